Source: an optimization exercise on an open RTL-to-GDS flow (aim: small area, a short achievable clock period and few clock cycles). Production flows keep margins and buffers that such runs may drop.
Where RTL was checked, it was by simulation tests only, not by an equivalence proof against the original.
Order is by start time. A run may have started before the one above it ended, and the first run may already hold edits.
Some runs may be left out. An edit can pass the tests and still lose a function that they never use.
Only the layout flow was run in run 2; the RTL was not checked for function there.
Power figures rest on the tool's default switching activity, not on a simulated workload.

`flow/constraint.sdc`:
```
create_clock -name core_clock -period 9.5 [get_ports {clk}]
set_input_delay 1.9000 -clock core_clock [delete_from_list [all_inputs] [get_ports {clk}]]
set_output_delay 1.9000 -clock core_clock [all_outputs]
set_load 0.01 [all_outputs]
```
`flow/run.sh`:
```
#!/bin/bash
# synth_recipe.tcl (not shown) runs the flow's synth.tcl, then flattens the netlist and writes it again
# the make line also repeats each setting of config.mk as NAME=value (left out here)
make -C /OpenROAD-flow-scripts/flow DESIGN_CONFIG=/design/flow/config.mk WORK_HOME=/design/flow/orfs CLKGATE_MAP_FILE= SYNTH_SCRIPT=/design/flow/synth_recipe.tcl finish
```
`flow/design.v`:
```
module Register #(parameter N = 32) (clk, rst, ld_en, flush, PL, Q);
    input clk, rst, ld_en, flush;
    input [N-1:0] PL;
    output reg [N-1:0] Q;
    always @(posedge clk, posedge rst) begin
        if(rst) Q <= N'('d0);
        else if(ld_en) begin
            if(flush)  Q <= N'('d0);
            else Q <= PL;
        end
    end
endmodule
module Mux_2to1 #(parameter N = 32) (s, J0, J1,  W);
    input s;
    input [N-1:0] J0;
    input [N-1:0] J1;
    output [N-1:0] W;
	assign W = s ? J1 : J0;
endmodule
module Mux_3to1 #(parameter N = 32) (s, J0, J1, J2, W);
    input [1:0] s;
    input [N-1:0] J0, J1, J2;
    output [N-1:0] W;
	assign W = (s == 2'b00) ? J0 :
               (s == 2'b01) ? J1 :
               (s == 2'b10) ? J2 : J0;
endmodule 
module Mux_4to1 #(parameter N = 32) (s, J0, J1, J2, J3, W);
    input [1:0] s;
    input [N-1:0] J0, J1, J2, J3;
    output [N-1:0] W;
	assign W = (s == 2'b00) ? J0 :
               (s == 2'b01) ? J1 :
               (s == 2'b10) ? J2 :
               (s == 2'b11) ? J3 : J0;
endmodule 
module Adder #(parameter len = 32)(a, b, result);
input [len -1 : 0] a;
input [len -1 : 0] b;
output  [len -1 : 0] result;
assign result = a + b;
endmodule
module Lshifter #(parameter num_of_shifts = 2, input_len = 32) (in, out);
input [input_len - 1 : 0] in;
output [input_len - 1 : 0] out;
assign out = in << num_of_shifts;
endmodule
module SignExt(in, out);
input [15:0] in;
output [31:0] out;
assign out = (in[15]) ? {16'b1111111111111111, in} : {16'b0000000000000000, in};
endmodule
module EqComparator(IN_A, IN_B, OUT_Q);
    input [31:0] IN_A, IN_B;
    output OUT_Q;
    assign OUT_Q = (IN_A == IN_B) ? 1'b1 : 1'b0;
endmodule
module ALU (operation, A, B, result, zero);
    input [2:0] operation;
    input [31:0] A;
    input [31:0] B;
    output reg [31:0] result; 
    output zero;
    parameter [2:0] ADD = 3'b010, SUB = 3'b110, SLT = 3'b111;
    always @(A, B, operation) begin
        result = 32'd0;
        case (operation)
            ADD : result = A+B;
            SUB : result = A-B;
            SLT : result = (A<B)? 32'd1 : 32'd0;
            default : result = 32'd0;
        endcase
    end
    assign zero = (result == 32'd0) ? 1'b1 : 1'b0;
endmodule
module RegFile #(parameter AddrL = 5, WL = 32) (clk, rst, regwrite, ReadReg1, ReadReg2, WriteReg, WriteData, ReadData1, ReadData2);
    input clk, rst, regwrite;
    input [AddrL - 1:0] ReadReg1, ReadReg2, WriteReg;
    input [WL-1:0] WriteData;
    output [WL-1:0] ReadData1, ReadData2;
    reg [WL-1:0] RF [1:(2**AddrL)-1];
    assign ReadData1 = (ReadReg1 ==  AddrL'('d0) | rst) ? WL'('d0) : RF[ReadReg1];
    assign ReadData2 = (ReadReg2 == AddrL'('d0) | rst) ? WL'('d0) : RF[ReadReg2];
    always @(negedge clk) begin
        if(regwrite & ~rst & (WriteReg != AddrL'('d0))) RF[WriteReg] <= WriteData;
    end
endmodule
module New_PC(input clk, rst, ld_en, input [31:0]PL, output [31:0] Q);
Register #(32) pc (clk, rst, ld_en, 1'b0, PL, Q);
endmodule
module IF_ID(input clk, rst, IF_ID_en, IF_ID_flush, input[31:0] inst_pl, output [31:0] inst_q,
                input [31:0] pc_pl, output [31:0] pc_q);
    Register #(32) instruction_reg (.clk(clk), .rst(rst), .ld_en(IF_ID_en), .flush(IF_ID_flush), .PL(inst_pl), .Q(inst_q));
    Register #(32) pc_after_addition (.clk(clk), .rst(rst), .ld_en(IF_ID_en), .flush(IF_ID_flush), .PL(pc_pl), .Q(pc_q));
endmodule
module ID_EX(input clk, 
             input rst,
             input [31:0] data_1_pl,
             input [31:0] data_2_pl,
             input [31:0] extended_pl,
             input [31:0] pc_after_add_pl, 
             input [4:0] rt_pl,
             input [4:0] rd_pl,
             input [4:0] rs_pl,
             input [2:0] we_pl, input [1:0] m_pl, input [5:0] ex_pl,
             output [31:0] data_1_out,
             output [31:0] data_2_out,
             output [31:0] extended_out,
             output [31:0] pc_after_add_out, 
             output [4:0] rt_out,
             output [4:0] rd_out,
             output [4:0] rs_out, 
             output [2:0] we_out, output [1:0] m_out, output [5:0] ex_out);
    Register #(32) read_data_1 (.clk(clk), .rst(rst), .ld_en(1'b1), .flush(1'b0), .PL(data_1_pl), .Q(data_1_out));
    Register #(32) read_data_2 (.clk(clk), .rst(rst), .ld_en(1'b1), .flush(1'b0), .PL(data_2_pl), .Q(data_2_out));
    Register #(32) extended (.clk(clk), .rst(rst), .ld_en(1'b1), .flush(1'b0), .PL(extended_pl), .Q(extended_out));
    Register #(32) pc_after_addition (.clk(clk), .rst(rst), .ld_en(1'b1), .flush(1'b0), .PL(pc_after_add_pl), .Q(pc_after_add_out));
    Register #(5) Rt (.clk(clk), .rst(rst), .ld_en(1'b1), .flush(1'b0), .PL(rt_pl), .Q(rt_out));
    Register #(5) Rd (.clk(clk), .rst(rst), .ld_en(1'b1), .flush(1'b0), .PL(rd_pl), .Q(rd_out));
    Register #(5) Rs (.clk(clk), .rst(rst), .ld_en(1'b1), .flush(1'b0), .PL(rs_pl), .Q(rs_out));
    Register #(3) WE (.clk(clk), .rst(rst), .ld_en(1'b1), .flush(1'b0), .PL(we_pl), .Q(we_out));   
    Register #(2) M (.clk(clk), .rst(rst), .ld_en(1'b1), .flush(1'b0), .PL(m_pl), .Q(m_out));   
    Register #(6) EX (.clk(clk), .rst(rst), .ld_en(1'b1), .flush(1'b0), .PL(ex_pl), .Q(ex_out));  
endmodule
module EX_MEM(input clk, 
             input rst,
             input [31:0] alu_result_pl,
             input [31:0] data_from_reg_pl,
             input [31:0] pc_after_add_pl,
             input [4:0] write_address_pl,
             input [2:0] we_pl, input [1:0] m_pl,
             output  [31:0] alu_result_out,
             output  [31:0] data_from_reg_out,
             output  [31:0] pc_after_add_out,
             output  [4:0] write_address_out,
             output  [2:0] we_out, output [1:0] m_out);
    Register #(32) alu_result (.clk(clk), .rst(rst), .ld_en(1'b1), .flush(1'b0), .PL(alu_result_pl), .Q(alu_result_out));
    Register #(32) read_data_from_reg (.clk(clk), .rst(rst), .ld_en(1'b1), .flush(1'b0), .PL(data_from_reg_pl), .Q(data_from_reg_out));
    Register #(32) pc_after_addition (.clk(clk), .rst(rst), .ld_en(1'b1), .flush(1'b0), .PL(pc_after_add_pl), .Q(pc_after_add_out));
    Register #(5) write_address (.clk(clk), .rst(rst), .ld_en(1'b1), .flush(1'b0), .PL(write_address_pl), .Q(write_address_out));
    Register #(3) WE (.clk(clk), .rst(rst), .ld_en(1'b1), .flush(1'b0), .PL(we_pl), .Q(we_out)); 
    Register #(2) M (.clk(clk), .rst(rst), .ld_en(1'b1), .flush(1'b0), .PL(m_pl), .Q(m_out));
endmodule
module MEM_WB(input clk, 
             input rst, 
             input [31:0] alu_result_pl,
             input [31:0] data_from_mem_pl,
             input [31:0] pc_after_add_pl,
             input [4:0] write_address_pl,
             input [2:0]we_pl,
             output  [31:0] alu_result_out,
             output  [31:0] data_from_mem_out,
             output  [31:0] pc_after_add_out,
             output  [4:0] write_address_out,
             output  [2:0]we_out);
    Register #(32) alu_result (.clk(clk), .rst(rst), .ld_en(1'b1), .flush(1'b0), .PL(alu_result_pl), .Q(alu_result_out));
    Register #(32) read_data_from_mem (.clk(clk), .rst(rst), .ld_en(1'b1), .flush(1'b0), .PL(data_from_mem_pl), .Q(data_from_mem_out));
    Register #(32) pc_after_addition (.clk(clk), .rst(rst), .ld_en(1'b1), .flush(1'b0), .PL(pc_after_add_pl), .Q(pc_after_add_out));
    Register #(5) write_address (.clk(clk), .rst(rst), .ld_en(1'b1), .flush(1'b0), .PL(write_address_pl), .Q(write_address_out));
    Register #(3) WE (.clk(clk), .rst(rst), .ld_en(1'b1), .flush(1'b0), .PL(we_pl), .Q(we_out)); 
endmodule
module alu_control(alu_op, function_bits, alu_operation, is_jr);
    input [1:0]alu_op;
    input [5:0]function_bits;
    output reg [2:0]alu_operation;
    output reg is_jr;
    always@(alu_op, function_bits) begin
        alu_operation = 3'd0;
        if(alu_op == 2'b00) begin                     
            alu_operation = 3'b010;
        end
        else if (alu_op == 2'b01) begin               
            alu_operation = 3'b110;
        end
        else if (alu_op == 2'b11) begin                
            alu_operation = 3'b111;
        end
        else begin
            case(function_bits)
            6'b100000: alu_operation = 3'b010;       
            6'b100010: alu_operation = 3'b110;       
            6'b101010: alu_operation = 3'b111;       
            6'b001000: alu_operation = 3'b111;       
            endcase
        end
    end
    always@(alu_op, function_bits) begin
        is_jr = 1'b0;
        if(alu_op == 2'b10 && function_bits == 6'b001000) begin
            is_jr = 1'b1;
        end
    end
endmodule
module central_control(opcode, is_jr, alu_op, pc_src, reg_dst, Ch_31, reg_write, alu_src, mem_read, mem_write, mem_to_reg, pc_to_reg, zero_flag, hazard_en, cond_hazard, IF_flush);
    input [5:0]opcode;
    input is_jr;
    output reg [1:0] alu_op;
    output reg [1:0] pc_src;
    output  reg reg_dst, Ch_31, reg_write, alu_src, mem_read, mem_write, mem_to_reg, pc_to_reg, hazard_en, cond_hazard, IF_flush;
    input zero_flag;
    always@(opcode) begin  
        alu_op = 2'b00;
        case(opcode)
            6'b000000: alu_op = 2'b10;  
            6'b100011: alu_op = 2'b00;  
            6'b101011: alu_op = 2'b00;  
            6'b001000: alu_op = 2'b00;  
            6'b001010: alu_op = 2'b11;  
            6'b000010: alu_op = 2'b01;  
            6'b000011: alu_op = 2'b01;  
            6'b000100: alu_op = 2'b01;  
            6'b000101: alu_op = 2'b01;  
        endcase
    end
    always@(opcode, is_jr) begin  
        {reg_dst, Ch_31, reg_write, alu_src, mem_read, mem_write, mem_to_reg, pc_to_reg, hazard_en, cond_hazard} = 10'b0000000000;
        case(opcode)
            6'b000000: begin
                if(is_jr == 1'b1) begin
                    {reg_dst, Ch_31, reg_write, alu_src, mem_read, mem_write, mem_to_reg, pc_to_reg, hazard_en, cond_hazard} = 10'b0000000011;  
                end
                else
                    {reg_dst, Ch_31, reg_write, alu_src, mem_read, mem_write, mem_to_reg, pc_to_reg, hazard_en, cond_hazard} = 10'b1010000010;  
            end
            6'b100011: {reg_dst, Ch_31, reg_write, alu_src, mem_read, mem_write, mem_to_reg, pc_to_reg, hazard_en, cond_hazard} = 10'b0011101010;  
            6'b101011: {reg_dst, Ch_31, reg_write, alu_src, mem_read, mem_write, mem_to_reg, pc_to_reg, hazard_en, cond_hazard} = 10'b0001010010;  
            6'b001000: {reg_dst, Ch_31, reg_write, alu_src, mem_read, mem_write, mem_to_reg, pc_to_reg, hazard_en, cond_hazard} = 10'b0011000010;  
            6'b001010: {reg_dst, Ch_31, reg_write, alu_src, mem_read, mem_write, mem_to_reg, pc_to_reg, hazard_en, cond_hazard} = 10'b0011000010;  
            6'b000010: {reg_dst, Ch_31, reg_write, alu_src, mem_read, mem_write, mem_to_reg, pc_to_reg, hazard_en, cond_hazard} = 10'b0000000000;  
            6'b000011: {reg_dst, Ch_31, reg_write, alu_src, mem_read, mem_write, mem_to_reg, pc_to_reg, hazard_en, cond_hazard} = 10'b0110000100;  
            6'b000100: {reg_dst, Ch_31, reg_write, alu_src, mem_read, mem_write, mem_to_reg, pc_to_reg, hazard_en, cond_hazard} = 10'b0000000011;  
            6'b000101: {reg_dst, Ch_31, reg_write, alu_src, mem_read, mem_write, mem_to_reg, pc_to_reg, hazard_en, cond_hazard} = 10'b0000000011;  
        endcase
    end
    always@(opcode, is_jr, zero_flag) begin  
        if(is_jr == 1'b1) begin pc_src = 2'b11; IF_flush = 1'b1; end        
        else if(opcode == 6'b000010 || opcode == 6'b000011) begin pc_src = 2'b10; IF_flush = 1'b1; end 
        else if(opcode == 6'b000100 && zero_flag == 1'b1) begin pc_src = 2'b01; IF_flush = 1'b1; end 
        else if(opcode == 6'b000101 && zero_flag == 1'b0) begin pc_src = 2'b01; IF_flush = 1'b1; end 
        else begin pc_src = 2'b00; IF_flush = 1'b0; end                                      
    end
endmodule
module Controller(opcode, function_bits, pc_src, reg_dst, Ch_31, reg_write, alu_src, mem_read, mem_write, mem_to_reg, pc_to_reg, alu_operation, zero_flag, hazard_en, cond_hazard, IF_flush);
    input [5:0] opcode;
    input [5:0] function_bits;
    input zero_flag;
    output [1:0] pc_src;
    output reg_dst, Ch_31, reg_write, alu_src, mem_read, mem_write, mem_to_reg, pc_to_reg, hazard_en, cond_hazard, IF_flush;
    output [2:0] alu_operation;
    wire [1:0]alu_op;
    wire is_jr;
    alu_control ALU_CU(.alu_op(alu_op), .function_bits(function_bits), .alu_operation(alu_operation), .is_jr(is_jr));
    central_control CENTERAL_CU(.opcode(opcode), .is_jr(is_jr), .alu_op(alu_op), .pc_src(pc_src), .reg_dst(reg_dst), .Ch_31(Ch_31),
                    .reg_write(reg_write), .alu_src(alu_src), .mem_read(mem_read), .mem_write(mem_write), .mem_to_reg(mem_to_reg), .pc_to_reg(pc_to_reg), .zero_flag(zero_flag),
                    .hazard_en(hazard_en), .cond_hazard(cond_hazard), .IF_flush(IF_flush));
endmodule
module HazardUnit(  
                    hazard_en,cond_hazard,
                    ID_EX_Rd,ID_EX_MemRead,ID_EX_RegWtrite,
                    EX_MEM_Rd,EX_MEM_RegWrite,
                    IF_ID_Rs,IF_ID_Rt,
                    IF_ID_Write,PC_Write,Inst_src
                );
    input hazard_en,cond_hazard;
    input ID_EX_MemRead,ID_EX_RegWtrite,EX_MEM_RegWrite;
    input [4:0] ID_EX_Rd,EX_MEM_Rd,IF_ID_Rs,IF_ID_Rt;
    output reg IF_ID_Write,PC_Write,Inst_src;
    always @(hazard_en,cond_hazard,
            ID_EX_Rd,ID_EX_MemRead,ID_EX_RegWtrite,
            EX_MEM_Rd,EX_MEM_RegWrite,
            IF_ID_Rs,IF_ID_Rt)
    begin
        {IF_ID_Write, PC_Write, Inst_src} = 3'b111;
        if(hazard_en) begin  
            if(cond_hazard) begin  
                if((ID_EX_MemRead | ID_EX_RegWtrite) & (ID_EX_Rd == IF_ID_Rs | ID_EX_Rd == IF_ID_Rt) & ID_EX_Rd != 5'b0000)
                    {IF_ID_Write, PC_Write, Inst_src} = 3'b000;
                else if(EX_MEM_RegWrite & (EX_MEM_Rd == IF_ID_Rs | EX_MEM_Rd == IF_ID_Rt) & EX_MEM_Rd != 5'b0000)
                    {IF_ID_Write, PC_Write, Inst_src} = 3'b000;
            end
            else begin   
                if(ID_EX_MemRead & (ID_EX_Rd == IF_ID_Rs | ID_EX_Rd == IF_ID_Rt) & ID_EX_Rd != 5'b0000)
                    {IF_ID_Write, PC_Write, Inst_src} = 3'b000;
            end
        end
    end
endmodule
module ForwardingUnit(MEM_WB_Rd, EX_MEM_Rd, EX_MEM_RegWrite, MEM_WB_RegWrite, ID_EX_Rs, ID_EX_Rt, forwardA, forwardB);
    input [4:0] MEM_WB_Rd, EX_MEM_Rd, ID_EX_Rs, ID_EX_Rt;
    input EX_MEM_RegWrite, MEM_WB_RegWrite;
    output reg [1:0] forwardA, forwardB;
    always @(MEM_WB_Rd, EX_MEM_Rd, EX_MEM_RegWrite, MEM_WB_RegWrite, ID_EX_Rs) begin
        if(EX_MEM_RegWrite & EX_MEM_Rd == ID_EX_Rs & EX_MEM_Rd != 5'b00000) forwardA = 2'b01;  
        else if (MEM_WB_RegWrite & MEM_WB_Rd == ID_EX_Rs & MEM_WB_Rd != 5'b00000) forwardA = 2'b10;  
        else forwardA = 2'b00;
    end
    always @(MEM_WB_Rd, EX_MEM_Rd, EX_MEM_RegWrite, MEM_WB_RegWrite, ID_EX_Rt) begin
        if(EX_MEM_RegWrite & EX_MEM_Rd == ID_EX_Rt & EX_MEM_Rd != 5'b00000) forwardB = 2'b01;  
        else if (MEM_WB_RegWrite & MEM_WB_Rd == ID_EX_Rt & MEM_WB_Rd != 5'b00000) forwardB = 2'b10;  
        else forwardB = 2'b00;
    end
endmodule
module pipeline_dp
(imem_addr, imem_rdata, dmem_addr, dmem_wdata, dmem_rd_en, dmem_wr_en, dmem_rdata, clk, rst, pc_en, pc_src, IF_ID_en, IF_ID_flush, reg_dst, jal_sel, forward_a, forward_b, alu_src,
 comparator_out, alu_opr, reg_write, mem_read, mem_write, mem_to_reg, pc_to_reg, ID_EX_Rd,
  ID_EX_MemRead, ID_EX_RegWtrite, EX_MEM_Rd, EX_MEM_RegWrite, IF_ID_Rs, IF_ID_Rt, opcode, function_bits, MEM_WB_Rd, ID_EX_Rs, ID_EX_Rt, MEM_WB_RegWrite);
output [31:0] imem_addr, dmem_addr, dmem_wdata;
output dmem_rd_en, dmem_wr_en;
input [31:0] imem_rdata, dmem_rdata;
input clk, rst, pc_en;
input [1:0] pc_src;
input IF_ID_en, IF_ID_flush;
input mem_read, mem_write;
input reg_dst, jal_sel, alu_src;
input [2:0]alu_opr;
input mem_to_reg, pc_to_reg;
input reg_write;
input [1:0]forward_a, forward_b;
output comparator_out;
wire [2:0]we_after_mem_wb;
wire [1:0]m_after_ex_mem;
wire [27:0] shifter2_out;
wire [31:0] pc_pl, pc_out, pc_plus_four, pc_plus_extended, inst_after_if_id, read_data_1_before_reg, read_data_2_before_reg, inst_mem_out, pc_after_if_id;
wire [31:0] inst_extended, inst_ex_shift, data_1_after_id_ex, data_2_after_id_ex, extended_after_id_ex, alu_result, alu_result_after_ex_mem;
wire [31:0]data_mem_read_data , alu_result_after_mem_wb, mem_data_after_mem_wb, mux2_3_result, mux2_4_result , mux2_5_result, pc_add_after_idex, pc_add_after_exem, pc_add_after_memwb;
wire [31:0]mux3_1_result, mux3_2_result, data_32_after_ex_mem; 
wire [4:0] rt_after_id_ex, rd_after_id_ex, rs_after_id_ex, from_mux2_2, write_address_after_ex_mem, mux2_1_result;
wire [2:0] we_after_id_ex, we_after_ex_mem;
wire [1:0] m_after_id_ex;
wire [2:0] alu_opr;
wire [5:0] ex_after_id_ex;
wire [4:0] write_address_after_mem_wb;
output [4:0]ID_EX_Rd, IF_ID_Rs, IF_ID_Rt;
output ID_EX_MemRead, ID_EX_RegWtrite, EX_MEM_RegWrite;
output [5:0]opcode, function_bits;
output [4:0] MEM_WB_Rd, EX_MEM_Rd, ID_EX_Rs, ID_EX_Rt;
output MEM_WB_RegWrite;
assign MEM_WB_Rd = write_address_after_mem_wb;
assign EX_MEM_Rd = write_address_after_ex_mem;
assign ID_EX_Rs = rs_after_id_ex;
assign ID_EX_Rt = rt_after_id_ex;
assign EX_MEM_RegWrite = we_after_ex_mem[2];
assign MEM_WB_RegWrite = we_after_mem_wb[2];
assign opcode = inst_after_if_id[31:26];
assign function_bits = inst_after_if_id[5:0];
assign ID_EX_Rd = from_mux2_2;
assign ID_EX_MemRead = m_after_id_ex[0];
assign ID_EX_RegWtrite = we_after_id_ex[2];
assign IF_ID_Rs = inst_after_if_id[25:21];
assign IF_ID_Rt = inst_after_if_id[20:16];
New_PC PC (.clk(clk), .rst(rst), .ld_en(pc_en), .PL(pc_pl), .Q(pc_out));
IF_ID if_id(.clk(clk), .rst(rst),  .IF_ID_en(IF_ID_en), .IF_ID_flush(IF_ID_flush), .inst_pl(inst_mem_out), .inst_q(inst_after_if_id), .pc_pl(pc_plus_four), .pc_q(pc_after_if_id)); 
ID_EX id_ex(.clk(clk), 
            .rst(rst), 
            .data_1_pl(read_data_1_before_reg),
            .data_2_pl(read_data_2_before_reg),
            .extended_pl(inst_extended),
            .pc_after_add_pl(pc_after_if_id),
            .rt_pl(inst_after_if_id[20:16]),
            .rd_pl(inst_after_if_id[15:11]),
            .rs_pl(inst_after_if_id[25:21]),
            .we_pl({reg_write, mem_to_reg, pc_to_reg}), .m_pl({mem_write, mem_read}), .ex_pl({alu_opr, alu_src, reg_dst, jal_sel}),
            .data_1_out(data_1_after_id_ex),
            .data_2_out(data_2_after_id_ex),
            .extended_out(extended_after_id_ex),
            .pc_after_add_out(pc_add_after_idex),
            .rt_out(rt_after_id_ex),
            .rd_out(rd_after_id_ex),
            .rs_out(rs_after_id_ex), 
            .we_out(we_after_id_ex),
            .m_out(m_after_id_ex),
            .ex_out(ex_after_id_ex));
EX_MEM ex_mem(.clk(clk), 
              .rst(rst), 
              .alu_result_pl(alu_result),
              .data_from_reg_pl(mux3_2_result),
              .pc_after_add_pl(pc_add_after_idex),
              .write_address_pl(from_mux2_2),
              .we_pl(we_after_id_ex),
              .m_pl(m_after_id_ex),
              .alu_result_out(alu_result_after_ex_mem),
              .data_from_reg_out(data_32_after_ex_mem),
              .pc_after_add_out(pc_add_after_exem),
              .write_address_out(write_address_after_ex_mem),
              .we_out(we_after_ex_mem),
              .m_out(m_after_ex_mem));
MEM_WB mem_wb(.clk(clk), 
              .rst(rst),  
              .alu_result_pl(alu_result_after_ex_mem),
              .data_from_mem_pl(data_mem_read_data),
              .pc_after_add_pl(pc_add_after_exem),
              .write_address_pl(write_address_after_ex_mem),
              .we_pl(we_after_ex_mem),
              .alu_result_out(alu_result_after_mem_wb),
              .data_from_mem_out(mem_data_after_mem_wb),
              .pc_after_add_out(pc_add_after_memwb),
              .write_address_out(write_address_after_mem_wb),
              .we_out(we_after_mem_wb));
Mux_4to1 #(32) pc_mux (.s(pc_src), .J0(pc_plus_four), .J1(pc_plus_extended), .J2({pc_plus_four[31:28], shifter2_out}), .J3(read_data_1_before_reg), .W(pc_pl));
Adder #(32) pc_four (.a(pc_out), .b(32'd4), .result(pc_plus_four));
Adder #(32) pc_plus_offset (.a(pc_after_if_id), .b(inst_ex_shift), .result(pc_plus_extended));
Lshifter #(2, 32) left_shifter1(.in(inst_extended), .out(inst_ex_shift));
Lshifter #(2, 28) left_shifter2(.in({2'b00, inst_after_if_id[25:0]}), .out(shifter2_out));
assign imem_addr = pc_out;
assign inst_mem_out = imem_rdata;
Mux_2to1 #(5) mux2_1 (.s(ex_after_id_ex[1]), .J0(rt_after_id_ex), .J1(rd_after_id_ex),  .W(mux2_1_result));
Mux_2to1 #(5) mux2_2 (.s(ex_after_id_ex[0]), .J0(mux2_1_result), .J1(5'd31), .W(from_mux2_2));
Mux_2to1 #(32) mux2_3 (.s(we_after_mem_wb[1]), .J0(alu_result_after_mem_wb), .J1(mem_data_after_mem_wb),  .W(mux2_3_result));
Mux_2to1 #(32) mux2_4 (.s(we_after_mem_wb[0]), .J0(mux2_3_result), .J1(pc_add_after_memwb),  .W(mux2_4_result));
Mux_2to1 #(32) mux2_5 (.s(ex_after_id_ex[2]), .J0(mux3_2_result), .J1(extended_after_id_ex),  .W(mux2_5_result));
SignExt sext(.in(inst_after_if_id[15:0]), .out(inst_extended));
EqComparator comp(.IN_A(read_data_1_before_reg), .IN_B(read_data_2_before_reg), .OUT_Q(comparator_out));
ALU alu (.operation(ex_after_id_ex[5:3]), .A(mux3_1_result), .B(mux2_5_result), .result(alu_result), .zero());
RegFile #(5,32)  reg_file(.clk(clk), .rst(rst), .regwrite(we_after_mem_wb[2]), .ReadReg1(inst_after_if_id[25:21]), .ReadReg2(inst_after_if_id[20:16]), .WriteReg(write_address_after_mem_wb), .WriteData(mux2_4_result), .ReadData1(read_data_1_before_reg), .ReadData2(read_data_2_before_reg));
Mux_3to1 #(32) mux3_1 (.s(forward_a), .J0(data_1_after_id_ex), .J1(alu_result_after_ex_mem), .J2(mux2_4_result), .W(mux3_1_result));
Mux_3to1 #(32) mux3_2 (.s(forward_b), .J0(data_2_after_id_ex), .J1(alu_result_after_ex_mem), .J2(mux2_4_result), .W(mux3_2_result));
assign dmem_addr = alu_result_after_ex_mem;
assign dmem_wdata = data_32_after_ex_mem;
assign dmem_rd_en = m_after_ex_mem[0];
assign dmem_wr_en = m_after_ex_mem[1];
assign data_mem_read_data = dmem_rdata;
endmodule
module MIPS_pipeline (
    input clk, rst,
    output [31:0] imem_addr,
    input  [31:0] imem_rdata,
    output [31:0] dmem_addr,
    output [31:0] dmem_wdata,
    output dmem_rd_en,
    output dmem_wr_en,
    input  [31:0] dmem_rdata
);
    wire [5:0] opcode;
    wire [5:0] function_bits;
    wire zero_flag;
    wire [1:0] pc_src;
    wire reg_dst, Ch_31, reg_write, alu_src, mem_read, mem_write, mem_to_reg, pc_to_reg, hazard_en, cond_hazard, IF_flush;
    wire [2:0] alu_operation;
    wire ID_EX_MemRead,ID_EX_RegWtrite;
    wire [4:0] ID_EX_Rd,EX_MEM_Rd,IF_ID_Rs,IF_ID_Rt;
    wire IF_ID_Write,PC_Write,control_src;
    wire [4:0] MEM_WB_Rd, ID_EX_Rs, ID_EX_Rt;
    wire EX_MEM_RegWrite, MEM_WB_RegWrite;
    wire [1:0] forwardA, forwardB;
    wire [10:0] control_signals;
    Controller controller(opcode, function_bits, pc_src, reg_dst, Ch_31, reg_write, alu_src, mem_read, mem_write, mem_to_reg, pc_to_reg, alu_operation, zero_flag, hazard_en, cond_hazard, IF_flush);
    HazardUnit hazard_unit(  
                    hazard_en,cond_hazard,
                    ID_EX_Rd,ID_EX_MemRead,ID_EX_RegWtrite,
                    EX_MEM_Rd,EX_MEM_RegWrite,
                    IF_ID_Rs,IF_ID_Rt,
                    IF_ID_Write,PC_Write,control_src
                );
    ForwardingUnit forwarding_unit(MEM_WB_Rd, EX_MEM_Rd, EX_MEM_RegWrite, MEM_WB_RegWrite, ID_EX_Rs, ID_EX_Rt, forwardA, forwardB);
    Mux_2to1 #(11) control_mux(control_src, 11'd0, {reg_dst, Ch_31, reg_write, alu_src, mem_read, mem_write, mem_to_reg, pc_to_reg, alu_operation}, control_signals);
    pipeline_dp datapath(imem_addr, imem_rdata, dmem_addr, dmem_wdata, dmem_rd_en, dmem_wr_en, dmem_rdata, clk, rst, PC_Write, pc_src, IF_ID_Write, IF_flush, control_signals[10], control_signals[9], forwardA, forwardB, control_signals[7],
                zero_flag, control_signals[2:0], control_signals[8], control_signals[6], control_signals[5], control_signals[4], control_signals[3], ID_EX_Rd,
                 ID_EX_MemRead, ID_EX_RegWtrite, EX_MEM_Rd, EX_MEM_RegWrite, IF_ID_Rs, IF_ID_Rt, opcode, function_bits, MEM_WB_Rd, ID_EX_Rs, ID_EX_Rt,
                 MEM_WB_RegWrite);
endmodule
```
`flow/config.mk`:
```
export PLATFORM = sky130hd
export DESIGN_NAME = MIPS_pipeline
export DESIGN_NICKNAME = MIPS_pipeline
export VERILOG_FILES = /design/flow/design.v
export SDC_FILE = /design/flow/constraint.sdc
export NUM_CORES = 8
export LEC_CHECK = 0
export CAP_MARGIN = 20
export CORE_MARGIN = 2
export CORE_UTILIZATION = 40
export SETUP_SLACK_MARGIN = 0.3
export SLEW_MARGIN = 20
```
==> results.tsv, run 1 <==
metric	value	unit
Crit Path Category	register to register	
Syn Area/Cell	14.8	sq um
worst hold slack	0.346	ns
top cells by area, synth	edfxtp_1, dfrtp_1, mux4_2, mux2i_1, ha_1	
WL met3	24.1	mm
P per Cell Area	239	nW/um^2
terminus of the critical flop-to-flop path	datapath.PC.pc.Q[3]$_DFFE_PP0P_	
vias in the first global route	49400	
max-cap violation count	0	
largest family of logic cells by synthesized area	multiplexers	
Async SR Flop Fraction	0.305	
Max Fanout on Critical Path	10	
Seq/Total Area, Yosys	0.594	
Die H	418	microns
CTS tree	built	
Post-Synthesis Cells	4618	
distinct cell type count after synthesis	96	
die area	175000	sq um
critical path arrival	9.84	ns
H-tree lvl count	4	
commonest cells after routing, fill and taps aside	inv_1, edfxtp_1, dfrtp_1	
Starting DRT DRC Count	6079	
outcome	no timing/DRC/antenna violations	
Nets	5984	
initial core utilization	0.404	
detailed placement HPWL	153	mm
Via Count	48500	
RR Startpoint	datapath.reg_file.RF[21][28]$_DFFE_NP_	
Hold Path Class	register to register	
DRC viols	0	
multiplexer area fraction after synthesis	0.187	
Final Power	19.9	mW
Final ANT Viol Nets	0	
post-synthesis xor/xnor area fraction	0.0187	
Slew @ Worst Pin	1.14	ns
synthesized area	68500	sq um
DR WL met2	114	mm
Global Route Usage Sum	0.273	
first-pass GRT wire length	341	mm
RSZ-0062 raised after global routing	false	
Final Max Tran Viols	0	
Synth warnings	11	
Worst Setup Start Kind	register	
Vias per Instance	5.94	
clock sink total	1428	
simple-gate share of the synthesized area	0.0585	
Slew headroom	0.241	
layout cells sized above 1	0.186	
hold wc startpoint	datapath.id_ex.pc_after_addition.Q[4]$_DFF_PP0_	
pin count of the biggest net entering global routing	176	
met1 WL	89.1	mm
Adder-Cell Fraction of Synth Area	0.0179	
hold path depth	0	
PortBufs	163	
Leakage	33.5	nW
Crit. End Element	register	
Num CTS Buffers	157	
Layout area overhead	21.5	%
CP cell instances	mux4_2, nor2b_1, a211oi_1, a21oi_1, a21oi_1, xnor2_1, nand4_1, nor4_4, and3_1, nor2_8, buf_4, buf_12, o221a_1, a31oi_1	
worst skew pair latency	0.84	ns
setup TNS	0	ns
final setup vio count	0	
routed len/inst	29.4	microns
CP max stage delay	0.65	ns
top layer in use	met5	
end of the worst hold path	datapath.ex_mem.pc_after_addition.Q[4]$_DFF_PP0_	
Worst EP required	10.24	ns
FP Rows	151	
Worst-path clk slew	0.06	ns
Post-CTS Hold Buffers	0	
drt total wl	240	mm
die width	418	microns
Root Driver	clkbuf_16	
reg2reg path depth	14	
worst slack, placed	0.124	ns
final setup margin	0.398	ns
Peak VDD IR	0.157	mV
Synth Register Bits	1428	
Yosys top cell by area	edfxtp_1	
Syn Nets	4780	
GRT overflow	0	
Non-Filler Instances	8170	
# IOs	164	
number of flops mapped to enable cells by yosys	992	
final hold vios	0	
Placed Cells	6889	
most frequent CP cell	a21oi_1	
CTS Buffer Depth	3	
top cell type's share of synthesized area	0.435	
GP Congestion	0.935	
Worst path slowest cell	nor4_4	
most common cell after layout, fill and taps aside	inv_1	
Core Box Area	170000	sq um
prevailing post-synth register cell	edfxtp_1	
drt first pass iters	5	
worst setup path start	datapath.reg_file.RF[21][28]$_DFFE_NP_	
Reg2Reg Setup Slack	0.40	ns
Worst Clk Skew	0.0763	ns
Buffers & Inverters on Critical Path	2	
post-synthesis compound-gate area fraction	0.0920	
Largest delay share family, worst path	simple AND/OR/NAND/NOR gates	
initial antenna violation count	6	
[sequential cells by signal, summed over array words and instances, names as in the netlist, 6 cells and up]
name	count
datapath.ex_mem.alu_result.Q	32
datapath.ex_mem.pc_after_addition.Q	32
datapath.id_ex.read_data_1.Q	32
datapath.ex_mem.read_data_from_reg.Q	32
datapath.reg_file.RF	992
datapath.id_ex.read_data_2.Q	32
datapath.if_id.instruction_reg.Q	32
datapath.PC.pc.Q	32
datapath.mem_wb.read_data_from_mem.Q	32
datapath.mem_wb.alu_result.Q	32
datapath.if_id.pc_after_addition.Q	32
datapath.id_ex.pc_after_addition.Q	32
datapath.mem_wb.pc_after_addition.Q	32
datapath.id_ex.extended.Q	12
datapath.id_ex.EX.Q	6
[per-layer routing]
metal  track usage  vias up
met3        0.0784      565
met4         0.153        6
li1              -    20600
met5             0        -
met1         0.336    24600
met2         0.433     2750
[cell usage after synthesis (all sizes together), types with 30 or more instances]
| cell | n |
|---|---|
| o21ai | 224 |
| nor2b | 43 |
| o31ai | 32 |
| nor3 | 40 |
| mux2 | 37 |
| nor2 | 238 |
| mux2i | 260 |
| a21o | 55 |
| nand2 | 286 |
| xor2 | 59 |
| nand3 | 86 |
| a211oi | 72 |
| a21oi | 184 |
| edfxtp | 992 |
| o22ai | 34 |
| dfrtp | 436 |
| a31oi | 33 |
| nand2b | 30 |
| clkbuf | 144 |
| mux4 | 434 |
| inv | 101 |
| ha | 93 |
| a22oi | 68 |
| xnor2 | 87 |
| a22o | 42 |
| buf | 169 |
[logic make-up after synthesis]
logic type / Yosys count
simple gates: 858
fa+ha+maj: 96
mux: 731
compound gates: 943
flops: 1428
buf+inv: 416
xor+xnor: 146
[report_power, final]
part           internal (mW)  switching (mW)
Clock                   4.36            3.78
Combinational           1.32            2.21
Sequential              7.68           0.528
Total                   13.4            6.52
[per-stage QoR]
stage | area (sq um) | utilization
floorplan | 68800 | -
global placement | 73900 | 0.435
detailed placement | 73900 | 0.436
CTS | 83200 | 0.490
global route | 83200 | 0.490
finish | 83200 | 0.490
[final cells by class]
class | count | area (sq um)
multi-input cells | 2774 | 26500
flip-flops and latches | 1428 | 40700
well taps | 2218 | 2780
clock inverters | 1105 | 5130
inverters | 102 | 387
repair buffers | 367 | 3600
diodes | 3 | 7.51
fillers | 14800 | 86500
clock buffers | 173 | 4110
[how the worst max path moves through the flow]
stage | endpoint | slack [ns] | cells after the start
2_1_floorplan | datapath.PC.pc.Q[18]$_DFFE_PP0P_ | -2.46 | 13
3_3_place_gp | datapath.PC.pc.Q[20]$_DFFE_PP0P_ | 0.20 | 14
3_5_place_dp | datapath.if_id.instruction_reg.Q[1]$_DFFE_PP0P_ | 0.12 | 14
4_1_cts | datapath.if_id.instruction_reg.Q[1]$_DFFE_PP0P_ | 0.35 | 14
5_1_grt | datapath.PC.pc.Q[3]$_DFFE_PP0P_ | 0.31 | 14
6_report | datapath.PC.pc.Q[3]$_DFFE_PP0P_ | 0.40 | 14
[worst reg2reg max path, cell delays in order (launching register included)]
cell	delay, ns
edfxtp_1	0.39
mux4_2	0.49
nor2b_1	0.16
a211oi_1	0.22
a21oi_1	0.12
a21oi_1	0.62
xnor2_1	0.19
nand4_1	0.22
nor4_4	0.65
and3_1	0.40
nor2_8	0.09
buf_4	0.17
buf_12	0.15
o221a_1	0.24
a31oi_1	0.19
[what timing repair did]
item | 4_1_cts | 5_1_grt
setup endpoints to repair | 51 | 50
setup buffers | 0 | 1
hold endpoints to repair | 0 | 0
resized for setup | 3 | 4
pin swaps | 1 | 4
Testbench counts, summed over its fixed seeds: cycles 57,895.
==> run 2: changes to the inputs <==
==> flow/design.v (replaced) <==
module MIPS_pipeline (
    input clk, rst,
    output [31:0] imem_addr,
    input  [31:0] imem_rdata,
    output [31:0] dmem_addr,
    output [31:0] dmem_wdata,
    output dmem_rd_en,
    output dmem_wr_en,
    input  [31:0] dmem_rdata
);
    reg [31:0] e_a;       
    reg [31:0] e_b;       
    reg [31:0] e_op2;     
    reg        e_cin;     
    reg [31:0] e_pc4;     
    reg [31:0] e_tgt;     
    reg        e_beq, e_bne, e_jmp, e_jr, e_lw, e_sw, e_jal, e_slt, e_we;
    reg [4:0]  e_rd;
    wire [32:0] sum = {1'b0, e_a} + {1'b0, e_op2} + {32'd0, e_cin};
    wire        lt  = ~sum[32];                
    wire [31:0] wb  = e_lw  ? dmem_rdata :
                      e_jal ? e_pc4 :
                      e_slt ? {31'd0, lt} : sum[31:0];
    wire eq    = (e_a == e_b);
    wire taken = e_jmp | (e_beq & eq) | (e_bne & ~eq);
    wire [31:0] next_pc = e_jr ? e_a : (taken ? e_tgt : e_pc4);
    assign imem_addr  = next_pc;
    assign dmem_addr  = sum[31:0];
    assign dmem_wdata = e_b;
    assign dmem_rd_en = e_lw;
    assign dmem_wr_en = e_sw;
    reg  [31:0] rf [1:31];
    wire [31:0] regs [0:31];
    assign regs[0] = 32'd0;
    genvar gi;
    generate
        for (gi = 1; gi < 32; gi = gi + 1) begin : g_rf
            always @(posedge clk)
                if (e_we && e_rd == gi) rf[gi] <= wb;
            assign regs[gi] = rf[gi];
        end
    endgenerate
    wire [31:0] inst = imem_rdata;
    wire [5:0]  op = inst[31:26];
    wire [5:0]  fn = inst[5:0];
    wire [4:0]  rs = inst[25:21];
    wire [4:0]  rt = inst[20:16];
    wire [4:0]  rd = inst[15:11];
    wire [31:0] simm = {{16{inst[15]}}, inst[15:0]};
    wire is_r    = (op == 6'b000000);
    wire f_add   = is_r & (fn == 6'b100000);
    wire f_sub   = is_r & (fn == 6'b100010);
    wire f_sltr  = is_r & (fn == 6'b101010);
    wire f_jr    = is_r & (fn == 6'b001000);
    wire f_addi  = (op == 6'b001000);
    wire f_slti  = (op == 6'b001010);
    wire f_lw    = (op == 6'b100011);
    wire f_sw    = (op == 6'b101011);
    wire f_beq   = (op == 6'b000100);
    wire f_bne   = (op == 6'b000101);
    wire f_j     = (op == 6'b000010);
    wire f_jal   = (op == 6'b000011);
    wire [4:0] dest = f_jal ? 5'd31 : (is_r ? rd : rt);
    wire f_we = (f_add | f_sub | f_sltr | f_addi | f_slti | f_lw | f_jal) & (dest != 5'd0);
    wire use_imm = f_addi | f_slti | f_lw | f_sw;
    wire inv     = f_sub | f_sltr | f_slti;
    wire [31:0] a_val = (e_we && e_rd == rs) ? wb : regs[rs];
    wire [31:0] b_val = (e_we && e_rd == rt) ? wb : regs[rt];
    wire [31:0] op2   = (use_imm ? simm : b_val) ^ {32{inv}};
    wire [31:0] pc4  = imem_addr + 32'd4;
    wire [31:0] pc8  = imem_addr + 32'd8;
    wire [31:0] btgt = pc4 + {simm[29:0], 2'b00};
    wire [31:0] jtgt = {pc8[31:28], inst[25:0], 2'b00};
    always @(posedge clk) begin
        e_a   <= a_val;
        e_b   <= b_val;
        e_op2 <= op2;
        e_tgt <= (f_j | f_jal) ? jtgt : btgt;
    end
    always @(posedge clk or posedge rst) begin
        if (rst) begin
            e_pc4 <= 32'd0;
            e_cin <= 1'b0;
            e_beq <= 1'b0; e_bne <= 1'b0; e_jmp <= 1'b0; e_jr <= 1'b0;
            e_lw  <= 1'b0; e_sw  <= 1'b0; e_jal <= 1'b0; e_slt <= 1'b0;
            e_we  <= 1'b0;
            e_rd  <= 5'd0;
        end else begin
            e_pc4 <= pc4;
            e_cin <= inv;
            e_beq <= f_beq; e_bne <= f_bne; e_jmp <= f_j | f_jal; e_jr <= f_jr;
            e_lw  <= f_lw;  e_sw  <= f_sw;  e_jal <= f_jal; e_slt <= f_sltr | f_slti;
            e_we  <= f_we;
            e_rd  <= dest;
        end
    end
endmodule
==> run 2 against run 1 <==
Still clean on timing, DRC and antenna. Via count shrank 7.0%. Global-route usage grew 10 points. Sequential power shrank 18%. Clock skew shrank 0.030 ns. Routed wire length grew 8.1%. Combinational power grew 4%. Die area shrank 24%. Critical path type unchanged.
==> results.tsv, run 2 <==
metric	value	unit
critical path arrival	8.40	ns
RR Startpoint	e_a[30]$_DFF_P_	
Worst EP required	10.18	ns
Placed Area	57100	sq um
Final Util	0.473	
outcome	no timing/DRC/antenna violations	
top cells by area, synth	edfxtp_1, a22oi_1, dfxtp_1, a221oi_1, a22o_1	
drt first pass iters	11	
setup TNS	0	ns
Sw Pwr	4.73	mW
Post-CTS Hold Buffers	0	
Post-CTS Resized	0	
Peak VDD IR	0.157	mV
Layout area overhead	17.2	%
GRT overflow	0	
distinct cell type count after synthesis	87	
Pint	10.6	mW
worst hold slack	0.669	ns
Async SR Flop Fraction	0.0403	
CTS Buffer Depth	3	
reg2reg path depth	25	
Final Cycle Share	0.812	
PortBufs	163	
Syn Area/Cell	13.3	sq um
GP Congestion	0.963	
DRC viols	0	
clock sink total	1167	
Slew @ Worst Pin	1.34	ns
top-count cell post-synth	edfxtp_1	
Vias per Instance	7.59	
critical path endpoint	e_tgt[31]$_DFF_P_	
Worst Setup Start Kind	register	
first-pass GRT wire length	346	mm
Crit Path Category	register to register	
Via Count	45200	
most common cell after layout, fill and taps aside	edfxtp_1	
worst slack, placed	1.97	ns
final setup margin	1.78	ns
Final Max Tran Viols	0	
Worst Clk Skew	0.0464	ns
initial core utilization	0.403	
Yosys top cell by area	edfxtp_1	
Synth warnings	2	
Synth Register Bits	1167	
Largest Register	rf	
Global Route Usage Sum	0.377	
P per Cell Area	250	nW/um^2
Reg2Reg Setup Slack	1.78	ns
top cells by count, synth	edfxtp_1, a22oi_1, a221oi_1	
worst setup path start	e_a[30]$_DFF_P_	
top cell type's share of synthesized area	0.570	
final setup vio count	0	
H-tree lvl count	3	
Max Fanout on Critical Path	29	
max-cap violation count	0	
routed len/inst	43.7	microns
Num CTS Buffers	117	
Layout Cell Area excl Fill	61200	sq um
Starting DRT DRC Count	11100	
Syn Nets	4051	
number of flops mapped to enable cells by yosys	992	
postcts setup bufs	0	
terminus of the critical flop-to-flop path	e_tgt[31]$_DFF_P_	
die area	134000	sq um
Slew headroom	0.0968	
Nets	4230	
fin crit period	7.72	ns
part of the power in the clock network	0.323	
Leakage	20.1	nW
worst skew pair latency	0.77	ns
f_max	0.130	GHz
Core Box Area	129000	sq um
Reg power frac	0.438	
FP Rows	132	
Post-Synthesis Cells	3916	
Final ANT Viol Nets	0	
prevailing post-synth register cell	edfxtp_1	
CTS tree	built	
max FFs per register	992	
vias in the first global route	42200	
drt total wl	260	mm
commonest cells after routing, fill and taps aside	edfxtp_1, a22oi_1, a221oi_1	
Hold Path Class	register to register	
initial antenna violation count	13	
layout cells sized above 1	0.129	
final hold vios	0	
detailed placement HPWL	149	mm
die width	365	microns
hold wc startpoint	e_pc4[2]$_DFF_PP0_	
RSZ-0062 raised after global routing	false	
synthesized area	52200	sq um
Seq/Total Area, Yosys	0.642	
Root Driver	clkbuf_16	
Worst-path clk slew	0.06	ns
Sw Share	0.309	
Die H	365	microns
# IOs	164	
pin count of the biggest net entering global routing	48	
Gate power share	0.239	
Crit. End Element	register	
-- run 2: stage by stage --
stage	std cells	total power, mW
floorplan	3916	8.70
global placement	5716	10.3
detailed placement	5716	10.3
CTS	5935	15.2
global route	5939	15.7
finish	5948	15.3
-- run 2: cell type report --
class	instances	area [sq um]
repair buffers	334	2990
inverters	55	206
clock buffers	144	3110
multi-input cells	2420	18300
clock inverters	75	946
fillers	11300	68200
flip-flops and latches	1167	33500
well taps	1742	2180
diodes	11	27.5
-- run 2: worst min path at each step --
stage | endpoint | slack [ns] | depth (start not counted)
finish | e_pc4[2]$_DFF_PP0_ | 0.67 | 1
global route | e_pc4[2]$_DFF_PP0_ | 0.71 | 1
CTS | e_pc4[2]$_DFF_PP0_ | 0.64 | 1
detailed placement | e_pc4[2]$_DFF_PP0_ | 0.64 | 1
global placement | e_pc4[2]$_DFF_PP0_ | 0.64 | 1
floorplan | e_pc4[1]$_DFF_PP0_ | 0.53 | 2
-- run 2: logic make-up after synthesis --
kind of cell	count (synthesis)	synth area share
buffers and inverters	329	0.0248
multiplexers	31	0.00625
XOR/XNOR	159	0.0267
AO/OA/AOI/OAI	1340	0.204
AND/OR/NAND/NOR	821	0.0796
flip-flops	1167	0.642
adder cells (fa/ha/maj)	69	0.0170
-- run 2: power by group through the flow --
stage | Clock [mW] | Sequential [mW] | Combinational, mW
6_report | 4.95 | 6.72 | 3.67
5_1_grt | 5.13 | 6.73 | 3.85
4_1_cts | 4.94 | 6.72 | 3.53
3_5_place_dp | 0 | 6.82 | 3.52
3_3_place_gp | 0 | 6.82 | 3.51
2_1_floorplan | 0 | 6.80 | 1.90
-- run 2: routing by layer --
| layer | routed length [microns] | global-route usage |
|---|---|---|
| met5 | 199 | 0.00327 |
| met4 | 22500 | 0.252 |
| met3 | 46600 | 0.176 |
| met2 | 105000 | 0.539 |
| met1 | 84900 | 0.453 |
-- run 2: critical path, cell delays in order, from the launching register on --
cell,delay (ns)
dfxtp_1,0.34
xor2_1,0.16
nor4_1,0.58
nand4_1,0.25
or4_4,0.73
and2_4,0.41
o311ai_1,0.61
inv_1,0.31
ha_1,0.30
nor2b_1,0.19
nand2_1,0.12
xnor2_1,0.19
ha_1,0.33
o21a_1,0.12
o21ai_0,0.27
o31ai_1,0.16
o31ai_1,0.61
a2111oi_0,0.24
buf_4,0.21
o21ai_0,0.34
a41oi_1,0.20
o21ai_0,0.28
nor2b_1,0.24
a211o_1,0.12
nand2_1,0.05
nor4_2,0.26
==> run 3: changes to the inputs <==
==> flow/design.v (replaced) <==
module ALU (
    input  [31:0] a, op2, b, ld,
    input         lda, ldb, lds, inv, slt, jal,
    input  [31:0] pc4,
    output [31:0] res,
    output [31:0] sdata
);
    wire [31:0] x_a = lda ? ld : a;
    wire [31:0] x_b = (ldb ? ld : op2) ^ {32{inv}};
    wire [32:0] sum = {1'b0, x_a} + {1'b0, x_b} + {32'd0, inv};
    wire        lt  = ~sum[32];
    assign res   = jal ? pc4 : slt ? {31'd0, lt} : sum[31:0];
    assign sdata = lds ? ld : b;
endmodule
module RegFile (
    input  [4:0]        ra, rb,
    input  [32*31-1:0]  rf,
    output [31:0]       da, db
);
    wire [31:0] regs [0:31];
    assign regs[0] = 32'd0;
    genvar i;
    generate
        for (i = 1; i < 32; i = i + 1) begin : g
            assign regs[i] = rf[32*(i-1) +: 32];
        end
    endgenerate
    assign da = regs[ra];
    assign db = regs[rb];
endmodule
module New_PC (
    input  [7:0]  z,
    input         jr, jmp, beq, bne,
    input  [31:0] a, tgt, pc4,
    output [31:0] next_pc
);
    wire eq = &z;
    wire [31:0] pc_eq = jr ? a : (jmp | beq) ? tgt : pc4;
    wire [31:0] pc_ne = jr ? a : (jmp | bne) ? tgt : pc4;
    assign next_pc = eq ? pc_eq : pc_ne;
endmodule
module Controller (
    input  [31:0] inst,
    input  [4:0]  e_rd,
    input         e_we, e_lw,
    input  [4:0]  m_rd,
    input         m_we,
    output [4:0]  dest,
    output        f_we, use_imm, use_tgt, inv, slt, lw, sw, beq, bne, jr, jmp, jal, is_j,
    output        hit_a, hit_b, ma, mb, stall, lda, ldb, lds
);
    wire [5:0] op = inst[31:26];
    wire [5:0] fn = inst[5:0];
    wire [4:0] rs = inst[25:21];
    wire [4:0] rt = inst[20:16];
    wire [4:0] rd = inst[15:11];
    wire is_r   = (op == 6'b000000);
    wire f_add  = is_r & (fn == 6'b100000);
    wire f_sub  = is_r & (fn == 6'b100010);
    wire f_sltr = is_r & (fn == 6'b101010);
    assign jr   = is_r & (fn == 6'b001000);
    wire f_addi = (op == 6'b001000);
    wire f_slti = (op == 6'b001010);
    assign lw   = (op == 6'b100011);
    assign sw   = (op == 6'b101011);
    assign beq  = (op == 6'b000100);
    assign bne  = (op == 6'b000101);
    wire f_j    = (op == 6'b000010);
    assign jal  = (op == 6'b000011);
    assign is_j = f_j | jal;
    assign jmp  = is_j;
    assign dest    = jal ? 5'd31 : (is_r ? rd : rt);
    assign f_we    = (f_add | f_sub | f_sltr | f_addi | f_slti | lw | jal) & (dest != 5'd0);
    assign use_imm = f_addi | f_slti | lw | sw;
    assign use_tgt = beq | bne | is_j;
    assign inv     = f_sub | f_sltr | f_slti;
    assign slt     = f_sltr | f_slti;
    assign hit_a = e_we & (e_rd == rs);
    assign hit_b = e_we & (e_rd == rt);
    assign ma    = m_we & (m_rd == rs);
    assign mb    = m_we & (m_rd == rt);
    assign stall = e_lw & (((beq | bne | jr) & hit_a) | ((beq | bne) & hit_b));
    assign lda   = e_lw & hit_a;
    assign ldb   = e_lw & hit_b & ~use_imm & ~use_tgt;
    assign lds   = e_lw & hit_b & sw;
endmodule
module ForwardingUnit (
    input  [31:0] ra, rb,
    input  [31:0] e_res, m_wb,
    input         hit_a, ma, hit_b, mb,
    input  [31:0] simm, tgt,
    input         use_imm, use_tgt,
    output [31:0] a_val, b_val, op2,
    output [7:0]  z
);
    assign a_val = hit_a ? e_res : ma ? m_wb : ra;
    assign b_val = hit_b ? e_res : mb ? m_wb : rb;
    assign op2   = use_tgt ? tgt : use_imm ? simm : b_val;
    wire [31:0] d = a_val ^ b_val;
    genvar k;
    generate
        for (k = 0; k < 8; k = k + 1) begin : g
            assign z[k] = ~|d[4*k+3:4*k];
        end
    endgenerate
endmodule
module pipeline_dp (
    input  [31:0] pc,
    input  [31:0] inst,
    input         is_j, stall,
    output [31:0] pc4_next,
    output [31:0] tgt
);
    wire [31:0] pc4  = {pc[31:2] + 30'd1, pc[1:0]};
    wire [3:0]  pc8h = pc[31:28] + {3'd0, &pc[27:3]};
    wire [29:0] off  = {{14{inst[15]}}, inst[15:0]};
    wire [29:0] bsum = pc[31:2] + off + 30'd1;
    assign tgt      = is_j ? {pc8h, inst[25:0], 2'b00} : {bsum, pc[1:0]};
    assign pc4_next = stall ? pc : pc4;
endmodule
module MIPS_pipeline (
    input clk, rst,
    output [31:0] imem_addr,
    input  [31:0] imem_rdata,
    output [31:0] dmem_addr,
    output [31:0] dmem_wdata,
    output dmem_rd_en,
    output dmem_wr_en,
    input  [31:0] dmem_rdata
);
    reg [31:0] e_a;       
    reg [31:0] e_b;       
    reg [31:0] e_op2;     
    reg [31:0] e_pc4;     
    reg [7:0]  e_z;       
    reg        e_inv, e_beq, e_bne, e_jmp, e_jr, e_lw, e_sw, e_jal, e_slt, e_we;
    reg        e_lda, e_ldb, e_lds;
    reg [4:0]  e_rd;
    reg [31:0] m_res;     
    reg [31:0] m_wdata;
    reg        m_lw, m_sw, m_we;
    reg [4:0]  m_rd;
    assign dmem_addr  = m_res;
    assign dmem_wdata = m_wdata;
    assign dmem_rd_en = m_lw;
    assign dmem_wr_en = m_sw;
    wire [31:0] m_wb = m_lw ? dmem_rdata : m_res;
    reg [31:0] rf [1:31];
    wire [32*31-1:0] rf_flat;
    genvar gi;
    generate
        for (gi = 1; gi < 32; gi = gi + 1) begin : g_rf
            always @(posedge clk)
                if (m_we && m_rd == gi) rf[gi] <= m_wb;
            assign rf_flat[32*(gi-1) +: 32] = rf[gi];
        end
    endgenerate
    wire [31:0] e_res, x_s;
    ALU alu (.a(e_a), .op2(e_op2), .b(e_b), .ld(dmem_rdata), .lda(e_lda), .ldb(e_ldb), .lds(e_lds),
             .inv(e_inv), .slt(e_slt), .jal(e_jal), .pc4(e_pc4), .res(e_res), .sdata(x_s));
    wire [31:0] next_pc;
    New_PC npc (.z(e_z), .jr(e_jr), .jmp(e_jmp), .beq(e_beq), .bne(e_bne),
                .a(e_a), .tgt(e_op2), .pc4(e_pc4), .next_pc(next_pc));
    assign imem_addr = next_pc;
    wire [31:0] inst = imem_rdata;
    wire [31:0] simm = {{16{inst[15]}}, inst[15:0]};
    wire [4:0]  dest;
    wire f_we, use_imm, use_tgt, inv, slt, lw, sw, beq, bne, jr, jmp, jal, is_j;
    wire hit_a, hit_b, ma, mb, stall, lda, ldb, lds;
    Controller ctl (.inst(inst), .e_rd(e_rd), .e_we(e_we), .e_lw(e_lw), .m_rd(m_rd), .m_we(m_we),
                    .dest(dest), .f_we(f_we), .use_imm(use_imm), .use_tgt(use_tgt), .inv(inv), .slt(slt),
                    .lw(lw), .sw(sw), .beq(beq), .bne(bne), .jr(jr), .jmp(jmp), .jal(jal), .is_j(is_j),
                    .hit_a(hit_a), .hit_b(hit_b), .ma(ma), .mb(mb), .stall(stall),
                    .lda(lda), .ldb(ldb), .lds(lds));
    wire [31:0] ra, rb;
    RegFile rfr (.ra(inst[25:21]), .rb(inst[20:16]), .rf(rf_flat), .da(ra), .db(rb));
    wire [31:0] pc4_next, tgt;
    pipeline_dp fpc (.pc(next_pc), .inst(inst), .is_j(is_j), .stall(stall), .pc4_next(pc4_next), .tgt(tgt));
    wire [31:0] a_val, b_val, op2;
    wire [7:0]  z;
    ForwardingUnit fwd (.ra(ra), .rb(rb), .e_res(e_res), .m_wb(m_wb), .hit_a(hit_a), .ma(ma),
                        .hit_b(hit_b), .mb(mb), .simm(simm), .tgt(tgt), .use_imm(use_imm),
                        .use_tgt(use_tgt), .a_val(a_val), .b_val(b_val), .op2(op2), .z(z));
    always @(posedge clk) begin
        e_a   <= a_val;
        e_b   <= b_val;
        e_op2 <= op2;
        e_z   <= z;
        m_res   <= e_res;
        m_wdata <= x_s;
    end
    always @(posedge clk or posedge rst) begin
        if (rst) begin
            e_pc4 <= 32'd0;
            e_inv <= 1'b0;
            e_beq <= 1'b0; e_bne <= 1'b0; e_jmp <= 1'b0; e_jr <= 1'b0;
            e_lw  <= 1'b0; e_sw  <= 1'b0; e_jal <= 1'b0; e_slt <= 1'b0;
            e_we  <= 1'b0;
            e_lda <= 1'b0; e_ldb <= 1'b0; e_lds <= 1'b0;
            e_rd  <= 5'd0;
            m_lw  <= 1'b0; m_sw <= 1'b0; m_we <= 1'b0;
            m_rd  <= 5'd0;
        end else begin
            e_pc4 <= pc4_next;
            if (stall) begin
                e_inv <= 1'b0;
                e_beq <= 1'b0; e_bne <= 1'b0; e_jmp <= 1'b0; e_jr <= 1'b0;
                e_lw  <= 1'b0; e_sw  <= 1'b0; e_jal <= 1'b0; e_slt <= 1'b0;
                e_we  <= 1'b0;
                e_lda <= 1'b0; e_ldb <= 1'b0; e_lds <= 1'b0;
            end else begin
                e_inv <= inv;
                e_beq <= beq; e_bne <= bne; e_jmp <= jmp; e_jr <= jr;
                e_lw  <= lw;  e_sw  <= sw;  e_jal <= jal; e_slt <= slt;
                e_we  <= f_we;
                e_lda <= lda; e_ldb <= ldb; e_lds <= lds;
            end
            e_rd  <= dest;
            m_lw  <= e_lw; m_sw <= e_sw; m_we <= e_we;
            m_rd  <= e_rd;
        end
    end
endmodule
--- a/flow/config.mk
+++ b/flow/config.mk
@@ -9,4 +9,4 @@
 export CORE_MARGIN = 2
 export CORE_UTILIZATION = 40
-export SETUP_SLACK_MARGIN = 0.3
+export SETUP_SLACK_MARGIN = 5
 export SLEW_MARGIN = 20
==> run 3 against run 2 <==
Sequential power is 2% higher. Global-route usage shrank 0.34 points. Clock skew is 0.0089 ns higher.
==> results.tsv, run 3 <==
metric	value	unit
DRC viols	0	
setup TNS	0	ns
Leakage	23.8	nW
hold wc startpoint	e_sw$_DFF_PP0_	
first-pass GRT wire length	369	mm
final setup vio count	0	
final hold vios	0	
top cell type's share of synthesized area	0.535	
top cells by area, synth	edfxtp_1, a22oi_1, dfxtp_1, nand2_1, dfrtp_1	
vias in the first global route	46000	
Worst Clk Skew	0.0553	ns
Slew headroom	0.149	
GRT overflow	0	
critical path arrival	5.33	ns
Nets	4979	
top cells by count, synth	edfxtp_1, a22oi_1, nand2_1	
pin count of the biggest net entering global routing	65	
Syn Area/Cell	12.6	sq um
Hold Path Class	register to register	
CTS tree	built	
drt first pass iters	17	
most common cell after layout, fill and taps aside	edfxtp_1	
fin crit period	4.69	ns
H-tree lvl count	3	
Worst-path clk slew	0.07	ns
simple-gate share of the synthesized area	0.0878	
prevailing post-synth register cell	edfxtp_1	
terminus of the critical flop-to-flop path	e_op2[30]$_DFF_P_	
Seq/Total Area, Yosys	0.622	
Crit Path Category	input port to register	
Final Cycle Share	0.494	
Core Box Area	138000	sq um
commonest cells after routing, fill and taps aside	edfxtp_1, a22oi_1, nand2_1	
Die H	377	microns
GP Congestion	1.01	
RR Startpoint	e_ldb$_DFF_PP0_	
Synth Register Bits	1218	
die width	377	microns
Worst Setup Start Kind	input port	
post-synthesis compound-gate area fraction	0.187	
multiplexer area fraction after synthesis	0.0340	
initial core utilization	0.404	
FP Rows	136	
Reg2Reg Setup Slack	4.95	ns
largest family of logic cells by synthesized area	compound AO/OA/AOI/OAI gates	
Max Fanout on Critical Path	11	
routed len/inst	41.2	microns
outcome	no timing/DRC/antenna violations	
RSZ-0062 raised after global routing	true	
distinct cell type count after synthesis	88	
Via Count	49900	
number of flops mapped to enable cells by yosys	992	
Worst EP required	10.14	ns
worst skew pair latency	0.79	ns
Final ANT Viol Nets	0	
Final Util	0.498	
Peak VDD IR	0.189	mV
CTS Buffer Depth	3	
Largest Register	rf	
Syn Nets	4560	
Async SR Flop Fraction	0.0476	
Non-Filler Instances	6758	
end of the worst hold path	m_sw$_DFF_PP0_	
detailed placement HPWL	158	mm
Final Power	15.8	mW
PortBufs	163	
initial antenna violation count	9	
Vias per Instance	7.38	
Num CTS Buffers	121	
Placed Cells	6240	
Global Route Usage Sum	0.374	
clock sink total	1218	
Root Driver	clkbuf_16	
max-cap violation count	0	
Slew @ Worst Pin	1.27	ns
Starting DRT DRC Count	12400	
drt total wl	278	mm
die area	142000	sq um
hold path depth	0	
Synth warnings	3	
f_max	0.213	GHz
Final Max Tran Viols	0	
synthesized area	55700	sq um
Yosys top cell by area	edfxtp_1	
Adder-Cell Fraction of Synth Area	0.0149	
max FFs per register	992	
top-count cell post-synth	edfxtp_1	
reg2reg path depth	16	
Crit. End Element	register	
P per Cell Area	230	nW/um^2
layout cells sized above 1	0.242	
Post-Synthesis Cells	4429	
post-synthesis xor/xnor area fraction	0.0261	
# IOs	164	
Layout area overhead	23.2	%
==> run 3: cells by family (layout without fill, tap and decap cells) <==
family          count (synthesis)  count (layout)
xor+xnor                      166             166
buf+inv                       356             881
flops                        1218            1218
compound gates               1435            1435
mux                           177             177
fa+ha+maj                      65              65
other cells                     0               8
simple gates                 1012            1014
==> run 3: how the worst max path moves through the flow <==
| stage | cells after the start | slack [ns] | endpoint | startpoint |
|---|---|---|---|---|
| after floorplan | 14 | 4.79 | e_z[7]$_DFF_P_ | dmem_rdata[19] |
| after global placement | 11 | 2.82 | e_z[4]$_DFF_P_ | imem_rdata[24] |
| after detailed placement | 14 | 3.01 | e_z[1]$_DFF_P_ | imem_rdata[18] |
| after CTS | 9 | 4.83 | imem_addr[9] | e_z[3]$_DFF_P_ |
| after global routing | 17 | 4.73 | e_z[7]$_DFF_P_ | dmem_rdata[11] |
| final | 14 | 4.81 | e_z[6]$_DFF_P_ | imem_rdata[23] |
==> run 3: routing by layer <==
metal / part of all wire / GRT usage / wire, microns / vias to the layer above
met5: 0.00094 / 0.00137 / 263 / -
met4: 0.092 / 0.252 / 25600 / 17
met3: 0.17 / 0.178 / 48600 / 1730
met2: 0.40 / 0.532 / 112000 / 5663
met1: 0.33 / 0.447 / 91800 / 23900
li1: - / - / - / 18500
==> run 3: area by class of cell <==
class	instances	area (sq um)
Inverter	55	210
Timing Repair Buffer	595	5440
Clock inverter	76	935
Sequential cell	1218	34600
Antenna cell	8	20.0
Clock buffer	155	3280
Tap cell	1794	2240
Fill cell	11800	69200
Multi-Input combinational cell	2857	21900
==> run 3: worst max-delay path: stages <==
cell and delay (ns):
clkdlybuf4s15_2 0.32, nand3b_1 0.32, buf_4 0.22, nor2_4 0.37, buf_4 0.30, buf_4 0.28
a22oi_1 0.13, nand3_1 0.11, nor3_1 0.06, a21oi_1 0.58, a211oi_1 0.15, a21oi_2 0.23
xor2_1 0.10, nor4_1 0.23
==> run 3: metrics by stage <==
| stage | hold WS [ns] | worst slack, ns | instance area (sq um) |
|---|---|---|---|
| 2_1_floorplan | 0.331 | 4.79 | 55700 |
| 3_3_place_gp | 0.336 | 2.82 | 60100 |
| 3_5_place_dp | 0.338 | 3.01 | 60100 |
| 4_1_cts | 0.358 | 4.83 | 67000 |
| 6_report | 0.355 | 4.81 | 68600 |
| 5_1_grt | 0.358 | 4.73 | 68600 |
==> run 3: where the power goes <==
| group | total, mW | internal, mW | switching [mW] | leakage (nW) |
|---|---|---|---|---|
| clock | 5.14 | 2.94 | 2.21 | 2.05 |
| combinational | 3.79 | 1.36 | 2.43 | 10.7 |
| sequential | 6.87 | 6.67 | 0.203 | 11.1 |
| total | 15.8 | 11.0 | 4.84 | 23.8 |
==> run 3: repair_timing <==
item / 4_1_cts / 5_1_grt
pin swaps: 137 / 109
hold buffers: 0 / 0
cloned: 3 / 4
endpoints found under the setup margin: 175 / 77
setup buffers: 185 / 86
gates resized for setup: 469 / 245
Testbench counts for the RTL of run 3, summed over its fixed seeds: cycles 43,473.
==> run 4: changes to the inputs <==
--- a/flow/design.v
+++ b/flow/design.v
@@ -31,11 +31,11 @@
 module New_PC (
     input  [7:0]  z,
-    input         jr, jmp, beq, bne,
+    input         jr, xt, xp, yt, yp,
     input  [31:0] a, tgt, pc4,
     output [31:0] next_pc
 );
     wire eq = &z;
-    wire [31:0] pc_eq = jr ? a : (jmp | beq) ? tgt : pc4;
-    wire [31:0] pc_ne = jr ? a : (jmp | bne) ? tgt : pc4;
+    wire [31:0] pc_eq = ({32{jr}} & a) | ({32{xt}} & tgt) | ({32{xp}} & pc4);
+    wire [31:0] pc_ne = ({32{jr}} & a) | ({32{yt}} & tgt) | ({32{yp}} & pc4);
     assign next_pc = eq ? pc_eq : pc_ne;
 endmodule
@@ -134,5 +134,6 @@
     reg [31:0] e_pc4;     
     reg [7:0]  e_z;       
-    reg        e_inv, e_beq, e_bne, e_jmp, e_jr, e_lw, e_sw, e_jal, e_slt, e_we;
+    reg        e_xt, e_xp, e_yt, e_yp;   
+    reg        e_inv, e_jr, e_lw, e_sw, e_jal, e_slt, e_we;
     reg        e_lda, e_ldb, e_lds;
     reg [4:0]  e_rd;
@@ -160,5 +161,5 @@
              .inv(e_inv), .slt(e_slt), .jal(e_jal), .pc4(e_pc4), .res(e_res), .sdata(x_s));
     wire [31:0] next_pc;
-    New_PC npc (.z(e_z), .jr(e_jr), .jmp(e_jmp), .beq(e_beq), .bne(e_bne),
+    New_PC npc (.z(e_z), .jr(e_jr), .xt(e_xt), .xp(e_xp), .yt(e_yt), .yp(e_yp),
                 .a(e_a), .tgt(e_op2), .pc4(e_pc4), .next_pc(next_pc));
     assign imem_addr = next_pc;
@@ -194,5 +195,5 @@
             e_pc4 <= 32'd0;
             e_inv <= 1'b0;
-            e_beq <= 1'b0; e_bne <= 1'b0; e_jmp <= 1'b0; e_jr <= 1'b0;
+            e_xt  <= 1'b0; e_xp  <= 1'b1; e_yt  <= 1'b0; e_yp  <= 1'b1; e_jr <= 1'b0;
             e_lw  <= 1'b0; e_sw  <= 1'b0; e_jal <= 1'b0; e_slt <= 1'b0;
             e_we  <= 1'b0;
@@ -205,5 +206,5 @@
             if (stall) begin
                 e_inv <= 1'b0;
-                e_beq <= 1'b0; e_bne <= 1'b0; e_jmp <= 1'b0; e_jr <= 1'b0;
+                e_xt  <= 1'b0; e_xp  <= 1'b1; e_yt  <= 1'b0; e_yp  <= 1'b1; e_jr <= 1'b0;
                 e_lw  <= 1'b0; e_sw  <= 1'b0; e_jal <= 1'b0; e_slt <= 1'b0;
                 e_we  <= 1'b0;
@@ -211,5 +212,7 @@
             end else begin
                 e_inv <= inv;
-                e_beq <= beq; e_bne <= bne; e_jmp <= jmp; e_jr <= jr;
+                e_xt  <= jmp | beq;       e_xp <= ~(jr | jmp | beq);
+                e_yt  <= jmp | bne;       e_yp <= ~(jr | jmp | bne);
+                e_jr  <= jr;
                 e_lw  <= lw;  e_sw  <= sw;  e_jal <= jal; e_slt <= slt;
                 e_we  <= f_we;
--- a/flow/config.mk
+++ b/flow/config.mk
@@ -9,4 +9,6 @@
 export CORE_MARGIN = 2
 export CORE_UTILIZATION = 40
+export CTS_CLUSTER_DIAMETER = 80
+export CTS_CLUSTER_SIZE = 25
 export SETUP_SLACK_MARGIN = 5
 export SLEW_MARGIN = 20
==> run 4 against run 3 <==
Power down 14%. Sequential share of layout area is 1.6 points higher. Critical endpoint is now e_z[0]$_DFF_P_. Die area increased by 1.4%. First-iteration DRC count fell by 9.3%. Cell count down 0.33%. Routed wire length grew 4.6%. Combinational power down 3%. Largest cell class unchanged. Maximum frequency fell by 0.70%. Clock skew shrank 0.020 ns. Clock power down 41%. Register-to-register slack better by 0.05 ns.
==> results.tsv, run 4 <==
metric	value	unit
max-cap violation count	0	
Slew headroom	0.208	
number of flops mapped to enable cells by yosys	992	
top cells by count, synth	edfxtp_1, a22oi_1, nand2_1	
RR Startpoint	e_z[5]$_DFF_P_	
PortBufs	163	
die area	144000	sq um
CP cell instances	buf_4, or3b_4, nor2_4, buf_8, a22oi_1, nand3_1, nor2_1, a21oi_2, a21oi_1, o21ai_1, xnor2_1, nor4_1	
top cell type's share of synthesized area	0.527	
Seq/Total Area, Yosys	0.613	
layout cells sized above 1	0.216	
distinct cell type count after synthesis	102	
Leakage	22.7	nW
register area	34700	sq um
Synth Register Bits	1219	
Max Fanout on Critical Path	25	
top cells by area, synth	edfxtp_1, a22oi_1, dfxtp_1, dfrtp_1, nand2_1	
initial core utilization	0.404	
Via Count	50200	
final setup vio count	0	
Worst Setup Start Kind	input port	
Post-CTS Hold Buffers	0	
top-count cell post-synth	edfxtp_1	
Die H	380	microns
worst hold slack	0.355	ns
Buffers & Inverters on Critical Path	2	
max FFs per register	992	
drt first pass iters	17	
Peak VDD IR	0.172	mV
Worst-path clk slew	0.10	ns
Final Power	13.6	mW
commonest cells after routing, fill and taps aside	edfxtp_1, a22oi_1, nand2_1	
initial antenna violation count	11	
# IOs	164	
Syn Area/Cell	12.5	sq um
worst setup path start	imem_rdata[23]	
Worst Clk Skew	0.0350	ns
detailed placement HPWL	164	mm
Global Route Usage Sum	0.387	
first-pass GRT wire length	389	mm
Hold Path Class	register to register	
GP Congestion	1.01	
Worst EP required	10.16	ns
Largest Register	rf	
pin count of the biggest net entering global routing	60	
most common cell after layout, fill and taps aside	edfxtp_1	
GRT overflow	0	
Core Box Area	140000	sq um
CTS tree	built	
hold wc startpoint	e_sw$_DFF_PP0_	
die width	380	microns
Final Max Tran Viols	0	
critical path arrival	5.38	ns
Nets	4951	
RSZ-0062 raised after global routing	true	
worst skew pair latency	0.77	ns
routed len/inst	43.2	microns
Final Cycle Share	0.497	
setup TNS	0	ns
vias in the first global route	46100	
Worst path slowest cell	or3b_4	
Async SR Flop Fraction	0.0484	
f_max	0.212	GHz
Yosys top cell by area	edfxtp_1	
area of the multi-input gates	22300	sq um
Layout area overhead	18.0	%
CP max stage delay	0.50	ns
Starting DRT DRC Count	11200	
filler cell count	12400	
clock sink total	1219	
H-tree lvl count	2	
drt total wl	291	mm
FP Rows	137	
Final ANT Viol Nets	0	
CTS Buffer Depth	3	
DRC viols	0	
Num CTS Buffers	59	
Vias per Instance	7.45	
fin crit period	4.72	ns
Synth warnings	3	
Root Driver	clkbuf_16	
final hold vios	0	
Crit. End Element	register	
P per Cell Area	204	nW/um^2
Crit Path Category	input port to register	
Slew @ Worst Pin	1.19	ns
Post-Synthesis Cells	4512	
Final Util	0.476	
Syn Nets	4643	
outcome	no timing/DRC/antenna violations	
Largest delay share family, worst path	simple AND/OR/NAND/NOR gates	
synthesized area	56500	sq um
prevailing post-synth register cell	edfxtp_1	
-- run 4: routing by layer --
layer  GRT usage  vias to the layer above  share of wire
met5           0                        -        0.00077
met4       0.279                       12           0.10
li1            -                    18700              -
met1       0.464                    23900           0.33
met3       0.174                     1821           0.17
met2       0.550                     5750           0.40
-- run 4: worst paths after layout --
kind | endpoint | slack, ns | depth (start not counted)
min in group asynchronous | m_sw$_DFF_PP0_ | 1.73 | 3
hold / removal | m_sw$_DFF_PP0_ | 0.36 | 0
hold reg to reg | m_sw$_DFF_PP0_ | 0.36 | 0
setup reg to reg | e_op2[31]$_DFF_P_ | 5.00 | 20
setup / recovery | e_z[0]$_DFF_P_ | 4.78 | 12
max in group asynchronous | e_ldb$_DFF_PP0_ | 7.10 | 3
-- run 4: cell type report --
cell class | instances | share of cell area
antenna | 11 | 0.000413
clock buffer | 71 | 0.0231
clock inverter | 19 | 0.00346
inverter | 71 | 0.00406
multi-input combinational | 2910 | 0.335
sequential | 1219 | 0.520
tap | 1876 | 0.0352
timing repair buffer | 559 | 0.0784
-- run 4: cell families (layout without fill, tap and decap cells) --
group,after synthesis,after routing,share of synthesized area
xor+xnor,164,164,0.0254
compound gates,1497,1497,0.197
fa+ha+maj,65,65,0.0147
buf+inv,385,720,0.0326
mux,150,150,0.0287
simple gates,1032,1034,0.0890
other cells,0,11,0
flops,1219,1219,0.613
-- run 4: timing repair --
item | in CTS | in global routing
pin swaps | 101 | 84
resized for setup | 434 | 229
endpoints found under the hold margin | 0 | 0
setup endpoints to repair | 181 | 76
buffers inserted | 177 | 48
cloned | 5 | 1
-- run 4: power breakdown --
part	leakage (nW)	internal (mW)	switching, mW
sequential	11.1	6.66	0.249
clock	0.874	1.22	1.82
combinational	10.7	1.23	2.43
total	22.7	9.11	4.49
-- run 4: per-stage QoR --
step	worst slack (ns)	cells	area, sq um
finish	4.78	6736	66600
global route	4.84	6725	66600
CTS	4.93	6676	65600
detailed placement	2.55	6404	61100
global placement	2.57	6404	61100
floorplan	4.97	4512	56700
-- run 4: worst reg2reg max path, stage by stage, from the launching register on --
cell,delay [ns]
dfxtp_2,0.37
nand4_1,0.11
buf_6,0.14
or2_4,0.27
buf_12,0.18
a221oi_1,0.24
o21ai_1,0.11
buf_4,0.17
buf_6,0.15
ha_4,0.25
and4_4,0.21
nor2b_1,0.13
o41a_1,0.32
or3_4,0.39
o311ai_4,0.29
a41oi_2,0.21
a31oi_2,0.24
xor2_1,0.20
o22ai_1,0.11
xnor2_1,0.21
a21oi_1,0.09
Testbench counts for the RTL of run 4, summed over its fixed seeds: cycles 43,473.
==> run 5: changes to the inputs <==
==> flow/flow/run.sh (new file) <==
#!/bin/bash
# Standard ORFS layout, with the port buffers inserted as buf_4 cells
# (the default choice is a slow delay buffer). The make output goes to
# flow_make.log in this folder.
set -euo pipefail
bash standard.sh "BUFFER_PORTS_ARGS=-buffer_cell sky130_fd_sc_hd__buf_4" finish > flow_make.log 2>&1
==> flow/standard.sh (new file) <==
#!/bin/bash
# synth_recipe.tcl (not shown) runs the flow's synth.tcl, then flattens the netlist and writes it again
# the make line also repeats each setting of config.mk as NAME=value (left out here)
make -C /OpenROAD-flow-scripts/flow DESIGN_CONFIG=/design/flow/config.mk WORK_HOME=/design/flow/orfs CLKGATE_MAP_FILE= SYNTH_SCRIPT=/design/flow/synth_recipe.tcl "${@:-finish}"
removed: flow/run.sh
==> run 5 against run 4 <==
Hold slack improved by 0.0076 ns. Largest cell class unchanged. Flip-flop and latch count did not move. Register-to-register slack barely moved. Highest routed layer unchanged. Critical path type unchanged. Still clean on timing, DRC and antenna. First-iteration DRC count fell by 2.3%. Clock power rose by 14%. Sequential share of layout area rose by 1.2 points. Cell area fell by 2.2%.
==> results.tsv, run 5 <==
metric	value	unit
outcome	no timing/DRC/antenna violations	
die area	144000	sq um
fin crit period	4.62	ns
most common cell after layout, fill and taps aside	edfxtp_1	
DRC viols	0	
GP Congestion	0.997	
Layout area overhead	15.3	%
Crit. End Element	register	
initial antenna violation count	12	
vias in the first global route	45700	
Worst Clk Skew	0.0359	ns
top cells by count, synth	edfxtp_1, a22oi_1, nand2_1	
Nets	4841	
drt first pass iters	13	
Die H	380	microns
# IOs	164	
Root Driver	clkbuf_16	
Placed Cells	6381	
PortBufs	163	
initial core utilization	0.404	
final hold vios	0	
Worst EP required	10.11	ns
CTS Buffer Depth	3	
prevailing post-synth register cell	edfxtp_1	
Slew headroom	0.121	
Worst-path clk slew	0.10	ns
routed len/inst	43.2	microns
RSZ-0062 raised after global routing	true	
Final Max Tran Viols	0	
synthesized area	56500	sq um
setup TNS	0	ns
CTS tree	built	
H-tree lvl count	3	
first-pass GRT wire length	382	mm
number of flops mapped to enable cells by yosys	992	
Yosys top cell by area	edfxtp_1	
Async SR Flop Fraction	0.0484	
Slew @ Worst Pin	1.31	ns
final setup vio count	0	
f_max	0.216	GHz
distinct cell type count after synthesis	102	
Global Route Usage Sum	0.380	
Worst Setup Start Kind	input port	
Num CTS Buffers	68	
max-cap violation count	0	
Via Count	49400	
Synth Register Bits	1219	
Final ANT Viol Nets	0	
Final Cycle Share	0.487	
pin count of the biggest net entering global routing	60	
Synth warnings	3	
top cell type's share of synthesized area	0.527	
commonest cells after routing, fill and taps aside	edfxtp_1, a22oi_1, buf_4	
clock sink total	1219	
Non-Filler Instances	6634	
Leakage	22.1	nW
Syn Nets	4643	
detailed placement HPWL	164	mm
Seq/Total Area, Yosys	0.613	
FP Rows	137	
Max Fanout on Critical Path	28	
Crit Path Category	input port to register	
top cells by area, synth	edfxtp_1, a22oi_1, dfxtp_1, dfrtp_1, nand2_1	
critical path arrival	5.24	ns
drt total wl	287	mm
Syn Area/Cell	12.5	sq um
top-count cell post-synth	edfxtp_1	
Largest Register	rf	
die width	380	microns
Vias per Instance	7.44	
worst skew pair latency	0.73	ns
P per Cell Area	212	nW/um^2
Peak VDD IR	0.135	mV
layout cells sized above 1	0.205	
Core Box Area	140000	sq um
Hold Path Class	register to register	
GRT overflow	0	
max FFs per register	992	
Starting DRT DRC Count	10900	
Post-Synthesis Cells	4512	
[run 5: cell counts after synthesis]
Identical to the previous run, type by type.
[run 5: power breakdown]
| part | total [mW] | leakage (nW) | switching [mW] | internal (mW) |
|---|---|---|---|---|
| Sequential | 6.89 | 11.1 | 0.232 | 6.65 |
| Combinational | 3.47 | 9.94 | 2.35 | 1.12 |
| Clock | 3.47 | 1.09 | 1.94 | 1.54 |
[run 5: cells by family after synthesis]
| logic type | count (synthesis) | synth area share |
|---|---|---|
| buffers and inverters | 385 | 0.0326 |
| DFF | 1219 | 0.613 |
| adders and majority gates | 65 | 0.0147 |
| xor gates and xnor gates | 164 | 0.0254 |
| and+or+nand+nor | 1032 | 0.0890 |
| AOI/OAI and AO/OA | 1497 | 0.197 |
| muxes | 150 | 0.0287 |
[run 5: worst paths after layout]
kind                                       end       startpoint  cells after the start  slack (ns)
max in group asynchronous       e_yt$_DFF_PP0_              rst                      3        7.32
hold reg to reg                 m_sw$_DFF_PP0_   e_sw$_DFF_PP0_                      0        0.36
setup / recovery                e_z[1]$_DFF_P_   imem_rdata[22]                     12        4.88
setup reg to reg             e_op2[26]$_DFF_P_  e_ldb$_DFF_PP0_                     18        5.01
hold / removal                  m_sw$_DFF_PP0_   e_sw$_DFF_PP0_                      0        0.36
min in group asynchronous  e_pc4[29]$_DFF_PP0_              rst                      3        1.47
[run 5: routing by layer]
metal  GRT usage  routed length (microns)  vias to the layer above
li1            -                        -                    18400
met1       0.475                    97000                    24000
met2       0.550                   118000                     5389
met3       0.143                    46800                     1498
met4       0.248                    24900                       14
met5     0.00694                      236                        -
[run 5: final cells by class]
cell class                 count  area, sq um
fill                       12500        74700
sequential                  1219        34700
multi-input combinational   2911        21900
timing repair buffer         439         3740
tap                         1876         2350
clock buffer                  77         1800
clock inverter                31          438
inverter                      71          269
antenna                       10         25.0
[run 5: critical path, cell delays in order]
cell and delay (ns):
buf_4 0.19, or3_1 0.57, nor2_4 0.34, buf_6 0.49, a22oi_1 0.19, nand2_1 0.13
nor3_1 0.07, a21oi_1 0.43, a211oi_1 0.17, a21oi_1 0.25, xnor2_1 0.11, nor4_1 0.25
[run 5: metrics by stage]
stage	setup WS (ns)	hold WS [ns]	util	instance area, sq um	total power, mW
6_report	4.88	0.363	0.466	65100	13.8
3_5_place_dp	3.37	0.340	0.432	60500	10.0
5_1_grt	4.85	0.364	0.466	65100	14.2
2_1_floorplan	4.97	0.331	-	56700	8.64
3_3_place_gp	3.37	0.339	0.432	60500	10.0
4_1_cts	4.95	0.362	0.458	64100	13.5
[run 5: repair_timing]
| action | in CTS | in global routing |
|---|---|---|
| resized for setup | 135 | 132 |
| cloned | 3 | 1 |
| pin swaps | 59 | 58 |
| buffers inserted | 91 | 40 |
| setup endpoints to repair | 118 | 52 |
| hold buffers | 0 | 0 |
==> run 6: changes to the inputs <==
==> flow/design.v (replaced) <==
module MIPS_pipeline (
    input clk, rst,
    output [31:0] imem_addr,
    input  [31:0] imem_rdata,
    output [31:0] dmem_addr,
    output [31:0] dmem_wdata,
    output dmem_rd_en,
    output dmem_wr_en,
    input  [31:0] dmem_rdata
);
    reg [31:0] pc, ras;
    reg [31:0] d_ir, d_pc;
    reg        d_v, d_pt, d_tok;           
    reg [31:0] e_a, e_b, e_op2, e_pc4, e_tgt;
    reg        e_inv, e_slt, e_jal, e_lw, e_sw, e_we;
    reg        e_beq, e_bne, e_jr, e_pt, e_tok;   
    reg        e_fam, e_fbm, e_ftm;       
    reg [4:0]  e_rd;
    reg [31:0] m_res, m_wdata;
    reg        m_lw, m_sw, m_we;
    reg [4:0]  m_rd;
    assign dmem_addr  = m_res;
    assign dmem_wdata = m_wdata;
    assign dmem_rd_en = m_lw;
    assign dmem_wr_en = m_sw;
    wire [31:0] m_wb = m_lw ? dmem_rdata : m_res;
    reg  [31:0] rf [1:31];
    wire [31:0] regs [0:31];
    assign regs[0] = 32'd0;
    genvar gi;
    generate
        for (gi = 1; gi < 32; gi = gi + 1) begin : g_rf
            always @(posedge clk)
                if (m_we && m_rd == gi) rf[gi] <= m_wb;
            assign regs[gi] = rf[gi];
        end
    endgenerate
    wire [31:0] x_a   = e_fam ? m_res : e_a;
    wire [31:0] x_op2 = e_fbm ? m_res : e_op2;
    wire [31:0] x_b   = e_ftm ? m_res : e_b;
    wire [32:0] sum   = {1'b0, x_a} + {1'b0, x_op2 ^ {32{e_inv}}} + {32'd0, e_inv};
    wire        lt    = ~sum[32];               
    wire [31:0] e_res = e_jal ? e_pc4 : e_slt ? {31'd0, lt} : sum[31:0];
    wire eq      = (x_a == x_b);
    wire taken   = e_beq ? eq : ~eq;            
    wire mis_br  = (e_beq | e_bne) & ((taken ^ e_pt) | (taken & ~e_tok));
    wire mis_jr  = e_jr & (x_a != d_pc);
    wire mis     = mis_br | mis_jr;
    wire [31:0] redirect = e_jr ? x_a : (taken ? e_tgt : e_pc4);
    wire [5:0]  op = d_ir[31:26];
    wire [5:0]  fn = d_ir[5:0];
    wire [4:0]  rs = d_ir[25:21];
    wire [4:0]  rt = d_ir[20:16];
    wire [4:0]  rd = d_ir[15:11];
    wire [31:0] simm = {{16{d_ir[15]}}, d_ir[15:0]};
    wire is_r    = (op == 6'b000000);
    wire f_add   = is_r & (fn == 6'b100000);
    wire f_sub   = is_r & (fn == 6'b100010);
    wire f_sltr  = is_r & (fn == 6'b101010);
    wire f_jr    = is_r & (fn == 6'b001000);
    wire f_addi  = (op == 6'b001000);
    wire f_slti  = (op == 6'b001010);
    wire f_lw    = (op == 6'b100011);
    wire f_sw    = (op == 6'b101011);
    wire f_beq   = (op == 6'b000100);
    wire f_bne   = (op == 6'b000101);
    wire f_jal   = (op == 6'b000011);
    wire [4:0] dest = f_jal ? 5'd31 : (is_r ? rd : rt);
    wire d_we    = (f_add | f_sub | f_sltr | f_addi | f_slti | f_lw | f_jal) & (dest != 5'd0);
    wire use_imm = f_addi | f_slti | f_lw | f_sw;
    wire use_rt  = is_r | f_beq | f_bne | f_sw;
    wire [31:0] d_pc4 = d_pc + 32'd4;
    wire [31:0] d_bt  = d_pc4 + {simm[29:0], 2'b00};
    wire fam = e_we & (e_rd == rs);
    wire ftm = e_we & (e_rd == rt);
    wire [31:0] rv_a = (m_we & (m_rd == rs)) ? m_wb : regs[rs];
    wire [31:0] rv_b = (m_we & (m_rd == rt)) ? m_wb : regs[rt];
    wire stall = d_v & e_lw & (fam | (ftm & use_rt));
    assign imem_addr = pc;
    wire [31:0] inst = imem_rdata;
    wire [5:0]  p_op = inst[31:26];
    wire p_br  = (p_op == 6'b000100) | (p_op == 6'b000101);
    wire p_j   = (p_op == 6'b000010) | (p_op == 6'b000011);
    wire p_jal = (p_op == 6'b000011);
    wire p_jr  = (p_op == 6'b000000) & (inst[5:0] == 6'b001000);
    wire [31:0] pc4  = pc + 32'd4;
    wire [3:0]  pc8h = pc[31:28] + {3'd0, &pc[27:3]};
    wire [14:0] blo  = {1'b0, pc[15:2]} + {1'b0, inst[13:0]} + 15'd1;
    wire p_tok = (inst[15:14] == 2'b00) ? ~blo[14] : (inst[15:14] == 2'b11) ? blo[14] : 1'b0;
    wire p_pt  = p_br & (p_op[0] | inst[15]);    
    wire [31:0] pred = p_jr ? ras :
                       p_j  ? {pc8h, inst[25:0], 2'b00} :
                       p_pt ? {pc[31:16], blo[13:0], pc[1:0]} : pc4;
    always @(posedge clk) begin
        if (!stall) begin
            d_ir <= inst;
            d_pc <= pc;
        end
        e_a   <= rv_a;
        e_b   <= rv_b;
        e_op2 <= use_imm ? simm : rv_b;
        e_pc4 <= d_pc4;
        e_tgt <= d_bt;
        m_res   <= e_res;
        m_wdata <= x_b;
    end
    always @(posedge clk or posedge rst) begin
        if (rst) begin
            pc <= 32'd0; ras <= 32'd0;
            d_v <= 1'b0; d_pt <= 1'b0; d_tok <= 1'b0;
            e_inv <= 1'b0; e_slt <= 1'b0; e_jal <= 1'b0; e_lw <= 1'b0; e_sw <= 1'b0; e_we <= 1'b0;
            e_beq <= 1'b0; e_bne <= 1'b0; e_jr <= 1'b0; e_pt <= 1'b0; e_tok <= 1'b0;
            e_fam <= 1'b0; e_fbm <= 1'b0; e_ftm <= 1'b0;
            e_rd <= 5'd0;
            m_lw <= 1'b0; m_sw <= 1'b0; m_we <= 1'b0; m_rd <= 5'd0;
        end else begin
            if (mis)         pc <= redirect;
            else if (!stall) pc <= pred;
            if (p_jal & ~mis & ~stall) ras <= pc4;
            if (mis)         begin d_v <= 1'b0; d_pt <= 1'b0; d_tok <= 1'b0; end
            else if (!stall) begin d_v <= 1'b1; d_pt <= p_pt; d_tok <= p_tok; end
            if (mis | stall | ~d_v) begin
                e_inv <= 1'b0; e_slt <= 1'b0; e_jal <= 1'b0; e_lw <= 1'b0; e_sw <= 1'b0; e_we <= 1'b0;
                e_beq <= 1'b0; e_bne <= 1'b0; e_jr <= 1'b0; e_pt <= 1'b0; e_tok <= 1'b0;
                e_fam <= 1'b0; e_fbm <= 1'b0; e_ftm <= 1'b0;
            end else begin
                e_inv <= f_sub | f_sltr | f_slti;
                e_slt <= f_sltr | f_slti;
                e_jal <= f_jal; e_lw <= f_lw; e_sw <= f_sw; e_we <= d_we;
                e_beq <= f_beq; e_bne <= f_bne; e_jr <= f_jr; e_pt <= d_pt; e_tok <= d_tok;
                e_fam <= fam;
                e_fbm <= ftm & ~use_imm;
                e_ftm <= ftm;
            end
            e_rd <= dest;
            m_lw <= e_lw; m_sw <= e_sw; m_we <= e_we; m_rd <= e_rd;
        end
    end
endmodule
==> flow/flow/run.sh (replaced) <==
#!/bin/bash
set -euo pipefail
bash standard.sh "BUFFER_PORTS_ARGS=-buffer_cell sky130_fd_sc_hd__buf_4" "SETUP_SLACK_MARGIN=6" finish > flow_make.log 2>&1
--- a/flow/config.mk
+++ b/flow/config.mk
@@ -10,5 +10,5 @@
 export CORE_UTILIZATION = 40
 export CTS_CLUSTER_DIAMETER = 80
-export CTS_CLUSTER_SIZE = 25
+export CTS_CLUSTER_SIZE = 20
 export SETUP_SLACK_MARGIN = 5
 export SLEW_MARGIN = 20
==> run 6 against run 5 <==
Maximum frequency increased by 25%. Critical path depth fell by 1. Power rose by 20%. First-iteration DRC count is 2.3% higher. Sequential power grew 22%. Flip-flop and latch count grew 153. Clock power grew 15%. Combinational power grew 19%.
==> results.tsv, run 6 <==
metric	value	unit
setup TNS	0	ns
worst slack, placed	4.89	ns
Nets	5000	
GP Congestion	0.970	
Non-Filler Instances	6933	
top cells by area, synth	edfxtp_1, dfxtp_1, a22oi_1, dfrtp_1, a221oi_1	
final setup vio count	0	
final setup margin	5.81	ns
routed len/inst	42.6	microns
Worst Clk Skew	0.0930	ns
Worst EP required	10.20	ns
top-count cell post-synth	edfxtp_1	
max-cap violation count	0	
distinct cell type count after synthesis	76	
pin count of the biggest net entering global routing	70	
Global Route Usage Sum	0.361	
filler cell count	13300	
most common cell after layout, fill and taps aside	edfxtp_1	
worst hold slack	0.345	ns
prevailing post-synth register cell	edfxtp_1	
FP Rows	143	
Slew headroom	0.124	
Starting DRT DRC Count	11200	
Crit Path Category	register to register	
Via Count	51800	
DRC viols	0	
Slew @ Worst Pin	1.28	ns
Final Util	0.471	
vias in the first global route	47300	
drt total wl	295	mm
Final ANT Viol Nets	0	
synthesized area	61400	sq um
Layout area overhead	16.7	%
number of flops mapped to enable cells by yosys	1056	
Seq/Total Area, Yosys	0.627	
Root Driver	clkbuf_16	
top cells by count, synth	edfxtp_1, a22oi_1, a221oi_1, a22o_1, clkbuf_1	
Placed Cells	6649	
Worst Setup Start Kind	register	
Final Max Tran Viols	0	
Leakage	24.5	nW
Synth warnings	2	
commonest cells after routing, fill and taps aside	edfxtp_1, a22oi_1, buf_4	
first-pass GRT wire length	394	mm
drt first pass iters	12	
Syn Nets	4759	
Vias per Instance	7.47	
clock sink total	1372	
top cell type's share of synthesized area	0.517	
worst skew pair latency	0.77	ns
Yosys top cell by area	edfxtp_1	
Core Box Area	152000	sq um
Async SR Flop Fraction	0.0685	
detailed placement HPWL	171	mm
Post-CTS Hold Buffers	0	
max FFs per register	992	
Layout Cell Area excl Fill	71600	sq um
critical path arrival	4.38	ns
Synth Register Bits	1372	
Worst-path clk slew	0.09	ns
PortBufs	163	
final hold vios	0	
Final Power	16.5	mW
Max Fanout on Critical Path	23	
initial core utilization	0.404	
Post-Synthesis Cells	4609	
Peak VDD IR	0.153	mV
Placed Area	65900	sq um
die width	396	microns
CTS tree	built	
# IOs	164	
GRT overflow	0	
Largest Register	rf	
fin crit period	3.69	ns
Crit. End Element	register	
layout cells sized above 1	0.208	
Syn Area/Cell	13.3	sq um
P per Cell Area	231	nW/um^2
Final Cycle Share	0.388	
Num CTS Buffers	84	
H-tree lvl count	3	
Hold Path Class	register to register	
CTS Buffer Depth	3	
Die H	396	microns
die area	157000	sq um
RSZ-0062 raised after global routing	true	
initial antenna violation count	17	
f_max	0.271	GHz
outcome	no timing/DRC/antenna violations	
## run 6: layout make-up
cell class / instances / area [sq um] / share of cell area
antenna: 8 / 20.0 / 0.000280
clock buffer: 115 / 2380 / 0.0332
clock inverter: 16 / 255 / 0.00356
inverter: 79 / 317 / 0.00442
multi-input combinational: 2859 / 23600 / 0.329
sequential: 1372 / 38500 / 0.538
tap: 2030 / 2540 / 0.0355
timing repair buffer: 454 / 4000 / 0.0559
## run 6: repair_timing
action                                  4_1_cts  5_1_grt
gates cloned                                 10        2
endpoints found under the setup margin      189      134
gates resized for setup                     163      193
buffers inserted                             66       66
pin swaps                                    55       88
## run 6: critical path, stage by stage (launching register included)
cell and delay (ns):
edfxtp_1 0.53, buf_4 0.18, nand2b_4 0.12, buf_4 0.17
nor2_4 0.53, buf_4 0.68, a222oi_1 0.23, nand4_1 0.13
nor3_1 0.07, buf_4 0.17, o22ai_1 0.51, mux2_2 0.28
## run 6: final timing paths
path / depth (start not counted) / slack (ns) / from / to
setup / recovery: 11 / 5.81 / d_ir[20]$_DFFE_PP_ / e_op2[29]$_DFF_P_
hold / removal: 0 / 0.34 / e_sw$_DFF_PP0_ / m_sw$_DFF_PP0_
setup reg to reg: 11 / 5.81 / d_ir[20]$_DFFE_PP_ / e_op2[29]$_DFF_P_
hold reg to reg: 0 / 0.34 / e_sw$_DFF_PP0_ / m_sw$_DFF_PP0_
max in group asynchronous: 3 / 6.84 / rst / pc[29]$_DFFE_PP0P_
min in group asynchronous: 2 / 1.24 / rst / m_sw$_DFF_PP0_
## run 6: cell families (layout without fill, tap and decap cells)
family / count (synthesis) / count (layout) / share of synthesized area
DFF: 1372 / 1372 / 0.627
buffers and inverters: 378 / 664 / 0.0245
adders and majority gates: 84 / 84 / 0.0175
muxes: 236 / 236 / 0.0432
and+or+nand+nor: 854 / 854 / 0.0700
xor gates and xnor gates: 281 / 281 / 0.0401
other: 0 / 8 / 0
AOI/OAI and AO/OA: 1404 / 1404 / 0.177
## run 6: per-layer routing
metal	global-route usage	part of all wire	vias up
met5	0	0.00066	-
met4	0.219	0.082	14
met3	0.152	0.17	1522
met2	0.511	0.41	5674
met1	0.457	0.34	25400
li1	-	-	19200
## run 6: power by group
part	switching (mW)	total (mW)	internal, mW
Clock	2.17	3.98	1.82
Combinational	2.54	4.12	1.58
Sequential	0.815	8.44	7.62
Testbench counts for the RTL of run 6, summed over its fixed seeds: cycles 46,525.
==> run 7: changes to the inputs <==
==> flow/design.v (replaced) <==
module MIPS_pipeline (
    input clk, rst,
    output [31:0] imem_addr,
    input  [31:0] imem_rdata,
    output [31:0] dmem_addr,
    output [31:0] dmem_wdata,
    output dmem_rd_en,
    output dmem_wr_en,
    input  [31:0] dmem_rdata
);
    reg [31:0] pc, ras;
    reg [31:0] e_a, e_b, e_op2, e_pc4;       
    reg        e_inv, e_slt, e_jal, e_lw, e_sw, e_we;
    reg        e_beq, e_bne, e_jr, e_pt, e_tok;   
    reg [4:0]  e_rd;
    reg [31:0] m_res, m_wdata;
    reg        m_lw, m_sw, m_we;
    reg [4:0]  m_rd;
    assign dmem_addr  = m_res;
    assign dmem_wdata = m_wdata;
    assign dmem_rd_en = m_lw;
    assign dmem_wr_en = m_sw;
    wire [31:0] m_wb = m_lw ? dmem_rdata : m_res;
    reg  [31:0] rf [1:31];
    wire [31:0] regs [0:31];
    assign regs[0] = 32'd0;
    genvar gi;
    generate
        for (gi = 1; gi < 32; gi = gi + 1) begin : g_rf
            always @(posedge clk)
                if (m_we && m_rd == gi) rf[gi] <= m_wb;
            assign regs[gi] = rf[gi];
        end
    endgenerate
    wire [31:0] x_a   = e_a;
    wire [31:0] x_op2 = e_op2;
    wire [31:0] x_b   = e_b;
    wire [32:0] sum   = {1'b0, x_a} + {1'b0, x_op2 ^ {32{e_inv}}} + {32'd0, e_inv};
    wire        lt    = ~sum[32];               
    wire [31:0] e_res = e_jal ? e_pc4 : e_slt ? {31'd0, lt} : sum[31:0];
    wire eq      = (x_a == x_b);
    wire taken   = e_beq ? eq : ~eq;            
    wire mis_br  = (e_beq | e_bne) & ((taken ^ e_pt) | (taken & ~e_tok));
    wire mis_jr  = e_jr & (x_a != pc);
    wire mis     = mis_br | mis_jr;
    wire [31:0] e_tgt    = e_pc4 + e_op2;
    wire [31:0] redirect = e_jr ? x_a : (taken ? e_tgt : e_pc4);
    assign imem_addr = pc;
    wire [31:0] inst = imem_rdata;
    wire [5:0]  op = inst[31:26];
    wire [5:0]  fn = inst[5:0];
    wire [4:0]  rs = inst[25:21];
    wire [4:0]  rt = inst[20:16];
    wire [4:0]  rd = inst[15:11];
    wire [31:0] simm = {{16{inst[15]}}, inst[15:0]};
    wire is_r    = (op == 6'b000000);
    wire f_add   = is_r & (fn == 6'b100000);
    wire f_sub   = is_r & (fn == 6'b100010);
    wire f_sltr  = is_r & (fn == 6'b101010);
    wire f_jr    = is_r & (fn == 6'b001000);
    wire f_addi  = (op == 6'b001000);
    wire f_slti  = (op == 6'b001010);
    wire f_lw    = (op == 6'b100011);
    wire f_sw    = (op == 6'b101011);
    wire f_beq   = (op == 6'b000100);
    wire f_bne   = (op == 6'b000101);
    wire f_j     = (op == 6'b000010);
    wire f_jal   = (op == 6'b000011);
    wire f_br    = f_beq | f_bne;
    wire [4:0] dest = f_jal ? 5'd31 : (is_r ? rd : rt);
    wire f_we    = (f_add | f_sub | f_sltr | f_addi | f_slti | f_lw | f_jal) & (dest != 5'd0);
    wire use_imm = f_addi | f_slti | f_lw | f_sw;
    wire use_rt  = is_r | f_br | f_sw;
    wire fam = e_we & (e_rd == rs);
    wire ftm = e_we & (e_rd == rt);
    wire stall = e_lw & (fam | (ftm & use_rt));
    wire fa  = fam | (m_we & (m_rd == rs));
    wire fb  = ftm | (m_we & (m_rd == rt));
    wire [31:0] bp_a = fam ? e_res : m_wb;
    wire [31:0] bp_b = ftm ? e_res : m_wb;
    wire [31:0] rv_a = fa ? bp_a : regs[rs];
    wire [31:0] rv_b = fb ? bp_b : regs[rt];
    wire [31:0] pc4  = pc + 32'd4;
    wire [3:0]  pc8h = pc[31:28] + {3'd0, &pc[27:3]};
    wire [10:0] blo  = {1'b0, pc[11:2]} + {1'b0, inst[9:0]} + 11'd1;
    wire p_tok = (inst[15:10] == 6'b000000) ? ~blo[10] : (inst[15:10] == 6'b111111) ? blo[10] : 1'b0;
    wire p_pt  = f_br & (f_bne | inst[15]);      
    wire [31:0] pred = f_jr ? ras :
                       (f_j | f_jal) ? {pc8h, inst[25:0], 2'b00} :
                       p_pt ? {pc[31:12], blo[9:0], pc[1:0]} : pc4;
    always @(posedge clk) begin
        e_a   <= rv_a;
        e_b   <= rv_b;
        e_op2 <= use_imm ? simm : f_br ? {simm[29:0], 2'b00} : rv_b;
        e_pc4 <= pc4;
        m_res   <= e_res;
        m_wdata <= x_b;
    end
    always @(posedge clk or posedge rst) begin
        if (rst) begin
            pc <= 32'd0; ras <= 32'd0;
            e_inv <= 1'b0; e_slt <= 1'b0; e_jal <= 1'b0; e_lw <= 1'b0; e_sw <= 1'b0; e_we <= 1'b0;
            e_beq <= 1'b0; e_bne <= 1'b0; e_jr <= 1'b0; e_pt <= 1'b0; e_tok <= 1'b0;
            e_rd <= 5'd0;
            m_lw <= 1'b0; m_sw <= 1'b0; m_we <= 1'b0; m_rd <= 5'd0;
        end else begin
            if (mis)         pc <= redirect;
            else if (!stall) pc <= pred;
            if (f_jal & ~stall) ras <= pc4;
            if (mis | stall) begin
                e_lw <= 1'b0; e_sw <= 1'b0; e_we <= 1'b0;
                e_beq <= 1'b0; e_bne <= 1'b0; e_jr <= 1'b0;
            end else begin
                e_lw <= f_lw; e_sw <= f_sw; e_we <= f_we;
                e_beq <= f_beq; e_bne <= f_bne; e_jr <= f_jr;
            end
            e_inv <= f_sub | f_sltr | f_slti;
            e_slt <= f_sltr | f_slti;
            e_jal <= f_jal; e_pt <= p_pt; e_tok <= p_tok;
            e_rd <= dest;
            m_lw <= e_lw; m_sw <= e_sw; m_we <= e_we; m_rd <= e_rd;
        end
    end
endmodule
==> run 7 against run 6 <==
Core utilization rose by 3.2 points. Die area is 4.7% lower. Combinational power up 3%. Via count increased by 6.2%. Hold slack gained 0.011 ns. Global-route usage is 3.9 points higher. Clock power shrank 4%. Maximum frequency fell by 2.4%. First-iteration DRC count grew 27%. Worst setup slack got worse by 0.091 ns. Sequential share of layout area down 4.7 points. Power shrank 6.1%. Largest power group unchanged.
==> results.tsv, run 7 <==
metric	value	unit
Placed Area	63000	sq um
top cells by area, synth	edfxtp_1, a22oi_1, dfxtp_1, dfrtp_1, nand2_1	
Crit Path Category	input port to register	
GRT overflow	0	
f_max	0.265	GHz
Worst-path clk slew	0.09	ns
number of flops mapped to enable cells by yosys	992	
fin crit period	3.78	ns
drt total wl	316	mm
clock sink total	1272	
Yosys top cell by area	edfxtp_1	
die area	149000	sq um
Reg2Reg Setup Slack	6.02	ns
filler cell count	12300	
setup TNS	0	ns
RSZ-0062 raised after global routing	true	
top-count cell post-synth	edfxtp_1	
Via Count	55000	
Peak VDD IR	0.153	mV
H-tree lvl count	3	
distinct cell type count after synthesis	99	
FP Rows	140	
top cells by count, synth	edfxtp_1, a22oi_1, nand2_1	
Final Cycle Share	0.398	
Vias per Instance	7.63	
worst skew pair latency	0.80	ns
Root Driver	clkbuf_16	
outcome	no timing/DRC/antenna violations	
CTS tree	built	
Final ANT Viol Nets	0	
commonest cells after routing, fill and taps aside	edfxtp_1, a22oi_1, buf_4	
Worst Clk Skew	0.0670	ns
routed len/inst	43.8	microns
most common cell after layout, fill and taps aside	edfxtp_1	
Synth Register Bits	1272	
DRC viols	0	
Final Util	0.503	
Slew headroom	0.203	
detailed placement HPWL	171	mm
initial core utilization	0.402	
final hold vios	0	
# IOs	164	
Global Route Usage Sum	0.400	
Starting DRT DRC Count	14200	
initial antenna violation count	18	
worst hold slack	0.356	ns
drt first pass iters	17	
Leakage	26.1	nW
Slew @ Worst Pin	1.20	ns
Final Max Tran Viols	0	
prevailing post-synth register cell	edfxtp_1	
GP Congestion	1.01	
PortBufs	163	
Syn Nets	4910	
Max Fanout on Critical Path	7	
Synth warnings	2	
max FFs per register	992	
Nets	5388	
Hold Path Class	register to register	
Core Box Area	145000	sq um
Layout area overhead	25.0	%
critical path arrival	4.49	ns
Async SR Flop Fraction	0.0692	
top cell type's share of synthesized area	0.510	
CTS Buffer Depth	3	
vias in the first global route	49700	
Crit. End Element	register	
first-pass GRT wire length	409	mm
synthesized area	58500	sq um
Worst EP required	10.21	ns
Seq/Total Area, Yosys	0.613	
Layout Cell Area excl Fill	73100	sq um
layout cells sized above 1	0.253	
Num CTS Buffers	83	
max-cap violation count	0	
Worst Setup Start Kind	input port	
pin count of the biggest net entering global routing	67	
Largest Register	rf	
final setup vio count	0	
die width	386	microns
P per Cell Area	213	nW/um^2
Die H	386	microns
Post-Synthesis Cells	4758	
Syn Area/Cell	12.3	sq um
-- run 7: cell types whose count changed in the layout (fill, tap and decap cells not counted), sizes merged, moves of 79 or more --
cell | before | now
nand2 | 124 | 425
buf | 452 | 702
xnor2 | 176 | 92
a221oi | 248 | 68
a22o | 248 | 76
a22oi | 440 | 760
mux2 | 124 | 37
mux2i | 112 | 33
-- run 7: kinds of logic after synthesis --
group / synth area share
adders and majority gates: 0.0188
muxes: 0.0132
and+or+nand+nor: 0.0993
xor gates and xnor gates: 0.0303
AOI/OAI and AO/OA: 0.196
buffers and inverters: 0.0291
DFF: 0.613
-- run 7: where the power goes --
part           internal, mW  switching [mW]
registers              6.98           0.489
clock network          1.74            2.10
logic                  1.42            2.81
total                  10.1            5.40
-- run 7: stage by stage --
| step | cells | setup WS (ns) | power [mW] |
|---|---|---|---|
| 3_5_place_dp | 6663 | 3.88 | 11.3 |
| 4_1_cts | 7054 | 5.93 | 15.2 |
| 3_3_place_gp | 6663 | 3.93 | 11.2 |
| 2_1_floorplan | 4758 | 5.50 | 9.56 |
| 6_report | 7211 | 5.72 | 15.5 |
| 5_1_grt | 7199 | 5.75 | 15.9 |
-- run 7: final timing paths --
check,cells after the start,to,from
max,13,e_op2[13]$_DFF_P_,imem_rdata[16]
min,0,m_sw$_DFF_PP0_,e_sw$_DFF_PP0_
max reg2reg,12,e_op2[18]$_DFF_P_,e_inv$_DFF_PP0_
min reg2reg,0,m_sw$_DFF_PP0_,e_sw$_DFF_PP0_
max in group asynchronous,3,pc[28]$_DFFE_PP0P_,rst
min in group asynchronous,2,e_beq$_DFF_PP0_,rst
-- run 7: layout make-up --
type	instances	area (sq um)	area share
diodes	17	42.5	0.000582
multi-input cells	3098	23900	0.328
inverters	61	251	0.00344
clock buffers	99	2200	0.0302
repair buffers	720	8000	0.109
well taps	1917	2400	0.0328
clock inverters	27	387	0.00529
flip-flops and latches	1272	35800	0.491
-- run 7: critical path, stage by stage --
cell and delay, ns:
buf_16 0.13, buf_12 0.13, or3b_4 0.45, nor2_4 0.41, buf_12 0.21, buf_12 0.12
buf_4 0.10, a222oi_1 0.09, nand3_1 0.11, nor3_2 0.05, a21oi_2 0.42, a221o_1 0.21
a21o_1 0.12
-- run 7: timing repair --
item                                    in CTS  in global routing
hold buffers                                 0                  0
gates resized for setup                    374                294
buffers inserted                           246                125
gates cloned                                19                 15
endpoints found under the setup margin     186                107
pin swaps                                  128                183
-- run 7: metal layers --
layer | part of all wire | vias to the layer above | GRT usage | wire length [microns]
met4 | 0.12 | 24 | 0.312 | 37300
met5 | 0.0023 | - | 0.0292 | 739
met2 | 0.39 | 6538 | 0.550 | 122000
li1 | - | 20000 | - | -
met1 | 0.32 | 26200 | 0.466 | 99600
met3 | 0.18 | 2306 | 0.205 | 55900
Testbench counts for the RTL of run 7, summed over its fixed seeds: cycles 45,282.
==> run 8: changes to the inputs <==
--- a/flow/design.v
+++ b/flow/design.v
@@ -94,4 +94,10 @@
         e_op2 <= use_imm ? simm : f_br ? {simm[29:0], 2'b00} : rv_b;
         e_pc4 <= pc4;
+        if (f_jal & ~stall) ras <= pc4;
+        e_inv <= f_sub | f_sltr | f_slti;
+        e_slt <= f_sltr | f_slti;
+        e_jal <= f_jal; e_pt <= p_pt; e_tok <= p_tok;
+        e_rd  <= dest;
+        m_rd  <= e_rd;
         m_res   <= e_res;
         m_wdata <= x_b;
@@ -99,13 +105,11 @@
     always @(posedge clk or posedge rst) begin
         if (rst) begin
-            pc <= 32'd0; ras <= 32'd0;
-            e_inv <= 1'b0; e_slt <= 1'b0; e_jal <= 1'b0; e_lw <= 1'b0; e_sw <= 1'b0; e_we <= 1'b0;
-            e_beq <= 1'b0; e_bne <= 1'b0; e_jr <= 1'b0; e_pt <= 1'b0; e_tok <= 1'b0;
-            e_rd <= 5'd0;
-            m_lw <= 1'b0; m_sw <= 1'b0; m_we <= 1'b0; m_rd <= 5'd0;
+            pc <= 32'd0;
+            e_lw <= 1'b0; e_sw <= 1'b0; e_we <= 1'b0;
+            e_beq <= 1'b0; e_bne <= 1'b0; e_jr <= 1'b0;
+            m_lw <= 1'b0; m_sw <= 1'b0; m_we <= 1'b0;
         end else begin
             if (mis)         pc <= redirect;
             else if (!stall) pc <= pred;
-            if (f_jal & ~stall) ras <= pc4;
             if (mis | stall) begin
                 e_lw <= 1'b0; e_sw <= 1'b0; e_we <= 1'b0;
@@ -115,9 +119,5 @@
                 e_beq <= f_beq; e_bne <= f_bne; e_jr <= f_jr;
             end
-            e_inv <= f_sub | f_sltr | f_slti;
-            e_slt <= f_sltr | f_slti;
-            e_jal <= f_jal; e_pt <= p_pt; e_tok <= p_tok;
-            e_rd <= dest;
-            m_lw <= e_lw; m_sw <= e_sw; m_we <= e_we; m_rd <= e_rd;
+            m_lw <= e_lw; m_sw <= e_sw; m_we <= e_we;
         end
     end
==> run 8 against run 7 <==
Critical endpoint is now e_op2[3]$_DFF_P_. Via count down 2.4%. Flip-flop and latch count did not move. Clock power is 4% lower. Largest cell class unchanged. Global-route usage decreased by 0.37 points. Synthesized cell count down 2.4%. Maximum frequency down 2.1%. Cell area is 2.2% lower. Largest power group unchanged. Sequential share of layout area up 1.3 points. Area after synthesis down 1.4%. Power down 1.8%.
==> results.tsv, run 8 <==
metric	value	unit
Layout area overhead	23.9	%
CP max stage delay	0.38	ns
synthesized area	57700	sq um
drt total wl	312	mm
Final Max Tran Viols	0	
multiplexer area fraction after synthesis	0.0131	
Die H	384	microns
Syn Area/Cell	12.4	sq um
GP Congestion	0.973	
pin count of the biggest net entering global routing	49	
P per Cell Area	214	nW/um^2
Seq/Total Area, Yosys	0.623	
distinct cell type count after synthesis	84	
GRT overflow	0	
die area	147000	sq um
drt first pass iters	17	
Slew headroom	0.190	
Starting DRT DRC Count	12900	
Syn Nets	4797	
layout cells sized above 1	0.241	
Reg2Reg Setup Slack	5.78	ns
Largest Register	rf	
routed len/inst	44.2	microns
Synth warnings	2	
die width	384	microns
Via Count	53700	
initial antenna violation count	19	
hold wc startpoint	e_sw$_DFF_PP0_	
initial core utilization	0.402	
top cell type's share of synthesized area	0.533	
Buffers & Inverters on Critical Path	6	
clock sink total	1272	
Final Cycle Share	0.406	
Hold Path Class	register to register	
Crit Path Category	input port to register	
largest family of logic cells by synthesized area	compound AO/OA/AOI/OAI gates	
Final ANT Viol Nets	0	
Worst EP required	10.09	ns
RR Startpoint	e_inv$_DFF_P_	
vias in the first global route	47800	
top cells by area, synth	edfxtp_1, a22oi_1, dfxtp_1, nand2_1, ha_1	
Global Route Usage Sum	0.396	
terminus of the critical flop-to-flop path	e_op2[3]$_DFF_P_	
max-cap violation count	0	
Worst Clk Skew	0.0490	ns
Yosys top cell by area	edfxtp_1	
Worst-path clk slew	0.08	ns
Worst path slowest cell	a221o_1	
most frequent CP cell	buf_12	
end of the worst hold path	m_sw$_DFF_PP0_	
number of flops mapped to enable cells by yosys	1024	
Core Box Area	143000	sq um
setup TNS	0	ns
Peak VDD IR	0.257	mV
worst hold slack	0.377	ns
Worst Setup Start Kind	input port	
final hold vios	0	
Vias per Instance	7.62	
detailed placement HPWL	165	mm
top cells by count, synth	edfxtp_1, a22oi_1, nand2_1	
Post-Synthesis Cells	4645	
Num CTS Buffers	79	
Root Driver	clkbuf_16	
simple-gate share of the synthesized area	0.0897	
f_max	0.259	GHz
PortBufs	163	
Max Fanout on Critical Path	7	
# IOs	164	
Adder-Cell Fraction of Synth Area	0.0191	
Final Power	15.3	mW
first-pass GRT wire length	400	mm
FP Rows	139	
Nets	5208	
Synth Register Bits	1272	
fin crit period	3.86	ns
Leakage	25.2	nW
CTS tree	built	
H-tree lvl count	3	
final setup vio count	0	
Crit. End Element	register	
prevailing post-synth register cell	edfxtp_1	
commonest cells after routing, fill and taps aside	edfxtp_1, a22oi_1, buf_4	
Async SR Flop Fraction	0.0322	
max FFs per register	992	
RSZ-0062 raised after global routing	true	
post-synthesis xor/xnor area fraction	0.0299	
filler cell count	12300	
CTS Buffer Depth	3	
top-count cell post-synth	edfxtp_1	
most common cell after layout, fill and taps aside	edfxtp_1	
Post-CTS Hold Buffers	0	
worst setup path start	imem_rdata[17]	
Largest delay share family, worst path	compound AO/OA/AOI/OAI gates	
worst skew pair latency	0.76	ns
reg2reg path depth	11	
hold path depth	0	
CP cell instances	buf_16, nand3b_1, buf_6, nor3_4, buf_12, buf_16, buf_12, buf_12, a222oi_1, nand3_1, nor3_2, a21oi_2, a221o_1, nor2_1, o31ai_1	
Slew @ Worst Pin	1.21	ns
outcome	no timing/DRC/antenna violations	
post-synthesis compound-gate area fraction	0.200	
critical path arrival	4.44	ns
DRC viols	0	
-- run 8: changes by cell type after synthesis, sizes merged, moves of 32 or more --
cell	delta
buf	-84
clkbuf	+67
nor2	-54
dfrtp	-47
a222oi	-43
a21oi	+39
and3	-38
edfxtp	+32
-- run 8: metal layers --
metal | up-vias | part of all wire | global-route usage | wire length, microns
met5 | - | 0.0020 | 0.0192 | 624
met4 | 22 | 0.11 | 0.303 | 35000
met3 | 2209 | 0.18 | 0.188 | 56400
met2 | 6558 | 0.39 | 0.551 | 122000
met1 | 25500 | 0.31 | 0.469 | 98000
li1 | 19400 | - | - | -
-- run 8: power breakdown --
group          switching (mW)  internal [mW]  total, mW
Sequential              0.482           6.97       7.46
Clock                    2.05           1.64       3.70
Combinational            2.73           1.37       4.10
Total                    5.27           9.99       15.3
-- run 8: layout make-up --
cell class / count / area (sq um) / share of cell area
clock inverter: 21 / 249 / 0.00349
antenna: 27 / 67.6 / 0.000946
timing repair buffer: 635 / 7190 / 0.101
tap: 1903 / 2380 / 0.0333
clock buffer: 125 / 2190 / 0.0307
multi-input combinational: 3019 / 23200 / 0.325
sequential: 1272 / 35900 / 0.503
inverter: 49 / 204 / 0.00285
-- run 8: worst register-to-register path: stages (launching register included) --
cell and delay (ns):
dfxtp_4 0.41, buf_6 0.17, buf_4 0.14, xor2_1 0.15, ha_1 0.34, a21oi_1 0.46, xnor2_1 0.11, a22oi_1 0.87
inv_1 0.29, a221o_1 0.45, nor2_1 0.12, o31ai_1 0.07
-- run 8: per-stage QoR --
step | util | instances | setup WS [ns] | instance area (sq um)
6_report | 0.498 | 7051 | 5.64 | 71400
5_1_grt | 0.498 | 7028 | 5.68 | 71400
4_1_cts | 0.475 | 6830 | 5.91 | 68000
3_5_place_dp | 0.434 | 6523 | 3.94 | 62200
3_3_place_gp | 0.434 | 6522 | 4.03 | 62200
2_1_floorplan | - | 4645 | 5.73 | 59200
-- run 8: how the worst max path moves through the flow --
stage	endpoint	slack (ns)	depth (start not counted)
2_1_floorplan	e_op2[23]$_DFF_P_	5.73	13
3_3_place_gp	e_a[28]$_DFF_P_	4.03	11
3_5_place_dp	e_a[21]$_DFF_P_	3.94	11
4_1_cts	e_a[17]$_DFF_P_	5.91	11
5_1_grt	e_op2[2]$_DFF_P_	5.68	12
6_report	e_op2[3]$_DFF_P_	5.64	15
-- run 8: cells by family (layout without fill, tap and decap cells) --
logic type | after synthesis | count (layout)
flip-flops | 1272 | 1272
adder cells (fa/ha/maj) | 86 | 86
other | 0 | 27
AO/OA/AOI/OAI | 1565 | 1568
XOR/XNOR | 197 | 197
buffers and inverters | 365 | 830
multiplexers | 71 | 71
AND/OR/NAND/NOR | 1089 | 1097
-- run 8: repair_timing --
item                       in CTS  in global routing
gates resized for setup       347                270
setup endpoints to repair     188                144
buffers inserted              138                175
hold endpoints to repair        0                  0
gates cloned                   23                 18
pin swaps                      83                171
Testbench counts for the RTL of run 8, summed over its fixed seeds: cycles 45,282.
==> run 9: changes to the inputs <==
--- a/flow/design.v
+++ b/flow/design.v
@@ -10,5 +10,7 @@
 );
     reg [31:0] pc, ras;
-    reg [31:0] e_a, e_b, e_op2, e_pc4;       
+    reg [31:0] e_a, e_b, e_pc4;
+    reg [15:0] e_imm;                      
+    reg        e_rtop;                     
     reg        e_inv, e_slt, e_jal, e_lw, e_sw, e_we;
     reg        e_beq, e_bne, e_jr, e_pt, e_tok;   
@@ -34,7 +36,8 @@
     endgenerate
     wire [31:0] x_a   = e_a;
-    wire [31:0] x_op2 = e_op2;
+    wire [31:0] e_simm = {{16{e_imm[15]}}, e_imm};
+    wire [31:0] x_op2 = e_rtop ? (e_b ^ {32{e_inv}}) : e_simm;
     wire [31:0] x_b   = e_b;
-    wire [32:0] sum   = {1'b0, x_a} + {1'b0, x_op2 ^ {32{e_inv}}} + {32'd0, e_inv};
+    wire [32:0] sum   = {1'b0, x_a} + {1'b0, x_op2} + {32'd0, e_inv};
     wire        lt    = ~sum[32];               
     wire [31:0] e_res = e_jal ? e_pc4 : e_slt ? {31'd0, lt} : sum[31:0];
@@ -44,5 +47,5 @@
     wire mis_jr  = e_jr & (x_a != pc);
     wire mis     = mis_br | mis_jr;
-    wire [31:0] e_tgt    = e_pc4 + e_op2;
+    wire [31:0] e_tgt    = e_pc4 + {e_simm[29:0], 2'b00};
     wire [31:0] redirect = e_jr ? x_a : (taken ? e_tgt : e_pc4);
     assign imem_addr = pc;
@@ -92,5 +95,6 @@
         e_a   <= rv_a;
         e_b   <= rv_b;
-        e_op2 <= use_imm ? simm : f_br ? {simm[29:0], 2'b00} : rv_b;
+        e_imm <= f_slti ? ~inst[15:0] : inst[15:0];
+        e_rtop <= ~use_imm;
         e_pc4 <= pc4;
         if (f_jal & ~stall) ras <= pc4;
==> flow/flow/run.sh (replaced) <==
#!/bin/bash
set -euo pipefail
bash standard.sh "BUFFER_PORTS_ARGS=-buffer_cell sky130_fd_sc_hd__buf_4" "SETUP_SLACK_MARGIN=5.7" finish > flow_make.log 2>&1
==> run 9 against run 8 <==
Core utilization is 3.1 points lower. Register-to-register slack worse by 0.10 ns. Clock skew is 0.0055 ns higher. Critical endpoint is now e_b[27]$_DFF_P_. Critical path type unchanged. Still clean on timing, DRC and antenna. Largest cell class unchanged. Sequential share of layout area is 3.6 points higher. Non-clock buffer count is 194 lower.
==> results.tsv, run 9 <==
metric	value	unit
outcome	no timing/DRC/antenna violations	
Synth warnings	2	
first-pass GRT wire length	390	mm
Sw Pwr	5.11	mW
Via Count	50700	
worst skew pair latency	0.75	ns
PortBufs	163	
worst slack, placed	3.82	ns
FP Rows	138	
most common cell after layout, fill and taps aside	edfxtp_1	
Synth Register Bits	1257	
Final Power	14.9	mW
Async SR Flop Fraction	0.0326	
CTS tree	built	
Root Driver	clkbuf_16	
Worst-path clk slew	0.08	ns
# IOs	164	
Die H	381	microns
Worst EP required	10.06	ns
Syn Area/Cell	12.8	sq um
Global Route Usage Sum	0.388	
Pint	9.83	mW
Sw Share	0.342	
Crit. End Element	register	
RR Startpoint	e_b[6]$_DFF_P_	
Syn Nets	4582	
Final ANT Viol Nets	0	
routed len/inst	44.6	microns
initial core utilization	0.402	
P per Cell Area	226	nW/um^2
DRC viols	0	
Yosys top cell by area	edfxtp_1	
GRT overflow	0	
drt first pass iters	14	
Gate power share	0.251	
f_max	0.259	GHz
part of the power in the clock network	0.251	
H-tree lvl count	3	
critical path arrival	4.43	ns
Slew @ Worst Pin	1.22	ns
Peak VDD IR	0.185	mV
Placed Area	61200	sq um
Nets	4786	
fin crit period	3.86	ns
Reg power frac	0.498	
max FFs per register	992	
initial antenna violation count	12	
top cell type's share of synthesized area	0.540	
detailed placement HPWL	173	mm
Seq/Total Area, Yosys	0.626	
Core Box Area	141000	sq um
GP Congestion	1.01	
Largest Register	rf	
Slew headroom	0.186	
Crit Path Category	input port to register	
Max Fanout on Critical Path	31	
Final Max Tran Viols	0	
Leakage	22.2	nW
Worst Clk Skew	0.0545	ns
Final Cycle Share	0.407	
hold wc startpoint	e_sw$_DFF_PP0_	
synthesized area	56900	sq um
top cells by area, synth	edfxtp_1, a22oi_1, dfxtp_1, a22o_1, dfrtp_1	
drt total wl	295	mm
die width	381	microns
commonest cells after routing, fill and taps aside	edfxtp_1, a22oi_1, buf_4	
max-cap violation count	0	
prevailing post-synth register cell	edfxtp_1	
final hold vios	0	
worst setup path start	imem_rdata[18]	
die area	145000	sq um
Starting DRT DRC Count	13700	
Reg2Reg Setup Slack	5.68	ns
RSZ-0062 raised after global routing	false	
top-count cell post-synth	edfxtp_1	
final setup vio count	0	
Final Util	0.468	
top cells by count, synth	edfxtp_1, a22oi_1, nor2_1	
distinct cell type count after synthesis	91	
setup TNS	0	ns
Hold Path Class	register to register	
vias in the first global route	46200	
Vias per Instance	7.67	
CTS Buffer Depth	3	
final setup margin	5.64	ns
layout cells sized above 1	0.178	
Num CTS Buffers	79	
pin count of the biggest net entering global routing	62	
Layout Cell Area excl Fill	66100	sq um
Layout area overhead	16.2	%
clock sink total	1257	
number of flops mapped to enable cells by yosys	1024	
Worst Setup Start Kind	input port	
Post-Synthesis Cells	4439	
-- run 9: changes by cell type after synthesis, moves of 35 or more --
cell,previous run,this run
a221oi_1,78,113
a22o_1,93,141
a22oi_1,755,639
buf_2,33,80
clkbuf_1,262,202
nand2_1,406,197
nand3_1,132,168
nor2_1,182,229
-- run 9: layout make-up --
type                       instances  area (sq um)
clock buffer                     124          2270
multi-input combinational       2818         21300
inverter                          46           176
tap                             1890          2360
fill                           12400         75300
sequential                      1257         35600
antenna                           12          30.0
clock inverter                    20           265
timing repair buffer             441          4040
-- run 9: metrics by stage --
stage	std cells	hold WS [ns]
6_report	6608	0.365
5_1_grt	6597	0.372
3_3_place_gp	6333	0.342
3_5_place_dp	6335	0.347
4_1_cts	6541	0.365
2_1_floorplan	4439	0.331
-- run 9: what timing repair did --
item                                    in CTS  in global routing
cloned                                       3                  4
endpoints found under the setup margin     158                 93
buffers inserted                            59                 50
pin swaps                                   35                 37
resized for setup                          187                123
hold buffers                                 0                  0
endpoints found under the hold margin        0                  0
-- run 9: power groups by stage --
| stage | Combinational, mW | Clock (mW) | Sequential [mW] |
|---|---|---|---|
| finish | 3.75 | 3.75 | 7.44 |
| detailed placement | 3.37 | 0 | 7.53 |
| global placement | 3.34 | 0 | 7.54 |
| CTS | 3.48 | 3.72 | 7.41 |
| floorplan | 1.91 | 0 | 7.25 |
| global route | 3.89 | 3.91 | 7.44 |
-- run 9: critical path: stages --
cell and delay (ns):
buf_8 0.15, buf_16 0.21, inv_1 0.13, buf_12 0.16, buf_4 0.48, nand2_1 0.13
nand3_2 0.13, buf_8 0.38, a21oi_1 0.12, a21oi_2 0.28, o221ai_1 0.22
-- run 9: path summary, 6_finish.rpt --
| path | cells after the start | end |
|---|---|---|
| worst max-delay path | 11 | e_b[27]$_DFF_P_ |
| worst min register to register | 0 | m_sw$_DFF_PP0_ |
| min in group asynchronous | 3 | e_sw$_DFF_PP0_ |
| worst min-delay path | 0 | m_sw$_DFF_PP0_ |
| worst max register to register | 9 | pc[22]$_DFFE_PP0P_ |
| max in group asynchronous | 3 | m_lw$_DFF_PP0_ |
-- run 9: kinds of logic (layout without fill, tap and decap cells) --
| group | count (synthesis) | count (layout) | share of synthesized area |
|---|---|---|---|
| compound gates | 1513 | 1513 | 0.202 |
| fa+ha+maj | 77 | 77 | 0.0175 |
| other cells | 0 | 12 | 0 |
| xor+xnor | 203 | 203 | 0.0312 |
| mux | 66 | 66 | 0.0123 |
| buf+inv | 365 | 631 | 0.0260 |
| flops | 1257 | 1257 | 0.626 |
| simple gates | 958 | 959 | 0.0845 |
-- run 9: routing by layer --
metal | track usage | vias to the layer above | part of all wire
met5 | 0 | - | 0.00032
met1 | 0.489 | 24500 | 0.34
met2 | 0.526 | 5974 | 0.39
met4 | 0.259 | 8 | 0.093
met3 | 0.184 | 1719 | 0.18
li1 | - | 18500 | -
Testbench counts for the RTL of run 9, summed over its fixed seeds: cycles 45,282.
==> run 10: changes to the inputs <==
==> flow/flow/run.sh (replaced) <==
#!/bin/bash
set -euo pipefail
bash standard.sh "BUFFER_PORTS_ARGS=-buffer_cell sky130_fd_sc_hd__buf_4" "SETUP_SLACK_MARGIN=6.2" finish > flow_make.log 2>&1
--- a/flow/config.mk
+++ b/flow/config.mk
@@ -13,2 +13,3 @@
 export SETUP_SLACK_MARGIN = 5
 export SLEW_MARGIN = 20
+export TNS_END_PERCENT = 0
==> run 10 against run 9 <==
Routed wire length rose by 0.28%. Sequential power barely moved. Via count rose by 0.58%. Critical path depth fell by 2. Critical path type unchanged. Sequential share of layout area barely moved. Core utilization barely moved. Combinational power barely moved. Largest cell class unchanged. Area after synthesis did not move. Power fell by 1.4%. Still clean. Die area did not move.
==> results.tsv, run 10 <==
metric	value	unit
initial core utilization	0.402	
Peak VDD IR	0.212	mV
Nets	4780	
P per Cell Area	223	nW/um^2
Hold Path Class	register to register	
final setup vio count	0	
Crit. End Element	register	
Worst Setup Start Kind	input port	
detailed placement HPWL	169	mm
drt total wl	296	mm
Syn Area/Cell	12.8	sq um
CTS Buffer Depth	3	
GP Congestion	1.01	
Via Count	51000	
max-cap violation count	0	
Syn Nets	4582	
clock sink total	1257	
Slew @ Worst Pin	1.26	ns
most common cell after layout, fill and taps aside	edfxtp_1	
GRT overflow	0	
Synth Register Bits	1257	
synthesized area	56900	sq um
Post-Synthesis Cells	4439	
PortBufs	163	
Max Fanout on Critical Path	31	
Final Max Tran Viols	0	
Largest Register	rf	
Global Route Usage Sum	0.390	
commonest cells after routing, fill and taps aside	edfxtp_1, a22oi_1, buf_4	
CTS tree	built	
DRC viols	0	
Worst-path clk slew	0.08	ns
die area	145000	sq um
Crit Path Category	input port to register	
RSZ-0062 raised after global routing	true	
Worst EP required	10.15	ns
Final Util	0.468	
vias in the first global route	46600	
Num CTS Buffers	77	
Synth warnings	2	
drt first pass iters	15	
f_max	0.259	GHz
routed len/inst	44.8	microns
Die H	381	microns
max FFs per register	992	
filler cell count	12400	
Seq/Total Area, Yosys	0.626	
initial antenna violation count	18	
Final ANT Viol Nets	0	
Vias per Instance	7.72	
pin count of the biggest net entering global routing	56	
# IOs	164	
worst skew pair latency	0.71	ns
H-tree lvl count	3	
outcome	no timing/DRC/antenna violations	
FP Rows	138	
prevailing post-synth register cell	edfxtp_1	
final hold vios	0	
Slew headroom	0.155	
distinct cell type count after synthesis	91	
Yosys top cell by area	edfxtp_1	
Post-CTS Hold Buffers	0	
Async SR Flop Fraction	0.0326	
top cell type's share of synthesized area	0.540	
critical path arrival	4.51	ns
die width	381	microns
top-count cell post-synth	edfxtp_1	
Core Box Area	141000	sq um
first-pass GRT wire length	392	mm
fin crit period	3.86	ns
layout cells sized above 1	0.177	
top cells by count, synth	edfxtp_1, a22oi_1, nor2_1	
Root Driver	clkbuf_16	
Final Cycle Share	0.407	
Starting DRT DRC Count	13500	
Leakage	22.2	nW
Layout area overhead	16.2	%
setup TNS	0	ns
Worst Clk Skew	0.0540	ns
top cells by area, synth	edfxtp_1, a22oi_1, dfxtp_1, a22o_1, dfrtp_1	
number of flops mapped to enable cells by yosys	1024	
==> run 10: cell count changes in the layout (fill, tap and decap cells not counted), moves of 5 or more <==
cell / before / now
dfxtp_1: 181 / 171
dfxtp_2: 9 / 18
diode_2: 12 / 18
nor4_1: 38 / 32
a21oi_1: 135 / 140
a21oi_2: 10 / 5
buf_8: 17 / 12
==> run 10: logic make-up after synthesis <==
family | count (synthesis) | share of synthesized area
compound gates | 1513 | 0.202
flops | 1257 | 0.626
simple gates | 958 | 0.0845
buf+inv | 365 | 0.0260
xor+xnor | 203 | 0.0312
fa+ha+maj | 77 | 0.0175
mux | 66 | 0.0123
==> run 10: worst max-delay path: stages <==
cell and delay, ns:
buf_8 0.16, or3b_2 0.62, nor2_4 0.15, buf_6 0.53, a22oi_1 0.24, nand3_1 0.11
nor3_1 0.06, a21oi_1 0.42, a221o_1 0.19
==> run 10: metal layers <==
layer	track usage	share of wire
met5	0.00661	0.0010
met3	0.189	0.19
met1	0.482	0.33
met2	0.533	0.39
met4	0.269	0.098
==> run 10: power breakdown <==
group	internal (mW)	switching [mW]	total [mW]
Clock	1.62	1.95	3.56
Sequential	6.88	0.550	7.43
Combinational	1.22	2.50	3.72
==> run 10: area by class of cell <==
type                            count  area, sq um  share of cell area
Sequential cell                  1257        35700               0.539
Multi-Input combinational cell   2819        21500               0.325
Timing Repair Buffer              436         4080              0.0617
Inverter                           46          173             0.00261
Clock inverter                     17          206             0.00312
Clock buffer                      120         2130              0.0323
Antenna cell                       18         45.0            0.000681
Tap cell                         1890         2360              0.0358
==> run 10: worst paths after layout <==
| check | startpoint | slack, ns | to | cells after the start |
|---|---|---|---|---|
| setup / recovery | imem_rdata[16] | 5.64 | e_b[21]$_DFF_P_ | 9 |
| hold / removal | e_sw$_DFF_PP0_ | 0.35 | m_sw$_DFF_PP0_ | 0 |
| setup reg to reg | e_a[0]$_DFF_P_ | 5.78 | e_a[16]$_DFF_P_ | 13 |
| hold reg to reg | e_sw$_DFF_PP0_ | 0.35 | m_sw$_DFF_PP0_ | 0 |
| max in group asynchronous | rst | 7.60 | m_lw$_DFF_PP0_ | 3 |
| min in group asynchronous | rst | 1.36 | pc[7]$_DFFE_PP0P_ | 3 |
==> run 10: what timing repair did <==
item / in CTS / in global routing
endpoints found under the setup margin: 197 / 192
gates resized for setup: 183 / 128
buffers inserted: 84 / 44
pin swaps: 53 / 38
gates cloned: 5 / 7
==> run 10: metrics by stage <==
| stage | hold WS (ns) | power (mW) | instances | setup WS (ns) | area, sq um |
|---|---|---|---|---|---|
| after floorplan | 0.331 | 9.16 | 4439 | 5.56 | 56900 |
| after global placement | 0.334 | 10.8 | 6306 | 3.70 | 60900 |
| after detailed placement | 0.339 | 10.8 | 6308 | 3.53 | 61000 |
| after CTS | 0.357 | 14.4 | 6534 | 5.76 | 65000 |
| after global routing | 0.385 | 15.1 | 6585 | 5.71 | 66100 |
| final | 0.353 | 14.7 | 6603 | 5.64 | 66100 |
==> run 11: changes to the inputs <==
--- a/flow/design.v
+++ b/flow/design.v
@@ -98,5 +98,4 @@
         e_rtop <= ~use_imm;
         e_pc4 <= pc4;
-        if (f_jal & ~stall) ras <= pc4;
         e_inv <= f_sub | f_sltr | f_slti;
         e_slt <= f_sltr | f_slti;
@@ -110,4 +109,5 @@
         if (rst) begin
             pc <= 32'd0;
+            ras <= 32'd0;
             e_lw <= 1'b0; e_sw <= 1'b0; e_we <= 1'b0;
             e_beq <= 1'b0; e_bne <= 1'b0; e_jr <= 1'b0;
@@ -116,4 +116,5 @@
             if (mis)         pc <= redirect;
             else if (!stall) pc <= pred;
+            if (f_jal & ~stall) ras <= pc4;
             if (mis | stall) begin
                 e_lw <= 1'b0; e_sw <= 1'b0; e_we <= 1'b0;
==> run 11 against run 10 <==
Area after synthesis hardly changed. Via count is 0.41% higher. Critical path type unchanged. Register-to-register slack better by 0.02 ns. Sequential share of layout area is 0.67 points lower. Die area hardly changed. Largest power group unchanged. Still clean. Global-route usage is 1.4 points higher.
==> results.tsv, run 11 <==
metric	value	unit
Syn Area/Cell	12.4	sq um
Nets	4944	
die width	381	microns
Starting DRT DRC Count	13600	
worst skew pair latency	0.77	ns
Final Cycle Share	0.409	
Non-Filler Instances	6761	
prevailing post-synth register cell	edfxtp_1	
CP cell instances	buf_8, nand3b_1, buf_12, buf_4, nor2_4, buf_6, a221oi_1, nand3_1, nor4_1, o21ai_0	
die area	145000	sq um
routed len/inst	45.1	microns
distinct cell type count after synthesis	84	
final setup vio count	0	
number of flops mapped to enable cells by yosys	992	
Yosys top cell by area	edfxtp_1	
worst hold slack	0.352	ns
Largest Register	rf	
max FFs per register	992	
GP Congestion	1.00	
critical path arrival	4.47	ns
Final ANT Viol Nets	0	
Crit Path Category	input port to register	
P per Cell Area	227	nW/um^2
outcome	no timing/DRC/antenna violations	
Placed Area	61200	sq um
detailed placement HPWL	172	mm
final setup margin	5.61	ns
top cells by area, synth	edfxtp_1, a22oi_1, dfxtp_1, dfrtp_1, nand2_1	
Post-Synthesis Cells	4582	
# IOs	164	
filler cell count	12600	
reg2reg path depth	13	
DRC viols	0	
Placed Cells	6466	
Vias per Instance	7.57	
worst slack, placed	3.93	ns
Die H	381	microns
Slew headroom	0.204	
Async SR Flop Fraction	0.0581	
Synth Register Bits	1257	
RR Startpoint	e_inv$_DFF_P_	
FP Rows	138	
top-count cell post-synth	edfxtp_1	
drt total wl	305	mm
drt first pass iters	14	
Worst EP required	10.08	ns
Worst path slowest cell	buf_6	
GRT overflow	0	
Peak VDD IR	0.268	mV
Reg2Reg Setup Slack	5.80	ns
Post-CTS Hold Buffers	0	
Leakage	23.1	nW
Final Max Tran Viols	0	
CP max stage delay	0.59	ns
Via Count	51200	
hold wc startpoint	e_sw$_DFF_PP0_	
Layout Cell Area excl Fill	66700	sq um
Hold Path Class	register to register	
top cells by count, synth	edfxtp_1, a22oi_1, nand2_1	
commonest cells after routing, fill and taps aside	edfxtp_1, a22oi_1, buf_4	
synthesized area	56900	sq um
max-cap violation count	0	
clock sink total	1257	
final hold vios	0	
critical path endpoint	e_a[1]$_DFF_P_	
Worst-path clk slew	0.09	ns
Seq/Total Area, Yosys	0.623	
setup TNS	0	ns
CTS tree	built	
Core Box Area	141000	sq um
Root Driver	clkbuf_16	
Worst Clk Skew	0.0487	ns
initial core utilization	0.402	
most common cell after layout, fill and taps aside	edfxtp_1	
RSZ-0062 raised after global routing	true	
Final Util	0.471	
Final Power	15.1	mW
Num CTS Buffers	78	
Slew @ Worst Pin	1.19	ns
top cell type's share of synthesized area	0.523	
Layout area overhead	17.1	%
worst setup path start	imem_rdata[22]	
PortBufs	163	
terminus of the critical flop-to-flop path	e_b[13]$_DFF_P_	
CTS Buffer Depth	3	
first-pass GRT wire length	402	mm
vias in the first global route	46900	
Max Fanout on Critical Path	27	
pin count of the biggest net entering global routing	74	
Global Route Usage Sum	0.404	
Worst Setup Start Kind	input port	
register area	35500	sq um
H-tree lvl count	3	
f_max	0.257	GHz
initial antenna violation count	17	
Crit. End Element	register	
area of the multi-input gates	21700	sq um
fin crit period	3.89	ns
Synth warnings	2	
Syn Nets	4725	
layout cells sized above 1	0.187	
[run 11: power by group]
group	switching (mW)	internal (mW)
Sequential	0.630	6.89
Combinational	2.63	1.28
Clock	2.03	1.68
[run 11: kinds of logic after synthesis]
group,Yosys count,synth area share
simple gates,1067,0.0880
fa+ha+maj,77,0.0175
flops,1257,0.623
xor+xnor,210,0.0323
buf+inv,369,0.0254
compound gates,1527,0.199
mux,75,0.0145
[run 11: worst min path at each step]
| stage | to | slack [ns] | depth (start not counted) |
|---|---|---|---|
| after floorplan | m_sw$_DFF_PP0_ | 0.33 | 0 |
| after global placement | m_sw$_DFF_PP0_ | 0.33 | 0 |
| after detailed placement | m_sw$_DFF_PP0_ | 0.34 | 0 |
| after CTS | m_sw$_DFF_PP0_ | 0.35 | 0 |
| after global routing | m_sw$_DFF_PP0_ | 0.36 | 0 |
| final | m_sw$_DFF_PP0_ | 0.35 | 0 |
[run 11: repair_timing]
action,4_1_cts,5_1_grt
cloned,10,1
pin swaps,91,37
buffers inserted,121,13
endpoints found under the setup margin,192,191
gates resized for setup,262,74
[run 11: layer usage]
layer	wire, microns	GRT usage
met1	97500	0.469
met2	121000	0.564
met3	51600	0.185
met4	34000	0.340
met5	349	0.00694
[run 11: area by class of cell]
type	instances	area share
diodes	11	0.000413
flip-flops and latches	1257	0.533
repair buffers	453	0.0655
multi-input cells	2956	0.326
clock buffers	118	0.0323
clock inverters	21	0.00505
well taps	1890	0.0355
inverters	55	0.00317
[run 11: critical path: cells and delay by family]
kind | cells | cell delay, ns
simple gates | 4 | 0.75
compound gates | 2 | 0.75
buf+inv | 4 | 1.00
Testbench counts for the RTL of run 11, summed over its fixed seeds: cycles 45,282.
==> run 12: changes to the inputs <==
--- a/flow/design.v
+++ b/flow/design.v
@@ -10,4 +10,5 @@
 );
     reg [31:0] pc, ras;
+    reg        ras_v;                     
     reg [31:0] e_a, e_b, e_pc4;
     reg [15:0] e_imm;                      
@@ -89,5 +90,5 @@
     wire p_tok = (inst[15:10] == 6'b000000) ? ~blo[10] : (inst[15:10] == 6'b111111) ? blo[10] : 1'b0;
     wire p_pt  = f_br & (f_bne | inst[15]);      
-    wire [31:0] pred = f_jr ? ras :
+    wire [31:0] pred = (f_jr & ras_v) ? ras :
                        (f_j | f_jal) ? {pc8h, inst[25:0], 2'b00} :
                        p_pt ? {pc[31:12], blo[9:0], pc[1:0]} : pc4;
@@ -98,4 +99,5 @@
         e_rtop <= ~use_imm;
         e_pc4 <= pc4;
+        if (f_jal & ~stall) ras <= pc4;
         e_inv <= f_sub | f_sltr | f_slti;
         e_slt <= f_sltr | f_slti;
@@ -109,5 +111,5 @@
         if (rst) begin
             pc <= 32'd0;
-            ras <= 32'd0;
+            ras_v <= 1'b0;
             e_lw <= 1'b0; e_sw <= 1'b0; e_we <= 1'b0;
             e_beq <= 1'b0; e_bne <= 1'b0; e_jr <= 1'b0;
@@ -116,5 +118,5 @@
             if (mis)         pc <= redirect;
             else if (!stall) pc <= pred;
-            if (f_jal & ~stall) ras <= pc4;
+            if (f_jal & ~stall) ras_v <= 1'b1;
             if (mis | stall) begin
                 e_lw <= 1'b0; e_sw <= 1'b0; e_we <= 1'b0;
==> run 12 against run 11 <==
Die area is 0.96% higher. Hold slack worse by 0.0053 ns. Area after synthesis is 0.97% higher. Routed wire length is 3.5% lower. Worst setup slack better by 0.18 ns. Register-to-register slack better by 0.09 ns.
==> results.tsv, run 12 <==
metric	value	unit
outcome	no timing/DRC/antenna violations	
Layout Cell Area excl Fill	67200	sq um
top cells by count, synth	edfxtp_1, a22oi_1, nand2_1	
final hold vios	0	
Crit. End Element	register	
met1 WL	92.2	mm
P per Cell Area	221	nW/um^2
CTS Buffer Depth	3	
most common cell after layout, fill and taps aside	edfxtp_1	
RSZ-0062 raised after global routing	true	
Async SR Flop Fraction	0.0334	
Final Power	14.9	mW
Global Route Usage Sum	0.387	
# IOs	164	
Num CTS Buffers	75	
Final Cycle Share	0.390	
layout cells sized above 1	0.186	
Peak VDD IR	0.248	mV
vias in the first global route	47000	
top layer in use	met5	
first-pass GRT wire length	391	mm
PortBufs	163	
GP Congestion	1.01	
Seq/Total Area, Yosys	0.620	
number of flops mapped to enable cells by yosys	1024	
Via Count	51100	
worst slack, placed	4.19	ns
Post-Synthesis Cells	4664	
worst skew pair latency	0.73	ns
Worst Clk Skew	0.0388	ns
clock sink total	1258	
worst hold slack	0.347	ns
Syn Area/Cell	12.3	sq um
top-count cell post-synth	edfxtp_1	
Layout area overhead	16.9	%
pin count of the biggest net entering global routing	60	
DRC viols	0	
terminus of the critical flop-to-flop path	e_b[22]$_DFF_P_	
routed len/inst	42.8	microns
Placed Area	61600	sq um
WL met3	48.9	mm
Die H	383	microns
Slew headroom	0.186	
CTS tree	built	
final setup vio count	0	
GRT overflow	0	
commonest cells after routing, fill and taps aside	edfxtp_1, a22oi_1, nand2_1	
initial core utilization	0.401	
setup TNS	0	ns
hold path depth	0	
top cells by area, synth	edfxtp_1, a22oi_1, dfxtp_1, nand2_1, xnor2_1	
top cell type's share of synthesized area	0.535	
max-cap violation count	0	
H-tree lvl count	3	
Root Driver	clkbuf_16	
Max Fanout on Critical Path	19	
Final ANT Viol Nets	0	
Yosys top cell by area	edfxtp_1	
initial antenna violation count	22	
Hold Path Class	register to register	
end of the worst hold path	m_sw$_DFF_PP0_	
DR WL met2	119	mm
hold wc startpoint	e_sw$_DFF_PP0_	
die width	383	microns
Reg2Reg Setup Slack	5.89	ns
Syn Nets	4807	
Slew @ Worst Pin	1.22	ns
fin crit period	3.71	ns
Final Max Tran Viols	0	
Synth Register Bits	1258	
Worst EP required	10.18	ns
Synth warnings	2	
reg2reg path depth	14	
drt total wl	294	mm
RR Startpoint	e_inv$_DFF_P_	
max FFs per register	992	
Worst-path clk slew	0.08	ns
Starting DRT DRC Count	12800	
Core Box Area	143000	sq um
detailed placement HPWL	164	mm
prevailing post-synth register cell	edfxtp_1	
Worst Setup Start Kind	input port	
Nets	5047	
drt first pass iters	16	
Vias per Instance	7.45	
die area	147000	sq um
distinct cell type count after synthesis	101	
Crit Path Category	input port to register	
final setup margin	5.79	ns
f_max	0.270	GHz
synthesized area	57500	sq um
FP Rows	139	
critical path arrival	4.39	ns
Leakage	23.2	nW
Largest Register	rf	
-- run 12: cell types whose count changed in the layout (fill, tap and decap cells not counted), sizes merged, moves of 22 or more --
cell / delta
a221oi: -74
a22o: -75
a22oi: +147
buf: +22
dfrtp: -31
edfxtp: +32
nand2: +109
nand3: -41
nor3: +48
xnor2: +28
xor2: -34
-- run 12: stage by stage --
stage / util / std cells
after CTS: 0.463 / 6824
after global routing: 0.469 / 6855
after detailed placement: 0.430 / 6567
after global placement: 0.430 / 6566
final: 0.469 / 6869
after floorplan: - / 4664
-- run 12: cell type report --
type                       count  area, sq um
fill                       12700        76000
sequential                  1258        35700
multi-input combinational   3041        22100
timing repair buffer         470         4540
tap                         1903         2380
clock buffer                 109         2050
inverter                      58          224
clock inverter                16          211
antenna                       14         35.0
-- run 12: worst max path at each step --
stage / depth (start not counted) / slack, ns / to / start
floorplan: 9 / 5.71 / pc[11]$_DFFE_PP0P_ / imem_rdata[1]
global placement: 14 / 3.94 / e_b[26]$_DFF_P_ / e_inv$_DFF_P_
detailed placement: 10 / 4.19 / e_a[22]$_DFF_P_ / imem_rdata[24]
CTS: 14 / 5.98 / e_b[22]$_DFF_P_ / e_inv$_DFF_P_
global route: 11 / 5.90 / e_b[18]$_DFF_P_ / imem_rdata[19]
finish: 10 / 5.79 / e_b[3]$_DFF_P_ / imem_rdata[17]
-- run 12: per-layer routing --
layer / up-vias / global-route usage
li1: 19000 / -
met4: 27 / 0.312
met2: 5851 / 0.555
met5: - / 0.00992
met3: 1907 / 0.166
met1: 24300 / 0.450
-- run 12: cells by family (layout without fill, tap and decap cells) --
logic type,after synthesis,in the layout,synth area share
xor+xnor,204,204,0.0314
mux,73,73,0.0135
simple gates,1164,1168,0.0947
flops,1258,1258,0.620
other cells,0,14,0
compound gates,1519,1519,0.195
buf+inv,369,653,0.0273
fa+ha+maj,77,77,0.0173
-- run 12: critical path: stages --
cell and delay, ns:
buf_6 0.18, or3b_2 0.61, nor2_4 0.17, buf_12 0.16
buf_8 0.35, a22oi_1 0.14, nand3_1 0.12, nor3_1 0.06
a21oi_1 0.47, a221o_1 0.18
-- run 12: power by group --
group	internal, mW	total [mW]	switching, mW
clock	1.61	3.53	1.92
sequential	6.89	7.36	0.474
combinational	1.32	3.98	2.66
-- run 12: what timing repair did --
action	4_1_cts	5_1_grt
setup buffers	127	28
gates cloned	5	3
pin swaps	56	45
setup endpoints to repair	190	219
gates resized for setup	254	114
hold buffers	0	0
Testbench counts for the RTL of run 12, summed over its fixed seeds: cycles 45,282.

## port drivers added, routing unchanged
The flow's constraints put no driver on any port. The routed layouts listed below were extracted and timed again, unchanged, in two steps. Step 1 assumes that a clkbuf_16 drives the clock port and a buf_2 every other input. Step 2 also shifts input and output timing later by t, the mid clock arrival at the registers, as if the neighbouring blocks saw the same clock. a / b / c = ideal ports / drivers / drivers and shift; a / b = the first two.
| run | t (ns) | setup slack, ns | hold slack, ns | slew at the worst register clock pin (ns) |
|---|---|---|---|---|
| run 2 | 0.835 | 1.784 / 1.784 / 1.784 | 0.669 / 0.669 / 0.669 | 0.07 / 0.07 |
| run 3 | 0.843 | 4.811 / 4.778 / 4.022 | 0.355 / 0.355 / 0.355 | 0.07 / 0.07 |
| run 4 | 0.828 | 4.778 / 4.830 / 4.003 | 0.355 / 0.355 / 0.355 | 0.11 / 0.11 |
| run 5 | 0.781 | 4.876 / 4.870 / 4.089 | 0.363 / 0.363 / 0.363 | 0.11 / 0.11 |
| run 6 | 0.796 | 5.814 / 5.814 / 5.215 | 0.345 / 0.345 / 0.345 | 0.10 / 0.10 |
| run 7 | 0.841 | 5.723 / 5.511 / 4.670 | 0.356 / 0.356 / 0.356 | 0.10 / 0.10 |
| run 8 | 0.830 | 5.644 / 5.546 / 4.717 | 0.377 / 0.377 / 0.377 | 0.10 / 0.10 |
| run 9 | 0.791 | 5.636 / 5.435 / 4.644 | 0.365 / 0.365 / 0.365 | 0.10 / 0.10 |
| run 10 | 0.775 | 5.638 / 5.549 / 4.774 | 0.353 / 0.353 / 0.353 | 0.10 / 0.10 |
| run 11 | 0.824 | 5.610 / 5.618 / 4.795 | 0.352 / 0.352 / 0.352 | 0.10 / 0.10 |
| run 12 | 0.803 | 5.793 / 5.840 / 5.037 | 0.347 / 0.347 / 0.347 | 0.10 / 0.10 |
After both steps every run listed still meets setup and hold. The setup slack of run 7, which loses most, moves by -0.212 ns with the drivers and by -1.053 ns with both steps.
